From an optimization exercise on the open Yosys and OpenROAD flow, aimed at small area; shortcuts taken in it are not production practice.
Function was checked by simulation only, so behaviour that the tests miss may differ from the original.
The runs stand in the order in which they began. Some may have run side by side, so a run need not build on the results above it, and the first need not be the original design.
The series may have gaps, and a smaller design here may also do less where the tests do not look.
No activity file was given, so power comes from the tool's default toggle rates.

<file path="flow/run.sh">
#!/bin/bash
# synth_recipe.tcl (not shown) runs the flow's synth.tcl, then flattens the netlist and writes it again
# the make line also repeats each setting of config.mk as NAME=value (left out here)
make -C /OpenROAD-flow-scripts/flow DESIGN_CONFIG=/design/flow/config.mk WORK_HOME=/design/flow/orfs CLKGATE_MAP_FILE= SYNTH_SCRIPT=/design/flow/synth_recipe.tcl finish
</file>
<file path="flow/config.mk">
export PLATFORM = sky130hd
export DESIGN_NAME = myname
export DESIGN_NICKNAME = myname
export VERILOG_FILES = /design/flow/design.v
export SDC_FILE = /design/flow/constraint.sdc
export NUM_CORES = 4
export LEC_CHECK = 0
export ABC_AREA = 1
export CAP_MARGIN = 20
export CORE_MARGIN = 2
export CORE_UTILIZATION = 40
export SLEW_MARGIN = 20
</file>
<file path="flow/constraint.sdc">
create_clock -name core_clock -period 5.0 [get_ports {clk}]
set_input_delay 1.0000 -clock core_clock [delete_from_list [all_inputs] [get_ports {clk}]]
set_output_delay 1.0000 -clock core_clock [all_outputs]
set_load 0.01 [all_outputs]
</file>
<file path="flow/design.v">
module myname(M,dotout,selout,clk,rst);
input clk;
input rst;
output wire [3:0] M;
output wire [15:0] dotout;
output reg [3:0] selout;
assign M=4'b0110;
reg [8:0] cnt;
reg [3:0] d;
wire [3:0] sel = selout;
wire [3:0] dn;
wire wrap = ~cnt[0] & ~cnt[1] & ~cnt[2] & ~cnt[4] & ~cnt[5] & ~cnt[6] & ~cnt[7];
always @(posedge clk) begin
  if(rst) begin selout<=4'd0; cnt<=9'd256; d<=4'd10; end
  else begin
    selout<=selout+4'd1;
    cnt<={cnt[7], cnt[6], cnt[5], cnt[4]^wrap, cnt[3], cnt[2], cnt[1], cnt[0]^wrap, cnt[8]^cnt[4]};
    if(wrap) d<=dn;
  end
end
wire n29, n30, n31, n32, n33, n34, n35, n36, n37, n38, n39, n40, n41, n42, n43, n44, n45, n46, n47, n48, n49, n50, n51, n52, n53, n54, n55, n56, n57, n58, n59, n60, n61, n62, n63, n64, n65, n66, n67, n69, n70, n71, n72, n73, n74, n75, n76, n77, n78, n79, n80, n81, n82, n83, n84, n85, n86, n87, n88, n89, n90, n91, n92, n93, n94, n95, n96, n97, n98, n99, n100, n101, n102, n103, n104, n105, n106, n107, n108, n109, n110, n111, n112, n113, n114, n116, n117, n118, n119, n120, n121, n122, n123, n124, n125, n126, n127, n128, n129, n130, n131, n132, n133, n134, n135, n136, n137, n138, n139, n140, n141, n142, n143, n144, n145, n146, n147, n148, n149, n151, n152, n153, n154, n155, n156, n157, n158, n159, n160, n161, n162, n164, n165, n166, n167, n168, n169, n170, n171, n172, n174, n175, n176, n178, n179, n180, n181, n183, n184, n185, n186, n189, n190, n191, n193, n194, n195, n196, n197, n199, n200, n201, n202, n204, n205, n208, n210, n212, n215;
assign n29 = ~sel[0];
assign n30 = ~sel[1];
assign n31 = ~sel[2];
assign n32 = ~sel[3];
assign n33 = ~d[0];
assign n34 = ~d[1];
assign n35 = ~d[2];
assign n36 = ~d[3];
assign n37 = ~n30 & ~sel[2];
assign n38 = ~n37;
assign n39 = ~sel[0] & ~n32;
assign n40 = ~n38 & ~n39;
assign n41 = ~n30 & ~sel[3];
assign n42 = ~sel[0] & ~sel[1];
assign n43 = ~n42;
assign n44 = ~n32 & ~n43;
assign n45 = n44 | (sel[0] & n41);
assign n46 = ~sel[2] & ~n32;
assign n47 = ~n31 & ~sel[3];
assign n48 = ~n47;
assign n49 = ~n48 | (~sel[2] & ~n32);
assign n50 = ~n45 | ~n49;
assign n51 = ~n30 & ~n32;
assign n52 = ~sel[1] & ~n31;
assign n53 = ~n41 & ~n52;
assign n54 = ~n53;
assign n55 = ~n46 & ~n54;
assign n56 = ~n33 & ~d[2];
assign n57 = ~n56;
assign n58 = ~n55 & ~n57;
assign n59 = ~n40 & (~n50 | ~n58);
assign n60 = ~d[0] & ~d[1];
assign n61 = ~n60;
assign n62 = ~d[1] & ~d[3];
assign n63 = ~n62;
assign n64 = ~d[0] & ~n63;
assign n65 = ~d[0] & ~n35;
assign n66 = ~n65;
assign n67 = ~n63 & ~n66;
assign dotout[1] = ~n59 & ~n63 & ~n66;
assign n69 = ~sel[0] | ~sel[3];
assign n70 = ~sel[0] | ~n51;
assign n71 = ~n70;
assign n72 = ~n31 & ~n70;
assign n73 = ~n64 & (~d[1] | ~d[3] | ~d[0]);
assign n74 = ~n37 & ~n52;
assign n75 = ~d[2] & ~n74;
assign n76 = ~n29 | ~sel[2];
assign n77 = n51 | sel[0] | n31;
assign n78 = ~d[1] & ~n77;
assign n79 = ~d[1] | ~n36;
assign n80 = ~n29 & ~sel[1];
assign n81 = ~n80;
assign n82 = ~sel[0] & ~n30;
assign n83 = ~n80 & ~n82;
assign n84 = ~n83;
assign n85 = ~n36 | ~n84;
assign n86 = ~n31 & ~n32;
assign n87 = ~n86;
assign n88 = ~n33 & ~n35;
assign n89 = ~n88;
assign n90 = ~d[1] & ~n89;
assign n91 = ~n34 & ~n57;
assign n92 = ~n90 & ~n91;
assign n93 = ~n35 & ~n61;
assign n94 = ~sel[2] | ~n35;
assign n95 = (~n87 & ~n92) | (~n73 & ~n94);
assign n96 = ~n95 & (~n46 | ~n93);
assign n97 = ~n96 & (~sel[3] | ~n85);
assign n98 = ~n29 & ~n38;
assign n99 = ~d[1] & ~n36;
assign n100 = ~n99;
assign n101 = ~n87 & ~d[3] & ~n43;
assign n102 = ~d[1] | ~n101;
assign n103 = ~n80 | ~n87;
assign n104 = n76 & n103;
assign n105 = ~n102 | (~n53 & ~n100 & ~n104);
assign n106 = ~n105 & (~n98 | ~n99);
assign n107 = ~n32 & ~n106;
assign n108 = ~n107;
assign n109 = ~n30 | ~n46;
assign n110 = ~d[1] | ~n109 | (~n42 & ~n48);
assign n111 = ~n61 | ~n110;
assign n112 = ~d[3] & (~n50 | ~n111);
assign n113 = ~n56 & (~n90 | ~n103);
assign n114 = (dotout[1] | n112) & (n72 | n113);
assign dotout[3] = n114 & (n29 | sel[3] | n61);
assign n116 = (~n31 & ~n81) | (~n33 & ~n76);
assign n117 = ~n43 & ~d[0] & ~d[2];
assign n118 = ~dotout[3] & ~n116 & ~n88 & ~n117;
assign n119 = ~n45 & ~n98;
assign n120 = ~n63 & (~n83 | ~n119);
assign n121 = ~n120 & ~n78 & ~n101;
assign n122 = ~n118 & ~n121 & ~d[3] & ~n86;
assign n123 = ~n57 & ~n100;
assign n124 = ~n123 | (~n44 & ~n54);
assign n125 = ~n124 | (~n31 & ~n71);
assign n126 = ~n30 & ~n79;
assign n127 = ~n36 & ~n69;
assign n128 = (~n94 & ~n127 & ~n126) | (~n122 & ~n125);
assign n129 = (~n57 & ~n128) | (~n56 & ~n108);
assign n130 = ~n85 & ~n39 & ~n110;
assign n131 = (n34 | n36 | n81) & (n50 | n62);
assign n132 = ~n57 & ~n131;
assign n133 = n130 | n132 | (n30 & n129);
assign n134 = ~n97 & ~n133;
assign n135 = (~sel[2] & ~d[0]) | (~n31 & ~n65);
assign n136 = ~sel[0] & ~n35;
assign n137 = ~n134 | ~n135 | ~n62 | ~n136;
assign n138 = ~n100 & ~d[0] & ~sel[0] & ~n38;
assign n139 = ~n122 & ~n138;
assign n140 = ~n139 | ~n137 | (~n79 & ~n134);
assign n141 = n78 | n140;
assign n142 = ~n128 | (~n79 & ~n109);
assign n143 = d[0] & n142 & (n35 | n141);
assign n144 = ~n47 & ~n104;
assign n145 = ~n30 & ~n40;
assign n146 = ~n145 & ~n144 & (~sel[0] | ~n32);
assign n147 = ~n105 & ~n35 & ~n146;
assign n148 = ~n147 & ~d[0] & ~n121;
assign n149 = ~n130 & ~n148 & ~n143 & (~n45 | ~n99);
assign dotout[6] = ~n149;
assign n151 = ~n55 & ~n79;
assign n152 = (~dotout[3] & ~n149) | (~dotout[6] & ~n151);
assign n153 = ~n152 | (~n108 & ~n151);
assign n154 = ~n153;
assign n155 = ~n138 & (~d[2] | ~n51 | ~n114);
assign n156 = (n48 | n56 | n81) & (n57 | n119);
assign n157 = ~n63 & (~n155 | ~n156 | ~n154);
assign n158 = ~n124 | (~n59 & ~n79);
assign n159 = ~n36 & ~n38;
assign n160 = ~d[3] & ~d[0] & ~d[2];
assign n161 = ~n159 & (~sel[1] | ~sel[2] | ~n160);
assign n162 = ~n161 & ~sel[3] & ~d[1];
assign dotout[10] = n107 | n158 | n157 | (n29 & n162);
assign n164 = ~n75 & ~dotout[10];
assign n165 = ~n159 & (~n35 | ~n98);
assign n166 = n165 | sel[3] | d[1];
assign n167 = n134 & n166 & (n35 | n100 | n109);
assign n168 = ~n167 | (~n73 & ~n164);
assign n169 = ~n168 | (~n56 & ~dotout[3]);
assign n170 = ~n77 & ~n57 & ~n146;
assign n171 = ~n170 & ~n143 & (~n46 | ~n117);
assign n172 = n171 & (n66 | n70) & (sel[3] | n169);
assign dotout[13] = ~n63 & ~n172;
assign n174 = ~n33 | (~sel[3] & ~n35 & ~sel[0]);
assign n175 = ~n74 | ~n32 | ~d[2];
assign n176 = ~dotout[13] & (~n62 | ~n175 | ~n174);
assign dotout[2] = ~n72 & ~n176;
assign n178 = ~n82 | ~n86;
assign n179 = ~n176 & (~d[0] | ~n178);
assign n180 = ~n56 | (~n49 & ~n98);
assign n181 = ~n100 & ~n180;
assign dotout[4] = n179 | n153 | n181;
assign n183 = ~n65 | ~n82;
assign n184 = ~n180 | (~n49 & ~n183);
assign n185 = ~n184;
assign n186 = dotout[4] & (n141 | n184);
assign dotout[5] = n105 | n158 | n186 | (n62 & n184);
assign dotout[7] = n168 | (~n61 & ~n109);
assign n189 = ~n35 | (~n74 & ~n84);
assign n190 = n32 & n64 & n189 & (n35 | n80);
assign n191 = ~n190 & (~n29 | ~n37 | ~d[2] | ~n99);
assign dotout[8] = ~n169 | ~n155 | n133 | ~n191;
assign n193 = ~n149 & ~n185;
assign n194 = ~n193 & ~n179 & (~n159 | ~n185 | ~n149);
assign n195 = n167 & (n81 | n94);
assign n196 = ~n176 & ~n195;
assign n197 = ~n196 & ~n129 & ~n140;
assign dotout[9] = ~n197 | (~n113 & ~n194);
assign n199 = ~n29 | ~n196;
assign n200 = ~n135 & ~d[3] & ~n81;
assign n201 = ~n200 & (~n37 | ~n56 | ~n69);
assign n202 = ~n153 & (~n32 | ~n181) & (~n162 | ~n201);
assign dotout[11] = ~n199 | ~n202 | (~d[1] & ~n162 & ~n201);
assign n204 = n168 & (n67 | n153);
assign n205 = ~n183 | (~n57 & ~n86 & ~n52 & ~n84);
assign dotout[12] = n204 | (n112 & n113) | (n62 & n205);
assign dotout[14] = dotout[1] | n196;
assign n208 = ~n59 | ~n89 | ~n29 | ~sel[2];
assign dotout[15] = ~n176 & (~n166 | ~n208 | ~n155);
assign n210 = ~n60 & (~n35 | ~n100);
assign dn[0] = ~n210 & (~n35 | ~n64);
assign n212 = ~n91 & ~n160;
assign dn[1] = ~n212 | (~n89 & ~n100);
assign dn[2] = ~d[3] & (~d[1] | ~n57 | ~n66);
assign n215 = ~n93 & ~n123;
assign dn[3] = ~n215 | (~d[0] & ~n79);
assign dotout[0] = 1'b0;
endmodule
</file>
==> impl_metrics.tcl, run 1 <==
set metrics [dict create \
    leakage_nw 1.35 \
    dieArea_mm2 0.00556 \
    crit_type "flop to primary output" \
    syn_area_mm2 0.00199 \
    drc 0 \
    areaGrowthSynthToFinish_pct 27.6 \
    vdd.ir_drop.worst_uv 158 \
    critPathMaxStageDelay_ns 0.53 \
    htreeDepth 1 \
    drive_gt1_frac 0.307 \
    synth.top_cell.area_share 0.171 \
    n_antenna_cell 0 \
    clk_pin_slew_ns 0.07 \
    hold_path_class "flop to flop" \
    design.core.area_mm2 0.00475 \
    max_cap_violations 0 \
    die_width_um 74.6 \
    cts_tree "built" \
    cp_max_fo 5 \
    nets 365 \
    synth_warnings 1 \
    die_h_um 74.6 \
    rows 25 \
    routed-wl-met3_um 601 \
    syn_avg_cell_area_um2 6.39 \
    place_hpwl_mm 5.42 \
    yosys_most_used_dff "dfxtp_1" \
    grt_max_degree 15 \
    max_freq_mhz 212 \
    ant_nets 0 \
    cp.arrival_ns 3.71 \
    fillers 496 \
    grt.total_usage 0.251 \
    grt_pass1_wl_mm 10.4 \
    start_kind "flop" \
    cts.sinks 17 \
    ys_seq_area_frac 0.171 \
    numPortBuffers 20 \
    pwr_density_cell_mw_per_mm2 257 \
    post_drt_wl_per_cell_um 16.4 \
    fin_crit_sh 0.943 \
    overflow 0 \
    hold_viol 0 \
    min_period_ns 4.71 \
    gp_congestion 1.02 \
    grt_pass1_vias 2036 \
    finClkSkew_ns 0.00494 \
    cts_buffer_depth 2 \
    clk_latency_ns 0.25 \
    final_max_slew_viol_count 0 \
    register_area_um2 355 \
    synth_cell_types 48 \
    status "finished clean" \
    synth.largest_area_cell "dfxtp_1" \
    antenna_found_initial 0 \
    synth_edf_count 0 \
    met2WireLength_mm 3.01 \
    cp.required_ns 4.00 \
    num_vias 2351 \
    start_util 0.419 \
    finalWirelength_mm 6.88 \
    crit_top_cell "nand2_2" \
    numCtsBuffers 3 \
    setup_ws_ns 0.287 \
    yosys-top-cells-area "dfxtp_1 17%, nand2_1 11%, ha_1 6.3%" \
    netlist_instances 312 \
    worst_pin_slew_ns 0.732 \
    place_ws_ns 0.115 \
    hold-worst-slack_ns 0.402 \
    setup_viol 0 \
    vias_per_cell 5.61 \
    multi_input_area_mm2 0.00148 \
    async_flop_share 0 \
    ys_ff_latch 17 \
    max-slew-margin-rel 0.506 \
    drtIter0Drc 278 \
    critPathSlowestCell "clkdlybuf4s50_1" \
    met1_length_mm 2.87 \
    cts_root_buf "clkbuf_8" \
    highest_layer "met4" \
    end_kind "primary output" \
    io_pins 26 \
    drtPass1Iterations 5 \
]
cells in the mapped netlist (3+ instances only):
library cell  number
a21oi_1           15
nand2_4           10
o21ai_1            3
inv_2             11
a211oi_1           5
nor2_4             3
buf_4              6
nand2_2           14
nand2_1           61
nor3_1            12
nand3_2            4
ha_1              10
buf_2              3
nand4_1            4
inv_1             33
nor2_1            33
nand3_1           14
dfxtp_1           17
o211ai_1           6
o21ai_0           14
where the power goes:
part	switching, mW	internal, mW
sequential	0.0227	0.151
combinational	0.238	0.140
clock	0.0468	0.0553
registers in the layout, indices dropped and copies added (netlist names):
signal,count
d,4
cnt,9
selout,4
critical path, delay by kind of cell (launching register included):
kind | cells | cell delay (ns)
fa+ha+maj | 1 | 0.20
buf+inv | 5 | 0.84
flops | 1 | 0.37
compound gates | 1 | 0.12
simple gates | 25 | 1.93
metal layers:
layer,up-vias,global-route usage
met3,40,0.0434
li1,1107,-
met2,160,0.389
met1,1044,0.333
met4,0,0.129
met5,-,0
logic make-up (layout without fill, tap and decap cells):
group           after synthesis  count (layout)  share of synthesized area
buf+inv                      60              97                      0.133
flops                        17              17                      0.171
fa+ha+maj                    10              10                     0.0628
compound gates               59              59                      0.193
other cells                   2               5                    0.00377
xor+xnor                      2               2                    0.00879
simple gates                162             162                      0.428
stage by stage:
stage	setup TNS, ns	power [mW]	util	cell area [um2]	std cells
finish	0	0.654	0.535	2540	419
global route	-0.102	0.692	0.535	2540	419
CTS	0	0.628	0.506	2400	413
detailed placement	0	0.524	0.494	2350	409
global placement	0	0.534	0.494	2350	409
floorplan	0	0.399	-	2000	315
area by class of cell:
type / instances / area share
tap: 67 / 0.0330
multi-input combinational: 238 / 0.580
inverter: 48 / 0.0758
clock buffer: 3 / 0.0162
clock inverter: 1 / 0.00197
timing repair buffer: 45 / 0.153
sequential: 17 / 0.140
worst paths after layout:
path / from / endpoint / slack (ns) / depth (start not counted)
max reg2reg: d[2]$_SDFFE_PP0P_ / d[3]$_SDFFE_PP1P_ / 3.62 / 5
min reg2reg: cnt[3]$_SDFF_PP0_ / cnt[4]$_SDFF_PP0_ / 0.40 / 2
max: selout[2]$_SDFF_PP0_ / dotout[13] / 0.29 / 32
min: cnt[3]$_SDFF_PP0_ / cnt[4]$_SDFF_PP0_ / 0.40 / 2
timing repair:
action,4_1_cts,5_1_grt
buffers inserted,0,6
hold buffers,0,0
pin swaps,0,7
resized for setup,8,41
setup endpoints to repair,6,10
layout by cell type (no fill, tap or decap), drive strengths merged, types with 2 or more instances in the layout:
cell type       n
buf            25
a211oi          5
a21oi          15
o21ai          18
nand2          85
inv            45
dlymetal6s2s    4
nor2           37
o22ai           2
nand3          19
conb            5
xnor2           2
clkbuf          5
o31ai           2
nor3           12
o211ai          7
nand4           4
dfxtp          17
nor4            2
ha             10
clkinv          4
clkdlybuf4s50  13
==> run 2, diff against run 1 <==
==> flow/flow/run.sh (new file) <==
#!/bin/bash
# Own layout flow: the standard synthesis, then its combinational logic re-mapped
# with flow/abc.script (registers, their names and cell types unchanged), then
# the standard ORFS flow with single-size port buffers.
set -euo pipefail
HERE=$(pwd)
FLOWDIR=$HERE/flow
RES=$HERE/orfs/results/sky130hd/myname/base
LIB=$FLOW_HOME/platforms/sky130hd/lib/sky130_fd_sc_hd__tt_025C_1v80.lib
EXTRA=()
[[ -f $FLOWDIR/make_args.txt ]] && mapfile -t EXTRA < <(grep -v '^#' $FLOWDIR/make_args.txt | grep .)
bash standard.sh synth > standard_synth.log 2>&1
if [[ -f $FLOWDIR/abc.script ]]; then
  cp $RES/1_2_yosys.v $HERE/std_1_2_yosys.v
  cat > remap.ys <<EOT
read_liberty -overwrite -ignore_miss_func -setattr liberty_cell $LIB
blackbox sky130_fd_sc_hd__dfxtp_1 sky130_fd_sc_hd__dfxtp_2 sky130_fd_sc_hd__dfxtp_4
read_verilog $HERE/std_1_2_yosys.v
hierarchy -top myname
flatten
rename -hide w:*.*
opt_clean -purge
delete A:liberty_cell
read_liberty -lib $LIB
abc -script $FLOWDIR/abc.script -liberty $LIB
opt_clean -purge
hilomap -singleton -hicell sky130_fd_sc_hd__conb_1 HI -locell sky130_fd_sc_hd__conb_1 LO
stat -liberty $LIB
check -assert
write_verilog -noattr -nohex -nodec $RES/1_2_yosys.v
EOT
  yosys -l remap.log remap.ys > /dev/null 2>&1
  rm -f $RES/1_synth.odb $RES/1_synth.sdc
fi
bash standard.sh "${EXTRA[@]}" finish > standard_finish.log 2>&1
==> flow/flow/abc.script (new file) <==
strash; dch; amap
==> flow/flow/make_args.txt (new file) <==
BUFFER_PORTS_ARGS=-buffer_cell sky130_fd_sc_hd__buf_1
==> flow/standard.sh (new file) <==
#!/bin/bash
# synth_recipe.tcl (not shown) runs the flow's synth.tcl, then flattens the netlist and writes it again
# the make line also repeats each setting of config.mk as NAME=value (left out here)
make -C /OpenROAD-flow-scripts/flow DESIGN_CONFIG=/design/flow/config.mk WORK_HOME=/design/flow/orfs CLKGATE_MAP_FILE= SYNTH_SCRIPT=/design/flow/synth_recipe.tcl "${@:-finish}"
removed: flow/run.sh
==> impl_metrics.tcl, run 2 <==
set metrics [dict create \
    place_hpwl_mm 6.21 \
    syn_avg_cell_area_um2 6.07 \
    syn_area_mm2 0.00151 \
    cts_root_buf "clkbuf_8" \
    grt.total_usage 0.660 \
    failed_stage "global routing" \
    grt_pass1_vias 3819 \
    start_util 0.414 \
    numPortBuffers 20 \
    htreeDepth 1 \
    cts_hold_buf 0 \
    numCtsBuffers 3 \
    stop_error "[ERROR GRT-0116] Global routing finished with congestion. Check the congestion regions in the DRC Viewer." \
    rows 22 \
    die_h_um 65.3 \
    die_width_um 65.3 \
    synth_warnings 1 \
    cts_buffer_depth 2 \
    grt_pass1_wl_mm 20.7 \
    overflow 2 \
    status "did not finish" \
    io_pins 26 \
    netlist_instances 248 \
    gp_congestion 1.04 \
    grt_max_degree 16 \
]
-- run 2: timing repair --
item / CTS
hold endpoints to repair: 0
buffers inserted: 83
resized for setup: 49
pin swaps: 16
setup endpoints to repair: 13
-- run 2: power groups by stage --
stage | logic (mW) | clock network, mW | registers, mW
after global placement | 0.388 | 0 | 0.165
after floorplan | 0.172 | 0 | 0.177
after detailed placement | 0.387 | 0 | 0.166
after CTS | 0.529 | 0.103 | 0.163
-- run 2: per-layer routing --
metal,GRT overflow,track usage
met3,1,0.432
met5,0,0.0556
met1,0,0.687
met2,0,0.858
met4,1,0.646
-- run 2: how the worst max path moves through the flow --
stage | end | from
CTS | dotout[9] | selout[1]$_SDFF_PP0_
detailed placement | dotout[9] | selout[1]$_SDFF_PP0_
global placement | dotout[9] | selout[1]$_SDFF_PP0_
floorplan | dotout[9] | d[0]$_SDFFE_PP0P_
-- run 2: stage by stage --
| stage | cells | setup TNS (ns) | setup slack [ns] | cell area [um2] | hold slack [ns] |
|---|---|---|---|---|---|
| detailed placement | 427 | -19.20 | -2.10 | 2630 | 0.432 |
| floorplan | 251 | -15.65 | -1.87 | 1690 | 0.412 |
| global placement | 427 | -18.13 | -2.01 | 2630 | 0.428 |
| CTS | 506 | -20.35 | -2.03 | 3440 | 0.457 |
==> run 3, diff against run 2 <==
--- a/flow/flow/run.sh
+++ b/flow/flow/run.sh
@@ -20,8 +20,6 @@
 flatten
 rename -hide w:*.*
 opt_clean -purge
-delete A:liberty_cell
-read_liberty -lib $LIB
 abc -script $FLOWDIR/abc.script -liberty $LIB
 opt_clean -purge
 hilomap -singleton -hicell sky130_fd_sc_hd__conb_1 HI -locell sky130_fd_sc_hd__conb_1 LO
removed: flow/flow/abc.script
==> impl_metrics.tcl, run 3 <==
set metrics [dict create \
    rows 25 \
    clk_pin_slew_ns 0.07 \
    vias_per_cell 5.58 \
    drtIter0Drc 255 \
    final_max_slew_viol_count 0 \
    die_h_um 74.6 \
    yosys_most_used_dff "dfxtp_1" \
    final_util 0.491 \
    synth.most_common_cell "nand2_1" \
    mostFrequentLayoutCells "59 x nand2_1, 31 x nor2_1, 30 x inv_1" \
    post_drt_wl_per_cell_um 17.0 \
    ant_nets 0 \
    cts.sinks 17 \
    start_util 0.419 \
    critPathSlowestCell "dfxtp_4" \
    cp.arrival_ns 3.70 \
    gp_congestion 1.02 \
    crit_type "flop to primary output" \
    hold_viol 0 \
    cts_buffer_depth 2 \
    hold-worst-slack_ns 0.401 \
    io_pins 26 \
    synth.top_cell.area_share 0.171 \
    ys_ff_latch 17 \
    grt.total_usage 0.256 \
    vdd.ir_drop.worst_uv 188 \
    layout_commonest_cell "nand2_1" \
    drc 0 \
    fin_cells 412 \
    areaGrowthSynthToFinish_pct 17.0 \
    cp.required_ns 4.00 \
    syn_avg_cell_area_um2 6.39 \
    setup_viol 0 \
    numPortBuffers 20 \
    crit_top_cell "nand2_2" \
    status "finished clean" \
    yosys-top-cells-area "dfxtp_1 17%, nand2_1 11%, ha_1 6.3%" \
    grt_pass1_wl_mm 10.8 \
    cts_tree "built" \
    design.core.area_mm2 0.00475 \
    critPathMaxStageDelay_ns 0.36 \
    drtPass1Iterations 5 \
    grt_max_degree 15 \
    syn_area_mm2 0.00199 \
    nets 358 \
    fin_crit_sh 0.939 \
    max_flop_register "cnt" \
    design_power_total_mw 0.618 \
    ys_seq_area_frac 0.171 \
    place_hpwl_mm 5.47 \
    finClkSkew_ns 0.00617 \
    clk_latency_ns 0.25 \
    synth.largest_area_cell "dfxtp_1" \
    hold_path_class "flop to flop" \
    finalWirelength_mm 6.99 \
    min_period_ns 4.70 \
    reg_top3 "cnt: 9 flops, d: 4 flops, selout: 4 flops" \
    cts_hold_buf 0 \
    dieArea_mm2 0.00556 \
    max_freq_mhz 213 \
    leakage_nw 1.16 \
    max-slew-margin-rel 0.456 \
    cts_root_buf "clkbuf_8" \
    overflow 0 \
    drive_gt1_frac 0.267 \
    netlist_instances 312 \
    fillers 503 \
    dpl.cell_count 403 \
    max_cap_violations 0 \
    num_vias 2297 \
    die_width_um 74.6 \
    synth_commonest_cells "61 x nand2_1, 33 x inv_1, 33 x nor2_1, 17 x dfxtp_1, 15 x a21oi_1" \
    numCtsBuffers 3 \
    async_flop_share 0 \
    htreeDepth 1 \
    largest_reg_flops 9 \
    worst_pin_slew_ns 0.806 \
    synth_warnings 1 \
    grt_pass1_vias 2101 \
    synth_cell_types 48 \
    end_kind "primary output" \
    cp_max_fo 11 \
    antenna_found_initial 0 \
    synth_edf_count 0 \
    n_antenna_cell 0 \
    pwr_density_cell_mw_per_mm2 265 \
    start_kind "flop" \
]
run 3: layout make-up:
class | instances | area [um2] | share of cell area
Multi-Input combinational cell | 238 | 1440 | 0.616
Sequential cell | 17 | 353 | 0.151
Timing Repair Buffer | 38 | 223 | 0.0955
Inverter | 48 | 190 | 0.0815
Tap cell | 67 | 83.8 | 0.0359
Clock buffer | 3 | 41.3 | 0.0177
Clock inverter | 1 | 5.00 | 0.00215
run 3: metrics by stage:
step	worst slack, ns	cell area (um2)	TNS, ns
6_report	0.304	2330	0
3_5_place_dp	0.450	2180	0
2_1_floorplan	0.632	2000	0
3_3_place_gp	0.491	2180	0
5_1_grt	-0.0576	2330	-0.112
4_1_cts	0.189	2230	0
run 3: critical path: cells and delay by family, from the launching register on:
family,cells,cell delay (ns)
flops,1,0.36
simple gates,31,2.30
fa+ha+maj,1,0.21
buf+inv,5,0.59
run 3: path summary, 6_finish.rpt:
check                                          start                 to  slack, ns  depth (start not counted)
worst max-delay path            selout[1]$_SDFF_PP0_          dotout[5]       0.30                         37
worst min-delay path               cnt[3]$_SDFF_PP0_  cnt[4]$_SDFF_PP0_       0.40                          2
worst max register to register     d[0]$_SDFFE_PP0P_  d[3]$_SDFFE_PP1P_       3.60                          6
worst min register to register     cnt[3]$_SDFF_PP0_  cnt[4]$_SDFF_PP0_       0.40                          2
run 3: kinds of logic after synthesis:
family,synth area share
buf+inv,0.133
fa+ha+maj,0.0628
simple gates,0.428
other cells,0.00377
xor+xnor,0.00879
flops,0.171
compound gates,0.193
run 3: layer usage:
layer / part of all wire / vias up / global-route usage
met5: 0 / - / 0
met4: 0.074 / 0 / 0.137
met3: 0.10 / 46 / 0.0285
met2: 0.42 / 164 / 0.385
met1: 0.40 / 993 / 0.356
li1: - / 1094 / -
run 3: power by group:
part           internal [mW]  switching (mW)  total, mW  leakage, nW
Combinational          0.112           0.233      0.346        0.995
Clock                 0.0551          0.0425     0.0976       0.0255
Sequential             0.151          0.0235      0.175        0.142
Total                  0.319           0.299      0.618         1.16
run 3: what timing repair did:
action	CTS	global route
resized for setup	0	30
setup endpoints to repair	0	7
buffers inserted	0	5
==> run 4, diff against run 3 <==
--- a/flow/flow/run.sh
+++ b/flow/flow/run.sh
@@ -20,6 +20,8 @@
 flatten
 rename -hide w:*.*
 opt_clean -purge
+delete A:liberty_cell
+read_liberty -lib $LIB
 abc -script $FLOWDIR/abc.script -liberty $LIB
 opt_clean -purge
 hilomap -singleton -hicell sky130_fd_sc_hd__conb_1 HI -locell sky130_fd_sc_hd__conb_1 LO
==> flow/flow/abc.script (new file) <==
strash; dch; amap
--- a/flow/config.mk
+++ b/flow/config.mk
@@ -8,5 +8,5 @@
 export ABC_AREA = 1
 export CAP_MARGIN = 20
 export CORE_MARGIN = 2
-export CORE_UTILIZATION = 40
+export CORE_UTILIZATION = 30
 export SLEW_MARGIN = 20
==> impl_metrics.tcl, run 4 <==
set metrics [dict create \
    status "finished with violations" \
    failed_checks "negative setup slack" \
    grt_pass1_wl_mm 12.8 \
    reg2reg_from "cnt[0]$_SDFF_PP0_" \
    nets 420 \
    drtPass1Iterations 7 \
    vias_per_cell 5.40 \
    areaGrowthSynthToFinish_pct 110 \
    hold_path_class "flop to flop" \
    max_flop_register "cnt" \
    max_freq_mhz 142 \
    cp.arrival_ns 6.02 \
    cts_tree "built" \
    numCtsBuffers 3 \
    place_hpwl_mm 6.71 \
    leakage_nw 1.39 \
    cts_root_buf "clkbuf_8" \
    start_util 0.315 \
    place_ws_ns -2.08 \
    grt.total_usage 0.317 \
    finClkSkew_ns 0.00763 \
    clk_pin_slew_ns 0.07 \
    crit_top_cell "buf_4" \
    finalWirelength_mm 8.61 \
    fin_crit_sh 1.40 \
    syn_area_mm2 0.00151 \
    cp_max_fo 5 \
    grt_max_degree 16 \
    antenna_found_initial 0 \
    hold_viol 0 \
    whs_path_depth 1 \
    n_antenna_cell 0 \
    final_util 0.661 \
    rsz0062_at_grt "yes" \
    timing.rr.end "d[0]$_SDFFE_PP0P_" \
    critPathMaxStageDelay_ns 0.47 \
    drtIter0Drc 202 \
    die_h_um 74.8 \
    max-slew-margin-rel 0.570 \
    synth_warnings 1 \
    rows 25 \
    syn_avg_cell_area_um2 6.07 \
    crit_type "flop to primary output" \
    final_max_slew_viol_count 0 \
    num_vias 2613 \
    cp.required_ns 4.00 \
    largest_reg_flops 9 \
    holdCritStartpoint "cnt[8]$_SDFF_PP1_" \
    min_period_ns 7.02 \
    start_kind "flop" \
    r2r_slack_ns 2.86 \
    ant_nets 0 \
    netlist_instances 248 \
    drive_gt1_frac 0.542 \
    holdPathEnd "cnt[0]$_SDFF_PP0_" \
    htreeDepth 1 \
    post_drt_wl_per_cell_um 17.8 \
    clk_latency_ns 0.25 \
    cts.sinks 17 \
    max_cap_violations 0 \
    setup_viol 12 \
    pwr_density_cell_mw_per_mm2 238 \
    worst_pin_slew_ns 0.640 \
    drc 0 \
    dpl.cell_count 443 \
    numPortBuffers 20 \
    cts_buffer_depth 2 \
    reg_top3 "cnt: 9 flops, d: 4 flops, selout: 4 flops" \
    dieArea_mm2 0.00560 \
    overflow 0 \
    design.core.area_mm2 0.00479 \
    design_power_total_mw 0.753 \
    setup_ws_ns -2.02 \
    r2r_cells 4 \
    vdd.ir_drop.worst_uv 209 \
    fin_cells 484 \
    layout_commonest_cell "buf_4" \
    gp_congestion 1.16 \
    fillers 427 \
    critPathSlowestCell "or4_4" \
    die_width_um 74.8 \
    grt_pass1_vias 2418 \
    io_pins 26 \
    cts_hold_buf 0 \
    end_kind "primary output" \
    mostFrequentLayoutCells "140 x buf_4, 47 x nor2_1, 23 x clkinv_1" \
]
-- run 4: cell types whose count changed in the layout (fill, tap and decap cells not counted), sizes merged, moves of 7 or more --
cell    previous run  this run
nand3             19         3
clkinv             4        35
ha                10         0
buf               37       156
nand2             85        18
o211ai             7         0
nor2              37        65
inv               45         3
-- run 4: how the worst max path moves through the flow --
stage                          from   endpoint  slack (ns)  depth (start not counted)
2_1_floorplan     d[0]$_SDFFE_PP0P_  dotout[9]       -1.87                         35
3_3_place_gp   selout[2]$_SDFF_PP0_  dotout[9]       -1.97                         34
3_5_place_dp   selout[2]$_SDFF_PP0_  dotout[9]       -2.08                         34
4_1_cts        selout[3]$_SDFF_PP0_  dotout[9]       -1.93                         37
5_1_grt        selout[1]$_SDFF_PP0_  dotout[8]       -2.47                         43
6_report          d[0]$_SDFFE_PP0P_  dotout[8]       -2.02                         39
-- run 4: routing by layer --
metal / up-vias / track usage / part of all wire
met5: - / 0 / 0
met2: 159 / 0.515 / 0.46
met1: 1181 / 0.406 / 0.41
met4: 0 / 0.181 / 0.058
met3: 41 / 0.0361 / 0.076
li1: 1232 / - / -
-- run 4: report_power, final --
part / switching [mW] / internal (mW) / total [mW]
clock: 0.0461 / 0.0552 / 0.101
sequential: 0.0139 / 0.150 / 0.164
combinational: 0.252 / 0.237 / 0.488
-- run 4: repair_timing --
item,in CTS,in global routing
resized for setup,32,31
setup endpoints to repair,13,13
pin swaps,5,1
buffers inserted,27,10
-- run 4: cell type report --
cell class | count | area (um2) | share of cell area
timing repair buffer | 162 | 1190 | 0.376
multi-input combinational | 197 | 1300 | 0.412
clock inverter | 1 | 5.00 | 0.00158
inverter | 37 | 178 | 0.0562
sequential | 17 | 360 | 0.114
clock buffer | 3 | 41.3 | 0.0131
tap | 67 | 83.8 | 0.0265
-- run 4: metrics by stage --
step,cell area (um2),hold WS (ns),setup TNS [ns]
floorplan,1690,0.412,-15.65
global placement,2630,0.422,-17.66
detailed placement,2630,0.426,-18.90
CTS,3000,0.444,-19.53
global route,3160,0.462,-25.91
finish,3160,0.445,-20.47
-- run 4: critical path: cells and delay by family, from the launching register on --
family	cells	cell delay [ns]
simple gates	7	1.14
flops	1	0.36
compound gates	14	2.41
buf+inv	18	1.83
==> run 5, diff against run 4 <==
==> flow/flow/abc.script (replaced) <==
strash; dch; map -B 0.9
==> impl_metrics.tcl, run 5 <==
set metrics [dict create \
    max_cap_violations 0 \
    whs_path_depth 2 \
    synth_warnings 1 \
    max-slew-margin-rel 0.566 \
    cp.required_ns 4.00 \
    drtIter0Drc 388 \
    vdd.ir_drop.worst_uv 173 \
    reg2reg_from "d[1]$_SDFFE_PP1P_" \
    overflow 0 \
    cts_tree "built" \
    dieArea_mm2 0.00601 \
    numPortBuffers 20 \
    setup_ws_ns 0.321 \
    reg_top3 "cnt: 9 flops, d: 4 flops, selout: 4 flops" \
    nets 358 \
    holdCritStartpoint "cnt[3]$_SDFF_PP0_" \
    max_flop_register "cnt" \
    grt.total_usage 0.238 \
    grt_pass1_vias 2180 \
    layout_commonest_cell "nand2_1" \
    hold-worst-slack_ns 0.409 \
    post_drt_wl_per_cell_um 16.8 \
    cts_buffer_depth 2 \
    num_vias 2403 \
    fin_crit_sh 0.936 \
    ant_nets 0 \
    hold_viol 0 \
    path_buf_inv 3 \
    cts.sinks 17 \
    min_period_ns 4.68 \
    critPathMaxStageDelay_ns 0.33 \
    mostFrequentLayoutCells "71 x nand2_1, 43 x clkinv_1, 42 x nor2_1" \
    areaGrowthSynthToFinish_pct 32.4 \
    drive_gt1_frac 0.192 \
    vias_per_cell 5.65 \
    crit_type "flop to primary output" \
    largest_reg_flops 9 \
    start_util 0.313 \
    final_cell_area_mm2 0.00215 \
    place_hpwl_mm 5.62 \
    finClkSkew_ns 0.00718 \
    io_pins 26 \
    r2r_cells 6 \
    syn_area_mm2 0.00162 \
    timing.rr.end "d[3]$_SDFFE_PP1P_" \
    final_max_slew_viol_count 0 \
    start_kind "flop" \
    rows 26 \
    clk_pin_slew_ns 0.07 \
    hold_path_class "flop to flop" \
    design_power_total_mw 0.581 \
    design.core.area_mm2 0.00517 \
    grt_max_degree 16 \
    critPathSlowestCell "dfxtp_1" \
    grt_pass1_wl_mm 11.3 \
    die_h_um 77.5 \
    gp_congestion 1.02 \
    cp.arrival_ns 3.68 \
    drtPass1Iterations 7 \
    max_freq_mhz 214 \
    pwr_density_cell_mw_per_mm2 270 \
    finalWirelength_mm 7.15 \
    cp_max_fo 11 \
    r2r_slack_ns 3.32 \
    antenna_found_initial 0 \
    htreeDepth 1 \
    dpl-instance-area_mm2 0.00198 \
    cts_root_buf "clkbuf_8" \
    die_width_um 77.5 \
    clk_latency_ns 0.25 \
    drc 0 \
    leakage_nw 0.919 \
    syn_avg_cell_area_um2 5.41 \
    place_ws_ns 0.306 \
    finalSetupTns_ns 0 \
    netlist_instances 300 \
    worst_pin_slew_ns 0.651 \
    holdPathEnd "cnt[4]$_SDFF_PP0_" \
    numCtsBuffers 3 \
    setup_viol 0 \
    n_antenna_cell 0 \
    status "finished clean" \
    end_kind "primary output" \
    critPathTopFamily "simple AND/OR/NAND/NOR gates" \
]
==> run 5: timing repair <==
action	4_1_cts	5_1_grt
buffers inserted	0	4
setup endpoints to repair	0	10
hold buffers	0	0
resized for setup	0	39
==> run 5: cell type report <==
class	count	area, um2
flip-flops and latches	17	345
well taps	70	87.6
fillers	577	3030
clock buffers	3	41.3
repair buffers	48	294
inverters	49	188
clock inverters	1	7.51
multi-input cells	237	1180
==> run 5: worst reg2reg max path: stages (launching register included) <==
cell and delay (ns):
dfxtp_1 0.44, clkinvlp_4 0.26, nor2_1 0.23, clkinv_1 0.25
o211ai_1 0.24, a21oi_1 0.08, o21ai_0 0.10
==> run 5: worst max path at each step <==
stage / from / depth (start not counted) / slack, ns / to
after floorplan: selout[0]$_SDFF_PP0_ / 30 / 0.49 / dotout[11]
after detailed placement: selout[3]$_SDFF_PP0_ / 32 / 0.31 / dotout[5]
final: selout[0]$_SDFF_PP0_ / 33 / 0.32 / dotout[5]
after global placement: selout[0]$_SDFF_PP0_ / 31 / 0.32 / dotout[11]
after CTS: selout[3]$_SDFF_PP0_ / 32 / 0.02 / dotout[5]
after global routing: selout[0]$_SDFF_PP0_ / 37 / -0.02 / dotout[5]
==> run 5: layer usage <==
layer	track usage	vias to the layer above	share of wire
met4	0.100	0	0.053
li1	-	1111	-
met3	0.0500	43	0.12
met5	0	-	0
met2	0.382	199	0.44
met1	0.309	1050	0.39
==> run 5: through the flow <==
step                utilization  cells
floorplan                     -    303
global placement          0.382    417
detailed placement        0.382    417
CTS                       0.391    421
global route              0.415    425
finish                    0.415    425
==> run 5: power by group <==
group | internal, mW | switching (mW) | total [mW]
registers | 0.150 | 0.0173 | 0.167
logic | 0.102 | 0.210 | 0.312
clock network | 0.0559 | 0.0456 | 0.102
total | 0.308 | 0.273 | 0.581
==> run 6, diff against run 5 <==
--- a/flow/config.mk
+++ b/flow/config.mk
@@ -6,7 +6,8 @@
 export NUM_CORES = 4
 export LEC_CHECK = 0
 export ABC_AREA = 1
-export CAP_MARGIN = 20
+export CAP_MARGIN = 0
 export CORE_MARGIN = 2
 export CORE_UTILIZATION = 30
-export SLEW_MARGIN = 20
+export GPL_TIMING_DRIVEN = 0
+export SLEW_MARGIN = 0
==> impl_metrics.tcl, run 6 <==
set metrics [dict create \
    numCtsBuffers 3 \
    nets 349 \
    vias_per_cell 5.68 \
    max_flop_register "cnt" \
    pwr_density_cell_mw_per_mm2 257 \
    synth_warnings 1 \
    cts_root_buf "clkbuf_8" \
    die_h_um 77.5 \
    cp_max_fo 6 \
    io_pins 26 \
    critPathSlowestCell "dfxtp_4" \
    grt.total_usage 0.212 \
    die_width_um 77.5 \
    gp_congestion 0.976 \
    place_ws_ns -0.676 \
    drive_gt1_frac 0.260 \
    status "finished clean" \
    place_hpwl_mm 4.91 \
    htreeDepth 1 \
    numPortBuffers 20 \
    critPathMaxStageDelay_ns 0.37 \
    fin_cells 416 \
    final_util 0.426 \
    worst_pin_slew_ns 0.640 \
    start_util 0.313 \
    areaGrowthSynthToFinish_pct 35.9 \
    cts.sinks 17 \
    cts_buffer_depth 2 \
    syn_avg_cell_area_um2 5.41 \
    post_drt_wl_per_cell_um 16.4 \
    rows 26 \
    max-slew-margin-rel 0.573 \
    layout_commonest_cell "nand2_1" \
    grt_max_degree 16 \
    setup_ws_ns 0.235 \
    mostFrequentLayoutCells "65 x nand2_1, 38 x clkinv_1, 31 x nor2_1" \
    drtPass1Iterations 5 \
    clk_latency_ns 0.25 \
    n_antenna_cell 0 \
    num_vias 2363 \
    antenna_found_initial 0 \
    cp.arrival_ns 3.77 \
    final_cell_area_mm2 0.00220 \
    largest_reg_flops 9 \
    grt_pass1_wl_mm 10.2 \
    min_period_ns 4.77 \
    dpl.cell_count 393 \
    hold-worst-slack_ns 0.396 \
    reg_top3 "cnt: 9 flops, d: 4 flops, selout: 4 flops" \
    design_power_total_mw 0.566 \
    max_freq_mhz 210 \
    cp.required_ns 4.00 \
    setup_viol 0 \
    fin_crit_sh 0.953 \
    crit_type "flop to primary output" \
    start_kind "flop" \
    hold_path_class "flop to flop" \
    overflow 0 \
    syn_area_mm2 0.00162 \
    clk_pin_slew_ns 0.06 \
    ant_nets 0 \
    drc 0 \
    leakage_nw 0.910 \
    dpl-instance-area_mm2 0.00180 \
    drtIter0Drc 255 \
    design.core.area_mm2 0.00517 \
    cts_tree "built" \
    end_kind "primary output" \
    vdd.ir_drop.worst_uv 156 \
    netlist_instances 300 \
    finClkSkew_ns 0.00308 \
    crit_top_cell "nand2_1" \
    max_cap_violations 0 \
    finalWirelength_mm 6.81 \
    grt_pass1_vias 2007 \
    fillers 551 \
    hold_viol 0 \
    finalSetupTns_ns 0 \
    r2r_slack_ns 3.30 \
    dieArea_mm2 0.00601 \
    final_max_slew_viol_count 0 \
]
==> run 6: report_power, final <==
part           internal [mW]  switching [mW]  leakage [nW]
clock                 0.0552          0.0439        0.0255
combinational         0.0869           0.192         0.741
sequential             0.152          0.0357         0.144
==> run 6: path summary, 6_finish.rpt <==
check / start / end / cells past startpoint
worst min register to register: cnt[3]$_SDFF_PP0_ / cnt[4]$_SDFF_PP0_ / 2
worst max register to register: d[1]$_SDFFE_PP1P_ / d[3]$_SDFFE_PP1P_ / 6
worst min-delay path: cnt[3]$_SDFF_PP0_ / cnt[4]$_SDFF_PP0_ / 2
worst max-delay path: selout[3]$_SDFF_PP0_ / dotout[5] / 36
==> run 6: worst max-delay path: cells and delay by family, from the launching register on <==
kind          cells  cell delay (ns)
buf+inv           2             0.30
flops             1             0.37
simple gates     34             2.84
==> run 6: what timing repair did <==
action / CTS / global route
gates resized for setup: 37 / 51
pin swaps: 1 / 5
gates cloned: 0 / 0
setup buffers: 5 / 14
setup endpoints to repair: 12 / 10
hold buffers: 0 / 0
==> run 6: area by class of cell <==
| cell class | instances | area, um2 | share of cell area |
|---|---|---|---|
| clock inverter | 1 | 5.00 | 0.00227 |
| clock buffer | 3 | 41.3 | 0.0187 |
| inverter | 49 | 209 | 0.0948 |
| tap | 70 | 87.6 | 0.0398 |
| sequential | 17 | 368 | 0.167 |
| multi-input combinational | 237 | 1270 | 0.578 |
| timing repair buffer | 39 | 219 | 0.0994 |
==> run 6: routing by layer <==
layer / share of wire / wire length (um) / vias up / GRT usage
met5: 0 / 0 / - / 0
met1: 0.41 / 2790 / 1039 / 0.283
met4: 0.048 / 324 / 0 / 0.0679
met2: 0.44 / 3020 / 181 / 0.345
li1: - / - / 1103 / -
met3: 0.099 / 676 / 40 / 0.0384
==> run 7, diff against run 6 <==
--- a/flow/config.mk
+++ b/flow/config.mk
@@ -6,8 +6,8 @@
 export NUM_CORES = 4
 export LEC_CHECK = 0
 export ABC_AREA = 1
-export CAP_MARGIN = 0
+export CAP_MARGIN = 20
 export CORE_MARGIN = 2
 export CORE_UTILIZATION = 30
 export GPL_TIMING_DRIVEN = 0
-export SLEW_MARGIN = 0
+export SLEW_MARGIN = 20
==> impl_metrics.tcl, run 7 <==
set metrics [dict create \
    design.core.area_mm2 0.00517 \
    design_power_total_mw 0.566 \
    hold-worst-slack_ns 0.396 \
    dpl-instance-area_mm2 0.00180 \
    n_antenna_cell 0 \
    layout_commonest_cell "nand2_1" \
    num_vias 2363 \
    vias_per_cell 5.68 \
    reg_top3 "cnt: 9 flops, d: 4 flops, selout: 4 flops" \
    max_flop_register "cnt" \
    crit_start "selout[3]$_SDFF_PP0_" \
    overflow 0 \
    status "finished clean" \
    critPathSlowestCell "dfxtp_4" \
    max_freq_mhz 210 \
    areaGrowthSynthToFinish_pct 35.9 \
    cts_tree "built" \
    finalWirelength_mm 6.81 \
    reg2reg_from "d[1]$_SDFFE_PP1P_" \
    vdd.ir_drop.worst_uv 156 \
    worst_pin_slew_ns 0.640 \
    cp.required_ns 4.00 \
    dpl.cell_count 393 \
    clk_latency_ns 0.25 \
    max-slew-margin-rel 0.573 \
    die_h_um 77.5 \
    grt_max_degree 16 \
    drtIter0Drc 255 \
    met2_usage 0.345 \
    final_cell_area_mm2 0.00220 \
    critPathMaxStageDelay_ns 0.37 \
    mostFrequentLayoutCells "65 x nand2_1, 38 x clkinv_1, 31 x nor2_1" \
    final_max_slew_viol_count 0 \
    syn_avg_cell_area_um2 5.41 \
    numPortBuffers 20 \
    netlist_instances 300 \
    clk_pin_slew_ns 0.06 \
    min_period_ns 4.77 \
    hold_viol 0 \
    end_kind "primary output" \
    cts.sinks 17 \
    start_util 0.313 \
    io_pins 26 \
    place_hpwl_mm 4.91 \
    crit_type "flop to primary output" \
    drc 0 \
    grt_pass1_vias 2007 \
    grtUsageMet3 0.0384 \
    drtPass1Iterations 5 \
    grt.met1_usage 0.283 \
    cts_hold_buf 0 \
    antenna_found_initial 0 \
    pwr_density_cell_mw_per_mm2 257 \
    htreeDepth 1 \
    numCtsBuffers 3 \
    largest_reg_flops 9 \
    cp_max_fo 6 \
    holdCritStartpoint "cnt[3]$_SDFF_PP0_" \
    max_cap_violations 0 \
    die_width_um 77.5 \
    nets 349 \
    dieArea_mm2 0.00601 \
    drive_gt1_frac 0.260 \
    cp.arrival_ns 3.77 \
    fin_cells 416 \
    leakage_nw 0.910 \
    grt_pass1_wl_mm 10.2 \
    fin_crit_sh 0.953 \
    syn_area_mm2 0.00162 \
    crit_top_cell "nand2_1" \
    cts_buffer_depth 2 \
    ant_nets 0 \
    hold_path_class "flop to flop" \
    grt.total_usage 0.212 \
    finClkSkew_ns 0.00308 \
    synth_warnings 1 \
    start_kind "flop" \
    grt-busiest-layer "met2" \
    gp_congestion 0.976 \
    setup_viol 0 \
    cts_root_buf "clkbuf_8" \
    post_drt_wl_per_cell_um 16.4 \
    rows 26 \
]
run 7: worst paths after layout:
kind	to	slack, ns	cells after the start
setup reg to reg	d[3]$_SDFFE_PP1P_	3.30	6
hold reg to reg	cnt[4]$_SDFF_PP0_	0.40	2
hold / removal	cnt[4]$_SDFF_PP0_	0.40	2
setup / recovery	dotout[5]	0.23	36
run 7: metrics by stage:
step / utilization / setup WS (ns) / TNS (ns)
after floorplan: - / 0.491 / 0
after global placement: 0.347 / -0.713 / -5.59
after detailed placement: 0.347 / -0.676 / -5.17
after CTS: 0.380 / 0.0121 / 0
after global routing: 0.426 / -0.0507 / -0.0507
final: 0.426 / 0.235 / 0
run 7: worst max-delay path: cells and delay by family (launching register included):
kind,cells,cell delay [ns]
buf+inv,2,0.30
simple gates,34,2.84
flops,1,0.37
run 7: cell type report:
| type | instances | area [um2] |
|---|---|---|
| fill | 551 | 2970 |
| clock buffer | 3 | 41.3 |
| tap | 70 | 87.6 |
| sequential | 17 | 368 |
| timing repair buffer | 39 | 219 |
| inverter | 49 | 209 |
| clock inverter | 1 | 5.00 |
| multi-input combinational | 237 | 1270 |
run 7: per-layer routing:
metal	share of wire	wire length (um)
met1	0.41	2790
met2	0.44	3020
met3	0.099	676
met4	0.048	324
met5	0	0
run 7: report_power, final:
group	switching, mW	internal [mW]	leakage, nW	total [mW]
Clock	0.0439	0.0552	0.0255	0.0991
Sequential	0.0357	0.152	0.144	0.188
Combinational	0.192	0.0869	0.741	0.279
Total	0.271	0.294	0.910	0.566
run 7: what timing repair did:
| action | in CTS | in global routing |
|---|---|---|
| resized for setup | 37 | 51 |
| setup buffers | 5 | 14 |
| setup endpoints to repair | 12 | 10 |
| pin swaps | 1 | 5 |
==> run 8, diff against run 7 <==
==> flow/design.v (replaced) <==
module myname(M,dotout,selout,clk,rst);
input clk;
input rst;
output wire [3:0] M;
output wire [15:0] dotout;
output reg [3:0] selout;
assign M=4'b0110;
reg [8:0] cnt;
reg [3:0] d;
wire [3:0] sel = selout;
wire [3:0] dn;
wire wrap = ~cnt[0] & ~cnt[1] & ~cnt[2] & ~cnt[4] & ~cnt[5] & ~cnt[6] & ~cnt[7];
always @(posedge clk) begin
  if(rst) begin selout<=4'd0; cnt<=9'd256; d<=4'd10; end
  else begin
    selout<=selout+4'd1;
    cnt<={cnt[7], cnt[6], cnt[5], cnt[4]^wrap, cnt[3], cnt[2], cnt[1], cnt[0]^wrap, cnt[8]^cnt[4]};
    if(wrap) d<=dn;
  end
end
wire n29, n30, n31, n32, n33, n34, n35, n36, n37, n38, n39, n40, n41, n42, n43, n44, n45, n46, n47, n49, n50, n51, n52, n53, n54, n55, n56, n57, n58, n59, n60, n61, n62, n63, n64, n65, n66, n67, n68, n69, n70, n71, n72, n73, n74, n75, n76, n77, n78, n79, n80, n81, n82, n83, n84, n85, n86, n87, n88, n89, n90, n91, n92, n93, n94, n95, n96, n97, n98, n99, n100, n101, n102, n103, n104, n105, n106, n107, n108, n109, n110, n111, n112, n113, n114, n115, n116, n117, n118, n119, n120, n121, n122, n123, n124, n125, n126, n127, n128, n129, n130, n131, n132, n133, n134, n135, n136, n137, n138, n140, n141, n142, n143, n144, n145, n146, n148, n149, n150, n151, n153, n155, n156, n157, n158, n159, n160, n161, n162, n163, n164, n165, n166, n167, n168, n171, n173, n174, n175, n177, n178, n179, n180, n181, n183, n184, n185, n186, n187, n188, n190, n191, n192, n193, n194, n195, n196, n199, n200, n201, n202, n204, n206, n208, n209, n211;
assign n29 = ~sel[0];
assign n30 = ~sel[1];
assign n31 = ~sel[2];
assign n32 = ~sel[3];
assign n33 = ~d[0];
assign n34 = ~d[1];
assign n35 = ~d[2];
assign n36 = ~d[3];
assign n37 = ~n30 & ~sel[2];
assign n38 = ~sel[0] & ~n32;
assign n39 = ~n38;
assign n40 = ~n37 | ~n39;
assign n41 = ~n35 & ~d[3];
assign n42 = ~d[1] & ~d[3];
assign n43 = ~n42;
assign n44 = ~d[2] | ~n42;
assign n45 = ~d[0] & ~d[3];
assign n46 = ~n33 | ~n42;
assign n47 = ~n35 & ~n46;
assign dotout[1] = ~n40 & ~n35 & ~n46;
assign n49 = ~dotout[1];
assign n50 = ~n30 & ~n32;
assign n51 = ~n50;
assign n52 = ~n29 & ~n30;
assign n53 = ~n30 & ~sel[3];
assign n54 = ~sel[1] & ~n32;
assign n55 = ~n53 & ~n54;
assign n56 = ~n52 & (~n30 | ~n38);
assign n57 = ~n55 & ~n56;
assign n58 = (~n35 | ~n57) & (~d[2] | ~n42 | ~n52);
assign n59 = ~sel[3] & ~n35;
assign n60 = ~n46 & ~n59;
assign n61 = ~d[3] & ~n59 & (~sel[3] | ~d[1]);
assign n62 = ~n33 & ~n61;
assign n63 = n58 | (~n60 & ~n62);
assign n64 = ~n51 & ~n63;
assign n65 = ~n29 & ~sel[3];
assign n66 = ~n38 & ~n65;
assign n67 = ~n66;
assign n68 = ~n37 & (~n30 | ~sel[2]);
assign n69 = ~n67 & ~n68;
assign n70 = ~sel[1] & ~sel[2];
assign n71 = ~sel[0] & ~sel[1];
assign n72 = ~n71;
assign n73 = ~sel[2] & ~n32;
assign n74 = ~n69 & (~n71 | ~n73);
assign n75 = ~n74;
assign n76 = ~n29 | ~sel[2];
assign n77 = ~d[1] & ~n76;
assign n78 = ~n51 | ~n77;
assign n79 = ~n29 | ~n32;
assign n80 = ~d[2] & ~n79;
assign n81 = ~n70 | ~n80;
assign n82 = ~n29 & ~n31;
assign n83 = ~n50 | ~n82;
assign n84 = ~n81 | ~n42 | ~n83;
assign n85 = n84 & (n55 | n65);
assign n86 = ~d[2] & ~n36;
assign n87 = ~d[3] & ~n31 & ~n32;
assign n88 = ~n78 | (~d[2] & ~n87 & ~n85);
assign n89 = ~n88;
assign n90 = ~n31 | ~n34;
assign n91 = ~sel[0] & ~n90;
assign n92 = ~n41 & ~n86;
assign n93 = ~n88 | ~d[0] | (~n82 & ~n91 & ~n92);
assign n94 = ~n93 | (~n46 & ~n74);
assign n95 = ~n30 | ~n94 | (~sel[0] & ~n33);
assign n96 = ~n66 & ~n95;
assign n97 = ~d[1] & ~n36;
assign n98 = ~n97;
assign n99 = ~n98 & ~n40 & ~n65;
assign n100 = ~n31 & ~d[0];
assign n101 = ~n57 & (~n29 | ~n32 | ~n100);
assign n102 = ~n33 & ~d[1];
assign n103 = ~d[0] | ~n42;
assign n104 = ~n43 & (~sel[3] | ~n33);
assign n105 = ~n31 & ~n52;
assign n106 = ~n105;
assign n107 = n104 & n101 & n105;
assign n108 = ~n99 & ~n107;
assign n109 = ~n51 & ~n108;
assign n110 = ~n34 & ~d[3];
assign n111 = ~n110;
assign n112 = ~n38 | (~n97 & ~n110);
assign n113 = ~n109 & ~n96 & (~n29 | ~n47 | ~n75);
assign n114 = ~n113 | (~n78 & ~n112);
assign n115 = ~n80 & (~n33 | ~d[2] | ~n65);
assign n116 = ~n33 & ~d[2];
assign n117 = ~n116;
assign n118 = ~n112 | (~n43 & ~n115);
assign n119 = ~n116 & ~n118;
assign n120 = ~n111 & ~n117;
assign n121 = ~n120 & ~n119 & (~n35 | ~n102);
assign n122 = (~n43 & ~n100 & ~n95) | (~n83 & ~n103);
assign n123 = ~n122;
assign n124 = ~d[2] & ~n123;
assign n125 = ~n30 & ~n31 & ~n124 & (~n67 | ~n120);
assign n126 = ~n72 | ~n121 | (~n30 & ~d[3]);
assign n127 = ~n125 & (~n31 | ~n63 | ~n126);
assign n128 = ~n127 | (~sel[1] & ~n31 & ~n121);
assign n129 = ~n114 & (~sel[2] | ~d[3] | ~n116);
assign n130 = n129 | n55 | n77;
assign n131 = ~n73 & (~sel[2] | ~n32);
assign n132 = ~n131;
assign n133 = ~n57 & ~n132;
assign n134 = ~n133;
assign n135 = ~n51 | (~n97 & ~n110);
assign n136 = ~n36 | ~n72;
assign n137 = ~n52 & ~n136;
assign n138 = ~n53 & ~n137;
assign dotout[8] = ~n128 | ~n130 | (~n134 & ~n138 & ~n135);
assign n140 = ~dotout[8];
assign n141 = ~n94 & (~n110 | ~dotout[8]);
assign n142 = ~n64 & ~n114 & (~n110 | ~n134 | ~n141);
assign n143 = ~n142;
assign n144 = ~n47 | ~n71;
assign n145 = ~n31 | ~n117;
assign n146 = (~n51 & ~n98 & ~n145) | (~sel[2] & ~n144);
assign dotout[2] = ~n84 & ~n146 & (~n33 | ~n142);
assign n148 = ~d[1] & ~n52;
assign n149 = ~n136 & ~n148 & ~n31 & ~sel[3];
assign n150 = ~n149 & (~n54 | ~n143);
assign n151 = n34 | n116 | n150;
assign dotout[3] = ~n123 | ~n151 | (~n49 & ~n65);
assign n153 = ~dotout[3] & (~n35 | ~n102 | ~d[3]);
assign dotout[4] = ~n142 | (~n133 & ~n153);
assign n155 = ~n44 & ~n131;
assign n156 = ~n72 | (~n29 & ~n132);
assign n157 = n156 & (sel[2] | n33);
assign n158 = ~n137 & ~n44 & ~n82;
assign n159 = ~n47 & ~n122 & ~n158;
assign n160 = n157 | n159;
assign n161 = n155 & (n75 | n160);
assign n162 = ~n160 & ~n71 & ~n155;
assign n163 = ~n97 | (~n37 & ~n132);
assign n164 = ~n163 & (~n106 | ~n117);
assign n165 = (~n37 | ~n39) & (~n72 | ~n116 | ~n73);
assign n166 = (~n106 & ~n135 & ~n119) | (~n111 & ~n165);
assign n167 = n164 | n96 | n166;
assign n168 = ~n162 & ~n161 & ~n167;
assign dotout[5] = ~n168;
assign dn[1] = ~n102 & (~n33 | ~n86) & (~d[2] | ~n98);
assign n171 = ~dn[1];
assign dotout[6] = ~n141 | (~n84 & ~n171) | (~n98 & ~n101);
assign n173 = ~n35 | ~n42 | ~n93;
assign n174 = (n140 & n173) | (n34 & n55 & n106);
assign n175 = n55 & (n30 | d[3]);
assign dotout[7] = ~n174 | (~d[1] & ~n104 & ~n145 & ~n175);
assign n177 = ~n43 & ~n116;
assign n178 = ~n141 & ~n177;
assign n179 = ~n79 & ~n140;
assign n180 = (n107 | n179 | n178) & (n36 | n76);
assign n181 = ~n168 & dotout[7];
assign dotout[9] = n181 | n146 | n180;
assign n183 = ~d[2] & ~n30 & ~sel[3];
assign n184 = ~sel[0] & ~n183;
assign n185 = ~n100 | (~n29 & ~n55);
assign n186 = (n33 | n35 | n56) & (n184 | n185);
assign n187 = ~n84 & ~n186;
assign n188 = n99 | n166;
assign dotout[10] = n181 | n124 | n187 | n188;
assign n190 = ~n145 | (~n70 & ~n177);
assign n191 = n45 | n90 | n138;
assign n192 = ~n190 | (~n116 & ~n191);
assign n193 = ~dotout[4] & ~n192;
assign n194 = ~n30 | ~d[2];
assign n195 = ~n194 & ~n29 & ~d[0];
assign n196 = ~n195 & ~n183 & ~n190;
assign dotout[11] = ~n193 & (~n191 | ~n196);
assign dotout[12] = ~n160 | (~n116 & ~n150);
assign n199 = ~sel[3] & ~n194;
assign n200 = ~n140 | (~n89 & ~n199);
assign n201 = ~n41 | (~n64 & ~n114);
assign n202 = ~dotout[2] | ~n200;
assign dotout[13] = ~n202 | (~n200 & ~n201 & ~dotout[2]);
assign n204 = n174 & (n29 | n31 | n194);
assign dotout[14] = ~n49 | (~n103 & ~n204);
assign n206 = ~n201 | (~n30 & ~n159);
assign dotout[15] = n206 & (n127 | n159);
assign n208 = ~d[2] | (~d[0] & ~d[3]);
assign n209 = ~n102 & (~n43 | ~n208);
assign dn[0] = ~n209 & (~n35 | ~n102);
assign n211 = ~n45 | (~d[1] & ~d[2]);
assign dn[2] = n208 & (n33 | n36) & (d[2] | n211);
assign dn[3] = ~n211 | (~n33 & ~n98);
assign dotout[0] = 1'b0;
endmodule
==> flow/flow/abc.script (replaced) <==
strash; dch; map -a
--- a/flow/config.mk
+++ b/flow/config.mk
@@ -9,5 +9,4 @@
 export CAP_MARGIN = 20
 export CORE_MARGIN = 2
 export CORE_UTILIZATION = 30
-export GPL_TIMING_DRIVEN = 0
 export SLEW_MARGIN = 20
==> impl_metrics.tcl, run 8 <==
set metrics [dict create \
    hold-worst-slack_ns 0.396 \
    areaGrowthSynthToFinish_pct 39.8 \
    drtPass1Iterations 6 \
    rsz0062_at_grt "no" \
    fin_crit_sh 0.957 \
    status "finished clean" \
    syn_area_mm2 0.00149 \
    drtIter0Drc 386 \
    place_ws_ns 0.0923 \
    finalSetupTns_ns 0 \
    reg_top3 "cnt: 9 flops, d: 4 flops, selout: 4 flops" \
    layout_commonest_cell "nor2_1" \
    design.core.area_mm2 0.00475 \
    cts_buffer_depth 2 \
    numCtsBuffers 3 \
    max_flop_register "cnt" \
    gp_congestion 1.07 \
    ant_nets 0 \
    die_h_um 74.5 \
    post_drt_wl_per_cell_um 15.3 \
    setup_ws_ns 0.215 \
    netlist_instances 264 \
    synth_warnings 1 \
    syn_avg_cell_area_um2 5.65 \
    drc 0 \
    dieArea_mm2 0.00555 \
    cts.sinks 17 \
    cts_root_buf "clkbuf_8" \
    antenna_found_initial 0 \
    n_antenna_cell 0 \
    hold_viol 0 \
    start_kind "flop" \
    vias_per_cell 5.48 \
    min_period_ns 4.79 \
    leakage_nw 0.811 \
    mostFrequentLayoutCells "66 x nor2_1, 35 x clkinv_1, 33 x buf_4" \
    grt_pass1_vias 1879 \
    largest_reg_flops 9 \
    io_pins 26 \
    grt_pass1_wl_mm 8.98 \
    pwr_density_cell_mw_per_mm2 268 \
    drive_gt1_frac 0.241 \
    rows 25 \
    place_hpwl_mm 4.46 \
    clk_latency_ns 0.25 \
    crit_type "flop to primary output" \
    end_kind "primary output" \
    setup_viol 0 \
    clk_pin_slew_ns 0.06 \
    cp.required_ns 4.00 \
    num_vias 2141 \
    htreeDepth 1 \
    cp_max_fo 8 \
    design_power_total_mw 0.559 \
    cts_tree "built" \
    final_max_slew_viol_count 0 \
    hold_path_class "flop to flop" \
    die_width_um 74.5 \
    max_cap_violations 0 \
    max-slew-margin-rel 0.633 \
    finClkSkew_ns 0.00162 \
    grt.total_usage 0.210 \
    start_util 0.314 \
    nets 327 \
    overflow 0 \
    cp.arrival_ns 3.79 \
    vdd.ir_drop.worst_uv 236 \
    max_freq_mhz 209 \
    grt_max_degree 13 \
    numPortBuffers 20 \
    finalWirelength_mm 6.00 \
    worst_pin_slew_ns 0.537 \
    fillers 540 \
]
## run 8: per-layer routing
layer | GRT usage | vias up | wire (um)
li1 | - | 1023 | -
met1 | 0.267 | 929 | 2360
met2 | 0.324 | 141 | 2630
met3 | 0.0474 | 48 | 668
met4 | 0.123 | 0 | 349
met5 | 0 | - | 0
## run 8: repair_timing
item	4_1_cts	5_1_grt
hold buffers	0	0
endpoints found under the hold margin	0	0
endpoints found under the setup margin	5	9
cloned	0	0
buffers inserted	0	14
resized for setup	3	46
pin swaps	0	12
## run 8: where the power goes
part           internal (mW)  switching [mW]  leakage [nW]  total, mW
Clock                 0.0552          0.0450        0.0255      0.100
Sequential             0.150          0.0225         0.143      0.173
Combinational          0.104           0.182         0.642      0.286
## run 8: metrics by stage
stage | area (um2) | utilization | cells
finish | 2080 | 0.438 | 391
global route | 2080 | 0.438 | 391
CTS | 1860 | 0.391 | 377
detailed placement | 1800 | 0.379 | 373
global placement | 1800 | 0.379 | 373
floorplan | 1500 | - | 267
## run 8: layout make-up
cell class                      instances  area (um2)  area share
Multi-Input combinational cell        205        1090       0.525
Sequential cell                        17         357       0.171
Timing Repair Buffer                   53         325       0.156
Inverter                               45         179      0.0858
Tap cell                               67        83.8      0.0402
Clock buffer                            3        41.3      0.0198
Clock inverter                          1        5.00     0.00240
## run 8: final timing paths
path / endpoint / slack (ns) / from / cells after the start
setup / recovery: dotout[11] / 0.21 / selout[1]$_SDFF_PP0_ / 22
hold reg to reg: cnt[4]$_SDFF_PP0_ / 0.40 / cnt[3]$_SDFF_PP0_ / 2
setup reg to reg: d[1]$_SDFFE_PP1P_ / 3.12 / d[3]$_SDFFE_PP1P_ / 8
hold / removal: cnt[4]$_SDFF_PP0_ / 0.40 / cnt[3]$_SDFF_PP0_ / 2
## run 8: critical path: stages, from the launching register on
cell and delay, ns:
dfxtp_4 0.38, buf_4 0.17, nor2_1 0.07, nor2_2 0.18, clkinv_1 0.17, nor2_1 0.23, a21oi_1 0.09, nand2_1 0.07
nor2_1 0.05, o21ai_0 0.14, nand2_1 0.09, a211oi_1 0.28, o31ai_1 0.11, a21oi_1 0.18, nand2_2 0.11, a21oi_2 0.19
a31oi_2 0.13, o32ai_2 0.30, nand3_1 0.11, nand2_1 0.10, o21ai_2 0.07, a41oi_2 0.15, buf_2 0.15
==> run 9, diff against run 8 <==
==> flow/flow/abc.script (replaced) <==
strash; dch; map -B 0.9
==> impl_metrics.tcl, run 9 <==
set metrics [dict create \
    status "finished clean" \
    drtIter0Drc 242 \
    grt.total_usage 0.204 \
    finalWirelength_mm 5.98 \
    hold_path_class "flop to flop" \
    crit_type "flop to primary output" \
    finalSetupTns_ns 0 \
    dieArea_mm2 0.00582 \
    die_h_um 76.3 \
    final_cell_area_mm2 0.00184 \
    clk_latency_ns 0.25 \
    syn_area_mm2 0.00157 \
    r2r_slack_ns 2.95 \
    finClkSkew_ns 0.00150 \
    start_util 0.309 \
    netlist_instances 294 \
    io_pins 26 \
    max-slew-margin-rel 0.644 \
    design_power_total_mw 0.520 \
    timing.rr.end "d[0]$_SDFFE_PP0P_" \
    cts.sinks 17 \
    fin_cells 398 \
    start_kind "flop" \
    cts_hold_buf 0 \
    gp_congestion 1.03 \
    largest_reg_flops 9 \
    htreeDepth 1 \
    overflow 0 \
    drc 0 \
    min_period_ns 4.55 \
    holdCritStartpoint "cnt[3]$_SDFF_PP0_" \
    place_hpwl_mm 4.85 \
    max_freq_mhz 220 \
    holdPathEnd "cnt[4]$_SDFF_PP0_" \
    dpl.cell_count 394 \
    cp_max_fo 11 \
    synth_warnings 1 \
    dpl-instance-area_mm2 0.00179 \
    cp.required_ns 4.00 \
    n_antenna_cell 0 \
    ant_nets 0 \
    cp.arrival_ns 3.55 \
    pwr_density_cell_mw_per_mm2 283 \
    vdd.ir_drop.worst_uv 193 \
    setup_viol 0 \
    cts_root_buf "clkbuf_8" \
    post_drt_wl_per_cell_um 15.0 \
    end_kind "primary output" \
    numPortBuffers 20 \
    die_width_um 76.3 \
    antenna_found_initial 0 \
    num_vias 2204 \
    numCtsBuffers 3 \
    setup_ws_ns 0.452 \
    design.core.area_mm2 0.00507 \
    cts_setup_buffers 0 \
    hold_viol 0 \
    hold-worst-slack_ns 0.402 \
    cts_tree "built" \
    rows 26 \
    nets 331 \
    clk_pin_slew_ns 0.06 \
    max_cap_violations 0 \
    reg2reg_from "d[0]$_SDFFE_PP0P_" \
    drtPass1Iterations 8 \
    final_max_slew_viol_count 0 \
    grt_pass1_wl_mm 9.61 \
    syn_avg_cell_area_um2 5.33 \
    cts_buffer_depth 2 \
    whs_path_depth 2 \
    areaGrowthSynthToFinish_pct 17.6 \
    grt_max_degree 13 \
    rsz0062_at_grt "no" \
    leakage_nw 0.801 \
    reg_top3 "cnt: 9 flops, d: 4 flops, selout: 4 flops" \
    r2r_cells 5 \
    worst_pin_slew_ns 0.527 \
    grt_pass1_vias 2035 \
    max_flop_register "cnt" \
    place_ws_ns 0.608 \
    drive_gt1_frac 0.0396 \
    fin_crit_sh 0.910 \
    mostFrequentLayoutCells "82 x nand2_1, 53 x clkinv_1, 49 x nor2_1" \
    vias_per_cell 5.54 \
    layout_commonest_cell "nand2_1" \
    final_util 0.363 \
]
==> run 9: changes by cell type in the layout (fill, tap and decap cells not counted), moves of 5 or more <==
cell	before	now
clkinv_1	35	53
nor2_1	66	49
inv_2	7	0
o21ai_0	15	20
dfxtp_1	12	17
nor2_4	5	0
nand2_1	30	82
nand3_1	5	28
buf_4	33	7
nor2_2	7	1
nor3_1	11	0
==> run 9: report_power, final <==
part / switching, mW / internal (mW) / total, mW
logic: 0.172 / 0.0716 / 0.243
clock network: 0.0437 / 0.0551 / 0.0989
registers: 0.0281 / 0.150 / 0.178
==> run 9: layout make-up <==
class                      instances  area [um2]
fill                             617        3230
multi-input combinational        227        1040
sequential                        17         340
inverter                          53         199
timing repair buffer              27         128
tap                               70        87.6
clock buffer                       3        41.3
clock inverter                     1        5.00
==> run 9: how the worst max path moves through the flow <==
stage | startpoint | end | depth (start not counted)
6_report | d[0]$_SDFFE_PP0P_ | dotout[11] | 21
3_5_place_dp | d[0]$_SDFFE_PP0P_ | dotout[11] | 21
3_3_place_gp | d[0]$_SDFFE_PP0P_ | dotout[11] | 21
2_1_floorplan | selout[2]$_SDFF_PP0_ | dotout[9] | 16
5_1_grt | d[0]$_SDFFE_PP0P_ | dotout[11] | 21
4_1_cts | d[0]$_SDFFE_PP0P_ | dotout[11] | 21
==> run 9: metal layers <==
layer	GRT usage	vias up	routed length (um)
li1	-	1036	-
met1	0.239	965	2260
met2	0.327	147	2640
met3	0.0273	56	502
met4	0.175	0	568
met5	0	-	0
==> run 9: critical path: stages, from the launching register on <==
cell,delay [ns]
dfxtp_1,0.56
clkinv_1,0.41
nor2_2,0.38
clkinv_1,0.30
nor2_1,0.25
nor2_1,0.08
nand4_1,0.10
nand3_1,0.11
nand3_1,0.12
nand3_1,0.09
nand2_1,0.10
nand2_1,0.05
nand2_1,0.11
nand2_1,0.07
nand2_1,0.08
nand2_1,0.07
nand3_1,0.06
nand2_1,0.07
nand3_1,0.07
nand2_1,0.05
clkinv_1,0.04
buf_1,0.13
==> run 9: what timing repair did <==
| item | in CTS | in global routing |
|---|---|---|
| endpoints found under the setup margin | 0 | 3 |
| hold endpoints to repair | 0 | 0 |
| resized for setup | 0 | 1 |
==> run 10, diff against run 9 <==
==> flow/design.v (replaced) <==
module myname(M,dotout,selout,clk,rst);
input clk;
input rst;
output wire [3:0] M;
output wire [15:0] dotout;
output reg [3:0] selout;
assign M=4'b0110;
reg [8:0] cnt;
reg [3:0] d;
wire [3:0] sel = selout;
wire [3:0] dn;
wire wrap = ~cnt[0] & ~cnt[1] & ~cnt[2] & ~cnt[4] & ~cnt[5] & ~cnt[6] & ~cnt[7];
always @(posedge clk) begin
  if(rst) begin selout<=4'd0; cnt<=9'd256; d<=4'd10; end
  else begin
    selout<=selout+4'd1;
    cnt<={cnt[7], cnt[6], cnt[5], cnt[4]^wrap, cnt[3], cnt[2], cnt[1], cnt[0]^wrap, cnt[8]^cnt[4]};
    if(wrap) d<=dn;
  end
end
wire n29, n30, n31, n32, n33, n34, n35, n36, n37, n38, n39, n40, n41, n42, n43, n44, n45, n46, n47, n48, n50, n51, n52, n53, n54, n55, n56, n57, n58, n59, n60, n61, n62, n63, n64, n65, n66, n67, n68, n69, n70, n71, n72, n73, n74, n75, n76, n77, n79, n80, n81, n82, n83, n84, n85, n86, n87, n88, n89, n90, n91, n92, n93, n94, n95, n96, n97, n98, n99, n100, n101, n102, n103, n104, n105, n106, n107, n108, n109, n110, n111, n112, n113, n114, n115, n116, n117, n118, n120, n121, n123, n124, n125, n126, n127, n128, n129, n130, n131, n132, n133, n135, n137, n138, n139, n140, n141, n142, n143, n144, n145, n146, n147, n148, n150, n151, n152, n153, n154, n155, n156, n157, n158, n160, n161, n162, n163, n164, n165, n166, n167, n168, n170, n171, n172, n173, n174, n175, n176, n178, n179, n180, n181, n182, n183, n185, n186, n187, n189, n190, n191, n192, n193, n194, n195, n197, n198, n199, n201, n202, n203, n204, n205, n208, n210, n211;
assign n29 = ~sel[0];
assign n30 = ~sel[1];
assign n31 = ~sel[2];
assign n32 = ~sel[3];
assign n33 = ~d[0];
assign n34 = ~d[1];
assign n35 = ~d[2];
assign n36 = ~d[3];
assign n37 = ~sel[1] | ~n32;
assign n38 = ~sel[2] & ~n37;
assign n39 = ~n38;
assign n40 = ~sel[2] & ~n29 & ~n30;
assign n41 = ~n40;
assign n42 = ~d[1] & ~d[3];
assign n43 = ~n42;
assign n44 = ~d[0] & ~n35;
assign n45 = ~n44;
assign n46 = ~d[0] & ~d[3];
assign n47 = ~n46;
assign n48 = ~n33 | ~n42;
assign dotout[1] = ~n35 & ~n48 & (~n39 | ~n41);
assign n50 = ~d[2] | ~d[0] | ~n42;
assign n51 = ~sel[0] & ~n30;
assign n52 = ~n29 & ~sel[1];
assign n53 = ~n51 & ~n52;
assign n54 = ~n53;
assign n55 = ~n37 | (~sel[1] & ~n32);
assign n56 = ~n55;
assign n57 = ~n54 & ~n56;
assign n58 = ~sel[0] & ~n35;
assign n59 = ~n58;
assign n60 = ~sel[2] & (~n32 | ~n33);
assign n61 = ~n29 & ~n32;
assign n62 = ~n61;
assign n63 = ~sel[0] & ~sel[3];
assign n64 = ~n31 | ~n63;
assign n65 = ~n30 & (~n62 | ~n64);
assign n66 = (~n44 | ~n65) & (~n59 | ~n60 | ~n57);
assign n67 = ~n31 & ~sel[3];
assign n68 = ~n58 | ~n30 | ~n67;
assign n69 = ~sel[0] & ~sel[1];
assign n70 = ~d[2] & ~n69;
assign n71 = ~sel[2] | (~n29 & ~n30);
assign n72 = ~n71;
assign n73 = ~d[0] | (~n70 & ~n72);
assign n74 = ~n43 & (~n68 | ~n73 | ~n66);
assign n75 = ~n74;
assign n76 = ~n30 & ~n31;
assign n77 = ~n62 & ~n30 & ~n31;
assign dotout[2] = ~n77 & (~n50 | ~n75);
assign n79 = ~sel[3] | ~n51;
assign n80 = ~sel[2] & ~n32;
assign n81 = ~n80;
assign n82 = ~n67 & ~n80;
assign n83 = ~n82;
assign n84 = ~n82 & ~n54 & ~n56;
assign n85 = n84 | (~n31 & ~n79);
assign n86 = ~n31 & ~n33;
assign n87 = ~n86 & (~n31 | ~n33);
assign n88 = ~n32 & ~n87;
assign n89 = ~n85 | ~n88;
assign n90 = ~n33 & ~d[2];
assign n91 = ~n90;
assign n92 = ~n44 & (~n52 | ~n90);
assign n93 = ~n61 & ~n71;
assign n94 = ~d[0] | ~n55 | ~n93;
assign n95 = n94 & n66 & (d[2] | n88 | n73);
assign n96 = ~n89 | (~n92 & ~n95);
assign n97 = ~n96;
assign n98 = ~n42 | ~n96;
assign n99 = ~d[1] & ~n36;
assign n100 = ~n99;
assign n101 = ~n67 | ~n91;
assign n102 = ~n57 & (~n67 | ~n91 | ~n29);
assign n103 = ~n100 & ~n102;
assign n104 = ~n76 & (~n30 | ~n31);
assign n105 = ~n104 | (~n29 & ~sel[3]);
assign n106 = ~n105;
assign n107 = ~n40 & ~n57;
assign n108 = ~n105 & ~n107;
assign n109 = ~n90 & ~n105 & ~n107;
assign n110 = ~n103 | ~n109;
assign n111 = ~n34 & ~d[3];
assign n112 = ~n111;
assign n113 = ~n112 & ~n90 & ~n82 & ~n106;
assign n114 = ~n51 & ~n60;
assign n115 = ~n114 | (~n82 & ~n106);
assign n116 = ~d[2] & (~n33 | ~n62);
assign n117 = ~n92 | (~n54 & ~n116);
assign n118 = ~n113 & (~n42 | ~n117 | ~n115);
assign dotout[12] = ~n110 | ~n118;
assign n120 = ~n98 & (~n110 | ~n118);
assign n121 = n77 & d[0] & n42;
assign dotout[3] = n121 | n113 | n120;
assign n123 = ~n55 & ~n104;
assign n124 = ~n123;
assign n125 = (~n99 | ~n108) & (~n111 | ~n124);
assign n126 = ~sel[0] & ~n39;
assign n127 = (~n108 & ~n126) | (~n99 & ~n111);
assign n128 = ~n127;
assign n129 = ~n127 | (~n81 & ~n100);
assign n130 = ~d[2] | ~n47;
assign n131 = ~d[2] & ~n47;
assign n132 = ~n36 & ~n91;
assign n133 = ~n131 & ~n132;
assign dn[2] = n130 & (n42 | n133);
assign n135 = ~n131 & (~d[1] | ~n90);
assign dn[1] = ~n135 | (~n45 & ~n100);
assign n137 = ~n85 | ~dn[2] | ~dn[1];
assign n138 = ~n137 | (~n76 & ~n112 & ~n53 & ~n83);
assign n139 = ~n138 & (~n30 | ~n91 | ~n129);
assign n140 = ~d[1] & ~n39;
assign n141 = ~n36 & ~n140;
assign n142 = n91 | n141 | n95 | (d[1] & n104);
assign n143 = ~n142 | (~n34 & ~n139);
assign n144 = ~n125 & ~n143;
assign n145 = ~n91 & ~n100;
assign n146 = ~n145 | (~n40 & ~n83);
assign n147 = ~n146 | ~n98 | (~n48 & ~n68);
assign n148 = ~n144 & ~n147;
assign dotout[4] = ~n148;
assign n150 = ~n91 & ~n84 & ~n112 & ~n123;
assign n151 = ~n150 & ~n128 & ~n120 & (~n40 | ~n111);
assign n152 = ~n69 | ~n32 | ~n33;
assign n153 = ~n35 & (~n41 | ~n79 | ~n152);
assign n154 = ~n36 | (~n82 & ~n130);
assign n155 = ~n154 & (~n87 | ~n153);
assign n156 = ~n151 | (~d[1] & ~n155);
assign n157 = ~n90 & ~n93;
assign n158 = ~n123 & ~n157;
assign dotout[5] = n156 & (n36 | n158);
assign n160 = (~sel[1] & ~sel[2]) | (~n32 & ~n35);
assign n161 = ~n33 & (~n31 | ~n54);
assign n162 = (~n148 & ~n160) | (~n43 & ~n161);
assign n163 = ~sel[0] & ~n97;
assign n164 = (~n162 | ~n163) & (~sel[0] | ~n132 | ~n97);
assign n165 = ~sel[1] & ~n164;
assign n166 = ~n103 & ~n143 & ~n165;
assign n167 = ~n35 & ~n106;
assign n168 = ~sel[0] & n160;
assign dotout[6] = ~n166 | (~n48 & ~n77 & ~n168 & ~n167);
assign n170 = ~n52 | ~n32 | ~n42 | ~n44;
assign n171 = n170 & (n111 | n135);
assign n172 = ~n33 & ~n29 & ~sel[3];
assign n173 = ~n124 & ~n172;
assign n174 = n139 & (n171 | n173);
assign n175 = ~d[2] & n121;
assign n176 = ~n74 | (~n153 & ~n175);
assign dotout[15] = ~n176;
assign n178 = ~n176 | (~n102 & ~n133);
assign n179 = ~n178 | ~n31 | ~n34;
assign n180 = ~n179 | (~n34 & ~n174) | (~n56 & ~n164);
assign n181 = ~n174 | (~n48 & ~n81) | (~n39 & ~n100);
assign n182 = ~n70 | ~n72;
assign n183 = ~n75 & ~n32 & ~n182;
assign dotout[7] = n181 | n180 | n183;
assign n185 = ~n175 & ~n181 & (~n80 | ~n99 | ~n148);
assign n186 = ~n32 | ~n69;
assign n187 = ~n185 & (~n127 | ~n186 | ~n181);
assign dotout[8] = ~n170 | n180 | n187;
assign n189 = (~n36 & ~n96) | (~n77 & ~n97);
assign n190 = (n38 & n172) | (n30 & n67 & n59);
assign n191 = n86 & (n52 | n63);
assign n192 = ~n45 & ~n64;
assign n193 = ~n189 & ~n190 & ~n191 & ~n192;
assign n194 = n193 | (~n34 & ~n126);
assign n195 = ~dotout[8] & ~n36 & ~n109;
assign dotout[9] = ~n195 & (~n166 | ~n194);
assign n197 = n145 & (n57 | n191);
assign n198 = ~n50 & ~n107;
assign n199 = ~n197 & ~n175 & ~n198;
assign dotout[10] = ~n199 | ~n151 | (~n101 & ~n174 & ~n53);
assign n201 = ~n33 | (~n29 & ~n71);
assign n202 = ~n189 & (~d[2] | ~n201);
assign n203 = ~n162 & (~n91 | ~n140);
assign n204 = ~n31 & ~n37;
assign n205 = ~n144 & (~n131 | ~n204);
assign dotout[11] = ~n205 | (~n202 & ~n203);
assign dotout[13] = ~n43 & ~n95;
assign n208 = ~dotout[1] & ~n183;
assign dotout[14] = ~n208 | (~n29 & ~n50 & ~n193);
assign n210 = ~n47 | (~n33 & ~d[1]);
assign n211 = ~n46 & ~n90;
assign dn[0] = (n35 | n210) & (d[1] | n211);
assign dn[3] = n210 & (n43 | n44);
assign dotout[0] = 1'b0;
endmodule
==> flow/flow/abc.script (replaced) <==
strash; dch; map -B 0.9; mfs2; strash; dch; map -B 0.9
==> impl_metrics.tcl, run 10 <==
set metrics [dict create \
    cp.required_ns 4.00 \
    min_period_ns 4.62 \
    path_buf_inv 5 \
    drive_gt1_frac 0.0432 \
    clk_latency_ns 0.25 \
    end_kind "primary output" \
    cts_hold_buf 0 \
    overflow 0 \
    hold_path_class "flop to flop" \
    hold_viol 0 \
    cts_tree "built" \
    numCtsBuffers 3 \
    design_power_total_mw 0.534 \
    design.core.area_mm2 0.00507 \
    drc 0 \
    final_max_slew_viol_count 0 \
    die_h_um 76.5 \
    finalWirelength_mm 5.95 \
    finalSetupTns_ns 0 \
    dpl.cell_count 390 \
    r2r_slack_ns 3.23 \
    io_pins 26 \
    grt_pass1_vias 1976 \
    synth_warnings 1 \
    areaGrowthSynthToFinish_pct 15.8 \
    path_cells "clkinv_1, nand2_1, nand2_1, nor2_1, nand3_1, nand2_1, nor2_1, o21ai_1, clkinv_1, nand2_1, clkinv_1, a21oi_1, o2111ai_1, nand2_1, nand3_1, nand2_1, clkinv_1, buf_1" \
    layout_commonest_cell "nand2_1" \
    timing.rr.end "d[1]$_SDFFE_PP1P_" \
    syn_area_mm2 0.00158 \
    grt_max_degree 16 \
    fin_cells 394 \
    max_freq_mhz 217 \
    mostFrequentLayoutCells "77 x nand2_1, 55 x nor2_1, 50 x clkinv_1" \
    drtIter0Drc 186 \
    max_cap_violations 0 \
    r2r_cells 6 \
    holdCritStartpoint "cnt[3]$_SDFF_PP0_" \
    drtPass1Iterations 5 \
    n_antenna_cell 0 \
    dieArea_mm2 0.00585 \
    setup_viol 0 \
    start_kind "flop" \
    htreeDepth 1 \
    crit_top_cell "nand2_1" \
    clk_pin_slew_ns 0.07 \
    vdd.ir_drop.worst_uv 178 \
    crit_type "flop to primary output" \
    max_flop_register "cnt" \
    die_width_um 76.5 \
    rsz0062_at_grt "no" \
    largest_reg_flops 9 \
    place_hpwl_mm 4.64 \
    critPathTopFamily "simple AND/OR/NAND/NOR gates" \
    fin_crit_sh 0.923 \
    antenna_found_initial 0 \
    reg_top3 "cnt: 9 flops, d: 4 flops, selout: 4 flops" \
    netlist_instances 294 \
    grt_pass1_wl_mm 9.52 \
    pwr_density_cell_mw_per_mm2 293 \
    cts_buffer_depth 2 \
    critPathSlowestCell "dfxtp_2" \
    final_util 0.360 \
    max-slew-margin-rel 0.450 \
    critPathMaxStageDelay_ns 0.50 \
    status "finished clean" \
    cp_max_fo 15 \
    leakage_nw 0.781 \
    num_vias 2160 \
    cts_root_buf "clkbuf_8" \
    syn_avg_cell_area_um2 5.36 \
    cts.sinks 17 \
    rows 26 \
    worst_pin_slew_ns 0.815 \
    grt.total_usage 0.199 \
    hold-worst-slack_ns 0.402 \
    ant_nets 0 \
    numPortBuffers 20 \
    finClkSkew_ns 0.00327 \
    nets 327 \
    whs_path_depth 2 \
    start_util 0.311 \
    post_drt_wl_per_cell_um 15.1 \
    holdPathEnd "cnt[4]$_SDFF_PP0_" \
    reg2reg_from "d[2]$_SDFFE_PP0P_" \
    gp_congestion 1.13 \
    cp.arrival_ns 3.62 \
    vias_per_cell 5.48 \
]
==> run 10: final cells by class <==
type	instances	area, um2
tap	70	87.6
sequential	17	343
clock buffer	3	41.3
timing repair buffer	23	97.6
fill	582	3250
inverter	51	195
clock inverter	1	5.00
multi-input combinational	229	1060
==> run 10: power breakdown <==
group	total [mW]	internal, mW	leakage [nW]	switching [mW]
Sequential	0.173	0.150	0.141	0.0225
Combinational	0.261	0.0785	0.614	0.182
Clock	0.100	0.0552	0.0255	0.0451
Total	0.534	0.284	0.781	0.250
==> run 10: stage by stage <==
step	worst slack (ns)	cell area, um2
floorplan	1.48	1590
global placement	0.135	1770
detailed placement	0.377	1770
CTS	0.0938	1820
global route	0.112	1830
finish	0.383	1830
==> run 10: worst reg2reg max path, cell delays in order, from the launching register on <==
cell      delay (ns)
dfxtp_1         0.45
clkinv_1        0.31
nor2_1          0.35
clkinv_1        0.14
o21ai_0         0.23
a21oi_1         0.11
o21ai_0         0.11
==> run 10: worst max-delay path by stage <==
stage / slack [ns] / to / from / depth (start not counted)
after floorplan: 1.48 / dotout[9] / selout[0]$_SDFF_PP0_ / 17
after global placement: 0.14 / dotout[9] / selout[0]$_SDFF_PP0_ / 18
after detailed placement: 0.38 / dotout[9] / selout[0]$_SDFF_PP0_ / 18
after CTS: 0.09 / dotout[9] / selout[0]$_SDFF_PP0_ / 18
after global routing: 0.11 / dotout[9] / selout[0]$_SDFF_PP0_ / 18
final: 0.38 / dotout[9] / selout[0]$_SDFF_PP0_ / 18
==> run 10: timing repair <==
item | 4_1_cts | 5_1_grt
endpoints found under the setup margin | 0 | 7
setup buffers | 0 | 0
gates resized for setup | 0 | 4
==> run 10: layer usage <==
| layer | part of all wire | global-route usage | up-vias |
|---|---|---|---|
| li1 | - | - | 1022 |
| met1 | 0.41 | 0.244 | 943 |
| met2 | 0.43 | 0.312 | 162 |
| met3 | 0.11 | 0.0498 | 33 |
| met4 | 0.045 | 0.122 | 0 |
| met5 | 0 | 0 | - |
==> run 11, diff against run 10 <==
--- a/flow/config.mk
+++ b/flow/config.mk
@@ -9,4 +9,7 @@
 export CAP_MARGIN = 20
 export CORE_MARGIN = 2
 export CORE_UTILIZATION = 30
+export CTS_BUF_LIST = sky130_fd_sc_hd__clkbuf_4 sky130_fd_sc_hd__clkbuf_8
+export CTS_CLUSTER_DIAMETER = 200
+export CTS_CLUSTER_SIZE = 30
 export SLEW_MARGIN = 20
==> impl_metrics.tcl, run 11 <==
set metrics [dict create \
    status "finished clean" \
    fin_crit_sh 0.923 \
    grt.total_usage 0.199 \
    finalWirelength_mm 5.95 \
    final_util 0.360 \
    reg_top3 "cnt: 9 flops, d: 4 flops, selout: 4 flops" \
    syn_area_mm2 0.00158 \
    end_kind "primary output" \
    largest_reg_flops 9 \
    drtPass1Iterations 5 \
    mostFrequentLayoutCells "77 x nand2_1, 55 x nor2_1, 50 x clkinv_1" \
    cts_buffer_depth 2 \
    vdd.ir_drop.worst_uv 178 \
    max_cap_violations 0 \
    num_vias 2160 \
    ant_nets 0 \
    max_freq_mhz 217 \
    die_h_um 76.5 \
    finClkSkew_ns 0.00327 \
    areaGrowthSynthToFinish_pct 15.8 \
    fillers 582 \
    place_ws_ns 0.377 \
    pwr_density_cell_mw_per_mm2 293 \
    fin_cells 394 \
    vias_per_cell 5.48 \
    overflow 0 \
    max-slew-margin-rel 0.450 \
    leakage_nw 0.781 \
    dieArea_mm2 0.00585 \
    design.core.area_mm2 0.00507 \
    syn_avg_cell_area_um2 5.36 \
    min_period_ns 4.62 \
    hold-worst-slack_ns 0.402 \
    start_util 0.311 \
    drive_gt1_frac 0.0432 \
    r2r_cells 6 \
    final_cell_area_mm2 0.00183 \
    grt_pass1_wl_mm 9.52 \
    cts_setup_buffers 0 \
    numPortBuffers 20 \
    clk_latency_ns 0.25 \
    cp.required_ns 4.00 \
    htreeDepth 1 \
    worst_pin_slew_ns 0.815 \
    design_power_total_mw 0.534 \
    cts.sinks 17 \
    rows 26 \
    grt_max_degree 16 \
    nets 327 \
    max_flop_register "cnt" \
    drc 0 \
    die_width_um 76.5 \
    clk_pin_slew_ns 0.07 \
    setup_viol 0 \
    n_antenna_cell 0 \
    crit_type "flop to primary output" \
    netlist_instances 294 \
    start_kind "flop" \
    io_pins 26 \
    dpl.cell_count 390 \
    numCtsBuffers 3 \
    cp_max_fo 15 \
    whs_path_depth 2 \
    setup_ws_ns 0.383 \
    cp.arrival_ns 3.62 \
    cts_root_buf "clkbuf_8" \
    antenna_found_initial 0 \
    hold_path_class "flop to flop" \
    cts_tree "built" \
    rsz0062_at_grt "no" \
    grt_pass1_vias 1976 \
    dpl-instance-area_mm2 0.00177 \
    place_hpwl_mm 4.64 \
    post_drt_wl_per_cell_um 15.1 \
    hold_viol 0 \
    final_max_slew_viol_count 0 \
    synth_warnings 1 \
    layout_commonest_cell "nand2_1" \
    gp_congestion 1.13 \
    drtIter0Drc 186 \
    finalSetupTns_ns 0 \
]
## run 11: what timing repair did
item / CTS / global route
hold buffers: 0 / 0
gates resized for setup: 0 / 4
hold endpoints to repair: 0 / 0
setup endpoints to repair: 0 / 7
## run 11: final cells by class
type	count	area (um2)	share of cell area
timing repair buffer	23	97.6	0.0535
multi-input combinational	229	1060	0.578
clock inverter	1	5.00	0.00274
clock buffer	3	41.3	0.0226
tap	70	87.6	0.0480
inverter	51	195	0.107
sequential	17	343	0.188
## run 11: worst paths after layout
kind                              from                 to  slack, ns
setup / recovery  selout[0]$_SDFF_PP0_          dotout[9]       0.38
hold / removal       cnt[3]$_SDFF_PP0_  cnt[4]$_SDFF_PP0_       0.40
setup reg to reg     d[2]$_SDFFE_PP0P_  d[1]$_SDFFE_PP1P_       3.23
hold reg to reg      cnt[3]$_SDFF_PP0_  cnt[4]$_SDFF_PP0_       0.40
## run 11: layer usage
metal | vias up | GRT usage | part of all wire
met3 | 33 | 0.0498 | 0.11
li1 | 1022 | - | -
met5 | - | 0 | 0
met1 | 943 | 0.244 | 0.41
met2 | 162 | 0.312 | 0.43
met4 | 0 | 0.122 | 0.045
## run 11: report_power, final
group	leakage [nW]	internal [mW]	total [mW]	switching, mW
registers	0.141	0.150	0.173	0.0225
clock network	0.0255	0.0552	0.100	0.0451
logic	0.614	0.0785	0.261	0.182
## run 11: critical path, stage by stage, from the launching register on
cell	delay (ns)
dfxtp_2	0.50
clkinv_1	0.29
nand2_1	0.15
nand2_1	0.26
nor2_1	0.39
nand3_1	0.14
nand2_1	0.11
nor2_1	0.08
o21ai_1	0.31
clkinv_1	0.20
nand2_1	0.10
clkinv_1	0.08
a21oi_1	0.16
o2111ai_1	0.18
nand2_1	0.11
nand3_1	0.08
nand2_1	0.07
clkinv_1	0.05
buf_1	0.12
==> run 12, diff against run 11 <==
--- a/flow/config.mk
+++ b/flow/config.mk
@@ -9,7 +9,5 @@
 export CAP_MARGIN = 20
 export CORE_MARGIN = 2
 export CORE_UTILIZATION = 30
-export CTS_BUF_LIST = sky130_fd_sc_hd__clkbuf_4 sky130_fd_sc_hd__clkbuf_8
-export CTS_CLUSTER_DIAMETER = 200
-export CTS_CLUSTER_SIZE = 30
+export CTS_BUF_LIST = sky130_fd_sc_hd__clkbuf_4
 export SLEW_MARGIN = 20
==> impl_metrics.tcl, run 12 <==
set metrics [dict create \
    cts.sinks 17 \
    n_antenna_cell 0 \
    place_hpwl_mm 4.64 \
    min_period_ns 4.68 \
    critPathSlowestCell "dfxtp_2" \
    critPathTopFamily "simple AND/OR/NAND/NOR gates" \
    end_kind "primary output" \
    hold_path_class "flop to flop" \
    fillers 585 \
    clk_pin_slew_ns 0.10 \
    reg_top3 "cnt: 9 flops, d: 4 flops, selout: 4 flops" \
    overflow 0 \
    grt_pass1_wl_mm 9.51 \
    finalSetupTns_ns 0 \
    setup_viol 0 \
    drive_gt1_frac 0.0432 \
    dpl-instance-area_mm2 0.00177 \
    status "finished clean" \
    syn_avg_cell_area_um2 5.36 \
    areaGrowthSynthToFinish_pct 14.6 \
    cp.required_ns 4.00 \
    gp_congestion 1.13 \
    cts_tree "built" \
    cts_root_buf "clkbuf_4" \
    path_buf_inv 5 \
    fin_crit_sh 0.935 \
    max_freq_mhz 214 \
    drc 0 \
    die_width_um 76.5 \
    clk_latency_ns 0.29 \
    cts_buffer_depth 2 \
    leakage_nw 0.773 \
    dieArea_mm2 0.00585 \
    synth_warnings 1 \
    finClkSkew_ns 0.00302 \
    crit_type "flop to primary output" \
    mostFrequentLayoutCells "77 x nand2_1, 55 x nor2_1, 50 x clkinv_1" \
    max_cap_violations 0 \
    final_max_slew_viol_count 0 \
    syn_area_mm2 0.00158 \
    htreeDepth 1 \
    hold-worst-slack_ns 0.406 \
    io_pins 26 \
    cts_hold_buf 0 \
    rows 26 \
    max-slew-margin-rel 0.494 \
    grt_pass1_vias 1974 \
    worst_pin_slew_ns 0.750 \
    vias_per_cell 5.52 \
    fin_cells 394 \
    drtPass1Iterations 5 \
    die_h_um 76.5 \
    rsz0062_at_grt "no" \
    critPathMaxStageDelay_ns 0.51 \
    crit_top_cell "nand2_1" \
    num_vias 2175 \
    grt_max_degree 16 \
    netlist_instances 294 \
    design.core.area_mm2 0.00507 \
    post_drt_wl_per_cell_um 14.9 \
    max_flop_register "cnt" \
    drtIter0Drc 208 \
    hold_viol 0 \
    numPortBuffers 20 \
    final_cell_area_mm2 0.00181 \
    path_cells "clkinv_1, nand2_1, nand2_1, nor2_1, nand3_1, nand2_1, nor2_1, o21ai_1, clkinv_1, nand2_1, clkinv_1, a21oi_1, o2111ai_1, nand2_1, nand3_1, nand2_1, clkinv_1, buf_1" \
    numCtsBuffers 3 \
    cp_max_fo 11 \
    start_kind "flop" \
    vdd.ir_drop.worst_uv 179 \
    antenna_found_initial 0 \
    finalWirelength_mm 5.89 \
    dpl.cell_count 390 \
    grt.total_usage 0.199 \
    final_util 0.356 \
    pwr_density_cell_mw_per_mm2 280 \
    start_util 0.311 \
    layout_commonest_cell "nand2_1" \
    ant_nets 0 \
    largest_reg_flops 9 \
    nets 327 \
    cp.arrival_ns 3.68 \
]
run 12: repair_timing:
item,4_1_cts,5_1_grt
setup buffers,0,0
gates resized for setup,0,4
setup endpoints to repair,0,7
run 12: final cells by class:
cell class                      count  area, um2  area share
Multi-Input combinational cell    229       1060       0.584
Sequential cell                    17        343       0.190
Inverter                           51        195       0.108
Timing Repair Buffer               23       97.6      0.0540
Tap cell                           70       87.6      0.0485
Clock buffer                        3       22.5      0.0125
Clock inverter                      1       5.00     0.00277
run 12: worst paths after layout:
path | startpoint | to | slack (ns) | depth (start not counted)
max reg2reg | d[2]$_SDFFE_PP0P_ | d[1]$_SDFFE_PP1P_ | 3.20 | 6
min reg2reg | cnt[3]$_SDFF_PP0_ | cnt[4]$_SDFF_PP0_ | 0.41 | 2
max | selout[1]$_SDFF_PP0_ | dotout[9] | 0.32 | 18
min | cnt[3]$_SDFF_PP0_ | cnt[4]$_SDFF_PP0_ | 0.41 | 2
run 12: worst register-to-register path: stages, from the launching register on:
cell	delay, ns
dfxtp_1	0.47
clkinv_1	0.33
nor2_1	0.35
clkinv_1	0.14
o21ai_0	0.23
a21oi_1	0.11
o21ai_0	0.11
run 12: stage by stage:
step | worst slack (ns) | power [mW]
after floorplan | 1.48 | 0.347
after global placement | 0.135 | 0.436
after detailed placement | 0.377 | 0.427
after CTS | 0.0373 | 0.503
after global routing | 0.0527 | 0.547
final | 0.323 | 0.506
run 12: routing by layer:
| metal | routed length [um] | vias up | track usage |
|---|---|---|---|
| met1 | 2350 | 944 | 0.247 |
| met3 | 685 | 31 | 0.0462 |
| li1 | - | 1027 | - |
| met5 | 0 | - | 0 |
| met4 | 261 | 0 | 0.122 |
| met2 | 2590 | 173 | 0.311 |
run 12: where the power goes:
part	internal (mW)	switching [mW]	leakage [nW]	total, mW
Sequential	0.150	0.0228	0.141	0.173
Clock	0.0297	0.0430	0.0177	0.0727
Combinational	0.0785	0.182	0.614	0.260
Total	0.258	0.248	0.773	0.506
==> run 13, diff against run 12 <==
--- a/flow/flow/run.sh
+++ b/flow/flow/run.sh
@@ -7,6 +7,9 @@
 FLOWDIR=$HERE/flow
 RES=$HERE/orfs/results/sky130hd/myname/base
 LIB=$FLOW_HOME/platforms/sky130hd/lib/sky130_fd_sc_hd__tt_025C_1v80.lib
+# the platform's don't-use cells (platforms/sky130hd/config.mk)
+DONT_USE="sky130_fd_sc_hd__lpflow_bleeder_1 sky130_fd_sc_hd__lpflow_clkbufkapwr_1 sky130_fd_sc_hd__lpflow_clkbufkapwr_16 sky130_fd_sc_hd__lpflow_clkbufkapwr_2 sky130_fd_sc_hd__lpflow_clkbufkapwr_4 sky130_fd_sc_hd__lpflow_clkbufkapwr_8 sky130_fd_sc_hd__lpflow_clkinvkapwr_1 sky130_fd_sc_hd__lpflow_clkinvkapwr_16 sky130_fd_sc_hd__lpflow_clkinvkapwr_2 sky130_fd_sc_hd__lpflow_clkinvkapwr_4 sky130_fd_sc_hd__lpflow_clkinvkapwr_8 sky130_fd_sc_hd__lpflow_decapkapwr_12 sky130_fd_sc_hd__lpflow_decapkapwr_3 sky130_fd_sc_hd__lpflow_decapkapwr_4 sky130_fd_sc_hd__lpflow_decapkapwr_6 sky130_fd_sc_hd__lpflow_decapkapwr_8 sky130_fd_sc_hd__lpflow_inputiso0n_1 sky130_fd_sc_hd__lpflow_inputiso0p_1 sky130_fd_sc_hd__lpflow_inputiso1n_1 sky130_fd_sc_hd__lpflow_inputiso1p_1 sky130_fd_sc_hd__lpflow_inputisolatch_1 sky130_fd_sc_hd__lpflow_isobufsrc_1 sky130_fd_sc_hd__lpflow_isobufsrc_16 sky130_fd_sc_hd__lpflow_isobufsrc_2 sky130_fd_sc_hd__lpflow_isobufsrc_4 sky130_fd_sc_hd__lpflow_isobufsrc_8 sky130_fd_sc_hd__lpflow_isobufsrckapwr_16 sky130_fd_sc_hd__lpflow_lsbuf_lh_hl_isowell_tap_1 sky130_fd_sc_hd__lpflow_lsbuf_lh_hl_isowell_tap_2 sky130_fd_sc_hd__lpflow_lsbuf_lh_hl_isowell_tap_4 sky130_fd_sc_hd__lpflow_lsbuf_lh_isowell_4 sky130_fd_sc_hd__lpflow_lsbuf_lh_isowell_tap_1 sky130_fd_sc_hd__lpflow_lsbuf_lh_isowell_tap_2 sky130_fd_sc_hd__lpflow_lsbuf_lh_isowell_tap_4 sky130_fd_sc_hd__probe_p_8 sky130_fd_sc_hd__probec_p_8"
+DU_ARGS=$(for c in $DONT_USE; do printf -- "-dont_use %s " $c; done)
 EXTRA=()
 [[ -f $FLOWDIR/make_args.txt ]] && mapfile -t EXTRA < <(grep -v '^#' $FLOWDIR/make_args.txt | grep .)
 bash standard.sh synth > standard_synth.log 2>&1
@@ -22,7 +25,7 @@
 opt_clean -purge
 delete A:liberty_cell
 read_liberty -lib $LIB
-abc -script $FLOWDIR/abc.script -liberty $LIB
+abc -script $FLOWDIR/abc.script -liberty $LIB $DU_ARGS
 opt_clean -purge
 hilomap -singleton -hicell sky130_fd_sc_hd__conb_1 HI -locell sky130_fd_sc_hd__conb_1 LO
 stat -liberty $LIB
==> impl_metrics.tcl, run 13 <==
set metrics [dict create \
    cp_max_fo 8 \
    grt.total_usage 0.210 \
    max_flop_register "cnt" \
    cts_hold_buf 0 \
    cts_root_buf "clkbuf_4" \
    numCtsBuffers 3 \
    dieArea_mm2 0.00575 \
    n_antenna_cell 0 \
    path_buf_inv 3 \
    intPower_mw 0.257 \
    p_sw_frac 0.491 \
    leakage_nw 0.753 \
    reg_top3 "cnt: 9 flops, d: 4 flops, selout: 4 flops" \
    cp.required_ns 4.00 \
    cts_tree "built" \
    place_hpwl_mm 4.46 \
    cp.arrival_ns 3.42 \
    gp_congestion 1.08 \
    finalWirelength_mm 5.66 \
    overflow 0 \
    cts_buffer_depth 2 \
    finalSetupTns_ns 0 \
    antenna_found_initial 0 \
    drive_gt1_frac 0.0343 \
    ant_nets 0 \
    max-slew-margin-rel 0.536 \
    critPathSlowestCell "dfxtp_1" \
    mostFrequentLayoutCells "81 x nand2_1, 48 x nor2_1, 45 x clkinv_1" \
    syn_avg_cell_area_um2 5.34 \
    synth_warnings 1 \
    start_kind "flop" \
    syn_area_mm2 0.00155 \
    final_max_slew_viol_count 0 \
    path_cells "clkinv_1, nand2_1, nand2_1, nand2_1, nand2_1, nand2_1, nand2_1, nand2_1, nand2_1, nand2_1, nand2_1, nand2_1, nand3_1, nand2_1, nand2_1, nand2_1, nand2_1, nand2_1, nand2_1, nand3_1, nand2_1, clkinv_1, buf_1" \
    setup_viol 0 \
    rsz0062_at_grt "no" \
    rows 26 \
    layout_commonest_cell "nand2_1" \
    crit_top_cell "nand2_1" \
    drtPass1Iterations 6 \
    register_area_um2 340 \
    max_freq_mhz 226 \
    num_vias 2143 \
    vias_per_cell 5.48 \
    status "finished clean" \
    io_pins 26 \
    clk_pin_slew_ns 0.10 \
    crit_type "flop to primary output" \
    share_comb_of_total_power 0.511 \
    largest_reg_flops 9 \
    critPathTopFamily "simple AND/OR/NAND/NOR gates" \
    htreeDepth 1 \
    sequentialPowerShare 0.350 \
    grt_pass1_vias 1912 \
    nets 324 \
    cts.sinks 17 \
    fin_crit_sh 0.884 \
    netlist_instances 290 \
    die_width_um 75.9 \
    finClkSkew_ns 0.00638 \
    start_util 0.307 \
    die_h_um 75.9 \
    pwr-share-clk 0.138 \
    end_kind "primary output" \
    critPathMaxStageDelay_ns 0.57 \
    pwr_density_cell_mw_per_mm2 284 \
    cts.repair.resized 0 \
    final_util 0.353 \
    multi_input_area_mm2 0.00105 \
    min_period_ns 4.42 \
    areaGrowthSynthToFinish_pct 14.9 \
    hold_viol 0 \
    vdd.ir_drop.worst_uv 179 \
    drtIter0Drc 350 \
    hold-worst-slack_ns 0.408 \
    clk_latency_ns 0.28 \
    worst_pin_slew_ns 0.696 \
    post_drt_wl_per_cell_um 14.5 \
    grt_max_degree 18 \
    cts_setup_buffers 0 \
    fillers 577 \
    hold_path_class "flop to flop" \
    drc 0 \
    design.core.area_mm2 0.00504 \
    max_cap_violations 0 \
    numPortBuffers 20 \
    p_switching_mw 0.248 \
    grt_pass1_wl_mm 9.25 \
]
## run 13: power groups by stage
stage / sequential (mW) / combinational [mW] / clock, mW
2_1_floorplan: 0.172 / 0.176 / 0
3_3_place_gp: 0.180 / 0.258 / 0
3_5_place_dp: 0.179 / 0.251 / 0
4_1_cts: 0.176 / 0.252 / 0.0748
5_1_grt: 0.179 / 0.290 / 0.0798
6_report: 0.177 / 0.258 / 0.0698
## run 13: path summary, 6_finish.rpt
| kind | slack (ns) | from | depth (start not counted) | to |
|---|---|---|---|---|
| worst max-delay path | 0.58 | selout[1]$_SDFF_PP0_ | 23 | dotout[9] |
| worst min-delay path | 0.41 | cnt[3]$_SDFF_PP0_ | 2 | cnt[4]$_SDFF_PP0_ |
| worst max register to register | 3.03 | d[0]$_SDFFE_PP0P_ | 8 | d[2]$_SDFFE_PP0P_ |
| worst min register to register | 0.41 | cnt[3]$_SDFF_PP0_ | 2 | cnt[4]$_SDFF_PP0_ |
## run 13: stage by stage
stage | setup slack, ns | cell area [um2] | power (mW) | instances
floorplan | 1.59 | 1560 | 0.348 | 293
global placement | 0.951 | 1750 | 0.437 | 387
detailed placement | 1.02 | 1750 | 0.430 | 387
CTS | 0.678 | 1780 | 0.503 | 391
global route | 0.326 | 1780 | 0.549 | 391
finish | 0.580 | 1780 | 0.505 | 391
## run 13: per-layer routing
layer  part of all wire  vias to the layer above  global-route usage
li1                   -                     1029                   -
met1               0.40                      926               0.281
met3               0.11                       33              0.0304
met2               0.43                      155               0.320
met4              0.054                        0               0.123
met5                  0                        -                   0
## run 13: worst register-to-register path, cell delays in order (launching register included)
cell and delay (ns):
dfxtp_1 0.58, clkinv_1 0.38, nor2_1 0.17, buf_4 0.22, nand2_1 0.07, nand2_1 0.12
nand2_1 0.09, a21oi_1 0.15, a211oi_1 0.06
## run 13: cell type report
type,instances,area share
repair buffers,24,0.0590
clock buffers,3,0.0126
flip-flops and latches,17,0.191
multi-input cells,231,0.590
well taps,70,0.0492
clock inverters,1,0.00281
inverters,45,0.0949
==> run 14, diff against run 13 <==
==> flow/design.v (replaced) <==
module myname(M,dotout,selout,clk,rst);
input clk;
input rst;
output wire [3:0] M;
output wire [15:0] dotout;
output reg [3:0] selout;
assign M=4'b0110;
reg [8:0] cnt;
reg [3:0] d;
wire [3:0] sel = selout;
wire [3:0] dn;
wire wrap = ~cnt[0] & ~cnt[1] & ~cnt[2] & ~cnt[4] & ~cnt[5] & ~cnt[6] & ~cnt[7];
always @(posedge clk) begin
  if(rst) begin selout<=4'd0; cnt<=9'd256; d<=4'd10; end
  else begin
    selout<=selout+4'd1;
    cnt<={cnt[7], cnt[6], cnt[5], cnt[4]^wrap, cnt[3], cnt[2], cnt[1], cnt[0]^wrap, cnt[8]^cnt[4]};
    if(wrap) d<=dn;
  end
end
wire n29, n30, n31, n32, n33, n34, n35, n36, n37, n38, n39, n40, n41, n42, n44, n45, n46, n47, n48, n49, n50, n51, n52, n53, n54, n55, n56, n57, n58, n59, n60, n61, n62, n63, n64, n65, n66, n67, n68, n69, n70, n71, n72, n73, n74, n75, n76, n77, n78, n79, n80, n81, n82, n83, n84, n85, n86, n87, n88, n89, n90, n91, n92, n93, n94, n95, n96, n97, n98, n99, n100, n101, n102, n103, n104, n105, n106, n107, n108, n109, n110, n111, n112, n113, n114, n115, n116, n117, n118, n119, n120, n121, n122, n123, n124, n125, n126, n127, n128, n129, n130, n131, n132, n133, n134, n135, n136, n137, n138, n139, n140, n142, n143, n145, n147, n148, n150, n151, n152, n153, n154, n155, n156, n158, n159, n160, n161, n162, n163, n164, n165, n166, n167, n170, n171, n172, n173, n174, n175, n176, n177, n178, n179, n180, n181, n182, n184, n185, n186, n187, n188, n189, n190, n191, n192, n194, n195, n196, n198, n199, n200, n202, n203, n204, n205, n206, n207, n208, n209, n210, n212, n213, n215, n217, n219, n220, n221, n223, n224;
assign n29 = ~sel[0];
assign n30 = ~sel[1];
assign n31 = ~sel[2];
assign n32 = ~sel[3];
assign n33 = ~d[0];
assign n34 = ~d[1];
assign n35 = ~d[2];
assign n36 = ~d[3];
assign n37 = ~d[1] & ~d[3];
assign n38 = ~n37;
assign n39 = ~n33 | ~n37;
assign n40 = ~n33 | ~d[2];
assign n41 = ~n35 & ~n39;
assign n42 = ~n41 | (~sel[0] & ~n32);
assign dotout[1] = ~n42 & ~n30 & ~sel[2];
assign n44 = ~n29 & ~sel[2];
assign n45 = ~n44;
assign n46 = ~n29 & ~sel[1];
assign n47 = ~n46;
assign n48 = ~n31 & ~n32;
assign n49 = ~n48;
assign n50 = ~n36 & ~n49;
assign n51 = ~n47 & ~n36 & ~n49;
assign n52 = ~n34 & ~d[3];
assign n53 = ~n52;
assign n54 = ~n30 & ~n53;
assign n55 = ~sel[2] & ~d[3];
assign n56 = ~n55;
assign n57 = ~n54 & ~n32 & ~n56;
assign n58 = ~sel[1] | ~n32;
assign n59 = ~n58 & ~sel[2] & ~d[1];
assign n60 = ~n29 & ~sel[3];
assign n61 = ~n59 & ~n57 & ~n51 & (~n37 | ~n60);
assign n62 = ~n44 | ~n61;
assign n63 = ~sel[0] & ~n31;
assign n64 = ~n63;
assign n65 = ~n33 & ~d[2];
assign n66 = ~n65;
assign n67 = ~d[1] & ~n36;
assign n68 = ~n67;
assign n69 = ~n66 | (~sel[3] & ~n68);
assign n70 = ~n69;
assign n71 = ~n69 & (~n30 | ~sel[3] | ~n52);
assign n72 = ~sel[1] | ~sel[3];
assign n73 = ~n37 | ~n72;
assign n74 = ~n54 & ~n66;
assign n75 = ~n71 & (~n73 | ~n74);
assign n76 = n62 & (n64 | n75);
assign n77 = ~n31 | ~n46;
assign n78 = ~sel[0] & ~n30;
assign n79 = ~n78;
assign n80 = ~n32 & ~n79;
assign n81 = ~d[1] & ~n80;
assign n82 = ~n36 & (~n77 | ~n81);
assign n83 = ~n31 & ~sel[3];
assign n84 = (~sel[2] & ~n32) | (~n31 & ~sel[3]);
assign n85 = ~n58 | (~sel[1] & ~n32);
assign n86 = ~n85;
assign n87 = ~n84 & ~n85;
assign n88 = ~sel[0] & ~sel[1];
assign n89 = ~n88;
assign n90 = ~sel[1] & ~sel[2];
assign n91 = ~n90 & (~sel[2] | ~n89);
assign n92 = ~n46 & ~n78;
assign n93 = ~n92;
assign n94 = ~n91 & ~d[3] & ~n93;
assign n95 = ~n82 & ~n87 & ~n94;
assign n96 = ~n95;
assign n97 = ~n38 | ~n95;
assign n98 = ~n66 | ~n52 | ~n84;
assign n99 = ~n98 | (~n76 & ~n97);
assign n100 = n87 & (n50 | n92);
assign n101 = ~n95 & ~n100 & ~n34 & ~n66;
assign n102 = ~n75 | (~n63 & ~n101);
assign n103 = ~n102 | (~n61 & ~n66);
assign n104 = ~n103;
assign n105 = ~n33 & ~n35;
assign n106 = ~n105;
assign n107 = ~n106 & ~sel[3] & ~n45;
assign n108 = (~n31 | ~sel[3]) & (~n46 | ~n83);
assign n109 = ~n64 | ~n108;
assign n110 = ~n72 & ~n109;
assign n111 = ~n110;
assign n112 = ~d[0] | ~n111;
assign n113 = ~sel[2] & ~n89;
assign n114 = ~n112 | (~d[0] & ~n113);
assign n115 = ~d[2] & ~n114;
assign n116 = ~n107 & ~n115;
assign n117 = ~n86 & ~n116;
assign n118 = ~n37 | (~n103 & ~n117);
assign n119 = ~n118;
assign n120 = ~n91 | (~sel[3] & ~n45);
assign n121 = ~n42 & (~n72 | ~n120);
assign n122 = ~n39 & ~n108;
assign n123 = ~n33 & ~n38;
assign n124 = ~n123;
assign n125 = ~n121 & (~n63 | ~n123);
assign n126 = ~n125;
assign n127 = (~n96 & ~n121) | (~n122 & ~n126);
assign n128 = n127 & (n47 | n118);
assign n129 = ~n64 & ~n85;
assign n130 = ~sel[2] | ~n93;
assign n131 = ~d[0] | ~sel[2] | ~n93;
assign n132 = ~sel[0] & ~n84;
assign n133 = ~n92 & ~n109;
assign n134 = ~n133;
assign n135 = ~n112 & ~n132 & ~n133;
assign n136 = ~n135 & (~n129 | ~n131);
assign n137 = ~n68 | (~n53 & ~n85);
assign n138 = ~n65 | ~n137;
assign n139 = ~n128 | (~n136 & ~n138);
assign n140 = ~n99 & ~n139;
assign dotout[4] = ~n140;
assign n142 = ~d[0] | (~sel[3] & ~d[2]);
assign n143 = ~n41 & (~n33 | ~n52) & (~d[0] | ~n67);
assign dn[3] = ~n143;
assign n145 = ~n111 | ~n37 | (~sel[0] & ~n32 & ~n143);
assign dotout[2] = ~n145 & (~n104 | ~n142 | ~n140);
assign n147 = ~n61 & ~n128;
assign n148 = (~n61 & ~n128) | (~n91 & ~n98);
assign dotout[3] = n148 | (~n111 & ~n124);
assign n150 = ~n30 | ~n83;
assign n151 = ~n87 & (~n64 | ~n66 | ~n150);
assign n152 = ~n36 & ~n151;
assign n153 = ~n65 & ~n132;
assign n154 = ~n97 & (~n62 | ~n153);
assign n155 = ~n36 | (~n35 & ~n136);
assign n156 = ~n154 & (~n34 | ~n155);
assign dotout[5] = (~n61 & ~n128) | (~n152 & ~n156);
assign n158 = ~d[1] & ~n106;
assign n159 = (~n55 | ~n92 | ~n158) & (~n41 | ~n93);
assign n160 = ~n86 & ~n68 & ~n93;
assign n161 = ~n32 & ~n64;
assign n162 = ~n60 & ~n161;
assign n163 = ~n35 & ~n162;
assign n164 = ~n100 & ~n39 & ~n163;
assign n165 = (~n133 & ~n159) | (~n160 & ~n164);
assign n166 = ~n53 & ~n134;
assign n167 = ~n103 & ~n166;
assign dotout[6] = ~n165 | ~n167;
assign dotout[13] = ~n118 | (~n125 & ~n129);
assign n170 = ~n68 & ~n120;
assign n171 = ~n165 & ~n170;
assign n172 = ~n90 & ~n134;
assign n173 = (~n70 & ~n172 & ~n171) | (~n65 & ~n170);
assign n174 = ~n173;
assign n175 = ~dotout[13] & ~n86 & ~n173;
assign n176 = n165 & (sel[1] | n37);
assign n177 = (~n31 | ~n34) & (~n35 | ~n37) & (~n48 | ~n52);
assign n178 = n107 | (n35 & n161);
assign n179 = ~n30 & ~n38;
assign n180 = ~n122 & ~n166 & ~n101 & (~n178 | ~n179);
assign n181 = ~n180 | (~n65 & ~n87 & ~n177 & ~n176);
assign n182 = ~n175 & ~n181;
assign dotout[7] = ~n182;
assign n184 = ~n35 & ~n46;
assign n185 = ~n80 & ~d[3] & ~n35 & ~n46;
assign n186 = ~d[1] & ~n185 & ~n154 & (~n32 | ~n88);
assign n187 = ~n186;
assign n188 = ~n58 & ~n65;
assign n189 = ~n188;
assign n190 = n114 & (n45 | n189) & (sel[3] | n40);
assign n191 = ~d[3] & ~n190;
assign n192 = ~n191 & (~d[3] | ~n174);
assign dotout[8] = (~n187 & ~n192) | (~n182 & ~n186);
assign n194 = dotout[6] & (d[1] | n147);
assign n195 = ~n113 | ~n33 | ~d[2];
assign n196 = ~n38 & ~n121 & (~n150 | ~n195 | ~n131);
assign dotout[9] = n194 | n119 | n174 | n196;
assign n198 = ~n92 | ~n105 | (~n44 & ~n85);
assign n199 = ~n198 | (~sel[3] & ~d[0] & ~n184 & ~n130);
assign n200 = ~n199 & ~n147 & (~n65 | ~n110);
assign dotout[10] = n154 | (~n38 & ~n200);
assign n202 = ~sel[2] | ~d[2];
assign n203 = ~n139 | ~n202;
assign n204 = ~n203 & (~n35 | ~n90);
assign n205 = ~n77 & ~n124;
assign n206 = ~n47 & ~n202;
assign n207 = n99 | n205 | (n33 & n37 & n206);
assign n208 = ~n119 & ~dotout[7] & ~n56 & ~n79;
assign n209 = ~n119 & (~n56 | ~n188);
assign n210 = ~n182 & ~n209;
assign dotout[11] = n210 | n207 | n204 | n208;
assign n212 = ~dotout[9] | ~d[3] | ~n63;
assign n213 = ~n148 & (~n94 | ~n188);
assign dotout[12] = ~n213 | ~n212 | (~n133 & ~n159);
assign n215 = ~dotout[7] & ~n206;
assign dotout[14] = dotout[1] | (~n124 & ~n215);
assign n217 = ~d[2] | (~n44 & ~n63);
assign dotout[15] = (~n30 & ~n38 & ~n116) | (~n127 & ~n217);
assign n219 = ~d[0] & ~d[2];
assign n220 = ~n219;
assign n221 = ~n158 & (~d[3] | ~n219);
assign dn[0] = ~n221 | (~d[0] & ~n53) | (~n34 & ~d[2]);
assign n223 = ~n40 & ~n68;
assign n224 = ~n223 & (~d[1] | ~n65);
assign dn[1] = ~n224 | (~d[3] & ~n220);
assign dn[2] = (~d[3] & ~n105 & ~n219) | (~n52 & ~n220);
assign dotout[0] = 1'b0;
endmodule
==> impl_metrics.tcl, run 14 <==
set metrics [dict create \
    final_max_slew_viol_count 0 \
    nets 315 \
    mostFrequentLayoutCells "80 x nand2_1, 43 x nor2_1, 42 x clkinv_1" \
    grt_pass1_wl_mm 9.54 \
    fillers 546 \
    start_util 0.316 \
    drive_gt1_frac 0.0321 \
    gp_congestion 1.05 \
    intPower_mw 0.257 \
    areaGrowthSynthToFinish_pct 15.1 \
    critPathTopFamily "simple AND/OR/NAND/NOR gates" \
    antenna_found_initial 0 \
    die_width_um 75.3 \
    met2WireLength_mm 2.54 \
    pwr_density_cell_mw_per_mm2 283 \
    reg_top3 "cnt: 9 flops, d: 4 flops, selout: 4 flops" \
    finalSetupTns_ns 0 \
    die_h_um 75.3 \
    design_power_total_mw 0.496 \
    p_switching_mw 0.239 \
    cp.required_ns 4.00 \
    clk_pin_slew_ns 0.09 \
    critPathSlowestCell "dfxtp_1" \
    start_kind "flop" \
    dieArea_mm2 0.00567 \
    status "finished clean" \
    end_kind "primary output" \
    synth_warnings 1 \
    leakage_nw 0.728 \
    path_buf_inv 3 \
    drc 0 \
    cts.sinks 17 \
    worst_pin_slew_ns 0.838 \
    num_vias 2175 \
    drtIter0Drc 380 \
    largest_reg_flops 9 \
    htreeDepth 1 \
    place_hpwl_mm 4.59 \
    syn_avg_cell_area_um2 5.42 \
    cts_buffer_depth 2 \
    ant_nets 0 \
    setup_ws_ns 0.537 \
    vias_per_cell 5.74 \
    cts_tree "built" \
    max_flop_register "cnt" \
    fin_crit_sh 0.893 \
    cts.repair.resized 0 \
    routed-wl-met3_um 727 \
    max-slew-margin-rel 0.436 \
    design.core.area_mm2 0.00482 \
    grt_pass1_vias 2039 \
    netlist_instances 281 \
    max_cap_violations 0 \
    p_sw_frac 0.482 \
    cts_hold_buf 0 \
    min_period_ns 4.46 \
    cts_setup_buffers 0 \
    grt.total_usage 0.218 \
    vdd.ir_drop.worst_uv 209 \
    finClkSkew_ns 0.00320 \
    numPortBuffers 20 \
    hold_viol 0 \
    crit_top_cell "nand2_1" \
    drtPass1Iterations 8 \
    highest_layer "met4" \
    syn_area_mm2 0.00152 \
    overflow 0 \
    crit_type "flop to primary output" \
    cp.arrival_ns 3.46 \
    place_ws_ns 1.01 \
    max_freq_mhz 224 \
    path_cells "clkinv_1, nand2_1, nand2_1, nor2_1, clkinv_1, nand3_1, nand2_1, nand2_1, nand2_1, nand3_1, nand2_1, nand4_1, nand2_1, o21ai_0, nand2_1, buf_1" \
    critPathMaxStageDelay_ns 0.65 \
    setup_viol 0 \
    share_comb_of_total_power 0.485 \
    layout_commonest_cell "nand2_1" \
    sequentialPowerShare 0.360 \
    grt_max_degree 16 \
    rsz0062_at_grt "no" \
    cts_root_buf "clkbuf_4" \
    met1_length_mm 2.31 \
    hold_path_class "flop to flop" \
    finalWirelength_mm 6.00 \
    io_pins 26 \
    numCtsBuffers 3 \
    rows 25 \
    cp_max_fo 13 \
    n_antenna_cell 0 \
    pwr-share-clk 0.156 \
    post_drt_wl_per_cell_um 15.8 \
    clk_latency_ns 0.29 \
]
-- run 14: metrics by stage --
| step | instances | hold WS, ns | utilization | area (um2) |
|---|---|---|---|---|
| 2_1_floorplan | 284 | 0.383 | - | 1540 |
| 3_3_place_gp | 375 | 0.384 | 0.358 | 1720 |
| 3_5_place_dp | 375 | 0.392 | 0.358 | 1720 |
| 4_1_cts | 379 | 0.406 | 0.364 | 1750 |
| 5_1_grt | 379 | 0.415 | 0.364 | 1750 |
| 6_report | 379 | 0.401 | 0.364 | 1750 |
-- run 14: power by group through the flow --
stage	registers (mW)	logic, mW	clock network (mW)
after global routing	0.180	0.266	0.0847
after global placement	0.181	0.242	0
final	0.178	0.240	0.0771
after CTS	0.177	0.232	0.0810
after detailed placement	0.180	0.231	0
after floorplan	0.172	0.158	0
-- run 14: path summary, 6_finish.rpt --
kind	startpoint	end	slack (ns)	depth (start not counted)
min	cnt[3]$_SDFF_PP0_	cnt[4]$_SDFF_PP0_	0.40	2
min reg2reg	cnt[3]$_SDFF_PP0_	cnt[4]$_SDFF_PP0_	0.40	2
max reg2reg	cnt[4]$_SDFF_PP0_	d[0]$_SDFFE_PP0P_	3.10	6
max	selout[3]$_SDFF_PP0_	dotout[14]	0.54	16
-- run 14: cell type report --
class                           count  area, um2  share of cell area
Multi-Input combinational cell    225       1040               0.591
Sequential cell                    17        340               0.194
Inverter                           42        158              0.0899
Timing Repair Buffer               24        105              0.0599
Tap cell                           67       83.8              0.0478
Clock buffer                        4       30.0              0.0171
-- run 14: worst register-to-register path, stage by stage, from the launching register on --
cell and delay, ns:
dfxtp_1 0.34, clkinv_1 0.06, nand4_1 0.09, nor4_1 0.65
clkinv_1 0.33, o21ai_0 0.22, a21oi_1 0.08
-- run 14: per-layer routing --
layer	GRT usage	up-vias
li1	-	998
met1	0.277	932
met2	0.343	187
met3	0.0335	58
met4	0.140	0
met5	0	-
==> run 15, diff against run 14 <==
==> flow/flow/make_args.txt (replaced) <==
BUFFER_PORTS_ARGS=-buffer_cell sky130_fd_sc_hd__buf_1
CTS_ARGS=-sink_clustering_enable -repair_clock_nets -buf_list sky130_fd_sc_hd__clkbuf_8 -root_buf sky130_fd_sc_hd__clkbuf_8 -dont_use_dummy_load -sink_clustering_size 30 -sink_clustering_max_diameter 500
==> impl_metrics.tcl, run 15 <==
set metrics [dict create \
    cp_max_fo 13 \
    max_freq_mhz 226 \
    holdPathEnd "cnt[4]$_SDFF_PP0_" \
    design_power_total_mw 0.514 \
    overflow 0 \
    drive_gt1_frac 0.0289 \
    final_util 0.366 \
    finalWirelength_mm 5.99 \
    max_cap_violations 0 \
    critPathMaxStageDelay_ns 0.64 \
    dpl.cell_count 375 \
    holdCritStartpoint "cnt[3]$_SDFF_PP0_" \
    crit_top_cell "nand2_1" \
    cp.arrival_ns 3.42 \
    dieArea_mm2 0.00567 \
    path_cells "clkinv_1, nand2_1, nand2_1, nor2_1, clkinv_1, nand3_1, nand2_1, nand2_1, nand2_1, nand3_1, nand2_1, nand4_1, nand2_1, o21ai_0, nand2_1, buf_1" \
    start_util 0.316 \
    finClkSkew_ns 0.00337 \
    syn_avg_cell_area_um2 5.42 \
    hold_viol 0 \
    rows 25 \
    layout_commonest_cell "nand2_1" \
    vdd.ir_drop.worst_uv 208 \
    syn_area_mm2 0.00152 \
    num_vias 2189 \
    clk_latency_ns 0.24 \
    antenna_found_initial 0 \
    cp.required_ns 4.00 \
    cts_setup_buffers 0 \
    status "finished clean" \
    drtPass1Iterations 5 \
    cts_tree "built" \
    numPortBuffers 20 \
    finalSetupTns_ns 0 \
    timing.rr.end "d[0]$_SDFFE_PP0P_" \
    cts_buffer_depth 2 \
    largest_reg_flops 9 \
    areaGrowthSynthToFinish_pct 15.8 \
    fin_crit_sh 0.884 \
    critPathTopFamily "simple AND/OR/NAND/NOR gates" \
    final_max_slew_viol_count 0 \
    synth_warnings 1 \
    place_hpwl_mm 4.59 \
    cts.repair.resized 0 \
    htreeDepth 1 \
    max-slew-margin-rel 0.448 \
    post_drt_wl_per_cell_um 15.9 \
    r2r_slack_ns 3.11 \
    leakage_nw 0.731 \
    cts_hold_buf 0 \
    mostFrequentLayoutCells "80 x nand2_1, 43 x nor2_1, 42 x clkinv_1" \
    ant_nets 0 \
    r2r_cells 6 \
    grt_pass1_vias 2039 \
    rsz0062_at_grt "no" \
    cts_root_buf "clkbuf_8" \
    vias_per_cell 5.79 \
    gp_congestion 1.05 \
    io_pins 26 \
    cts.sinks 17 \
    drc 0 \
    n_antenna_cell 0 \
    critPathSlowestCell "dfxtp_1" \
    die_h_um 75.3 \
    min_period_ns 4.42 \
    grt_max_degree 16 \
    reg2reg_from "cnt[4]$_SDFF_PP0_" \
    path_buf_inv 3 \
    max_flop_register "cnt" \
    drtIter0Drc 410 \
    setup_viol 0 \
    whs_path_depth 2 \
    worst_pin_slew_ns 0.821 \
    fin_cells 378 \
    end_kind "primary output" \
    hold_path_class "flop to flop" \
    design.core.area_mm2 0.00482 \
    nets 315 \
    reg_top3 "cnt: 9 flops, d: 4 flops, selout: 4 flops" \
    die_width_um 75.3 \
    pwr_density_cell_mw_per_mm2 291 \
    netlist_instances 281 \
    numCtsBuffers 3 \
    clk_pin_slew_ns 0.06 \
    grt_pass1_wl_mm 9.52 \
    grt.total_usage 0.217 \
    start_kind "flop" \
    crit_type "flop to primary output" \
]
[run 15: metrics by stage]
stage | instance area [um2] | hold WS, ns | setup slack (ns)
detailed placement | 1720 | 0.392 | 1.01
global placement | 1720 | 0.384 | 0.871
floorplan | 1540 | 0.383 | 1.60
global route | 1770 | 0.409 | 0.235
finish | 1770 | 0.397 | 0.580
CTS | 1770 | 0.401 | 0.726
[run 15: layout make-up]
class | instances | area (um2)
inverter | 42 | 158
tap | 67 | 83.8
clock buffer | 3 | 41.3
sequential | 17 | 340
multi-input combinational | 225 | 1040
fill | 547 | 3050
timing repair buffer | 24 | 105
[run 15: metal layers]
metal	up-vias	share of wire	global-route usage
li1	996	-	-
met1	949	0.39	0.277
met2	195	0.43	0.343
met3	49	0.12	0.0335
met4	0	0.062	0.135
met5	-	0	0
[run 15: worst max-delay path by stage]
stage                       to  slack, ns                 start  depth (start not counted)
finish              dotout[14]       0.58  selout[3]$_SDFF_PP0_                         16
global route        dotout[14]       0.23  selout[3]$_SDFF_PP0_                         16
CTS                 dotout[14]       0.73  selout[3]$_SDFF_PP0_                         16
detailed placement  dotout[14]       1.01  selout[3]$_SDFF_PP0_                         16
global placement    dotout[12]       0.87  selout[3]$_SDFF_PP0_                         19
floorplan           dotout[12]       1.60  selout[3]$_SDFF_PP0_                         18
[run 15: report_power, final]
group | internal, mW | switching (mW)
clock network | 0.0533 | 0.0399
logic | 0.0705 | 0.171
registers | 0.150 | 0.0286
[run 15: worst reg2reg max path, cell delays in order (launching register included)]
cell      delay, ns
dfxtp_1        0.33
clkinv_1       0.06
nand4_1        0.09
nor4_1         0.64
clkinv_1       0.33
o21ai_0        0.22
a21oi_1        0.08
==> run 16, diff against run 15 <==
==> flow/flow/make_args.txt (replaced) <==
BUFFER_PORTS_ARGS=-buffer_cell sky130_fd_sc_hd__buf_1
CTS_ARGS=-sink_clustering_enable -repair_clock_nets -buf_list sky130_fd_sc_hd__clkbuf_4 -dont_use_dummy_load
==> impl_metrics.tcl, run 16 <==
set metrics [dict create \
    worst_pin_slew_ns 0.820 \
    crit_type "flop to primary output" \
    start_kind "flop" \
    highest_layer "met4" \
    cts_buffer_depth 2 \
    cts_tree "built" \
    hold_viol 0 \
    drtIter0Drc 389 \
    clk_pin_slew_ns 0.09 \
    final_cell_area_mm2 0.00175 \
    cp_max_fo 13 \
    max_flop_register "cnt" \
    post_drt_wl_per_cell_um 15.8 \
    finalWirelength_mm 5.97 \
    start_util 0.316 \
    overflow 0 \
    reg_top3 "cnt: 9 flops, d: 4 flops, selout: 4 flops" \
    mostFrequentLayoutCells "80 x nand2_1, 43 x nor2_1, 42 x clkinv_1" \
    syn_area_mm2 0.00152 \
    rsz0062_at_grt "no" \
    met2WireLength_mm 2.57 \
    hold_path_class "flop to flop" \
    routed-wl-met3_um 689 \
    netlist_instances 281 \
    dieArea_mm2 0.00567 \
    multi_input_area_mm2 0.00104 \
    ant_nets 0 \
    fin_crit_sh 0.883 \
    design.core.area_mm2 0.00482 \
    final_max_slew_viol_count 0 \
    end_kind "primary output" \
    max-slew-margin-rel 0.448 \
    setup_viol 0 \
    syn_avg_cell_area_um2 5.42 \
    finalSetupTns_ns 0 \
    max_cap_violations 0 \
    vias_per_cell 5.70 \
    areaGrowthSynthToFinish_pct 14.6 \
    nets 315 \
    io_pins 26 \
    setup_ws_ns 0.586 \
    min_period_ns 4.41 \
    num_vias 2154 \
    cts_root_buf "clkbuf_4" \
    finClkSkew_ns 0.00648 \
    grt.total_usage 0.217 \
    place_ws_ns 1.01 \
    vdd.ir_drop.worst_uv 172 \
    pwr_density_cell_mw_per_mm2 277 \
    drive_gt1_frac 0.0289 \
    rows 25 \
    htreeDepth 1 \
    max_freq_mhz 227 \
    drtPass1Iterations 6 \
    fillers 546 \
    numCtsBuffers 3 \
    cts.sinks 17 \
    grt_max_degree 16 \
    grt_pass1_wl_mm 9.52 \
    final_util 0.363 \
    met1_length_mm 2.33 \
    largest_reg_flops 9 \
    status "finished clean" \
    dpl-instance-area_mm2 0.00172 \
    numPortBuffers 20 \
    cp.arrival_ns 3.41 \
    die_width_um 75.3 \
    register_area_um2 340 \
    cp.required_ns 4.00 \
    place_hpwl_mm 4.59 \
    synth_warnings 1 \
    leakage_nw 0.724 \
    gp_congestion 1.05 \
    layout_commonest_cell "nand2_1" \
    antenna_found_initial 0 \
    cts.repair.resized 0 \
    clk_latency_ns 0.28 \
    drc 0 \
    cts_hold_buf 0 \
    die_h_um 75.3 \
    design_power_total_mw 0.484 \
    n_antenna_cell 0 \
    cts_setup_buffers 0 \
    grt_pass1_vias 2035 \
]
-- run 16: power breakdown --
part | switching (mW) | internal (mW) | total, mW | leakage [nW]
Sequential | 0.0285 | 0.150 | 0.178 | 0.140
Clock | 0.0366 | 0.0279 | 0.0645 | 0.0138
Combinational | 0.171 | 0.0705 | 0.241 | 0.570
Total | 0.236 | 0.248 | 0.484 | 0.724
-- run 16: critical path: stages (launching register included) --
cell      delay [ns]
dfxtp_1         0.64
clkinv_1        0.37
nand2_1         0.20
nand2_1         0.15
nor2_1          0.33
clkinv_1        0.11
nand3_1         0.19
nand2_1         0.10
nand2_1         0.07
nand2_1         0.11
nand3_1         0.11
nand2_1         0.13
nand4_1         0.12
nand2_1         0.11
o21ai_0         0.21
nand2_1         0.07
buf_1           0.13
-- run 16: area by class of cell --
| cell class | count | share of cell area |
|---|---|---|
| multi-input cells | 225 | 0.594 |
| flip-flops and latches | 17 | 0.195 |
| clock buffers | 3 | 0.0129 |
| inverters | 42 | 0.0903 |
| repair buffers | 24 | 0.0602 |
| well taps | 67 | 0.0480 |
-- run 16: per-layer routing --
| layer | GRT usage | vias to the layer above |
|---|---|---|
| met5 | 0 | - |
| met4 | 0.135 | 0 |
| met3 | 0.0335 | 55 |
| met2 | 0.343 | 184 |
| met1 | 0.277 | 917 |
| li1 | - | 998 |
-- run 16: through the flow --
step                      hold WS [ns]  instances
final                            0.402        378
after global routing             0.415        378
after CTS                        0.406        378
after detailed placement         0.392        375
after global placement           0.384        375
after floorplan                  0.383        284
-- run 16: worst paths after layout --
| path | from | endpoint | slack [ns] | cells after the start |
|---|---|---|---|---|
| worst min-delay path | cnt[3]$_SDFF_PP0_ | cnt[4]$_SDFF_PP0_ | 0.40 | 2 |
| worst max register to register | cnt[4]$_SDFF_PP0_ | d[0]$_SDFFE_PP0P_ | 3.10 | 6 |
| worst min register to register | cnt[3]$_SDFF_PP0_ | cnt[4]$_SDFF_PP0_ | 0.40 | 2 |
| worst max-delay path | selout[3]$_SDFF_PP0_ | dotout[14] | 0.59 | 16 |
==> run 17, diff against run 16 <==
--- a/flow/config.mk
+++ b/flow/config.mk
@@ -10,4 +10,5 @@
 export CORE_MARGIN = 2
 export CORE_UTILIZATION = 30
 export CTS_BUF_LIST = sky130_fd_sc_hd__clkbuf_4
+export GPL_TIMING_DRIVEN = 0
 export SLEW_MARGIN = 20
==> impl_metrics.tcl, run 17 <==
set metrics [dict create \
    reg_top3 "cnt: 9 flops, d: 4 flops, selout: 4 flops" \
    post_drt_wl_per_cell_um 15.0 \
    crit_start "d[0]$_SDFFE_PP0P_" \
    final_max_slew_viol_count 0 \
    met2_usage 0.298 \
    die_h_um 75.3 \
    max_flop_register "cnt" \
    num_vias 2047 \
    syn_avg_cell_area_um2 5.42 \
    setup_viol 0 \
    cts_root_buf "clkbuf_4" \
    syn_area_mm2 0.00152 \
    mostFrequentLayoutCells "80 x nand2_1, 43 x nor2_1, 42 x clkinv_1" \
    numPortBuffers 20 \
    leakage_nw 0.704 \
    fillers 551 \
    layout_commonest_cell "nand2_1" \
    numCtsBuffers 3 \
    grt.met1_usage 0.297 \
    die_width_um 75.3 \
    overflow 0 \
    vdd.ir_drop.worst_uv 184 \
    max_freq_mhz 227 \
    max_cap_violations 0 \
    clk_latency_ns 0.28 \
    start_util 0.316 \
    place_hpwl_mm 4.38 \
    drive_gt1_frac 0.0195 \
    final_cell_area_mm2 0.00172 \
    dieArea_mm2 0.00567 \
    cts_setup_buffers 0 \
    nets 311 \
    fin_crit_sh 0.879 \
    finalSetupTns_ns 0 \
    dpl.cell_count 371 \
    pwr_density_cell_mw_per_mm2 273 \
    grt.total_usage 0.209 \
    reg2reg_from "cnt[4]$_SDFF_PP0_" \
    cp.arrival_ns 3.40 \
    antenna_found_initial 0 \
    grt_max_degree 16 \
    dpl-instance-area_mm2 0.00169 \
    cp_max_fo 9 \
    max-slew-margin-rel 0.280 \
    finalWirelength_mm 5.60 \
    grt-busiest-layer "met2" \
    synth_warnings 1 \
    crit_type "flop to primary output" \
    cts_buffer_depth 2 \
    htreeDepth 1 \
    worst_pin_slew_ns 1.08 \
    design.core.area_mm2 0.00482 \
    rows 25 \
    hold_viol 0 \
    netlist_instances 281 \
    end_kind "primary output" \
    min_period_ns 4.40 \
    drc 0 \
    cp.required_ns 4.00 \
    cts.sinks 17 \
    drtIter0Drc 319 \
    hold_path_class "flop to flop" \
    place_ws_ns 0.818 \
    grt_pass1_vias 1875 \
    io_pins 26 \
    ant_nets 0 \
    start_kind "flop" \
    status "finished clean" \
    clk_pin_slew_ns 0.10 \
    grtUsageMet3 0.0442 \
    gp_congestion 0.952 \
    finClkSkew_ns 0.0244 \
    vias_per_cell 5.47 \
    cts_tree "built" \
    n_antenna_cell 0 \
    final_util 0.357 \
    rsz0062_at_grt "no" \
    largest_reg_flops 9 \
    fin_cells 374 \
    holdCritStartpoint "cnt[6]$_SDFF_PP0_" \
    areaGrowthSynthToFinish_pct 12.7 \
    hold-worst-slack_ns 0.383 \
    grt_pass1_wl_mm 9.07 \
    design_power_total_mw 0.469 \
    setup_ws_ns 0.604 \
    drtPass1Iterations 6 \
]
## run 17: power breakdown
group          internal (mW)  switching [mW]
combinational         0.0647           0.164
sequential             0.150          0.0273
clock                 0.0279          0.0351
total                  0.242           0.226
## run 17: timing repair
action	CTS	global route
resized for setup	0	1
setup endpoints to repair	0	1
hold buffers	0	0
## run 17: area by class of cell
cell class / count / area [um2] / share of cell area
Sequential cell: 17 / 342 / 0.199
Tap cell: 67 / 83.8 / 0.0488
Multi-Input combinational cell: 225 / 1040 / 0.604
Clock buffer: 3 / 22.5 / 0.0131
Inverter: 42 / 158 / 0.0918
Timing Repair Buffer: 20 / 75.1 / 0.0437
## run 17: worst paths after layout
kind / end / slack (ns) / depth (start not counted)
max: dotout[14] / 0.60 / 14
min: cnt[7]$_SDFF_PP0_ / 0.38 / 2
max reg2reg: d[0]$_SDFFE_PP0P_ / 3.09 / 6
min reg2reg: cnt[7]$_SDFF_PP0_ / 0.38 / 2
## run 17: worst max-delay path: stages (launching register included)
cell and delay [ns]:
dfxtp_1 0.51, clkinv_1 0.34, nor2_1 0.44, clkinv_1 0.33, o21ai_0 0.19, a31oi_1 0.06, nor2_1 0.18, nand2_1 0.13
nand3_1 0.10, nand2_1 0.14, nand4_1 0.18, nand2_1 0.15, o21ai_0 0.20, nand2_1 0.06, buf_1 0.12
## run 17: routing by layer
metal / vias to the layer above / wire (um) / part of all wire
li1: 989 / - / -
met1: 877 / 2260 / 0.40
met2: 156 / 2360 / 0.42
met3: 25 / 780 / 0.14
met4: 0 / 206 / 0.037
met5: - / 0 / 0
==> run 18, diff against run 17 <==
--- a/flow/config.mk
+++ b/flow/config.mk
@@ -8,7 +8,6 @@
 export ABC_AREA = 1
 export CAP_MARGIN = 20
 export CORE_MARGIN = 2
-export CORE_UTILIZATION = 30
+export CORE_UTILIZATION = 40
 export CTS_BUF_LIST = sky130_fd_sc_hd__clkbuf_4
-export GPL_TIMING_DRIVEN = 0
 export SLEW_MARGIN = 20
==> impl_metrics.tcl, run 18 <==
set metrics [dict create \
    status "finished clean" \
    io_pins 26 \
    rows 22 \
    dieArea_mm2 0.00432 \
    pwr_density_cell_mw_per_mm2 282 \
    grt_pass1_vias 1999 \
    place_ws_ns 0.992 \
    drc 0 \
    finalWirelength_mm 6.03 \
    cp.required_ns 4.00 \
    vdd.ir_drop.worst_uv 173 \
    netlist_instances 281 \
    final_max_slew_viol_count 0 \
    setup_ws_ns 0.506 \
    fillers 445 \
    grt_pass1_wl_mm 9.68 \
    min_period_ns 4.49 \
    n_antenna_cell 0 \
    htreeDepth 1 \
    cts_buffer_depth 2 \
    crit_top_cell "nand2_1" \
    gp_congestion 1.05 \
    numCtsBuffers 3 \
    max_flop_register "cnt" \
    layout_commonest_cell "nand2_1" \
    grt.total_usage 0.294 \
    path_cells "clkinv_1, nand2_1, nand2_1, nor2_1, clkinv_1, nand3_1, nand2_1, nand2_1, nand2_1, nand3_1, nand3_1, nand2_1, nand2_1, nand2_1, nand2_1, nand2_1, nand2_1, nand2_1, buf_1" \
    die_width_um 65.7 \
    hold_viol 0 \
    num_vias 2122 \
    start_util 0.416 \
    end_kind "primary output" \
    max_freq_mhz 223 \
    cp_max_fo 13 \
    cts.repair.resized 0 \
    crit_type "flop to primary output" \
    finalSetupTns_ns 0 \
    cp.arrival_ns 3.49 \
    post_drt_wl_per_cell_um 16.9 \
    die_h_um 65.7 \
    largest_reg_flops 9 \
    critPathMaxStageDelay_ns 0.67 \
    numPortBuffers 20 \
    cts_hold_buf 0 \
    multi_input_area_mm2 0.00104 \
    setup_viol 0 \
    finClkSkew_ns 0.0245 \
    cts_root_buf "clkbuf_4" \
    ant_nets 0 \
    hold_path_class "flop to flop" \
    design.core.area_mm2 0.00366 \
    drive_gt1_frac 0.0227 \
    clk_pin_slew_ns 0.10 \
    areaGrowthSynthToFinish_pct 12.1 \
    grt_max_degree 16 \
    reg_top3 "cnt: 9 flops, d: 4 flops, selout: 4 flops" \
    drtIter0Drc 338 \
    vias_per_cell 5.94 \
    leakage_nw 0.714 \
    hold-worst-slack_ns 0.402 \
    mostFrequentLayoutCells "80 x nand2_1, 43 x nor2_1, 42 x clkinv_1" \
    start_kind "flop" \
    nets 313 \
    max-slew-margin-rel 0.422 \
    drtPass1Iterations 7 \
    critPathSlowestCell "dfxtp_1" \
    fin_crit_sh 0.899 \
    cts.sinks 17 \
    register_area_um2 340 \
    rsz0062_at_grt "no" \
    overflow 0 \
    place_hpwl_mm 4.61 \
    max_cap_violations 0 \
    antenna_found_initial 0 \
    worst_pin_slew_ns 0.859 \
    syn_area_mm2 0.00152 \
    cts_setup_buffers 0 \
    cts_tree "built" \
    clk_latency_ns 0.29 \
    syn_avg_cell_area_um2 5.42 \
    r2r_slack_ns 3.03 \
    synth_warnings 1 \
]
[run 18: final timing paths]
kind,from,to,depth (start not counted)
min,cnt[3]$_SDFF_PP0_,cnt[4]$_SDFF_PP0_,2
min reg2reg,cnt[3]$_SDFF_PP0_,cnt[4]$_SDFF_PP0_,2
max reg2reg,cnt[4]$_SDFF_PP0_,d[0]$_SDFFE_PP0P_,6
max,selout[3]$_SDFF_PP0_,dotout[12],19
[run 18: cell type report]
cell class,instances,share of cell area
inverters,42,0.0923
flip-flops and latches,17,0.199
repair buffers,22,0.0527
clock buffers,3,0.0132
well taps,48,0.0352
multi-input cells,225,0.607
[run 18: power breakdown]
part           total, mW  internal [mW]  leakage [nW]  switching (mW)
clock             0.0648         0.0279        0.0138          0.0369
combinational      0.237         0.0677         0.560           0.170
sequential         0.180          0.150         0.140          0.0302
[run 18: worst max-delay path, delay by kind of cell, from the launching register on]
kind                   cells  cell delay, ns
AND/OR/NAND/NOR           16            1.91
flip-flops                 1            0.67
buffers and inverters      3            0.62
[run 18: metrics by stage]
stage | instances | power, mW | cell area (um2) | utilization
after floorplan | 284 | 0.330 | 1540 | -
after global placement | 354 | 0.416 | 1690 | 0.460
after detailed placement | 354 | 0.409 | 1690 | 0.460
after CTS | 357 | 0.475 | 1710 | 0.467
final | 357 | 0.482 | 1710 | 0.467
after global routing | 357 | 0.516 | 1710 | 0.467
[run 18: per-layer routing]
metal | wire, um | track usage
met1 | 2260 | 0.358
met2 | 2780 | 0.485
met3 | 658 | 0.0394
met4 | 330 | 0.185
met5 | 0 | 0
==> run 19, diff against run 18 <==
--- a/flow/config.mk
+++ b/flow/config.mk
@@ -10,4 +10,5 @@
 export CORE_MARGIN = 2
 export CORE_UTILIZATION = 40
 export CTS_BUF_LIST = sky130_fd_sc_hd__clkbuf_4
+export GPL_TIMING_DRIVEN = 0
 export SLEW_MARGIN = 20
==> impl_metrics.tcl, run 19 <==
set metrics [dict create \
    numCtsBuffers 3 \
    dpl-instance-area_mm2 0.00167 \
    finClkSkew_ns 0.0286 \
    io_pins 26 \
    mostFrequentLayoutCells "80 x nand2_1, 43 x nor2_1, 42 x clkinv_1" \
    final_util 0.462 \
    worst_pin_slew_ns 1.06 \
    layout_commonest_cell "nand2_1" \
    start_kind "flop" \
    finalSetupTns_ns 0 \
    place_hpwl_mm 4.36 \
    synth_warnings 1 \
    hold_path_class "flop to flop" \
    vdd.ir_drop.worst_uv 179 \
    cts_root_buf "clkbuf_4" \
    path_cells "clkinv_1, nand2_1, nand2_1, nor2_1, clkinv_1, nand3_1, nand2_1, nand2_1, nand2_1, nand3_1, nand2_1, nand4_1, nand2_1, o21ai_0, nand2_1, buf_1" \
    netlist_instances 281 \
    antenna_found_initial 0 \
    grt.total_usage 0.272 \
    die_h_um 65.7 \
    end_kind "primary output" \
    reg2reg_from "cnt[4]$_SDFF_PP0_" \
    final_cell_area_mm2 0.00169 \
    dieArea_mm2 0.00432 \
    critPathSlowestCell "dfxtp_1" \
    design.core.area_mm2 0.00366 \
    leakage_nw 0.703 \
    hold-worst-slack_ns 0.402 \
    vias_per_cell 5.85 \
    r2r_slack_ns 3.06 \
    grt-busiest-layer "met2" \
    cts_tree "built" \
    whs_path_depth 1 \
    htreeDepth 1 \
    final_max_slew_viol_count 0 \
    num_vias 2075 \
    areaGrowthSynthToFinish_pct 11.1 \
    syn_avg_cell_area_um2 5.42 \
    overflow 0 \
    cp.required_ns 4.00 \
    post_drt_wl_per_cell_um 15.7 \
    fin_cells 355 \
    rows 22 \
    clk_pin_slew_ns 0.10 \
    drtPass1Iterations 6 \
    max_cap_violations 0 \
    clk_latency_ns 0.29 \
    gp_congestion 1.01 \
    met2_usage 0.452 \
    cts_setup_buffers 0 \
    dpl.cell_count 352 \
    drtIter0Drc 220 \
    max_freq_mhz 213 \
    grt_max_degree 16 \
    critPathMaxStageDelay_ns 0.65 \
    largest_reg_flops 9 \
    max_flop_register "cnt" \
    path_buf_inv 3 \
    cp.arrival_ns 3.69 \
    holdPathEnd "cnt[8]$_SDFF_PP1_" \
    drive_gt1_frac 0.0163 \
    start_util 0.416 \
    syn_area_mm2 0.00152 \
    grt.met1_usage 0.338 \
    cts_hold_buf 0 \
    r2r_cells 6 \
    critPathTopFamily "simple AND/OR/NAND/NOR gates" \
    die_width_um 65.7 \
    fin_crit_sh 0.937 \
    cts.sinks 17 \
    pwr_density_cell_mw_per_mm2 277 \
    hold_viol 0 \
    status "finished clean" \
    finalWirelength_mm 5.57 \
    drc 0 \
    grt_pass1_vias 1910 \
    reg_top3 "cnt: 9 flops, d: 4 flops, selout: 4 flops" \
    min_period_ns 4.69 \
    grt_pass1_wl_mm 9.07 \
    cts.repair.resized 0 \
    timing.rr.end "d[0]$_SDFFE_PP0P_" \
    nets 311 \
    grtUsageMet3 0.0308 \
    n_antenna_cell 0 \
    holdCritStartpoint "cnt[7]$_SDFF_PP0_" \
    ant_nets 0 \
    numPortBuffers 20 \
    setup_viol 0 \
    crit_type "flop to primary output" \
    cp_max_fo 13 \
    rsz0062_at_grt "no" \
    max-slew-margin-rel 0.291 \
    crit_start "selout[3]$_SDFF_PP0_" \
    crit_top_cell "nand2_1" \
    cts_buffer_depth 2 \
]
==> run 19: stage by stage <==
stage	setup WS, ns	power (mW)
2_1_floorplan	1.60	0.330
3_3_place_gp	0.713	0.404
3_5_place_dp	0.829	0.400
4_1_cts	0.466	0.467
5_1_grt	0.0393	0.507
6_report	0.314	0.469
==> run 19: routing by layer <==
layer	vias to the layer above	share of wire
li1	995	-
met1	892	0.38
met2	158	0.45
met3	30	0.11
met4	0	0.056
met5	-	0
==> run 19: worst register-to-register path: cells and delay by family (launching register included) <==
kind | cells | cell delay, ns
buffers and inverters | 2 | 0.40
DFF | 1 | 0.34
AOI/OAI and AO/OA | 2 | 0.31
and+or+nand+nor | 2 | 0.73
==> run 19: how the worst max path moves through the flow <==
stage / end / slack, ns / cells past startpoint
finish: dotout[14] / 0.31 / 16
global route: dotout[14] / 0.04 / 16
CTS: dotout[14] / 0.47 / 16
detailed placement: dotout[14] / 0.83 / 16
global placement: dotout[14] / 0.71 / 16
floorplan: dotout[12] / 1.60 / 18
==> run 19: area by class of cell <==
| class | count | area [um2] |
|---|---|---|
| Clock buffer | 3 | 22.5 |
| Fill cell | 437 | 1970 |
| Inverter | 42 | 158 |
| Multi-Input combinational cell | 225 | 1040 |
| Sequential cell | 17 | 340 |
| Tap cell | 48 | 60.1 |
| Timing Repair Buffer | 20 | 75.1 |
==> run 19: power breakdown <==
group | leakage, nW | switching [mW] | internal, mW | total [mW]
Combinational | 0.549 | 0.162 | 0.0647 | 0.227
Sequential | 0.140 | 0.0285 | 0.150 | 0.178
Clock | 0.0138 | 0.0366 | 0.0279 | 0.0645
==> run 20, diff against run 19 <==
--- a/flow/config.mk
+++ b/flow/config.mk
@@ -8,7 +8,7 @@
 export ABC_AREA = 1
 export CAP_MARGIN = 20
 export CORE_MARGIN = 2
-export CORE_UTILIZATION = 40
+export CORE_UTILIZATION = 50
 export CTS_BUF_LIST = sky130_fd_sc_hd__clkbuf_4
 export GPL_TIMING_DRIVEN = 0
 export SLEW_MARGIN = 20
==> impl_metrics.tcl, run 20 <==
set metrics [dict create \
    cp_max_fo 13 \
    syn_area_mm2 0.00152 \
    cts_setup_buffers 0 \
    final_cell_area_mm2 0.00167 \
    netlist_instances 281 \
    htreeDepth 1 \
    max_cap_violations 0 \
    rsz0062_at_grt "no" \
    drtIter0Drc 217 \
    share_comb_of_total_power 0.481 \
    cts.repair.resized 0 \
    crit_type "flop to primary output" \
    max_freq_mhz 215 \
    setup_viol 0 \
    cts_root_buf "clkbuf_4" \
    finalWirelength_mm 5.33 \
    place_ws_ns 0.858 \
    multi_input_area_mm2 0.00104 \
    fillers 326 \
    min_period_ns 4.64 \
    vdd.ir_drop.worst_uv 199 \
    leakage_nw 0.703 \
    crit_top_cell "nand2_1" \
    grt.total_usage 0.320 \
    max-slew-margin-rel 0.343 \
    grt_pass1_vias 1881 \
    grt_max_degree 16 \
    drive_gt1_frac 0.0163 \
    dieArea_mm2 0.00351 \
    drtPass1Iterations 5 \
    cp.required_ns 4.00 \
    setup_ws_ns 0.355 \
    critPathMaxStageDelay_ns 0.64 \
    end_kind "primary output" \
    cp.arrival_ns 3.64 \
    clk_latency_ns 0.28 \
    register_area_um2 340 \
    layout_commonest_cell "nand2_1" \
    cts_tree "built" \
    cts_hold_buf 0 \
    numCtsBuffers 3 \
    dpl.cell_count 337 \
    worst_pin_slew_ns 0.981 \
    start_kind "flop" \
    p_sw_frac 0.481 \
    finalSetupTns_ns 0 \
    post_drt_wl_per_cell_um 15.7 \
    numPortBuffers 20 \
    finClkSkew_ns 0.0199 \
    drc 0 \
    final_max_slew_viol_count 0 \
    critPathSlowestCell "dfxtp_1" \
    reg_top3 "cnt: 9 flops, d: 4 flops, selout: 4 flops" \
    ant_nets 0 \
    die_width_um 59.2 \
    place_hpwl_mm 4.13 \
    fin_crit_sh 0.929 \
    cts_buffer_depth 2 \
    hold_path_class "flop to flop" \
    largest_reg_flops 9 \
    rows 20 \
    status "finished clean" \
    dpl-instance-area_mm2 0.00165 \
    cts.sinks 17 \
    max_flop_register "cnt" \
    nets 311 \
    areaGrowthSynthToFinish_pct 9.85 \
    n_antenna_cell 0 \
    mostFrequentLayoutCells "80 x nand2_1, 43 x nor2_1, 42 x clkinv_1" \
    fin_cells 340 \
    io_pins 26 \
    start_util 0.512 \
    syn_avg_cell_area_um2 5.42 \
    grt_pass1_wl_mm 8.65 \
    synth_warnings 1 \
    num_vias 2105 \
    vias_per_cell 6.19 \
    design.core.area_mm2 0.00298 \
    path_cells "clkinv_1, nand2_1, nand2_1, nor2_1, clkinv_1, nand3_1, nand2_1, nand2_1, nand2_1, nand3_1, nand3_1, nand2_1, nand2_1, nand2_1, nand2_1, nand2_1, nand2_1, nand2_1, buf_1" \
    hold_viol 0 \
    intPower_mw 0.242 \
    sequentialPowerShare 0.381 \
    clk_pin_slew_ns 0.10 \
    p_switching_mw 0.224 \
    antenna_found_initial 0 \
    die_h_um 59.2 \
    overflow 0 \
    gp_congestion 0.997 \
    pwr_density_cell_mw_per_mm2 279 \
    pwr-share-clk 0.138 \
]
## run 20: cell counts in the layout (fill, tap and decap cells not counted)
Identical to the previous run, type by type.
## run 20: power by group through the flow
| stage | registers [mW] | logic (mW) | clock network [mW] |
|---|---|---|---|
| after floorplan | 0.172 | 0.158 | 0 |
| after global placement | 0.180 | 0.220 | 0 |
| after detailed placement | 0.180 | 0.217 | 0 |
| after CTS | 0.177 | 0.217 | 0.0668 |
| after global routing | 0.180 | 0.248 | 0.0743 |
| final | 0.178 | 0.224 | 0.0644 |
## run 20: path summary, 6_finish.rpt
kind	slack [ns]	start	cells past startpoint	endpoint
min	0.40	cnt[6]$_SDFF_PP0_	2	cnt[7]$_SDFF_PP0_
max reg2reg	3.02	cnt[4]$_SDFF_PP0_	6	d[0]$_SDFFE_PP0P_
min reg2reg	0.40	cnt[6]$_SDFF_PP0_	2	cnt[7]$_SDFF_PP0_
max	0.36	selout[3]$_SDFF_PP0_	19	dotout[12]
## run 20: routing by layer
layer  vias up  share of wire  global-route usage
met5         -              0                   0
met2       162           0.45               0.496
met3        44           0.10              0.0306
met4         0          0.086               0.256
met1       917           0.37               0.401
li1        982              -                   -
## run 20: metrics by stage
step / hold slack, ns / total power, mW / utilization
2_1_floorplan: 0.383 / 0.330 / -
3_3_place_gp: 0.386 / 0.401 / 0.555
3_5_place_dp: 0.392 / 0.397 / 0.555
4_1_cts: 0.405 / 0.461 / 0.562
5_1_grt: 0.405 / 0.502 / 0.562
6_report: 0.403 / 0.467 / 0.562
## run 20: layout make-up
class	count	area share
multi-input cells	225	0.620
flip-flops and latches	17	0.203
inverters	42	0.0942
repair buffers	20	0.0448
well taps	33	0.0247
clock buffers	3	0.0135
## run 20: critical path, delay by kind of cell (launching register included)
family,cells,cell delay (ns)
buffers and inverters,3,0.66
and+or+nand+nor,16,2.06
DFF,1,0.64
==> run 21, diff against run 20 <==
==> flow/flow/make_args.txt (replaced) <==
BUFFER_PORTS_ARGS=-buffer_cell sky130_fd_sc_hd__buf_1
CTS_ARGS=-sink_clustering_enable -repair_clock_nets -buf_list sky130_fd_sc_hd__clkbuf_4 -dont_use_dummy_load
SKIP_REPAIR_TIE_FANOUT=1
==> impl_metrics.tcl, run 21 <==
set metrics [dict create \
    status "finished clean" \
    synth_warnings 1 \
    dpl-instance-area_mm2 0.00164 \
    io_pins 26 \
    grt_pass1_vias 1899 \
    vias_per_cell 6.14 \
    fillers 322 \
    cts.sinks 17 \
    htreeDepth 1 \
    cts_buffer_depth 2 \
    cts_tree "built" \
    grtUsageMet3 0.0371 \
    syn_avg_cell_area_um2 5.42 \
    grt_pass1_wl_mm 8.71 \
    overflow 0 \
    syn_area_mm2 0.00152 \
    finalSetupTns_ns 0 \
    crit_type "flop to primary output" \
    hold_path_class "flop to flop" \
    final_cell_area_mm2 0.00166 \
    antenna_found_initial 0 \
    leakage_nw 0.694 \
    hold-worst-slack_ns 0.410 \
    max_cap_violations 0 \
    timing.rr.end "d[0]$_SDFFE_PP0P_" \
    setup_viol 0 \
    design.core.area_mm2 0.00298 \
    rows 20 \
    r2r_slack_ns 2.93 \
    nets 308 \
    fin_cells 337 \
    max_freq_mhz 221 \
    drtPass1Iterations 5 \
    worst_pin_slew_ns 1.02 \
    ant_nets 0 \
    finalWirelength_mm 5.37 \
    mostFrequentLayoutCells "80 x nand2_1, 43 x nor2_1, 42 x clkinv_1" \
    vdd.ir_drop.worst_uv 201 \
    die_width_um 59.2 \
    reg2reg_from "cnt[4]$_SDFF_PP0_" \
    die_h_um 59.2 \
    r2r_cells 6 \
    start_util 0.512 \
    clk_latency_ns 0.30 \
    cp_max_fo 13 \
    cts_root_buf "clkbuf_4" \
    finClkSkew_ns 0.0330 \
    max_flop_register "cnt" \
    cp.arrival_ns 3.52 \
    min_period_ns 4.52 \
    numCtsBuffers 3 \
    end_kind "primary output" \
    largest_reg_flops 9 \
    layout_commonest_cell "nand2_1" \
    grt-busiest-layer "met2" \
    place_hpwl_mm 4.22 \
    rsz0062_at_grt "no" \
    n_antenna_cell 0 \
    fin_crit_sh 0.905 \
    cts_setup_buffers 0 \
    cts.repair.resized 0 \
    design_power_total_mw 0.465 \
    drtIter0Drc 182 \
    reg_top3 "cnt: 9 flops, d: 4 flops, selout: 4 flops" \
    netlist_instances 281 \
    dieArea_mm2 0.00351 \
    final_max_slew_viol_count 0 \
    cp.required_ns 4.00 \
    met2_usage 0.531 \
    gp_congestion 0.959 \
    holdPathEnd "cnt[8]$_SDFF_PP1_" \
    numPortBuffers 20 \
    max-slew-margin-rel 0.316 \
    grt.total_usage 0.335 \
    areaGrowthSynthToFinish_pct 9.11 \
    dpl.cell_count 334 \
    cts_hold_buf 0 \
    hold_viol 0 \
    num_vias 2070 \
    pwr_density_cell_mw_per_mm2 280 \
    clk_pin_slew_ns 0.10 \
    grt.met1_usage 0.408 \
    drc 0 \
    post_drt_wl_per_cell_um 15.9 \
    start_kind "flop" \
    whs_path_depth 1 \
    drive_gt1_frac 0.0164 \
    grt_max_degree 16 \
    holdCritStartpoint "cnt[7]$_SDFF_PP0_" \
]
-- run 21: cell type report --
cell class | count | area, um2 | area share
multi-input cells | 222 | 1030 | 0.617
flip-flops and latches | 17 | 340 | 0.205
inverters | 42 | 158 | 0.0948
repair buffers | 20 | 75.1 | 0.0451
well taps | 33 | 41.3 | 0.0248
clock buffers | 3 | 22.5 | 0.0135
-- run 21: routing by layer --
metal	routed length (um)	part of all wire	vias to the layer above
li1	-	-	988
met1	1960	0.37	881
met2	2460	0.46	156
met3	561	0.10	45
met4	382	0.071	0
met5	0	0	-
-- run 21: worst max path at each step --
| stage | from | endpoint | slack (ns) | depth (start not counted) |
|---|---|---|---|---|
| 3_3_place_gp | selout[3]$_SDFF_PP0_ | dotout[12] | 0.89 | 19 |
| 6_report | selout[3]$_SDFF_PP0_ | dotout[14] | 0.48 | 16 |
| 3_5_place_dp | selout[3]$_SDFF_PP0_ | dotout[14] | 0.97 | 16 |
| 5_1_grt | selout[3]$_SDFF_PP0_ | dotout[14] | 0.13 | 16 |
| 4_1_cts | selout[3]$_SDFF_PP0_ | dotout[12] | 0.61 | 19 |
| 2_1_floorplan | selout[3]$_SDFF_PP0_ | dotout[12] | 1.60 | 18 |
-- run 21: report_power, final --
part           leakage [nW]  internal [mW]  switching (mW)
registers             0.140          0.150          0.0281
logic                 0.540         0.0647           0.159
clock network        0.0138         0.0279          0.0358
-- run 21: stage by stage --
stage                util  worst slack (ns)
finish              0.558             0.476
global route        0.558             0.125
CTS                 0.558             0.606
detailed placement  0.551             0.970
global placement    0.551             0.887
floorplan               -              1.60
-- run 21: critical path: stages, from the launching register on --
cell	delay, ns
dfxtp_1	0.67
clkinv_1	0.41
nand2_1	0.21
nand2_1	0.16
nor2_1	0.34
clkinv_1	0.11
nand3_1	0.14
nand2_1	0.08
nand2_1	0.06
nand2_1	0.09
nand3_1	0.10
nand2_1	0.13
nand4_1	0.17
nand2_1	0.12
o21ai_0	0.23
nand2_1	0.07
buf_1	0.13
==> run 22, diff against run 21 <==
==> flow/design.v (replaced) <==
module myname(M,dotout,selout,clk,rst);
input clk;
input rst;
output wire [3:0] M;
output wire [15:0] dotout;
output reg [3:0] selout;
assign M=4'b0110;
reg [8:0] cnt;
reg [3:0] d;
wire [3:0] sel = selout;
wire [3:0] dn;
wire wrap = ~cnt[0] & ~cnt[1] & ~cnt[2] & ~cnt[4] & ~cnt[5] & ~cnt[6] & ~cnt[7];
always @(posedge clk) begin
  if(rst) begin selout<=4'd0; cnt<=9'd256; d<=4'd10; end
  else begin
    selout<=selout+4'd1;
    cnt<={cnt[7], cnt[6], cnt[5], cnt[4]^wrap, cnt[3], cnt[2], cnt[1], cnt[0]^wrap, cnt[8]^cnt[4]};
    if(wrap) d<=dn;
  end
end
wire n29, n30, n31, n32, n33, n34, n35, n36, n37, n38, n39, n40, n41, n42, n43, n44, n45, n46, n48, n49, n50, n51, n52, n53, n54, n55, n56, n57, n58, n59, n60, n61, n62, n63, n64, n65, n66, n67, n68, n69, n70, n71, n72, n73, n74, n75, n76, n77, n78, n79, n80, n81, n82, n83, n84, n85, n86, n87, n88, n89, n90, n91, n92, n93, n94, n95, n96, n97, n98, n99, n100, n101, n102, n103, n104, n105, n106, n107, n108, n109, n110, n111, n112, n113, n114, n115, n116, n117, n118, n119, n120, n121, n122, n123, n124, n125, n126, n127, n128, n129, n130, n132, n133, n134, n135, n136, n138, n139, n140, n141, n142, n143, n144, n145, n146, n147, n148, n149, n150, n151, n152, n153, n154, n155, n156, n157, n158, n159, n160, n161, n162, n165, n166, n167, n168, n169, n170, n171, n172, n174, n176, n178, n180, n181, n184, n185, n186, n187, n188, n190, n191, n192, n193, n194, n196, n198, n199, n201, n202, n203;
assign n29 = ~sel[0];
assign n30 = ~sel[1];
assign n31 = ~sel[2];
assign n32 = ~sel[3];
assign n33 = ~d[0];
assign n34 = ~d[1];
assign n35 = ~d[2];
assign n36 = ~d[3];
assign n37 = ~d[1] & ~d[3];
assign n38 = ~n37;
assign n39 = ~n35 & ~n38;
assign n40 = ~n39;
assign n41 = ~n33 | ~n39;
assign n42 = ~n30 & ~sel[2];
assign n43 = ~n42;
assign n44 = ~sel[0] & ~n32;
assign n45 = ~n44;
assign n46 = ~n42 | ~n45;
assign dotout[1] = ~n41 & ~n46;
assign n48 = ~n29 & ~sel[3];
assign n49 = ~n44 & ~n48;
assign n50 = ~n49;
assign n51 = ~n41 & ~n50;
assign n52 = ~n30 | ~sel[2];
assign n53 = ~sel[3] & ~n52;
assign n54 = ~n29 | ~n53;
assign n55 = ~n30 & ~n32;
assign n56 = ~n55;
assign n57 = ~n54 | ~n43 | ~n56;
assign n58 = ~n51 | ~n57;
assign n59 = ~d[1] | ~n36;
assign n60 = ~sel[2] & ~sel[3];
assign n61 = ~n60;
assign n62 = ~n29 & ~sel[1];
assign n63 = ~n62;
assign n64 = ~n63 | (~sel[0] & ~n30);
assign n65 = ~n31 & ~n32;
assign n66 = ~n65;
assign n67 = (~n60 | ~n64) & (~n62 | ~n65);
assign n68 = ~n59 & ~n67;
assign n69 = ~n33 & ~d[2];
assign n70 = ~n69;
assign n71 = ~n30 & ~n31;
assign n72 = ~n71;
assign n73 = ~n37 | (~n35 & ~n72);
assign n74 = ~n29 & ~n30;
assign n75 = ~n60 | ~n74;
assign n76 = ~n75;
assign n77 = ~d[0] | ~n66;
assign n78 = ~n75 | ~n77;
assign n79 = ~n73 & ~n78;
assign n80 = ~d[1] & ~n36;
assign n81 = ~n80;
assign n82 = ~n79 & (~n31 | ~n56 | ~n80);
assign n83 = ~n29 & (~n66 | ~n70);
assign n84 = ~sel[0] & ~n31;
assign n85 = ~n84;
assign n86 = ~sel[1] & (~n61 | ~n85);
assign n87 = n82 | n83 | n86;
assign n88 = n87 & (n63 | n66 | n70);
assign n89 = ~d[3] & ~n88;
assign n90 = ~sel[1] & ~sel[2];
assign n91 = ~n72 | (~sel[1] & ~sel[2]);
assign n92 = ~n34 & ~n91;
assign n93 = ~n88 | (~d[3] & ~n92);
assign n94 = ~n43 | (~n55 & ~n60);
assign n95 = ~n50 & ~n94;
assign n96 = ~n70 & ~n95;
assign n97 = ~n93 | ~n96;
assign n98 = (~n59 & ~n67) | (~n89 & ~n97);
assign n99 = ~n46 | (~n45 & ~n52);
assign n100 = ~n90 | (~n29 & ~n32);
assign n101 = n100 & d[0] & n35;
assign n102 = ~n57 & ~n85;
assign n103 = n101 & (n72 | n102);
assign n104 = ~n99 & ~n103;
assign n105 = ~n59 & ~n104;
assign n106 = n53 | n69 | n84;
assign n107 = ~n105 & (~n80 | ~n94 | ~n106);
assign n108 = ~n69 & ~sel[0] & ~n107;
assign n109 = ~n108;
assign n110 = ~sel[0] | ~d[2];
assign n111 = ~n32 & ~n90;
assign n112 = ~sel[0] & ~n35;
assign n113 = ~n110 & ~n111;
assign n114 = ~n113 & (~n111 | ~n112);
assign n115 = ~n95 & ~d[0] & ~n73;
assign n116 = ~n98 & ~n108 & (~n114 | ~n115);
assign n117 = ~n116 | ~n94 | ~d[1] | ~n36;
assign n118 = ~n32 & n99;
assign n119 = ~n80 | ~n118;
assign n120 = ~n32 & ~d[0];
assign n121 = ~n61 & ~n74;
assign n122 = ~n54 | (~n77 & ~n121);
assign n123 = ~n122 & (~n71 | ~n120 | ~n29);
assign n124 = ~d[1] & ~d[2];
assign n125 = n119 & n117 & (n70 | n81 | n123);
assign n126 = ~n58 | ~n125;
assign n127 = ~n32 & ~d[2];
assign n128 = ~n76 & ~n102;
assign n129 = (~n32 & ~d[2] & ~n100) | (~n33 & ~n128);
assign n130 = ~n98 & ~n108 & ~n129 & (~sel[1] | ~n126);
assign dotout[13] = ~n38 & ~n130;
assign n132 = (~n63 & ~dotout[13]) | (~n62 & ~n89);
assign n133 = ~n132 & (~n58 | ~n125 | ~sel[1]);
assign n134 = ~n133;
assign n135 = ~n49 & ~n64;
assign n136 = ~n135;
assign dotout[6] = ~n116 | (~n81 & ~n136);
assign n138 = n87 | n29 | sel[3];
assign n139 = ~d[0] | ~n37;
assign n140 = ~d[0] & ~d[3];
assign n141 = ~n140;
assign n142 = ~n140 & ~n43 & ~n69;
assign n143 = ~d[2] & ~n141;
assign n144 = ~n143;
assign n145 = ~n72 & ~n144;
assign n146 = ~n142 & ~n145 & (~sel[2] | ~d[3] | ~n69);
assign n147 = ~n146 & ~sel[3] & ~d[1];
assign n148 = ~n118 & ~n135;
assign n149 = ~n65 | ~n74;
assign n150 = ~d[2] & ~n139 & ~n149;
assign n151 = ~n150;
assign n152 = ~n151 | ~n119 | (~n33 & ~n40 & ~n148);
assign n153 = ~n152 & (~n139 | ~n147);
assign n154 = ~n138 & ~n153;
assign n155 = ~n154 & (~n138 | ~n153);
assign n156 = ~n155 & ~n133 & (~n69 | ~n80 | ~dotout[6]);
assign n157 = ~sel[2] | ~n37;
assign n158 = ~sel[1] | ~n157 | n156 | ~n48;
assign n159 = ~n104 | (~n36 & ~n56);
assign n160 = ~n159 | (~n36 & ~n104);
assign n161 = ~n144 & ~d[1] & ~n91;
assign n162 = ~n68 & ~n161 & (~d[1] | ~n96 | ~n160);
assign dotout[7] = ~n88 | ~n162 | ~n158 | (~n32 & ~n109);
assign dotout[5] = ~n107 | ~n134 | (~n40 & ~n123);
assign n165 = ~dotout[7] | ~dotout[5];
assign n166 = ~n165;
assign n167 = n121 & (n51 | n101);
assign n168 = ~n81 & ~n43 & ~n69;
assign n169 = ~n85 & ~n139;
assign n170 = ~n136 | (~n168 & ~n169);
assign n171 = n112 | sel[1] | n120;
assign n172 = ~n170 | (~n157 & ~n171);
assign dotout[9] = n166 | n98 | n167 | n172;
assign n174 = (d[2] | dotout[9]) & (d[0] | n127);
assign dotout[2] = n37 & n149 & (n126 | n174);
assign n176 = n57 | ~n70;
assign dotout[3] = ~n134 | (~n139 & ~n149) | (~n117 & ~n176);
assign n178 = ~n126 & ~n133 & (~n55 | ~n169);
assign dotout[4] = ~n178;
assign n180 = ~n82 & n123;
assign n181 = (~n162 & ~n180) | (~n41 & ~n171);
assign dotout[8] = n150 | n181 | n166 | (n29 & n168);
assign dotout[10] = ~n156 | (~n59 & ~n104);
assign n184 = n132 & (n36 | n91);
assign n185 = ~n31 | ~d[0] | ~n39;
assign n186 = ~n185 & n64;
assign n187 = ~n52 & ~n110;
assign n188 = ~n186 & ~n147 & (~n33 | ~n39 | ~n187);
assign dotout[11] = ~n117 | ~n188 | (~n178 & ~n184);
assign n190 = ~n36 | ~n74;
assign n191 = ~n176 & (~n125 | ~n190);
assign n192 = ~n40 & ~n87;
assign n193 = ~n41 & ~sel[0] & ~n30;
assign n194 = ~n133 & ~n191 & ~n192 & ~n193;
assign dotout[12] = ~n194 | (~n64 & ~n185);
assign n196 = ~dotout[7] & ~n187;
assign dotout[14] = (~n41 & ~n46) | (~n139 & ~n196);
assign n198 = ~n165 | (~sel[0] & ~n178);
assign n199 = ~n198 | (~sel[0] & ~n178 & ~n165);
assign dotout[15] = ~n151 | (~n40 & ~n199);
assign n201 = ~n35 & ~n140;
assign n202 = ~n37 & (~d[0] | ~n80);
assign n203 = ~n201 | ~n202;
assign dn[0] = n203 & (n201 | n202);
assign dn[1] = ~n144 | (~n81 & ~n203) | (~n34 & ~n70);
assign dn[2] = ~n201 & (~d[1] | ~n143) & (~d[0] | ~d[3]);
assign dn[3] = (~n33 & ~n81) | (~n124 & ~n141);
assign dotout[0] = 1'b0;
endmodule
==> impl_metrics.tcl, run 22 <==
set metrics [dict create \
    final_max_slew_viol_count 0 \
    max_cap_violations 0 \
    drc 0 \
    min_period_ns 4.42 \
    end_kind "primary output" \
    max_flop_register "cnt" \
    path_cells "clkinv_1, nand2_1, clkinv_1, a21oi_1, clkinv_1, nand3_1, nand2_1, nand3_1, nand4_1, nor2_1, clkinv_1, nand2_1, nor2_1, nand3_1, nand2_1, nand2_1, nand2_1, nand2_1, buf_1" \
    dieArea_mm2 0.00336 \
    dpl.cell_count 320 \
    place_hpwl_mm 3.69 \
    cts.repair.resized 0 \
    netlist_instances 269 \
    critPathSlowestCell "dfxtp_1" \
    die_h_um 57.9 \
    clk_pin_slew_ns 0.09 \
    cts_tree "built" \
    path_buf_inv 5 \
    leakage_nw 0.680 \
    critPathMaxStageDelay_ns 0.55 \
    crit_top_cell "nand2_1" \
    cp.required_ns 4.00 \
    start_util 0.527 \
    cts_setup_buffers 0 \
    fillers 300 \
    crit_type "flop to primary output" \
    mostFrequentLayoutCells "70 x nand2_1, 46 x nor2_1, 42 x clkinv_1" \
    fin_crit_sh 0.885 \
    max_freq_mhz 226 \
    cts_hold_buf 0 \
    drtIter0Drc 222 \
    antenna_found_initial 0 \
    syn_area_mm2 0.00145 \
    finalSetupTns_ns 0 \
    cts.sinks 17 \
    pwr_density_cell_mw_per_mm2 337 \
    critPathTopFamily "simple AND/OR/NAND/NOR gates" \
    post_drt_wl_per_cell_um 14.3 \
    clk_latency_ns 0.28 \
    htreeDepth 1 \
    status "finished clean" \
    rsz0062_at_grt "no" \
    grt_pass1_wl_mm 7.76 \
    numCtsBuffers 3 \
    numPortBuffers 20 \
    cts_buffer_depth 2 \
    start_kind "flop" \
    gp_congestion 1.01 \
    hold_viol 0 \
    cts_root_buf "clkbuf_4" \
    areaGrowthSynthToFinish_pct 9.38 \
    drive_gt1_frac 0.0137 \
    rows 19 \
    layout_commonest_cell "nand2_1" \
    n_antenna_cell 0 \
    num_vias 1893 \
    grt.total_usage 0.295 \
    vias_per_cell 5.86 \
    finClkSkew_ns 0.000476 \
    ant_nets 0 \
    vdd.ir_drop.worst_uv 343 \
    met2_usage 0.417 \
    syn_avg_cell_area_um2 5.40 \
    grt_max_degree 15 \
    die_width_um 57.9 \
    fin_cells 323 \
    setup_viol 0 \
    grt.met1_usage 0.455 \
    hold_path_class "flop to flop" \
    cp.arrival_ns 3.42 \
    drtPass1Iterations 5 \
    overflow 0 \
    synth_warnings 1 \
    nets 296 \
    design.core.area_mm2 0.00276 \
    grt-busiest-layer "met1" \
    grt_pass1_vias 1647 \
    reg_top3 "cnt: 9 flops, d: 4 flops, selout: 4 flops" \
    largest_reg_flops 9 \
    io_pins 26 \
    max-slew-margin-rel 0.646 \
    finalWirelength_mm 4.63 \
    cp_max_fo 11 \
    worst_pin_slew_ns 0.530 \
    grtUsageMet3 0.0580 \
]
[run 22: final timing paths]
check                            to                 start  cells after the start  slack, ns
hold / removal    cnt[4]$_SDFF_PP0_     cnt[3]$_SDFF_PP0_                      2       0.40
hold reg to reg   cnt[4]$_SDFF_PP0_     cnt[3]$_SDFF_PP0_                      2       0.40
setup reg to reg  d[1]$_SDFFE_PP1P_     d[2]$_SDFFE_PP0P_                      5       3.14
setup / recovery         dotout[15]  selout[2]$_SDFF_PP0_                     19       0.58
[run 22: worst reg2reg max path: stages (launching register included)]
cell      delay (ns)
dfxtp_1         0.50
clkinv_1        0.38
nand2_1         0.35
clkinv_1        0.26
o21ai_0         0.21
nand2_1         0.06
[run 22: metrics by stage]
step	area (um2)	utilization	hold WS, ns	setup slack [ns]	power [mW]
2_1_floorplan	1450	-	0.383	1.63	0.382
5_1_grt	1590	0.577	0.419	0.241	0.579
3_5_place_dp	1570	0.569	0.390	1.05	0.464
6_report	1590	0.577	0.400	0.577	0.536
4_1_cts	1590	0.577	0.403	0.725	0.530
3_3_place_gp	1570	0.569	0.385	0.967	0.467
[run 22: power by group]
part | switching (mW) | internal, mW
Clock | 0.0396 | 0.0279
Sequential | 0.0348 | 0.155
Combinational | 0.195 | 0.0833
Total | 0.269 | 0.267
[run 22: layer usage]
layer | vias to the layer above | wire length (um)
met3 | 15 | 531
met5 | - | 0
met1 | 818 | 2090
li1 | 939 | -
met2 | 121 | 1920
met4 | 0 | 80
[run 22: area by class of cell]
type                    instances  area [um2]  area share
repair buffers                 20        75.1      0.0472
flip-flops and latches         17         340       0.214
clock buffers                   3        22.5      0.0142
well taps                      31        38.8      0.0244
inverters                      42         158      0.0991
multi-input cells             210         956       0.601
==> run 23, diff against run 22 <==
--- a/flow/config.mk
+++ b/flow/config.mk
@@ -8,7 +8,7 @@
 export ABC_AREA = 1
 export CAP_MARGIN = 20
 export CORE_MARGIN = 2
-export CORE_UTILIZATION = 50
+export CORE_UTILIZATION = 40
 export CTS_BUF_LIST = sky130_fd_sc_hd__clkbuf_4
 export GPL_TIMING_DRIVEN = 0
 export SLEW_MARGIN = 20
==> impl_metrics.tcl, run 23 <==
set metrics [dict create \
    post_drt_wl_per_cell_um 13.6 \
    syn_area_mm2 0.00145 \
    clk_latency_ns 0.29 \
    rsz0062_at_grt "no" \
    whs_path_depth 2 \
    reg_top3 "cnt: 9 flops, d: 4 flops, selout: 4 flops" \
    cp.required_ns 4.00 \
    place_hpwl_mm 3.74 \
    pwr_density_cell_mw_per_mm2 331 \
    numCtsBuffers 3 \
    ant_nets 0 \
    fin_cells 338 \
    r2r_cells 5 \
    htreeDepth 1 \
    worst_pin_slew_ns 0.525 \
    max_freq_mhz 232 \
    overflow 0 \
    rows 21 \
    grt_max_degree 15 \
    nets 296 \
    n_antenna_cell 0 \
    drive_gt1_frac 0.0137 \
    setup_viol 0 \
    die_h_um 64.3 \
    finalSetupTns_ns 0 \
    design_power_total_mw 0.532 \
    netlist_instances 269 \
    start_util 0.426 \
    die_width_um 64.3 \
    cts_buffer_depth 2 \
    final_max_slew_viol_count 0 \
    mostFrequentLayoutCells "70 x nand2_1, 46 x nor2_1, 42 x clkinv_1" \
    grt_pass1_wl_mm 8.07 \
    grt_pass1_vias 1764 \
    cp.arrival_ns 3.31 \
    design.core.area_mm2 0.00342 \
    holdCritStartpoint "cnt[3]$_SDFF_PP0_" \
    place_ws_ns 1.10 \
    finClkSkew_ns 0.0182 \
    crit_start "selout[2]$_SDFF_PP0_" \
    io_pins 26 \
    grt.total_usage 0.244 \
    dieArea_mm2 0.00413 \
    vias_per_cell 5.55 \
    cts_hold_buf 0 \
    min_period_ns 4.31 \
    finalWirelength_mm 4.58 \
    vdd.ir_drop.worst_uv 188 \
    synth_warnings 1 \
    max_flop_register "cnt" \
    end_kind "primary output" \
    cts_setup_buffers 0 \
    start_kind "flop" \
    areaGrowthSynthToFinish_pct 10.7 \
    hold_path_class "flop to flop" \
    drtIter0Drc 172 \
    drtPass1Iterations 4 \
    num_vias 1877 \
    setup_ws_ns 0.686 \
    numPortBuffers 20 \
    cp_max_fo 11 \
    cts.repair.resized 0 \
    max-slew-margin-rel 0.649 \
    largest_reg_flops 9 \
    fin_crit_sh 0.863 \
    reg2reg_from "d[2]$_SDFFE_PP0P_" \
    max_cap_violations 0 \
    drc 0 \
    layout_commonest_cell "nand2_1" \
    crit_type "flop to primary output" \
    leakage_nw 0.680 \
    dpl.cell_count 335 \
    cts.sinks 17 \
    cts_root_buf "clkbuf_4" \
    gp_congestion 0.949 \
    antenna_found_initial 0 \
    status "finished clean" \
    syn_avg_cell_area_um2 5.40 \
    clk_pin_slew_ns 0.07 \
    cts_tree "built" \
    hold_viol 0 \
]
==> run 23: worst max-delay path, cell delays in order (launching register included) <==
cell and delay (ns):
dfxtp_1 0.56, clkinv_1 0.35, nand2_1 0.24, clkinv_1 0.15, a21oi_1 0.22, nand2_1 0.11, nand2_1 0.07, clkinv_1 0.09
nand3_1 0.17, nand4_1 0.17, nor2_1 0.19, clkinv_1 0.12, nand2_1 0.07, nor2_1 0.06, nand3_1 0.12, nand2_1 0.06
nand2_1 0.05, nand2_1 0.04, nand2_1 0.05, buf_1 0.15
==> run 23: metal layers <==
metal | part of all wire | track usage
met4 | 0.033 | 0.117
met5 | 0 | 0
met2 | 0.43 | 0.385
met1 | 0.45 | 0.332
met3 | 0.092 | 0.0229
==> run 23: where the power goes <==
group	leakage (nW)	internal (mW)	switching (mW)
Clock	0.0138	0.0280	0.0378
Sequential	0.140	0.155	0.0339
Combinational	0.526	0.0834	0.193
==> run 23: path summary, 6_finish.rpt <==
path / to / slack (ns)
worst min register to register: cnt[4]$_SDFF_PP0_ / 0.41
worst max register to register: d[1]$_SDFFE_PP1P_ / 3.24
worst min-delay path: cnt[4]$_SDFF_PP0_ / 0.41
worst max-delay path: dotout[15] / 0.69
==> run 23: metrics by stage <==
step	hold slack, ns	utilization	area, um2
2_1_floorplan	0.383	-	1450
3_3_place_gp	0.394	0.464	1590
3_5_place_dp	0.393	0.464	1590
4_1_cts	0.405	0.471	1610
5_1_grt	0.430	0.471	1610
6_report	0.405	0.471	1610
==> run 23: layout make-up <==
type | instances | area (um2)
repair buffers | 20 | 75.1
flip-flops and latches | 17 | 340
clock buffers | 3 | 22.5
multi-input cells | 210 | 956
fillers | 382 | 1810
inverters | 42 | 158
well taps | 46 | 57.6
==> run 24, diff against run 23 <==
==> flow/flow/abc.script (replaced) <==
strash; dch; map -B 0.9; mfs2; strash; dch; map -B 0.9; mfs2; strash; dch; map -B 0.9
==> impl_metrics.tcl, run 24 <==
set metrics [dict create \
    vias_per_cell 5.65 \
    ant_nets 0 \
    sequentialPowerShare 0.363 \
    cp.required_ns 4.00 \
    die_h_um 64.0 \
    n_antenna_cell 0 \
    syn_avg_cell_area_um2 5.51 \
    synth_warnings 1 \
    max_freq_mhz 223 \
    cts_setup_buffers 0 \
    cp.arrival_ns 3.49 \
    worst_pin_slew_ns 0.668 \
    numCtsBuffers 3 \
    grt_max_degree 17 \
    post_drt_wl_per_cell_um 14.4 \
    cts_tree "built" \
    start_util 0.425 \
    min_period_ns 4.49 \
    vdd.ir_drop.worst_uv 220 \
    dieArea_mm2 0.00409 \
    cp_max_fo 16 \
    antenna_found_initial 0 \
    max-slew-margin-rel 0.543 \
    cts.repair.resized 0 \
    areaGrowthSynthToFinish_pct 10.8 \
    cts_root_buf "clkbuf_4" \
    reg_top3 "cnt: 9 flops, d: 4 flops, selout: 4 flops" \
    finalSetupTns_ns 0 \
    grt_pass1_vias 1727 \
    drive_gt1_frac 0.0141 \
    end_kind "primary output" \
    cts_hold_buf 0 \
    fin_crit_sh 0.898 \
    rows 21 \
    cts.sinks 17 \
    start_kind "flop" \
    die_width_um 64.0 \
    grt.total_usage 0.247 \
    syn_area_mm2 0.00144 \
    nets 288 \
    max_cap_violations 0 \
    numPortBuffers 20 \
    gp_congestion 1.02 \
    pwr_density_cell_mw_per_mm2 341 \
    grt_pass1_wl_mm 8.18 \
    drtIter0Drc 179 \
    largest_reg_flops 9 \
    rsz0062_at_grt "no" \
    io_pins 26 \
    dpl.cell_count 327 \
    fillers 374 \
    share_comb_of_total_power 0.516 \
    drtPass1Iterations 5 \
    drc 0 \
    mostFrequentLayoutCells "68 x nand2_1, 51 x nor2_1, 38 x clkinv_1" \
    place_hpwl_mm 3.65 \
    leakage_nw 0.661 \
    setup_viol 0 \
    hold_path_class "flop to flop" \
    clk_pin_slew_ns 0.10 \
    htreeDepth 1 \
    max_flop_register "cnt" \
    status "finished clean" \
    cts_buffer_depth 2 \
    final_max_slew_viol_count 0 \
    p_switching_mw 0.272 \
    r2r_slack_ns 3.07 \
    crit_type "flop to primary output" \
    finalWirelength_mm 4.74 \
    overflow 0 \
    layout_commonest_cell "nand2_1" \
    hold_viol 0 \
    pwr-share-clk 0.121 \
    design.core.area_mm2 0.00339 \
    num_vias 1864 \
    fin_cells 330 \
    p_sw_frac 0.500 \
    netlist_instances 261 \
    finClkSkew_ns 0.0262 \
    intPower_mw 0.272 \
    clk_latency_ns 0.29 \
]
==> run 24: metal layers <==
layer | routed length, um | share of wire | global-route usage | vias to the layer above
met4 | 176 | 0.037 | 0.0951 | 0
li1 | - | - | - | 914
met2 | 2070 | 0.44 | 0.385 | 117
met1 | 1940 | 0.41 | 0.334 | 811
met3 | 548 | 0.12 | 0.0458 | 22
met5 | 0 | 0 | 0 | -
==> run 24: final timing paths <==
path	start	to	cells past startpoint
max	selout[1]$_SDFF_PP0_	dotout[11]	16
min	cnt[5]$_SDFF_PP0_	cnt[6]$_SDFF_PP0_	2
max reg2reg	d[2]$_SDFFE_PP0P_	d[1]$_SDFFE_PP1P_	5
min reg2reg	cnt[5]$_SDFF_PP0_	cnt[6]$_SDFF_PP0_	2
==> run 24: critical path, cell delays in order, from the launching register on <==
cell	delay, ns
dfxtp_1	0.73
nand2_1	0.34
clkinv_1	0.19
nand2_1	0.09
nand2_1	0.07
o21bai_1	0.08
nand2_1	0.17
nand2_1	0.12
nand2_1	0.10
nand3_1	0.15
nand4_1	0.17
nor2_1	0.10
nor2_1	0.20
o2111ai_1	0.20
o21ai_0	0.20
o211ai_1	0.14
buf_1	0.15
==> run 24: metrics by stage <==
| step | hold WS (ns) | total power [mW] | area [um2] | setup WS, ns | utilization |
|---|---|---|---|---|---|
| after detailed placement | 0.392 | 0.471 | 1570 | 1.02 | 0.464 |
| final | 0.386 | 0.543 | 1590 | 0.511 | 0.470 |
| after global routing | 0.386 | 0.593 | 1590 | 0.258 | 0.470 |
| after floorplan | 0.383 | 0.389 | 1440 | 1.69 | - |
| after global placement | 0.383 | 0.477 | 1570 | 0.971 | 0.464 |
| after CTS | 0.388 | 0.541 | 1590 | 0.678 | 0.470 |
==> run 24: power by group through the flow <==
stage	clock network, mW	registers [mW]	logic, mW
after floorplan	0	0.186	0.203
after detailed placement	0	0.199	0.272
final	0.0659	0.197	0.280
after global placement	0	0.199	0.278
after CTS	0.0708	0.197	0.274
after global routing	0.0759	0.202	0.316
==> run 24: cell type report <==
type                       count  area, um2  area share
timing repair buffer          20       75.1      0.0471
clock buffer                   3       22.5      0.0141
multi-input combinational    206        956       0.600
sequential                    17        340       0.214
inverter                      38        143      0.0895
tap                           46       57.6      0.0361

[re-timing with driven ports]
No port has a modelled driver above. Below, the same layouts with a new extraction and two added sets of constraints.
Step 1 (the two cells are an assumption about what drives the block):
set clk [get_ports {clk}]
set_driving_cell -lib_cell sky130_fd_sc_hd__clkbuf_16 $clk
set_driving_cell -lib_cell sky130_fd_sc_hd__buf_2 [delete_from_list [all_inputs] $clk]
Step 2, shift: input delay + t, output delay - t, t = (earliest + latest rising clock arrival at the registers) / 2. This alone moves slack from input paths to output paths.
Three values: ideal ports, drivers, drivers and shift; two values: the first two.
run	t (ns)	slack for setup (ns)	latest minus earliest clock arrival (ns)
run 1	0.274	0.287 / 0.263 / 0.536	0.005 / 0.005
run 3	0.266	0.304 / 0.281 / 0.547	0.006 / 0.007
run 4	0.270	-2.018 / -2.040 / -1.770	0.008 / 0.008
run 5	0.268	0.321 / 0.299 / 0.566	0.007 / 0.007
run 6	0.269	0.235 / 0.214 / 0.482	0.003 / 0.003
run 7	0.269	0.235 / 0.214 / 0.482	0.003 / 0.003
run 8	0.267	0.215 / 0.195 / 0.462	0.002 / 0.002
run 9	0.266	0.452 / 0.431 / 0.696	0.001 / 0.001
run 10	0.270	0.383 / 0.360 / 0.630	0.004 / 0.003
run 11	0.270	0.383 / 0.360 / 0.630	0.004 / 0.003
run 12	0.305	0.323 / 0.303 / 0.609	0.003 / 0.003
run 13	0.298	0.580 / 0.561 / 0.859	0.006 / 0.006
run 14	0.302	0.537 / 0.522 / 0.824	0.003 / 0.004
run 15	0.259	0.580 / 0.562 / 0.821	0.003 / 0.004
run 16	0.289	0.586 / 0.570 / 0.860	0.007 / 0.007
run 17	0.288	0.604 / 0.587 / 0.876	0.025 / 0.025
run 18	0.293	0.506 / 0.489 / 0.783	0.024 / 0.025
run 19	0.290	0.314 / 0.296 / 0.587	0.029 / 0.029
run 20	0.292	0.355 / 0.336 / 0.628	0.020 / 0.020
run 21	0.298	0.476 / 0.457 / 0.756	0.033 / 0.033
run 22	0.299	0.577 / 0.557 / 0.857	0.001 / 0.001
run 23	0.299	0.686 / 0.666 / 0.966	0.018 / 0.019
run 24	0.299	0.511 / 0.490 / 0.789	0.027 / 0.026
